Background: an optimization exercise with open tools, aiming at small area. Do not read the settings as production practice.
Where RTL was checked, it was by simulation tests only, not by an equivalence proof against the original.
Order is by start time. A run may have started before the one above it ended, and the first run may already hold edits.
Some runs may be left out. An edit can pass the tests and still lose a function that they never use.
For runs 9 to 11, only the layout was checked, not whether the RTL still works.
Power figures rest on the tool's default switching activity, not on a simulated workload.

[flow/design.v]
module mux2_to_1(input_a,input_b,sel,result);
input [15:0] input_a;
input [15:0] input_b;
input sel;
output [15:0] result;
reg    [15:0] result;
always@(*)
begin
	case(sel)
	0:begin result <= input_a; end
	1:begin result <= input_b; end
	default: begin result <= 16'b0; end
	endcase
end
endmodule
module mux2_to_1_3bit(input_a,input_b,sel,result);
input [2:0] input_a;
input [2:0] input_b;
input sel;
output [2:0] result;
reg    [2:0] result;
always@(*)
begin
	case(sel)
	0:begin result <= input_a; end
	1:begin result <= input_b; end
	default: begin result <= 3'b0; end
	endcase
end
endmodule
module mux3Bit_4_to_1(input_a,input_b, input_c, input_d, sel,result);
input [2:0] input_a;
input [2:0] input_b;
input [2:0] input_c;
input [2:0] input_d;
input [1:0] sel;
output reg [2:0] result;
always@(*)
begin
	case(sel)
	2'b00:begin result <= input_a; end
	2'b01:begin result <= input_b; end
	2'b10:begin result <= input_c; end
	2'b11:begin result <= input_d; end
	default: begin result <= 3'b0; end
	endcase
end
endmodule
module mux4_to_1(input_a,input_b, input_c, input_d, sel,result);
input [15:0] input_a;
input [15:0] input_b;
input [15:0] input_c;
input [15:0] input_d;
input [1:0]sel;
output [15:0] result;
reg    [15:0] result;
always@(*)
begin
	case(sel)
	2'b00:begin result <= input_a; end
	2'b01:begin result <= input_b; end
	2'b10:begin result <= input_c; end
	2'b11:begin result <= input_d; end
	default: begin result <= 16'b0; end
	endcase
end
endmodule
module register(clk, in, out);
input [15:0] in;
output reg [15:0] out;
input clk;
always @(posedge clk)begin
out <= in;
end
endmodule 
module register2bit(clk, in, out); 
input [1:0] in;
output reg [1:0] out;
input clk;
always @(posedge clk)begin
out <= in;
end
endmodule 
module regsel(clk, regwrite, in, out);
input [15:0] in;
output reg [15:0] out;
input clk, regwrite;
always @(posedge clk)begin
out <= regwrite == 1'b1 ? in : out;
end
endmodule 
module regsel2bit(reset, clk, regwrite, in, out);
input [1:0] in;
output reg [1:0] out;
input reset, clk, regwrite;
always @(posedge clk)begin
out <= reset == 1'b0 ? 2'b00 : regwrite == 1'b1 ? in : out;
end
endmodule 
module regfile(reset, clk, rdAddrA, rdDataA, rdDataB, rdAddrB, wrenbl, wrAddr, wrData, rg0, rg1, rg2, rg3, rg4, rg5, rg6, rg7);
input reset, clk, wrenbl; 
input [2:0] rdAddrA, rdAddrB, wrAddr;
input[15:0] wrData;
output[15:0] rdDataA, rdDataB; 
output reg [15:0] rg0, rg1, rg2, rg3, rg4, rg5, rg6, rg7;
assign rdDataA = rdAddrA == 3'd0 ? rg0 :
		    rdAddrA == 3'd1 ? rg1 :
		    rdAddrA == 3'd2 ? rg2 :
		    rdAddrA == 3'd3 ? rg3 : 
			 rdAddrA == 3'd4 ? rg4 :
		    rdAddrA == 3'd5 ? rg5 :
		    rdAddrA == 3'd6 ? rg6 : 
			 rdAddrA == 3'd7 ? rg7 : 15'd0;
assign rdDataB = rdAddrB == 3'd0 ? rg0 :
		    rdAddrB == 3'd1 ? rg1 :
		    rdAddrB == 3'd2 ? rg2 :
		    rdAddrB == 3'd3 ? rg3 : 
			 rdAddrB == 3'd4 ? rg4 :
		    rdAddrB == 3'd5 ? rg5 :
		    rdAddrB == 3'd6 ? rg6 : 
			 rdAddrB == 3'd7 ? rg7 : 15'd0;
always @ (posedge clk) begin
		if(reset==0) begin
			rg0<=16'h0000; rg1<=16'h0000; rg2<=16'h0000; rg3<=16'h0000;
			rg4<=16'h0000; rg5<=16'h0000; rg6<=16'h0000; rg7<=16'h0000;
		end
		else if(wrenbl)
			case(wrAddr)
				3'd0: rg0<=wrData;
				3'd1: rg1<=wrData;
				3'd2: rg2<=wrData;
				3'd3: rg3<=wrData;
				3'd4: rg4<=wrData;
				3'd5: rg5<=wrData;
				3'd6: rg6<=wrData;
				3'd7: rg7<=wrData;
			endcase
end			
endmodule
module alu(r1, r2, op, carry, zf, out1); 		 
input [15:0] r1, r2;
input[1:0] op;
output carry, zf;
output reg [15:0] out1;
always @(*)
begin
case(op)
2'b00: out1 <= r1+r2;              
2'b01: out1 <= r1-r2;					 
2'b10: out1 <= ~(r1&r2); 			 
2'b11: out1 <= 16'h1111;					 
endcase
end
assign zf = out1 == 16'h0000 ? 1'b1 : 1'b0;
assign carry= ((r1&16'h8000)==(r2&16'h8000)) ? ((r1&16'h8000)==16'h8000 ? 1'b1: 1'b0): ((out1 & 16'h8000)==16'h8000 ? 1'b0: 1'b1);
endmodule
module Encoder (enbl, inst, dout, out_en, clk, reset);
input enbl, clk, reset;
input [7:0] inst;
output reg [2:0] dout; 
reg [7:0] din;
output reg out_en;
always @ (posedge clk) begin
if (reset==1'b0) begin din<=8'b00000000; end
	else if (enbl==1'b1) begin din<=inst; end
	else din[dout]<=1'b0;
end
always @(*) begin
	 if (din[0]==1'b1) begin  dout<=3'b000;  out_en<=1'b1; end
else if (din[1]==1'b1) begin  dout<=3'b001;  out_en<=1'b1; end
else if (din[2]==1'b1) begin  dout<=3'b010;  out_en<=1'b1; end
else if (din[3]==1'b1) begin  dout<=3'b011;  out_en<=1'b1; end
else if (din[4]==1'b1) begin  dout<=3'b100;  out_en<=1'b1; end
else if (din[5]==1'b1) begin  dout<=3'b101;   out_en<=1'b1;end
else if (din[6]==1'b1) begin  dout<=3'b110;  out_en<=1'b1; end
else if (din[7]==1'b1) begin  dout<=3'b111;  out_en<=1'b1; end
else begin dout<=3'b000; out_en<=1'b0; end
end
endmodule 
module Datapath(reset, clk, memAddr, memWrData, R_pc, ccr_update,
 memDataOut, aluSrca, aluScrb, RegDst, RegWrite, B_C,
 MemtoReg, IorD, IrWrite, Aluop, instr, zero, overflow, flagreg,aluout,aluRegOut, irOut,enbl,C_add, out_en,regA_in, rg0, rg1, rg2, rg3, rg4, rg5, rg6, rg7);
input reset, clk,  ccr_update,enbl;
input wire [15:0] memDataOut;
output wire [15:0] memAddr, memWrData;
input aluSrca, RegWrite, regA_in,   IrWrite; 
input [1:0] Aluop,R_pc,  B_C,aluScrb, RegDst, MemtoReg,IorD;
output [15:0] instr,aluRegOut,aluout; output zero, overflow; output [1:0] flagreg; 
output [15:0]irOut;
wire [15:0] aluRegOut, irOut,mux_b_A_out, mux_after_mdr_Out, regFileOutA, regFileOutB, regAout, regBout, small_mux_before_alu_out, big_mux_before_alu_out;
wire [2:0] mux_after_ir_out, Pc_sel, mux4B_C_out;
output [15:0]  rg0, rg1, rg2, rg3, rg4, rg5, rg6, rg7;
wire [2:0]regCkBits= irOut[11:9];
output wire [2:0]C_add;
output wire out_en;
wire [15:0] count_addr;
assign count_addr[15:3]=13'b0000000000000;
assign count_addr[2:0]=C_add;
wire [2:0]regAkBits= irOut[8:6];            
wire [2:0]regBkBits= irOut[5:3];
wire [15:0]ir2signextend_kbaad= (irOut[5]==0)?(irOut & 16'h003F):(irOut | 16'hFFC0);
wire [15:0]jtype_signextend_kbaad= (irOut[8]==0)?(irOut & 16'h01FF):(irOut | 16'hFE00);
wire [15:0] aluout; 
wire [15:0]instr=irOut;
wire [7:0]inst=irOut[7:0];
wire [1:0]flags;
assign flags[0]= zero;
assign flags[1]= overflow;
assign memWrData= regFileOutB;
mux4_to_1 mux_after_pc(regFileOutA,regAout,16'h0000, aluout, IorD, memAddr); 
mux2_to_1 mux_bef_RegA(regFileOutA, aluout, regA_in,mux_b_A_out );
regsel ir( clk, IrWrite, memDataOut, irOut);
mux3Bit_4_to_1 mux4PcSelect(regAkBits,regBkBits,regCkBits, 3'b111, R_pc, Pc_sel);
mux3Bit_4_to_1 mux_after_ir(regBkBits, regCkBits, 3'b111, C_add, RegDst, mux_after_ir_out);
mux3Bit_4_to_1 mux4B_C(regBkBits,regAkBits, C_add, regCkBits, B_C, mux4B_C_out);
mux4_to_1 mux_after_mdr(memDataOut, aluRegOut,aluout, jtype_signextend_kbaad, MemtoReg , mux_after_mdr_Out);  
regfile regFile(reset, clk, Pc_sel, regFileOutA, regFileOutB, mux4B_C_out, RegWrite, mux_after_ir_out, mux_after_mdr_Out, rg0, rg1, rg2, rg3, rg4, rg5, rg6, rg7);
register regA(clk, mux_b_A_out, regAout);
register regB(clk, regFileOutB, regBout);
mux2_to_1 small_mux_before_alu(regAout, regFileOutA, aluSrca, small_mux_before_alu_out);
mux4_to_1 big_mux_before_alu(regFileOutB, ir2signextend_kbaad, count_addr, 16'h0001, aluScrb, big_mux_before_alu_out);      
alu alu1(small_mux_before_alu_out, big_mux_before_alu_out, Aluop, overflow, zero, aluout);
regsel2bit flagregs(reset, clk, ccr_update, flags, flagreg );
register aluOutReg(clk, aluout, aluRegOut);
Encoder encoder(enbl, inst, C_add, out_en, clk, reset);
endmodule
module controller(reset, clk, mem_read, mem_write,  R_pc,
						alusrc_a, alusrc_b, regdst, reg_w,b_c, memtoreg,
						i_d, ir_w, alu_op, inst, car_zer, st,ccr_update,enbl,count, out_en,regA_in);
input clk, reset;
output reg mem_read, mem_write,  alusrc_a, reg_w,  ir_w, ccr_update,enbl,regA_in;
input [15:0] inst;
input [1:0] car_zer;
input [2:0] count;
input out_en;
output [15:0]st;
output reg [1:0] alusrc_b,i_d, alu_op,R_pc,b_c, regdst, memtoreg;
reg [15:0]state;
reg [15:0]next_state;
assign st=state;
parameter state_reset 			= 16'b0000000000000000;
parameter read 					= 16'b0000000000000001;
parameter decode 					= 16'b0000000000000010;
parameter adi_execute 			= 16'b0000000000000100;
parameter regw_frm_aluout 		= 16'b0000000000001000;
parameter i_type_load 			= 16'b0000000000010000;
parameter lhi_execute 			= 16'b0000000000100000;
parameter i_type_store 			= 16'b0000000010000000;
parameter branch_compare 		= 16'b0000000100000000;
parameter br_check 				= 16'b0000001000000000;
parameter br_yes 					= 16'b0000010000000000;
parameter jmp_add 				= 16'b0000100000000000;
parameter jmp_store_pc 			= 16'b0001000000000000;
parameter add 						= 16'b0010000000000000;
parameter nanda 					= 16'b0100000000000000;
parameter jlr 						= 16'b1000000000000000;
parameter lw_execute 			= 16'b1000000000000011;
parameter sw_execute 			= 16'b1000000000000101;
parameter LM1 						= 16'b1000000000111100;
parameter LM2			 			= 16'b1000000001111111;
parameter SM1			 			= 16'b1111000001111111;
parameter SM2			 			= 16'b0000100001111110;
always @(posedge clk) begin 
		if(reset==0) begin 
			state <= state_reset; 
		end
		else begin 
			state <= next_state;  
		end
end 
always @(*) begin
		if(reset==0) next_state=state_reset;
		else
			case(state)
	 state_reset:  begin 
						next_state=read; 
						end
	 read: 			begin 
						next_state=decode; 
						end
	 decode: 
		begin
			if(inst [15:12] == 4'b0000 ) begin
					if ( inst[1:0] ==2'b00 )next_state = add;	
					else if( inst[1:0] ==2'b10 ) begin                      
						 if (car_zer == 2'b10 || car_zer == 2'b11)           
								next_state = add;
						 else  
								next_state = read;
					end
					else if( inst[1:0] ==2'b01 ) begin                     
						 if (car_zer==2'b01 || car_zer==2'b11)              
								next_state = add;
						 else  
								next_state = read;
					end
					else 
						next_state = read;
			end
			else if(inst [15:12] == 4'b0010 ) begin
					if ( inst[1:0] ==2'b00 )	next_state = nanda;	
					else if( inst[1:0] ==2'b10 ) begin                      
						 if (car_zer == 2'b10 || car_zer == 2'b11)           
								next_state = nanda;
						 else  
								next_state = read;
					end
					else if( inst[1:0] ==2'b01 ) begin                     
						 if (car_zer==2'b01 || car_zer==2'b11)              
								next_state = nanda;
						 else  
								next_state = read;
					end				
					else next_state = read;
			end
			else if(inst [15:12] == 4'b0001 ) begin
				    next_state=adi_execute;    
			end      
         else if(inst [15:12] == 4'b0011 ) begin
					   next_state= lhi_execute;   
			end                         
	      else if(inst [15:12] == 4'b0100 ) begin
					next_state=lw_execute;      end 						 
			else if(inst [15:12] == 4'b0101 ) begin											
					next_state=sw_execute;      end                  
			else if(inst [15:12] == 4'b0110 ) begin
						  next_state= LM1; end                  
				else if(inst [15:12] == 4'b0111 ) begin
                    next_state=  SM1;  end                 
			else if(inst [15:12] == 4'b1100 ) begin
               next_state= branch_compare;  end      
			else if(inst [15:12] == 4'b1000 ) begin
               next_state= jmp_add;    end       
			else if(inst [15:12] == 4'b1001 ) begin
               next_state= jmp_add;    end       
			else next_state= read;
		end
	LM1: begin next_state=LM2; end
	LM2: begin if(out_en==1) next_state=LM2; 
					else next_state=read;		end
	SM1: begin next_state=SM2; end
	SM2: begin if(out_en==1) next_state=SM2; 
					else next_state=read;		end		
	add:		begin next_state=regw_frm_aluout; end
	nanda:	begin next_state=read; end
	adi_execute:		begin next_state=read; end  
	lw_execute:      begin next_state=i_type_load; end
	sw_execute:      begin next_state=i_type_store; end
	branch_compare: begin next_state=br_check; end
	br_check:begin 
					if (car_zer == 2'b01 || car_zer == 2'b11 ) next_state=br_yes;
					else next_state=read; 
				end
	jmp_add: begin if (inst[12]== 1'b0)  next_state=jmp_store_pc;
					else next_state=jlr; 
				end					
	jlr: begin next_state=read; end
	regw_frm_aluout: begin next_state=read; end
	lhi_execute: begin next_state=read; end
	i_type_load: begin next_state=read; end
	i_type_store: begin next_state= read; end
	br_yes: begin next_state= read; end
	jmp_store_pc: begin next_state = read; end
	default: next_state = state_reset;
		endcase
end
always @ (state ,out_en) begin
	case(state)
	state_reset:
		  begin
	  mem_read <= 1'b0;
	  mem_write <= 1'b0;
	  R_pc <= 2'b11;         
	  alusrc_a <= 1'b1;
	  alusrc_b <= 2'b11;
	  regdst <= 2'b10;
	  reg_w <= 1'b0;
	  memtoreg <= 2'b10;
	  i_d <= 2'b00;
	  ir_w <= 1'b0;
	  alu_op <= 2'b00;
	  b_c<=2'b00;
	  ccr_update<=1'b0;
	  enbl<=0;
	  regA_in<=0;
	  end
	read:
	  begin
	  mem_read <= 1'b1;
	  mem_write <= 1'b0;
	  R_pc <= 2'b11;         
	  alusrc_a <= 1'b1;
	  alusrc_b <= 2'b11;
	  regdst <= 2'b10;
	  reg_w <= 1'b1;
	  memtoreg <= 2'b10;
	  i_d <= 2'b00;
	  ir_w <= 1'b1;
	  alu_op <= 2'b00;
	  b_c<=2'b00;
	  ccr_update<=1'b0;
	  enbl<=0;
	  regA_in<=0;
	  end
	 	decode:
	  begin
	  mem_read <= 1'b0;     
	  mem_write <= 1'b0;    
	  R_pc <= 2'b00;          
	  alusrc_a <= 1'b1;    
	  alusrc_b <= 2'b11;  
	  regdst <= 2'b10;     
	  reg_w <= 1'b0;      
	  memtoreg <= 2'b10;    
	  i_d <= 2'b00;  			 
	  ir_w <= 1'b0;	
	  alu_op <= 2'b00;       
	  b_c<=2'b00;
	  ccr_update<=1'b0;
	  enbl<=0;
	  regA_in<=0;
	  end	 	
	LM1:
	  begin
	  mem_read <= 1'b1;
	  mem_write <= 1'b0;
	  R_pc <= 2'b10;         
	  alusrc_a <= 1'b1;
	  alusrc_b <= 2'b10;
	  regdst <= 2'b11;		 
	  reg_w <= 1'b0;
	  memtoreg <= 2'b00;		 
	  i_d <= 2'b11;
	  ir_w <= 1'b0;
	  alu_op <= 2'b00;
	  b_c<=2'b10;				 
	  ccr_update<=1'b0;
	  enbl<=1;
	  regA_in<=0;
	  end
LM2:
	  begin
	  mem_read <= 1'b1;
	  mem_write <= 1'b0;
	  R_pc <= 2'b10;         
	  alusrc_a <= 1'b0;
	  alusrc_b <= 2'b11;
	  regdst <= 2'b11;		 
	  reg_w <= out_en;
	  memtoreg <= 2'b00;
	  i_d <= 2'b01;
	  ir_w <= 1'b0;
	  alu_op <= 2'b00;
	  b_c<=2'b00;
	  ccr_update<=1'b0;
	  enbl<=0;
	  regA_in<=1;
	  end
SM1:
	  begin
	  mem_read <= 1'b1;
	  mem_write <= 1'b0;
	  R_pc <= 2'b10;         
	  alusrc_a <= 1'b1;
	  alusrc_b <= 2'b10;
	  regdst <= 2'b11;		 
	  reg_w <= 1'b0;
	  memtoreg <= 2'b00;		 
	  i_d <= 2'b11;
	  ir_w <= 1'b0;
	  alu_op <= 2'b00;
	  b_c<=2'b10;				 
	  ccr_update<=1'b0;
	  enbl<=1;
	  regA_in<=0;
	  end
SM2:
	  begin
	  mem_read <= 1'b0;
	  mem_write <= out_en;
	  R_pc <= 2'b10;         
	  alusrc_a <= 1'b0;
	  alusrc_b <= 2'b11;
	  regdst <= 2'b11;		 
	  reg_w <= 1'b0;
	  memtoreg <= 2'b00;
	  i_d <= 2'b01;
	  ir_w <= 1'b0;
	  alu_op <= 2'b00;
	  b_c<=2'b10;
	  ccr_update<=1'b0;
	  enbl<=0;
	  regA_in<=1;
	  end
	add:
	  begin
	  mem_read <= 1'b0;     
	  mem_write <= 1'b0;    
	  R_pc <= 2'b10;          
	  alusrc_a <= 1'b0;    
	  alusrc_b <= 2'b00;  
	  regdst <= 2'b00;     
	  reg_w <= 1'b0;      
	  memtoreg <= 2'b10;    
	  i_d <= 2'b00;  			 
	  ir_w <= 1'b0;	
	  alu_op <= 2'b00;
	  b_c<=2'b01;
	  ccr_update<=1'b1;
	  enbl<=0;
	  regA_in<=0;
	  end
	regw_frm_aluout:
	  begin
	  mem_read <= 1'b0;     
	  mem_write <= 1'b0;    
	  R_pc <= 2'b10;         
	  alusrc_a <= 1'b0;     
	  alusrc_b <= 2'b00;    
	  regdst <= 2'b00;                   
	  reg_w <= 1'b1;      
	  memtoreg <= 2'b10;   
	  i_d <= 2'b00;  			 
	  ir_w <= 1'b0;	
	  alu_op <= 2'b00;
	  b_c<=2'b01;
	  ccr_update<=1'b0;
		enbl<=0;
	  regA_in<=0;
	  end		  
	nanda:
	  begin
	  mem_read <= 1'b0;     
	  mem_write <= 1'b0;    
	  R_pc <= 2'b10;          
	  alusrc_a <= 1'b1;    
	  alusrc_b <= 2'b00;  
	  regdst <= 2'b00;     
	  reg_w <= 1'b1;      
	  memtoreg <= 2'b10;    
	  i_d <= 2'b00;  			 
	  ir_w <= 1'b0;	
	  alu_op <= 2'b10;
	  b_c<=2'b01;
	  ccr_update<=1'b0;
		enbl<=0;
	  regA_in<=0;
	  end	  
	lhi_execute:
	  begin
	  mem_read <= 1'b1;     
	  mem_write <= 1'b0;    
	  R_pc <= 2'b00;          
	  alusrc_a <= 1'b0;     
	  alusrc_b <= 2'b00;    
	  regdst <= 2'b01;              
	  reg_w <= 1'b1;      
	  memtoreg <= 2'b11;    
	  i_d <= 2'b00;  			 
	  ir_w <= 1'b0;	       
	  alu_op <= 2'b10;       
	  b_c<=2'b00;
	  ccr_update<=1'b0;
	  enbl<=0;
	  regA_in<=0;
	  end	 	  
	adi_execute:
	  begin
	  mem_read <= 1'b0;      
	  mem_write <= 1'b0;     
	  R_pc <= 2'b00;                 
	  alusrc_a <= 1'b0;         
	  alusrc_b <= 2'b01;  
	  regdst <= 2'b01;                   
	  reg_w <= 1'b1;      
	  memtoreg <= 2'b10;    
	  i_d <= 2'b00;       
	  ir_w <= 1'b0;	
	  alu_op <= 2'b00;
	  b_c<=2'b11;        
	  ccr_update<=1'b1;
	  enbl<=0;
	  regA_in<=0;
	  end	  
	lw_execute:
	  begin
	  mem_read <= 1'b1;      
	  mem_write <= 1'b0;     
	  R_pc <= 2'b00;                 
	  alusrc_a <= 1'b0;         
	  alusrc_b <= 2'b01;  
	  regdst <= 2'b01;     
	  reg_w <= 1'b1;      
	  memtoreg <= 2'b00;    
	  i_d <= 2'b11;       
	  ir_w <= 1'b0;	
	  alu_op <= 2'b00;
	  b_c<=2'b11;        
	  ccr_update<=1'b0;
	  enbl<=0;
	  regA_in<=0;
	  end	  
	sw_execute:
	  begin
	  mem_read <= 1'b0;      
	  mem_write <= 1'b0;     
	  R_pc <= 2'b00;                 
	  alusrc_a <= 1'b0;         
	  alusrc_b <= 2'b01;  
	  regdst <= 2'b10;     
	  reg_w <= 1'b0;      
	  memtoreg <= 2'b11;    
	  i_d <= 2'b00;       
	  ir_w <= 1'b0;	
	  alu_op <= 2'b00;
	  b_c<=2'b11;        
	  ccr_update<=1'b0;
	  enbl<=0;
	  regA_in<=0;
	  end	  
	i_type_load:
	  begin
	  mem_read <= 1'b0;     
	  mem_write <= 1'b0;   
	  R_pc <= 2'b10;                 
	  alusrc_a <= 1'b0;   
	  alusrc_b <= 2'b10;   
	  regdst <= 2'b01;                  
	  reg_w <= 1'b0;      
	  memtoreg <= 2'b00;      
	  i_d <= 2'b11;  			
	  ir_w <= 1'b0;	
	  alu_op <= 2'b00;      
	  b_c<=2'b00;	
	  ccr_update<=1'b1;
	  enbl<=0;
	  regA_in<=0;
	  end		
	i_type_store:
	  begin
     mem_read <= 1'b0;     
	  mem_write <= 1'b1;   
	  R_pc <= 2'b00;       
	  alusrc_a <= 1'b0;   
	  alusrc_b <= 2'b01;   
	  regdst <= 2'b01;       
	  reg_w <= 1'b0;          
	  memtoreg <= 2'b00;      
	  i_d <= 2'b11;  			
	  ir_w <= 1'b0;	
	  alu_op <= 2'b00;      
	  b_c<=2'b11;
	  ccr_update<=1'b0;
	  enbl<=0;
	  regA_in<=0;
	  end	
   branch_compare: 
    begin
	  mem_read <= 1'b0;      
	  mem_write <= 1'b0;     
	  R_pc <= 2'b00;                 
	  alusrc_a <= 1'b0;         
	  alusrc_b <= 2'b00;  
	  regdst <= 2'b10;     
	  reg_w <= 1'b0;       
	  memtoreg <= 2'b00;    
	  i_d <= 2'b00;       
	  ir_w <= 1'b0;	
	  alu_op <= 2'b01;
	  b_c<=2'b11;        
	  ccr_update<=1'b1;
	  enbl<=0;
	  regA_in<=0;
	  end	
   br_check: 
    begin
	  mem_read <= 1'b0;      
	  mem_write <= 1'b0;     
	  R_pc <= 2'b00;                 
	  alusrc_a <= 1'b0;         
	  alusrc_b <= 2'b00;  
	  regdst <= 2'b10;     
	  reg_w <= 1'b0;       
	  memtoreg <= 2'b00;    
	  i_d <= 2'b00;       
	  ir_w <= 1'b0;	
	  alu_op <= 2'b01;
	  b_c<=2'b11;        
	  ccr_update<=1'b0;
	  enbl<=0;
	  regA_in<=0;
	  end		  
   br_yes:
	  begin
	  mem_read <= 1'b0;
	  mem_write <= 1'b0;
	  R_pc <= 2'b11;         
	  alusrc_a <= 1'b1;
	  alusrc_b <= 2'b01;
	  regdst <= 2'b10;
	  reg_w <= 1'b1;
	  memtoreg <= 2'b10;
	  i_d <= 2'b00;
	  ir_w <= 1'b0;
	  alu_op <= 2'b00;
	  b_c <=2'b11;    
	  ccr_update<=1'b0;
	  enbl<=0;
	  regA_in<=0;
	  end
   jmp_add:
	  begin
	  mem_read <= 1'b0;
	  mem_write <= 1'b0;
	  R_pc <= 2'b11;         
	  alusrc_a <= 1'b1;
	  alusrc_b <= 2'b10;	 
	  regdst <= 2'b01;
	  reg_w <= 1'b1;
	  memtoreg <= 2'b10;
	  i_d <= 2'b00;
	  ir_w <= 1'b0;
	  alu_op <= 2'b00;
	  b_c <=2'b11;    
	  ccr_update<=1'b0;
	  enbl<=0;
	  regA_in<=0;
	  end
   jmp_store_pc:
	  begin
	  mem_read <= 1'b0;
	  mem_write <= 1'b0;
	  R_pc <= 2'b11;         
	  alusrc_a <= 1'b1;
	  alusrc_b <= 2'b01;
	  regdst <= 2'b10;
	  reg_w <= 1'b1;
	  memtoreg <= 2'b10;
	  i_d <= 2'b00;
	  ir_w <= 1'b0;
	  alu_op <= 2'b00;
	  b_c <=2'b11;    
	  ccr_update<=1'b0;
	  enbl<=0;
	  regA_in<=0;
	  end
   jlr:
	  begin
	  mem_read <= 1'b0;
	  mem_write <= 1'b0;
	  R_pc <= 2'b00;         
	  alusrc_a <= 1'b1;
	  alusrc_b <= 2'b10;
	  regdst <= 2'b10;
	  reg_w <= 1'b1;
	  memtoreg <= 2'b10;
	  i_d <= 2'b00;
	  ir_w <= 1'b0;
	  alu_op <= 2'b00;
	  b_c <=2'b00;    
	  ccr_update<=1'b0;
	  enbl<=0;
	  regA_in<=0;
	  end
	  default:
		begin
	  mem_read <= 1'b1;
	  mem_write <= 1'b0;
	  R_pc <= 2'b11;         
	  alusrc_a <= 1'b1;
	  alusrc_b <= 2'b11;
	  regdst <= 2'b10;
	  reg_w <= 1'b1;
	  memtoreg <= 2'b10;
	  i_d <= 2'b00;
	  ir_w <= 1'b1;
	  alu_op <= 2'b00;
	  b_c<=2'b00;
	  ccr_update<=1'b0;
	  enbl<=0;
	  regA_in<=0;
	  end
endcase
	  end
endmodule	  
module risc(clk, reset, mem_addr, mem_wdata, mem_rdata, mem_read, mem_write,
            rg0, rg1, rg2, rg3, rg4, rg5, rg6, rg7);
input clk, reset;
output [15:0] mem_addr, mem_wdata;
input  [15:0] mem_rdata;
output mem_read, mem_write;
wire ccr_update,aluSrca, regA_in, RegWrite, IrWrite, zero, overflow, enbl;
wire [1:0] aluSrcb,  R_pc, RegDst, Aluop,b_c, MemtoReg, IorD, flagreg;
wire [2:0] count;
wire out_en;
output [15:0] rg0, rg1, rg2, rg3, rg4, rg5, rg6, rg7;
wire [15:0] memAddr, memWrData, memDataOut, instr;
wire [15:0]st1,o2,o4, irOutt;
assign mem_addr = memAddr;
assign mem_wdata = memWrData;
assign memDataOut = mem_rdata;
Datapath dp (reset, clk, memAddr, memWrData, R_pc, ccr_update,
 memDataOut, aluSrca, aluSrcb, RegDst, RegWrite, b_c,
 MemtoReg, IorD, IrWrite, Aluop, instr, zero, overflow, flagreg,o4,o2,irOutt,enbl,count, out_en,regA_in,  rg0, rg1, rg2, rg3, rg4, rg5, rg6, rg7);
controller con(reset, clk, mem_read, mem_write,  R_pc,
				aluSrca, aluSrcb, RegDst, RegWrite, b_c, MemtoReg,
				IorD, IrWrite, Aluop, instr, flagreg,st1, ccr_update,enbl,count, out_en,regA_in);
endmodule
[flow/run.sh]
#!/bin/bash
# synth_recipe.tcl (not shown) runs the flow's synth.tcl, then flattens the netlist and writes it again
# the make line also repeats each setting of config.mk as NAME=value (left out here)
make -C /OpenROAD-flow-scripts/flow DESIGN_CONFIG=/design/flow/config.mk WORK_HOME=/design/flow/orfs CLKGATE_MAP_FILE= SYNTH_SCRIPT=/design/flow/synth_recipe.tcl finish
[flow/config.mk]
export PLATFORM = sky130hd
export DESIGN_NAME = risc
export DESIGN_NICKNAME = risc
export VERILOG_FILES = /design/flow/design.v
export SDC_FILE = /design/flow/constraint.sdc
export NUM_CORES = 4
export LEC_CHECK = 0
export CAP_MARGIN = 20
export CORE_MARGIN = 2
export CORE_UTILIZATION = 40
export SLEW_MARGIN = 20
[flow/constraint.sdc]
create_clock -name core_clock -period 10.0 [get_ports {clk}]
set_input_delay 2.0000 -clock core_clock [delete_from_list [all_inputs] [get_ports {clk}]]
set_output_delay 2.0000 -clock core_clock [all_outputs]
set_load 0.01 [all_outputs]
==> flow_summary.toml, run 1 <==
[critical_path]
reg2reg_slack_ps = 2550
path_max_fanout = 10
worstSetupPathType = "reg -> out"
max_stage_delay_ps = 640
cp.arrival_ps = 7520
r2r-end = "dp.regFile.rg7[14]$_SDFFE_PN0P_"
critPathLaunch = "con.state[8]$_SDFF_PN0_"
cp-endpoint = "mem_addr[14]"
cp_common_cell = "o21ai_0"
cp.required_ps = 8000
worst_setup_path_start_kind = "register"
r2r-start = "con.state[8]$_SDFF_PN0_"
ff2ff_path_depth = 30
cp_slowest_cell = "or4_4"
worstSetupEndpointType = "output port"

[power]
p_sw_uw = 1930
irDropWorstVdd_mv = 0.152
p_per_area_nw_per_um2 = 238
netSwitchingFraction = 0.489
p_int_uw = 2020
seq_power_share = 0.248
p_clk_frac = 0.182
combPwrFrac = 0.570
power.leakage_uw = 0.00627

[run_status]
outcome = "complete, no violations"

[synthesis]
yosysTopAreaCellShare = 0.258
syn-mean-instance-area_um2 = 7.61
yosys-top-cells-area = "dfxtp_1, nand2_1, mux2i_1, a21oi_1, nor2_1"
syn-num-nets = 1777
synth_commonest_cells = "nand2_1, dfxtp_1, nor2_1, a21oi_1, mux2i_1"
ys_seq_area_frac = 0.294
synth_ff_type = "dfxtp_1"
yosysWarnings = 10
synth_area_um2 = 13200
synth_edf_count = 16
ys_types = 103
yosysMostFrequentCell = "nand2_1"
netlist_instances = 1737
yosysTopAreaCell = "dfxtp_1"
async_flop_share = 0
ys_ff_latch = 186

[floorplanning]
start_util = 0.406
die-area_um2 = 34500
dieHeight_um = 186
io-pin-count = 180
die_w_um = 186
coreArea_um2 = 32500
rows = 66

[finish]
multiInputGateArea_um2 = 8820
fill_cells = 3206
register_area_um2 = 3890
fin_cells = 2371
nets = 1956
area_growth_syn_to_layout_pct = 25.3
diodes = 0
final_layout_size_suffix_gt1_frac = 0.127

[clock_tree]
postCtsHoldBufs = 0
clkSlewWorstSetupHoldPaths_ps = 70
cts_tree = "built"
clk_latency_ps = 480
cts.htree.levels = 4
cts_sinks = 186
cts_buffers = 17
cts-root-buf = "clkbuf_16"
cts.path.max_buffers = 2

[global_route]
antenna_found_initial = 0
grt_max_degree = 91
grt_pass1_wl_um = 94700
grt-ovfl-total = 0
grt_pass1_vias = 14000
grtUsageTotal = 0.377

[timing]
rsz0062_at_grt = "false"
max_freq_mhz = 105
finalSetupTns_ps = 0
setup_viol_count_final = 0
relSlewSlack = 0.272
hold_viol_final = 0
slew_viol_final = 0
finClkSkew_ps = 19.6
worst_pin_slew_ps = 1090
layout_worst_path_cycle_share = 0.952
fin_crit_ps = 9520

[route]
drcViolationCount = 0
first_iter_violations = 2089
wl_per_cell_um = 27.7
wirelength_um = 65600
vias = 15200
postRouteAntennaNets = 0
firstDrtPassIters = 6
via_per_inst = 6.42

[job]
maxCapViolCount = 0

[place]
port_buffers = 179
gp_congestion = 1.02
place_inst = 2322
dp_hpwl_um = 50400

[hold_path]
min-delay-start = "dp.regFile.rg0[12]$_SDFFE_PN0P_"
hold_path.class = "reg -> reg"
[per-layer routing]
| layer | vias up | GRT usage | wire, um |
|---|---|---|---|
| met4 | 0 | 0.178 | 3510 |
| met5 | - | 0 | 0 |
| met2 | 986 | 0.569 | 28000 |
| met3 | 185 | 0.0749 | 6590 |
| met1 | 7286 | 0.516 | 27500 |
| li1 | 6770 | - | - |
[sequential cells by signal, summed over array words and instances (netlist names)]
name	count
con.state	16
dp.encoder.din	8
dp.flagregs.out	2
dp.ir.out	16
dp.regA.out	16
dp.regFile.rg0	16
dp.regFile.rg1	16
dp.regFile.rg2	16
dp.regFile.rg3	16
dp.regFile.rg4	16
dp.regFile.rg5	16
dp.regFile.rg6	16
dp.regFile.rg7	16
[power by group through the flow]
| stage | Combinational, uW | Sequential (uW) | Clock [uW] |
|---|---|---|---|
| finish | 2250 | 978 | 717 |
| global route | 2350 | 983 | 749 |
| CTS | 2130 | 971 | 720 |
| detailed placement | 2100 | 987 | 0 |
| global placement | 2100 | 987 | 0 |
| floorplan | 1280 | 913 | 0 |
[cells by family (layout without fill, tap and decap cells)]
group | Yosys count | count (layout) | share of synthesized area
adder cells (fa/ha/maj) | 22 | 22 | 0.0214
buffers and inverters | 147 | 339 | 0.0511
AND/OR/NAND/NOR | 745 | 745 | 0.272
XOR/XNOR | 27 | 27 | 0.0179
multiplexers | 99 | 99 | 0.0771
flip-flops | 186 | 186 | 0.294
AO/OA/AOI/OAI | 511 | 511 | 0.267
[worst min path at each step]
stage	cells after the start	to	slack, ps
final	2	dp.regFile.rg0[12]$_SDFFE_PN0P_	510
after global routing	2	dp.regFile.rg1[6]$_SDFFE_PN0P_	540
after detailed placement	2	dp.regFile.rg1[7]$_SDFFE_PN0P_	490
after global placement	2	dp.regFile.rg0[12]$_SDFFE_PN0P_	490
after CTS	2	dp.regFile.rg1[7]$_SDFFE_PN0P_	510
after floorplan	2	con.state[10]$_SDFF_PN0_	440
[worst max-delay path: cells and delay by family, from the launching register on]
family,cells,cell delay (ps)
AO/OA/AOI/OAI,15,2880
AND/OR/NAND/NOR,6,1770
buffers and inverters,3,870
adder cells (fa/ha/maj),2,730
flip-flops,1,440
multiplexers,1,200
XOR/XNOR,1,150
[per-stage QoR]
stage / utilization / cell area (um2) / setup WS, ps / total power, uW / hold slack, ps
5_1_grt: 0.509 / 16500 / 14.5 / 4080 / 538
4_1_cts: 0.502 / 16300 / 51.0 / 3820 / 509
3_5_place_dp: 0.481 / 15700 / 390 / 3090 / 492
2_1_floorplan: - / 13200 / 1410 / 2190 / 437
3_3_place_gp: 0.481 / 15700 / 481 / 3080 / 485
6_report: 0.509 / 16500 / 479 / 3940 / 508
[repair_timing]
action / CTS / global route
buffers inserted: 6 / 11
setup endpoints to repair: 1 / 5
pin swaps: 4 / 10
resized for setup: 1 / 36
[layout make-up]
cell class,instances,share of cell area
clock buffer,19,0.0281
clock inverter,13,0.00930
inverter,30,0.00688
multi-input combinational,1404,0.533
sequential,186,0.235
tap,442,0.0334
timing repair buffer,277,0.154
[cells in the final DEF, fill, tap and decap left out, types with 28 or more instances in the layout]
cell / count
a211oi_1: 34
buf_4: 96
mux2i_1: 81
a31oi_1: 34
nand2_1: 287
inv_1: 28
o21ai_0: 71
nor2_1: 157
nand3_1: 75
dfxtp_1: 164
clkdlybuf4s50_1: 178
a21oi_1: 135
==> inputs of run 2 (changes only) <==
==> flow/design.v (replaced) <==
module risc(clk, reset, mem_addr, mem_wdata, mem_rdata, mem_read, mem_write,
            rg0, rg1, rg2, rg3, rg4, rg5, rg6, rg7);
input clk, reset;
output [15:0] mem_addr, mem_wdata;
input  [15:0] mem_rdata;
output mem_read, mem_write;
output reg [15:0] rg0, rg1, rg2, rg3, rg4, rg5, rg6, rg7;
localparam P_RST = 3'd0, P_FET = 3'd1, P_DEC = 3'd2,
           P_E1  = 3'd3, P_E2  = 3'd4, P_E3  = 3'd5;
reg [2:0]  ph;
reg [15:0] ir;
reg [15:0] t;
reg        cf, zf;
wire fet = ph == P_FET;
wire dec = ph == P_DEC;
wire e1  = ph == P_E1;
wire e2  = ph == P_E2;
wire e3  = ph == P_E3;
wire [3:0] op = ir[15:12];
wire [2:0] ra = ir[11:9];
wire [2:0] rb = ir[8:6];
wire [2:0] rc = ir[5:3];
wire [1:0] cz = ir[1:0];
wire o_add  = op == 4'b0000;
wire o_adi  = op == 4'b0001;
wire o_nand = op == 4'b0010;
wire o_lhi  = op == 4'b0011;
wire o_lw   = op == 4'b0100;
wire o_sw   = op == 4'b0101;
wire o_lm   = op == 4'b0110;
wire o_sm   = op == 4'b0111;
wire o_lmsm = op[3:1] == 3'b011;
wire o_j    = op[3:1] == 3'b100;
wire o_jal  = op == 4'b1000;
wire o_jlr  = op == 4'b1001;
wire o_beq  = op == 4'b1100;
wire [15:0] sext6 = {{10{ir[5]}}, ir[5:0]};
wire [15:0] sext9 = {{7{ir[8]}}, ir[8:0]};
wire [7:0] msk = ir[7:0];
wire       out_en = |msk;
reg  [2:0] cadd;
always @(*) begin
  casez (msk)
    8'b???????1: cadd = 3'd0;
    8'b??????10: cadd = 3'd1;
    8'b?????100: cadd = 3'd2;
    8'b????1000: cadd = 3'd3;
    8'b???10000: cadd = 3'd4;
    8'b??100000: cadd = 3'd5;
    8'b?1000000: cadd = 3'd6;
    default:     cadd = 3'd7;
  endcase
end
wire cond_ok = (cz == 2'b00) | (cz == 2'b10 & cf) | (cz == 2'b01 & zf);
wire dec_go  = ((o_add | o_nand) & cond_ok) | o_adi | o_lhi | o_lw | o_sw |
               o_lmsm | o_j | o_beq;
reg [2:0] aaddr;
always @(*) begin
  aaddr = 3'd7;
  if (dec)
    aaddr = o_beq ? ra : rb;
  else if (e1)
    aaddr = (o_lhi | o_beq) ? rb : o_j ? 3'd7 : ra;
  else if (e2)
    aaddr = o_lmsm ? cadd : o_jal ? 3'd7 : o_jlr ? rb : ra;
end
reg [15:0] pa;
always @(*) begin
  case (aaddr)
    3'd0: pa = rg0;
    3'd1: pa = rg1;
    3'd2: pa = rg2;
    3'd3: pa = rg3;
    3'd4: pa = rg4;
    3'd5: pa = rg5;
    3'd6: pa = rg6;
    default: pa = rg7;
  endcase
end
wire a_t = (e1 & (o_adi | o_lw | o_sw)) | (e2 & (o_add | o_lmsm | o_sw | o_beq | o_lw));
wire [15:0] a = a_t ? t : pa;
wire b_t   = e1 & (o_add | o_nand | o_beq);
wire b_imm = (dec & (o_adi | o_lw | o_sw)) | (e2 & o_jal) | e3;
wire b_ff  = dec & o_beq;
wire [15:0] b = ({16{b_t}} & t) | ({16{b_imm}} & sext6) | {16{b_ff}};
wire cin   = fet | (e1 & o_beq) | (e2 & o_lmsm);
wire nand_op = (dec & o_beq) | (e1 & o_nand);
wire [15:0] sum = a + b + {15'd0, cin};
wire [15:0] y = nand_op ? ~(a & b) : sum;
wire z15  = ~|a[14:0];
wire a15  = a[15];
wire r2s  = b[15] ^ (e1 & o_beq);
wire fcar = (a15 == r2s) ? a15 : ~y[15];
assign mem_addr  = a;
assign mem_wdata = pa;
assign mem_read  = fet | (e1 & (o_lhi | o_lw | o_lmsm)) | (e2 & o_lm);
assign mem_write = e2 & ((o_sw) | (o_sm & out_en));
wire wen = fet | (e1 & (o_adi | o_lhi | o_lw | o_nand | o_j)) |
           (e2 & (o_add | (o_lm & out_en) | o_j)) | e3;
reg [2:0] waddr;
always @(*) begin
  waddr = 3'd7;
  if (e1)
    waddr = o_nand ? rc : ra;
  else if (e2)
    waddr = o_add ? rc : o_lm ? cadd : 3'd7;
end
wire [15:0] wd = (e1 & o_lw) | (e2 & o_lm) ? mem_rdata :
                 (e1 & o_lhi) ? sext9 : y;
wire [15:0] wdg = wd & {16{reset}};
wire [7:0] we;
genvar k;
generate for (k = 0; k < 8; k = k + 1) begin : g_we
  assign we[k] = ~reset | (wen & waddr == k);
end endgenerate
always @(posedge clk) begin
  if (we[0]) rg0 <= wdg;
  if (we[1]) rg1 <= wdg;
  if (we[2]) rg2 <= wdg;
  if (we[3]) rg3 <= wdg;
  if (we[4]) rg4 <= wdg;
  if (we[5]) rg5 <= wdg;
  if (we[6]) rg6 <= wdg;
  if (we[7]) rg7 <= wdg;
end
always @(posedge clk) t <= y;
always @(posedge clk) begin
  if (fet)
    ir <= mem_rdata;
  else if (e2 & o_lmsm)
    ir[7:0] <= msk & (msk - 8'd1);
end
always @(posedge clk) begin
  if (!reset) begin
    cf <= 1'b0;
    zf <= 1'b0;
  end else begin
    if (dec & o_add & cond_ok) begin
      cf <= a15;
      zf <= z15;
    end
    if (dec & o_lw) begin
      cf <= 1'b0;
      zf <= z15 & ~a15;
    end
    if (dec & o_adi) cf <= fcar;
    if (e1 & o_adi) zf <= z15 & ~a15;
    if (e1 & o_beq) cf <= fcar;
    if (e2 & o_beq) zf <= z15 & ~a15;
  end
end
always @(posedge clk) begin
  if (!reset)
    ph <= P_RST;
  else case (ph)
    P_RST: ph <= P_FET;
    P_FET: ph <= P_DEC;
    P_DEC: ph <= dec_go ? P_E1 : P_FET;
    P_E1:  ph <= (o_add | o_lw | o_sw | o_lmsm | o_beq | o_j) ? P_E2 : P_FET;
    P_E2:  ph <= (o_lmsm & out_en) ? P_E2 :
                 (o_beq & z15 & ~a15) ? P_E3 : P_FET;
    default: ph <= P_FET;
  endcase
end
endmodule
==> run 2 against run 1 <==
Compared with the run above: non-clock buffer count fell by 80; maximum frequency rose by 33%; register-to-register slack improved by 450 ps; first-iteration DRC count fell by 58%; sequential share of layout area rose by 17 points; flip-flop and latch count fell by 21; worst setup slack improved by 2400 ps; area after synthesis fell by 32%.
==> flow_summary.toml, run 2 <==
[synthesis]
synth_top_family_by_area = "compound AO/OA/AOI/OAI gates"
synth_area_um2 = 9030
synth_compound_area_frac = 0.189
ys_types = 91
synthXorXnorAreaFrac = 0.0116
synth_commonest_cells = "edfxtp_1, nand2_1, nor2_1, a21oi_1, o21ai_0"
syn-num-nets = 875
netlist_instances = 839
yosys-top-cells-area = "edfxtp_1, dfxtp_1, nand2_1, nor2_1, mux2i_1"
synth_ff_type = "edfxtp_1"
syn-mean-instance-area_um2 = 10.8
ys_seq_area_frac = 0.525
synth_edf_count = 144
synth.mux.area_fraction = 0.0499
yosysMostFrequentCell = "edfxtp_1"
synthAdderAreaFrac = 0.0277
yosysTopAreaCell = "edfxtp_1"
ys_ff_latch = 165
yosysWarnings = 1
yosysTopAreaCellShare = 0.479
synth-simple-area-share = 0.154
async_flop_share = 0

[clock_tree]
cts-root-buf = "clkbuf_16"
clk_latency_ps = 440
postCtsResizedCells = 0
clkSlewWorstSetupHoldPaths_ps = 70
cts.htree.levels = 4
cts_sinks = 165
cts.path.max_buffers = 2
postCtsSetupBuffers = 0
cts_tree = "built"
postCtsHoldBufs = 0
cts_buffers = 17

[floorplanning]
rows = 54
die-area_um2 = 23800
io-pin-count = 180
start_util = 0.411
die_w_um = 154
dieHeight_um = 154
coreArea_um2 = 22000

[hold_path]
hold_path.class = "reg -> reg"
min-delay-start = "cf$_SDFFE_PN0P_"

[timing]
setup_viol_count_final = 0
relSlewSlack = 0.341
fin_crit_ps = 7140
finalHoldWorstSlack_ps = 671
worst_pin_slew_ps = 985
layout_worst_path_cycle_share = 0.714
max_freq_mhz = 140
slew_viol_final = 0
hold_viol_final = 0
rsz0062_at_grt = "false"
finalSetupTns_ps = 0
finClkSkew_ps = 13.9

[critical_path]
cp.required_ps = 8000
worstSetupPathType = "reg -> out"
critPathLaunch = "ph[0]$_SDFF_PN0_"
max_stage_delay_ps = 770
cp_common_cell = "nand3_1"
r2r-start = "ph[0]$_SDFF_PN0_"
path_max_fanout = 28
critPathBufInv = 2
cp_slowest_cell = "nor2_1"
worstSetupEndpointType = "output port"
cp_top_family = "simple AND/OR/NAND/NOR gates"
worst_setup_path_start_kind = "register"
path_cells = "nand3b_1 > nor2_1 > nand2_1 > nand3_1 > buf_4 > nand3_1 > or2_2 > o31a_1 > mux2_2 > clkdlybuf4s50_1"
cp.arrival_ps = 5140

[place]
dp_hpwl_um = 23900
port_buffers = 179
gp_congestion = 0.989
place_inst = 1254

[power]
power.leakage_uw = 0.00442
p_per_area_nw_per_um2 = 189
irDropWorstVdd_mv = 0.144

[route]
via_per_inst = 6.11
wl_per_cell_um = 25.5
drcViolationCount = 0
postRouteAntennaNets = 0
wirelength_um = 32800
firstDrtPassIters = 5
first_iter_violations = 882
vias = 7853

[finish]
fin_cells = 1286
area_growth_syn_to_layout_pct = 29.2
mostFrequentLayoutCell = "clkdlybuf4s50_1"
layout_common_cells = "clkdlybuf4s50_1, edfxtp_1, nand2_1, nor2_1, a21oi_1"
final_layout_size_suffix_gt1_frac = 0.0815
nets = 1029
final_core_util = 0.531
diodes = 0

[global_route]
antenna_found_initial = 0
grt-ovfl-total = 0
grtUsageTotal = 0.275
grt_max_degree = 42
grt_pass1_vias = 7472
grt_pass1_wl_um = 48400

[run_status]
outcome = "complete, no violations"

[job]
maxCapViolCount = 0
-- run 2: cell types whose count changed after synthesis, sizes merged, moves of 24 or more --
cell / delta
dfxtp: -149
nand2: -209
nand3: -51
a211oi: -24
nor2: -85
mux2i: -56
o21ai: -48
or2: -25
a31oi: -24
edfxtp: +128
clkbuf: -39
a21oi: -95
-- run 2: final cells by class --
type                    instances  area (um2)
inverters                      21        78.8
fillers                      1942       10300
flip-flops and latches        165        4740
repair buffers                197        1930
clock buffers                  18         429
multi-input cells             591        3980
clock inverters                14         158
well taps                     280         350
-- run 2: logic make-up (layout without fill, tap and decap cells) --
family                     count (synthesis)  after routing
adders and majority gates                 19             19
AOI/OAI and AO/OA                        239            239
and+or+nand+nor                          280            280
buffers and inverters                     83            250
xor gates and xnor gates                  12             12
DFF                                      165            165
muxes                                     41             41
-- run 2: worst register-to-register path: cells and delay by family (launching register included) --
| kind | cells | cell delay (ps) |
|---|---|---|
| adder cells (fa/ha/maj) | 2 | 950 |
| AND/OR/NAND/NOR | 5 | 1690 |
| buffers and inverters | 1 | 260 |
| AO/OA/AOI/OAI | 13 | 3040 |
| flip-flops | 1 | 720 |
-- run 2: report_power, final --
part           internal [uW]  total [uW]  switching (uW)
clock                    335         651             316
sequential               873         949            76.6
combinational            278         606             329
-- run 2: final timing paths --
path / slack, ps / depth (start not counted) / endpoint
max reg2reg: 3000 / 21 / rg5[10]$_DFFE_PP_
max: 2860 / 10 / mem_addr[5]
min: 670 / 3 / cf$_SDFFE_PN0P_
min reg2reg: 670 / 3 / cf$_SDFFE_PN0P_
-- run 2: routing by layer --
metal  GRT usage  share of wire  vias up
met5           0              0        -
met4       0.110          0.034        0
met3      0.0507          0.079       64
met2       0.425           0.45      420
met1       0.384           0.43     3860
li1            -              -     3509
-- run 2: stage by stage --
step | instance area, um2 | total power [uW] | setup slack, ps
6_report | 11700 | 2210 | 2860
5_1_grt | 11700 | 2290 | 2400
4_1_cts | 11700 | 2210 | 2980
3_5_place_dp | 11100 | 1560 | 3140
3_3_place_gp | 11100 | 1560 | 3310
2_1_floorplan | 9030 | 1220 | 4480
==> inputs of run 3 (changes only) <==
--- a/flow/design.v
+++ b/flow/design.v
@@ -38,5 +38,11 @@
 wire [15:0] sext9 = {{7{ir[8]}}, ir[8:0]};
 wire [7:0] msk = ir[7:0];
-wire       out_en = |msk;
+wire [8:0] mlow;
+assign mlow[0] = 1'b0;
+genvar m;
+generate for (m = 0; m < 8; m = m + 1) begin : g_msk
+  assign mlow[m+1] = mlow[m] | msk[m];
+end endgenerate
+wire       out_en = mlow[8];
 reg  [2:0] cadd;
 always @(*) begin
@@ -86,6 +92,14 @@
 wire cin   = fet | (e1 & o_beq) | (e2 & o_lmsm);
 wire nand_op = (dec & o_beq) | (e1 & o_nand);
-wire [15:0] sum = a + b + {15'd0, cin};
-wire [15:0] y = nand_op ? ~(a & b) : sum;
+wire [16:0] c;
+wire [15:0] sum;
+assign c[0] = cin;
+genvar i;
+generate for (i = 0; i < 16; i = i + 1) begin : g_add
+  assign sum[i]  = a[i] ^ b[i] ^ c[i];
+  assign c[i+1]  = (a[i] & b[i]) | (c[i] & (a[i] ^ b[i]));
+end endgenerate
+wire [15:0] nandv = ~(pa & (t | {16{b_ff}}));
+wire [15:0] y = nand_op ? nandv : sum;
 wire z15  = ~|a[14:0];
 wire a15  = a[15];
@@ -129,5 +143,5 @@
     ir <= mem_rdata;
   else if (e2 & o_lmsm)
-    ir[7:0] <= msk & (msk - 8'd1);
+    ir[7:0] <= msk & mlow[7:0];
 end
 always @(posedge clk) begin
==> flow/flow/run.sh (new file) <==
#!/bin/bash
# The standard layout (standard.sh) with these changes to how the layout
# is made:
#  - synthesis: synth_recipe.tcl unchanged, except that ABC maps the logic with
#    an area script (flow/area.abc); see flow/area_synth.tcl;
#  - each port gets a buf_1 as its port buffer;
#  - CTS uses clkbuf_8 cells and no dummy loads.
# make's output goes to standard.log; ORFS's per-step logs stay under orfs/logs.
set -euo pipefail
WORK=$(pwd)
export AREA_ABC_SCRIPT=$WORK/flow/area.abc
export FLOW_SYNTH_TCL=$WORK/synth_recipe.tcl
export BUFFER_PORTS_ARGS="-buffer_cell sky130_fd_sc_hd__buf_1"
export CTS_ARGS="-sink_clustering_enable -repair_clock_nets -dont_use_dummy_load -buf_list sky130_fd_sc_hd__clkbuf_8"
sed "s|SYNTH_SCRIPT=[^ ]*|SYNTH_SCRIPT=$WORK/flow/area_synth.tcl|" standard.sh > my_standard.sh
grep -q "SYNTH_SCRIPT=$WORK/flow/area_synth.tcl" my_standard.sh
bash my_standard.sh > standard.log 2>&1
==> flow/flow/area.abc (new file) <==
strash
dc2
dch -f
map -a
strash
dc2
dch -f
map -a
strash
dch -f
map -a
==> flow/flow/area_synth.tcl (new file) <==
# The standard flow's synthesis script (synth_recipe.tcl, sourced unchanged) with one
# change: ABC's technology mapping uses flow/area.abc, an area-oriented
# script, in place of ORFS's script. Registers are mapped before ABC runs,
# so they are exactly the standard synthesis's.
proc abc {args} {
  set i [lsearch -exact $args -script]
  if { $i >= 0 } {
    lset args [expr { $i + 1 }] $::env(AREA_ABC_SCRIPT)
  }
  yosys abc {*}$args
}
source $::env(FLOW_SYNTH_TCL)
==> flow/standard.sh (new file) <==
#!/bin/bash
# synth_recipe.tcl (not shown) runs the flow's synth.tcl, then flattens the netlist and writes it again
# the make line also repeats each setting of config.mk as NAME=value (left out here)
make -C /OpenROAD-flow-scripts/flow DESIGN_CONFIG=/design/flow/config.mk WORK_HOME=/design/flow/orfs CLKGATE_MAP_FILE= SYNTH_SCRIPT=/design/flow/synth_recipe.tcl "${@:-finish}"
--- a/flow/config.mk
+++ b/flow/config.mk
@@ -9,3 +9,4 @@
 export CORE_MARGIN = 2
 export CORE_UTILIZATION = 40
+export GPL_TIMING_DRIVEN = 0
 export SLEW_MARGIN = 20
removed: flow/run.sh
==> run 3 against run 2 <==
Compared with the run above: via count down 15%; synthesized cell count fell by 20%; register-to-register slack got worse by 2700 ps; clock skew increased by 28 ps; sequential share of layout area grew 8.9 points; flip-flop and latch count stayed put; non-clock buffer count is 29 higher; critical path type is now reg -> reg.
==> flow_summary.toml, run 3 <==
[global_route]
grtUsageTotal = 0.263
grt_pass1_wl_um = 38500
grt_max_degree = 22
antenna_found_initial = 0
grt_pass1_vias = 6356
grt-ovfl-total = 0

[synthesis]
synth_edf_count = 144
yosysWarnings = 1
async_flop_share = 0
ys_ff_latch = 165
yosys-top-cells-area = "edfxtp_1, dfxtp_1, a22oi_1, a21oi_1, o21ai_0"
synth_ff_type = "edfxtp_1"
syn-num-nets = 705
ys_types = 31
ys_seq_area_frac = 0.631
synth_area_um2 = 7510
yosysTopAreaCell = "edfxtp_1"
yosysTopAreaCellShare = 0.575
yosysMostFrequentCell = "edfxtp_1"
netlist_instances = 672
synth_commonest_cells = "edfxtp_1, clkinv_1, a21oi_1, nor2_1, nand2_1"
syn-mean-instance-area_um2 = 11.2

[clock_tree]
cts_tree = "built"
clkSlewWorstSetupHoldPaths_ps = 70
cts-root-buf = "clkbuf_8"
cts.path.max_buffers = 2
cts.htree.levels = 4
cts_sinks = 165
cts_buffers = 17
clk_latency_ps = 460

[critical_path]
max_stage_delay_ps = 430
critPathLaunch = "ir[13]$_DFFE_PP_"
worstSetupEndpointType = "register"
worst_setup_path_start_kind = "register"
cp_slowest_cell = "fa_1"
cp_common_cell = "fa_2"
path_max_fanout = 8
cp.required_ps = 10230
worstSetupPathType = "reg -> reg"
cp.arrival_ps = 9900
r2r-start = "ir[13]$_DFFE_PP_"

[floorplanning]
die_w_um = 141
rows = 50
dieHeight_um = 141
die-area_um2 = 19900
coreArea_um2 = 18600
start_util = 0.404
io-pin-count = 180

[job]
maxCapViolCount = 0

[place]
dpl_cell_area_um2 = 8930
gp_congestion = 0.969
dp_hpwl_um = 18900
port_buffers = 179
place_ws_ps = -2480

[timing]
layout_worst_path_cycle_share = 0.967
fin_crit_ps = 9670
max_freq_mhz = 103
hold_viol_final = 0
finClkSkew_ps = 41.7
relSlewSlack = 0.261
worst_slack_ps = 335
setup_viol_count_final = 0
finalSetupTns_ps = 0
worst_pin_slew_ps = 1100
slew_viol_final = 0

[hold_path]
hold_path.class = "reg -> reg"
min-delay-start = "cf$_SDFFE_PN0P_"

[power]
power.leakage_uw = 0.00321
irDropWorstVdd_mv = 0.0904
p_per_area_nw_per_um2 = 194

[finish]
final_core_util = 0.515
nets = 949
mostFrequentLayoutCell = "buf_1"
design_area_um2 = 9570
final_layout_size_suffix_gt1_frac = 0.160
area_growth_syn_to_layout_pct = 27.4
diodes = 0
layout_common_cells = "buf_1, edfxtp_1, a21oi_1, clkinv_1, nand2_1"

[route]
wl_per_cell_um = 23.0
via_per_inst = 5.84
firstDrtPassIters = 5
drcViolationCount = 0
postRouteAntennaNets = 0
vias = 6700
first_iter_violations = 737
wirelength_um = 26400

[run_status]
outcome = "complete, no violations"
-- run 3: changes by cell type in the layout (fill, tap and decap cells not counted), moves of 18 or more --
cell | previous run | this run
o21ai_0 | 31 | 53
clkinv_1 | 0 | 68
nand2_1 | 79 | 61
a22oi_1 | 2 | 55
a21oi_1 | 44 | 69
mux2i_1 | 27 | 0
clkdlybuf4s50_1 | 179 | 0
buf_1 | 0 | 178
nor2_1 | 76 | 47
inv_1 | 21 | 0
-- run 3: cell type report --
type / count / area, um2
fillers: 1675 / 9010
flip-flops and latches: 165 / 4750
multi-input cells: 425 / 2800
repair buffers: 225 / 1160
inverters: 81 / 328
well taps: 234 / 293
clock buffers: 17 / 234
plain buffers: 1 / 7.51
-- run 3: kinds of logic (layout without fill, tap and decap cells) --
| logic type | Yosys count | count (layout) | share of synthesized area |
|---|---|---|---|
| flops | 165 | 165 | 0.631 |
| fa+ha+maj | 15 | 15 | 0.0400 |
| buf+inv | 82 | 324 | 0.0415 |
| xor+xnor | 2 | 2 | 0.00233 |
| compound gates | 229 | 229 | 0.184 |
| simple gates | 179 | 179 | 0.101 |
-- run 3: per-layer routing --
| metal | wire [um] | vias up | global-route usage |
|---|---|---|---|
| li1 | - | 2995 | - |
| met1 | 10800 | 3273 | 0.354 |
| met2 | 12500 | 380 | 0.414 |
| met3 | 2340 | 52 | 0.0584 |
| met4 | 766 | 0 | 0.107 |
| met5 | 0 | - | 0 |
-- run 3: where the power goes --
| part | switching, uW | internal (uW) |
|---|---|---|
| clock network | 208 | 150 |
| logic | 371 | 158 |
| registers | 64.3 | 904 |
-- run 3: stage by stage --
step	std cells	hold slack [ps]	power [uW]
2_1_floorplan	672	469	1240
3_3_place_gp	1085	486	1450
3_5_place_dp	1107	486	1470
4_1_cts	1137	495	1850
5_1_grt	1148	520	1940
6_report	1148	495	1860
-- run 3: path summary, 6_finish.rpt --
| kind | cells past startpoint | slack, ps | endpoint |
|---|---|---|---|
| setup / recovery | 39 | 330 | rg7[15]$_DFFE_PP_ |
| hold / removal | 2 | 490 | cf$_SDFFE_PN0P_ |
| hold reg to reg | 2 | 490 | cf$_SDFFE_PN0P_ |
| setup reg to reg | 39 | 330 | rg7[15]$_DFFE_PP_ |
-- run 3: worst max-delay path, delay by kind of cell, from the launching register on --
family | cells | cell delay (ps)
DFF | 1 | 420
adders and majority gates | 15 | 5670
buffers and inverters | 8 | 980
AOI/OAI and AO/OA | 7 | 1070
and+or+nand+nor | 9 | 1300
-- run 3: what timing repair did --
action,in CTS,in global routing
hold buffers,0,0
pin swaps,10,8
gates resized for setup,46,28
setup endpoints to repair,62,26
setup buffers,13,11
cloned,0,0
==> inputs of run 4 (changes only) <==
--- a/flow/config.mk
+++ b/flow/config.mk
@@ -8,5 +8,5 @@
 export CAP_MARGIN = 20
 export CORE_MARGIN = 2
-export CORE_UTILIZATION = 40
+export CORE_UTILIZATION = 60
 export GPL_TIMING_DRIVEN = 0
 export SLEW_MARGIN = 20
==> run 4 against run 3 <==
Compared with the run above: total power grew 1.1%; sequential power is essentially flat; hold slack gained 26 ps; flip-flop and latch count is the same; area after synthesis is the same; final cell count shrank 6.3%; final area shrank 2.3%; die area shrank 32%; critical path depth grew 1; synthesized cell count is the same; worst setup slack lost 64 ps; sequential share of layout area grew 1.1 points; critical endpoint is now cf$_SDFFE_PN0P_.
==> flow_summary.toml, run 4 <==
[hold_path]
min-delay-start = "cf$_SDFFE_PN0P_"
hold_path.class = "reg -> reg"
whs_path_depth = 2
holdPathEnd = "cf$_SDFFE_PN0P_"

[finish]
mostFrequentLayoutCell = "buf_1"
fill_cells = 808
register_area_um2 = 4750
design_area_um2 = 9350
nets = 943
diodes = 0
layout_common_cells = "buf_1, edfxtp_1, a21oi_1, clkinv_1, nand2_1"
multiInputGateArea_um2 = 2800
area_growth_syn_to_layout_pct = 24.5
final_layout_size_suffix_gt1_frac = 0.160

[critical_path]
r2r-end = "cf$_SDFFE_PN0P_"
cp_top_family = "adder cells"
worstSetupPathType = "reg -> reg"
worst_setup_path_start_kind = "register"
ff2ff_path_depth = 40
r2r-start = "ir[1]$_DFFE_PP_"
path_max_fanout = 6
cp.required_ps = 10310
critPathBufInv = 5
cp.arrival_ps = 10040
cp_common_cell = "fa_2"
cp_slowest_cell = "edfxtp_1"
reg2reg_slack_ps = 270
max_stage_delay_ps = 440
worstSetupEndpointType = "register"

[synthesis]
ys_types = 31
yosysTopAreaCell = "edfxtp_1"
yosysTopAreaCellShare = 0.575
syn-num-nets = 705
synth_area_um2 = 7510
synth_edf_count = 144
ys_seq_area_frac = 0.631
yosysMostFrequentCell = "edfxtp_1"
ys_ff_latch = 165
yosysWarnings = 1
async_flop_share = 0
netlist_instances = 672
synth_ff_type = "edfxtp_1"
synth_commonest_cells = "edfxtp_1, clkinv_1, a21oi_1, nor2_1, nand2_1"
yosys-top-cells-area = "edfxtp_1, dfxtp_1, a22oi_1, a21oi_1, o21ai_0"
syn-mean-instance-area_um2 = 11.2

[route]
firstDrtPassIters = 8
drcViolationCount = 0
wl_per_cell_um = 24.0
routed.top_layer = "met4"
wirelength_um = 25800
via_per_inst = 6.54
first_iter_violations = 1151
vias = 7038
dr_wl_met3_um = 3440
m1WireLength_um = 8810
routed-wl-met2_um = 12100
postRouteAntennaNets = 0

[floorplanning]
rows = 40
die_w_um = 116
die-area_um2 = 13400
start_util = 0.620
dieHeight_um = 116
coreArea_um2 = 12100
io-pin-count = 180

[clock_tree]
clk_latency_ps = 460
cts.htree.levels = 4
cts.path.max_buffers = 2
cts_sinks = 165
cts_tree = "built"
cts-root-buf = "clkbuf_8"
clkSlewWorstSetupHoldPaths_ps = 70
cts_buffers = 17
postCtsHoldBufs = 0

[place]
dpl_cell_area_um2 = 8670
port_buffers = 179
dp_hpwl_um = 18000
gp_congestion = 1.03

[power]
power.leakage_uw = 0.00317
p_per_area_nw_per_um2 = 200
irDropWorstVdd_mv = 0.160

[global_route]
grt_pass1_vias = 6888
grt_pass1_wl_um = 37500
antenna_found_initial = 0
grt_max_degree = 26
grt-ovfl-total = 0
grtUsageTotal = 0.387

[timing]
fin_crit_ps = 9730
worst_pin_slew_ps = 1160
layout_worst_path_cycle_share = 0.973
finClkSkew_ps = 34.0
relSlewSlack = 0.216
setup_viol_count_final = 0
hold_viol_final = 0
max_freq_mhz = 103
finalHoldWorstSlack_ps = 521
slew_viol_final = 0

[run_status]
outcome = "complete, no violations"

[job]
maxCapViolCount = 0
## run 4: cell count changes in the layout (fill, tap and decap cells not counted), moves of 4 or more
cell	previous run	this run
o21ai_2	2	6
buf_6	11	6
o21ai_4	8	4
buf_16	4	0
clkinv_2	6	10
clkinv_1	68	63
## run 4: cell families (layout without fill, tap and decap cells)
group,after synthesis,after routing,synth area share
simple gates,179,179,0.101
fa+ha+maj,15,15,0.0400
xor+xnor,2,2,0.00233
buf+inv,82,318,0.0415
flops,165,165,0.631
compound gates,229,229,0.184
## run 4: metrics by stage
step	instances	util	worst slack [ps]	setup TNS, ps	power, uW
after global placement	1019	0.694	-1830	-53530	1430
after floorplan	672	-	11.5	0	1240
after global routing	1076	0.772	-59.2	-59.2	1940
after detailed placement	1034	0.716	-2200	-73620	1470
after CTS	1069	0.760	26.4	0	1840
final	1076	0.772	270	0	1880
## run 4: how the worst max path moves through the flow
stage | startpoint | end | slack [ps] | cells after the start
finish | ir[1]$_DFFE_PP_ | cf$_SDFFE_PN0P_ | 270 | 40
global placement | ir[1]$_DFFE_PP_ | rg3[15]$_DFFE_PP_ | -1830 | 39
CTS | ir[1]$_DFFE_PP_ | rg5[15]$_DFFE_PP_ | 30 | 40
detailed placement | ir[1]$_DFFE_PP_ | rg1[15]$_DFFE_PP_ | -2200 | 39
floorplan | ir[1]$_DFFE_PP_ | rg0[15]$_DFFE_PP_ | 10 | 39
global route | ir[1]$_DFFE_PP_ | cf$_SDFFE_PN0P_ | -60 | 40
## run 4: worst reg2reg max path: cells and delay by family, from the launching register on
family                   cells  cell delay, ps
adder cells (fa/ha/maj)     15            5790
AO/OA/AOI/OAI                9            1560
AND/OR/NAND/NOR             11            1210
buffers and inverters        5             590
flip-flops                   1             440
## run 4: per-layer routing
metal | vias to the layer above | global-route usage
met2 | 609 | 0.610
met4 | 0 | 0.223
met3 | 132 | 0.120
li1 | 2973 | -
met1 | 3324 | 0.476
met5 | - | 0
## run 4: timing repair
action | 4_1_cts | 5_1_grt
pin swaps | 12 | 11
buffers inserted | 18 | 7
gates resized for setup | 55 | 31
setup endpoints to repair | 62 | 26
## run 4: power by group
| part | switching (uW) | internal [uW] |
|---|---|---|
| registers | 65.8 | 904 |
| logic | 385 | 158 |
| clock network | 213 | 150 |
## run 4: layout make-up
cell class	instances	share of cell area
inverters	81	0.0353
well taps	168	0.0225
flip-flops and latches	165	0.507
repair buffers	219	0.110
clock buffers	17	0.0250
plain buffers	1	0.000803
multi-input cells	425	0.299
==> inputs of run 5 (changes only) <==
--- a/flow/config.mk
+++ b/flow/config.mk
@@ -8,5 +8,4 @@
 export CAP_MARGIN = 20
 export CORE_MARGIN = 2
-export CORE_UTILIZATION = 60
-export GPL_TIMING_DRIVEN = 0
+export CORE_UTILIZATION = 40
 export SLEW_MARGIN = 20
==> run 5 against run 4 <==
Compared with the run above: register-to-register slack gained 280 ps; critical path depth fell by 2; global-route usage shrank 12 points; critical endpoint is now rg4[15]$_DFFE_PP_.
==> flow_summary.toml, run 5 <==
[run_status]
outcome = "complete, no violations"

[synthesis]
synth_area_um2 = 7510
ys_types = 31
syn-mean-instance-area_um2 = 11.2
yosysTopAreaCell = "edfxtp_1"
yosysMostFrequentCell = "edfxtp_1"
async_flop_share = 0
yosys-top-cells-area = "edfxtp_1, dfxtp_1, a22oi_1, a21oi_1, o21ai_0"
netlist_instances = 672
yosysTopAreaCellShare = 0.575
synth_ff_type = "edfxtp_1"
ys_seq_area_frac = 0.631
syn-num-nets = 705
synth_commonest_cells = "edfxtp_1, clkinv_1, a21oi_1, nor2_1, nand2_1"
synth_edf_count = 144
ys_ff_latch = 165
yosysWarnings = 1

[critical_path]
cp.required_ps = 10310
worstSetupEndpointType = "register"
r2r-start = "ir[14]$_DFFE_PP_"
worstSetupPathType = "reg -> reg"
reg2reg_slack_ps = 550
path_max_fanout = 8
worst_setup_path_start_kind = "register"
cp.arrival_ps = 9760
cp_slowest_cell = "fa_1"
max_stage_delay_ps = 440
critPathLaunch = "ir[14]$_DFFE_PP_"
cp_common_cell = "fa_1"

[route]
firstDrtPassIters = 5
drcViolationCount = 0
vias = 6736
wirelength_um = 26600
wl_per_cell_um = 22.6
first_iter_violations = 675
postRouteAntennaNets = 0
via_per_inst = 5.72

[floorplanning]
die_w_um = 141
die-area_um2 = 19900
io-pin-count = 180
dieHeight_um = 141
rows = 50
coreArea_um2 = 18600
start_util = 0.404

[timing]
worst_pin_slew_ps = 1050
setup_viol_count_final = 0
max_freq_mhz = 106
rsz0062_at_grt = "false"
relSlewSlack = 0.292
finalSetupTns_ps = 0
layout_worst_path_cycle_share = 0.945
finClkSkew_ps = 38.8
fin_crit_ps = 9450
slew_viol_final = 0
worst_slack_ps = 551
hold_viol_final = 0

[global_route]
grt_max_degree = 25
grt-ovfl-total = 0
grt_pass1_wl_um = 39400
grt_pass1_vias = 6499
grtUsageTotal = 0.268
antenna_found_initial = 0

[finish]
fin_cells = 1178
final_core_util = 0.507
final_layout_size_suffix_gt1_frac = 0.142
design_area_um2 = 9420
nets = 979
layout_common_cells = "buf_1, edfxtp_1, clkinv_1, buf_4, a21oi_1"
area_growth_syn_to_layout_pct = 25.3
diodes = 0
mostFrequentLayoutCell = "buf_1"
fill_cells = 1749

[clock_tree]
cts-root-buf = "clkbuf_8"
cts.path.max_buffers = 2
postCtsHoldBufs = 0
clk_latency_ps = 480
cts_sinks = 165
clkSlewWorstSetupHoldPaths_ps = 70
cts_tree = "built"
cts.htree.levels = 4
cts_buffers = 17

[job]
maxCapViolCount = 0

[place]
port_buffers = 179
dpl_cell_area_um2 = 9090
place_ws_ps = -95.2
dp_hpwl_um = 19400
gp_congestion = 0.932
place_inst = 1157

[hold_path]
hold_path.class = "reg -> reg"
min-delay-start = "cf$_SDFFE_PN0P_"

[power]
p_per_area_nw_per_um2 = 197
power.leakage_uw = 0.00326
irDropWorstVdd_mv = 0.0993
## run 5: cell counts after synthesis
Identical to the previous run, type by type.
## run 5: final timing paths
path,cells after the start,to
max,38,rg4[15]$_DFFE_PP_
max reg2reg,38,rg4[15]$_DFFE_PP_
min,2,cf$_SDFFE_PN0P_
min reg2reg,2,cf$_SDFFE_PN0P_
## run 5: report_power, final
part           switching [uW]  internal [uW]
Combinational             365            160
Clock                     216            150
Sequential               64.1            904
Total                     646           1210
## run 5: area by class of cell
class / count / area, um2 / share of cell area
Inverter: 81 / 308 / 0.0327
Timing Repair Buffer: 256 / 1250 / 0.133
Sequential cell: 165 / 4740 / 0.504
Multi-Input combinational cell: 425 / 2590 / 0.275
Clock buffer: 17 / 234 / 0.0249
Tap cell: 234 / 293 / 0.0311
## run 5: kinds of logic after synthesis
group / count (synthesis) / synth area share
AOI/OAI and AO/OA: 229 / 0.184
and+or+nand+nor: 179 / 0.101
DFF: 165 / 0.631
buffers and inverters: 82 / 0.0415
adders and majority gates: 15 / 0.0400
xor gates and xnor gates: 2 / 0.00233
## run 5: timing repair
action                                  4_1_cts  5_1_grt
resized for setup                             4       19
endpoints found under the setup margin       17       35
buffers inserted                              2        2
pin swaps                                     1        5
## run 5: metrics by stage
stage	total power, uW	hold WS, ps
3_5_place_dp	1490	508
5_1_grt	1950	541
6_report	1860	527
4_1_cts	1850	519
2_1_floorplan	1240	469
3_3_place_gp	1490	509
## run 5: worst max-delay path: cells and delay by family (launching register included)
| kind | cells | cell delay [ps] |
|---|---|---|
| adder cells (fa/ha/maj) | 15 | 5890 |
| AO/OA/AOI/OAI | 7 | 1160 |
| AND/OR/NAND/NOR | 9 | 1090 |
| buffers and inverters | 7 | 770 |
| flip-flops | 1 | 390 |
## run 5: routing by layer
layer  GRT usage  part of all wire  up-vias
met5           0                 0        -
met4       0.102             0.027        0
met3      0.0615             0.092       49
met2       0.404              0.46      365
met1       0.379              0.42     3280
li1            -                 -     3042
==> inputs of run 6 (changes only) <==
--- a/flow/design.v
+++ b/flow/design.v
@@ -6,7 +6,8 @@
 output mem_read, mem_write;
 output reg [15:0] rg0, rg1, rg2, rg3, rg4, rg5, rg6, rg7;
-localparam P_RST = 3'd0, P_FET = 3'd1, P_DEC = 3'd2,
-           P_E1  = 3'd3, P_E2  = 3'd4, P_E3  = 3'd5;
+localparam P_RST = 3'd0, P_FET = 3'd1, P_DEC = 3'd2, P_E1 = 3'd3,
+           P_E2  = 3'd4, P_E3  = 3'd5, P_E2L = 3'd6;
 reg [2:0]  ph;
+reg [2:0]  aq;
 reg [15:0] ir;
 reg [15:0] t;
@@ -17,4 +18,5 @@
 wire e2  = ph == P_E2;
 wire e3  = ph == P_E3;
+wire e2l = ph == P_E2L;
 wire [3:0] op = ir[15:12];
 wire [2:0] ra = ir[11:9];
@@ -44,16 +46,16 @@
   assign mlow[m+1] = mlow[m] | msk[m];
 end endgenerate
-wire       out_en = mlow[8];
-reg  [2:0] cadd;
+wire       m_any = mlow[8];
+reg  [2:0] m_idx;
 always @(*) begin
   casez (msk)
-    8'b???????1: cadd = 3'd0;
-    8'b??????10: cadd = 3'd1;
-    8'b?????100: cadd = 3'd2;
-    8'b????1000: cadd = 3'd3;
-    8'b???10000: cadd = 3'd4;
-    8'b??100000: cadd = 3'd5;
-    8'b?1000000: cadd = 3'd6;
-    default:     cadd = 3'd7;
+    8'b???????1: m_idx = 3'd0;
+    8'b??????10: m_idx = 3'd1;
+    8'b?????100: m_idx = 3'd2;
+    8'b????1000: m_idx = 3'd3;
+    8'b???10000: m_idx = 3'd4;
+    8'b??100000: m_idx = 3'd5;
+    8'b?1000000: m_idx = 3'd6;
+    default:     m_idx = 3'd7;
   endcase
 end
@@ -61,14 +63,35 @@
 wire dec_go  = ((o_add | o_nand) & cond_ok) | o_adi | o_lhi | o_lw | o_sw |
                o_lmsm | o_j | o_beq;
-reg [2:0] aaddr;
-always @(*) begin
-  aaddr = 3'd7;
-  if (dec)
-    aaddr = o_beq ? ra : rb;
+wire beq_taken;
+reg [2:0] nph;
+always @(*) begin
+  case (ph)
+    P_RST: nph = P_FET;
+    P_FET: nph = P_DEC;
+    P_DEC: nph = dec_go ? P_E1 : P_FET;
+    P_E1:  nph = o_lmsm ? (m_any ? P_E2 : P_E2L) :
+                 (o_add | o_lw | o_sw | o_beq | o_j) ? P_E2 : P_FET;
+    P_E2:  nph = o_lmsm ? (m_any ? P_E2 : P_E2L) :
+                 beq_taken ? P_E3 : P_FET;
+    default: nph = P_FET;
+  endcase
+end
+wire [3:0] n_op = mem_rdata[15:12];
+reg  [2:0] na;
+always @(*) begin
+  na = 3'd7;
+  if (nph == P_FET)
+    na = 3'd7;
+  else if (fet)
+    na = (n_op == 4'b1100) ? mem_rdata[11:9] : mem_rdata[8:6];
+  else if (dec)
+    na = (o_lhi | o_beq) ? rb : o_j ? 3'd7 : ra;
   else if (e1)
-    aaddr = (o_lhi | o_beq) ? rb : o_j ? 3'd7 : ra;
+    na = o_lmsm ? m_idx : o_jlr ? rb : o_jal ? 3'd7 : ra;
   else if (e2)
-    aaddr = o_lmsm ? cadd : o_jal ? 3'd7 : o_jlr ? rb : ra;
-end
+    na = o_lmsm ? m_idx : 3'd7;
+end
+always @(posedge clk) aq <= na;
+wire [2:0] aaddr = aq;
 reg [15:0] pa;
 always @(*) begin
@@ -84,12 +107,19 @@
   endcase
 end
-wire a_t = (e1 & (o_adi | o_lw | o_sw)) | (e2 & (o_add | o_lmsm | o_sw | o_beq | o_lw));
+wire [3:0] nop = mem_rdata[15:12];
+wire n_adi_lw_sw = nop == 4'b0001 || nop == 4'b0100 || nop == 4'b0101;
+wire n_beq       = nop == 4'b1100;
+reg a_t, b_t, b_imm, b_ff, cin, nand_op;
+always @(posedge clk) begin
+  a_t     <= (dec & (o_adi | o_lw | o_sw)) | (e1 & (o_add | o_lw | o_sw | o_beq)) |
+             ((e1 | e2) & o_lmsm);
+  b_t     <= dec & (((o_add | o_nand) & cond_ok) | o_beq);
+  b_imm   <= (fet & n_adi_lw_sw) | (e1 & o_jal) | (e2 & beq_taken);
+  b_ff    <= fet & n_beq;
+  cin     <= (nph == P_FET) | (dec & o_beq) | ((e1 | e2) & o_lmsm & m_any);
+  nand_op <= (fet & n_beq) | (dec & o_nand & cond_ok);
+end
 wire [15:0] a = a_t ? t : pa;
-wire b_t   = e1 & (o_add | o_nand | o_beq);
-wire b_imm = (dec & (o_adi | o_lw | o_sw)) | (e2 & o_jal) | e3;
-wire b_ff  = dec & o_beq;
 wire [15:0] b = ({16{b_t}} & t) | ({16{b_imm}} & sext6) | {16{b_ff}};
-wire cin   = fet | (e1 & o_beq) | (e2 & o_lmsm);
-wire nand_op = (dec & o_beq) | (e1 & o_nand);
 wire [16:0] c;
 wire [15:0] sum;
@@ -106,10 +136,11 @@
 wire r2s  = b[15] ^ (e1 & o_beq);
 wire fcar = (a15 == r2s) ? a15 : ~y[15];
+assign beq_taken = o_beq & z15 & ~a15;
 assign mem_addr  = a;
 assign mem_wdata = pa;
-assign mem_read  = fet | (e1 & (o_lhi | o_lw | o_lmsm)) | (e2 & o_lm);
-assign mem_write = e2 & ((o_sw) | (o_sm & out_en));
+assign mem_read  = fet | (e1 & (o_lhi | o_lw | o_lmsm)) | ((e2 | e2l) & o_lm);
+assign mem_write = e2 & (o_sw | o_sm);
 wire wen = fet | (e1 & (o_adi | o_lhi | o_lw | o_nand | o_j)) |
-           (e2 & (o_add | (o_lm & out_en) | o_j)) | e3;
+           (e2 & (o_add | o_lm | o_j)) | e3;
 reg [2:0] waddr;
 always @(*) begin
@@ -118,5 +149,5 @@
     waddr = o_nand ? rc : ra;
   else if (e2)
-    waddr = o_add ? rc : o_lm ? cadd : 3'd7;
+    waddr = o_add ? rc : o_lm ? aq : 3'd7;
 end
 wire [15:0] wd = (e1 & o_lw) | (e2 & o_lm) ? mem_rdata :
@@ -142,5 +173,5 @@
   if (fet)
     ir <= mem_rdata;
-  else if (e2 & o_lmsm)
+  else if ((e1 | e2) & o_lmsm)
     ir[7:0] <= msk & mlow[7:0];
 end
@@ -167,13 +198,6 @@
   if (!reset)
     ph <= P_RST;
-  else case (ph)
-    P_RST: ph <= P_FET;
-    P_FET: ph <= P_DEC;
-    P_DEC: ph <= dec_go ? P_E1 : P_FET;
-    P_E1:  ph <= (o_add | o_lw | o_sw | o_lmsm | o_beq | o_j) ? P_E2 : P_FET;
-    P_E2:  ph <= (o_lmsm & out_en) ? P_E2 :
-                 (o_beq & z15 & ~a15) ? P_E3 : P_FET;
-    default: ph <= P_FET;
-  endcase
+  else
+    ph <= nph;
 end
 endmodule
--- a/flow/config.mk
+++ b/flow/config.mk
@@ -6,6 +6,6 @@
 export NUM_CORES = 4
 export LEC_CHECK = 0
-export CAP_MARGIN = 20
+export CAP_MARGIN = 0
 export CORE_MARGIN = 2
 export CORE_UTILIZATION = 40
-export SLEW_MARGIN = 20
+export SLEW_MARGIN = 0
==> run 6 against run 5 <==
Compared with the run above: still clean on timing, DRC and antenna; register-to-register slack improved by 400 ps; routed wire length up 1.4%; maximum frequency increased by 4.4%; hold slack gained 40 ps; combinational power increased by 21%; sequential power grew 12%; clock skew down 5.9 ps; total power up 12%; area after synthesis is 3.8% higher; largest power group unchanged.
==> flow_summary.toml, run 6 <==
[finish]
mostFrequentLayoutCell = "buf_1"
area_growth_syn_to_layout_pct = 18.1
final_core_util = 0.478
multiInputGateArea_um2 = 2590
diodes = 0
final_layout_size_suffix_gt1_frac = 0.0526
register_area_um2 = 4920
layout_common_cells = "buf_1, edfxtp_1, clkinv_1, a21oi_1, nor2_1"
fill_cells = 1847
nets = 948

[timing]
setup_viol_count_final = 0
finalHoldWorstSlack_ps = 567
hold_viol_final = 0
max_freq_mhz = 111
layout_worst_path_cycle_share = 0.905
slew_viol_final = 0
fin_crit_ps = 9050
worst_pin_slew_ps = 1320
relSlewSlack = 0.121
finalSetupTns_ps = 0
finClkSkew_ps = 32.9
rsz0062_at_grt = "false"
worst_slack_ps = 952

[synthesis]
yosys-top-cells-area = "edfxtp_1, dfxtp_1, a22oi_1, a21oi_1, o21ai_0"
synth-simple-area-share = 0.0963
async_flop_share = 0
synth_commonest_cells = "edfxtp_1, clkinv_1, a21oi_1, nor2_1, o21ai_0"
synth.mux.area_fraction = 0
ys_types = 32
synthAdderAreaFrac = 0.0385
yosysTopAreaCell = "edfxtp_1"
yosysMostFrequentCell = "edfxtp_1"
synth_compound_area_frac = 0.187
synth_ff_type = "edfxtp_1"
synth_edf_count = 144
netlist_instances = 700
yosysTopAreaCellShare = 0.554
ys_seq_area_frac = 0.631
ys_ff_latch = 174
synthXorXnorAreaFrac = 0.00337
synth_area_um2 = 7800
syn-num-nets = 733
synth_top_family_by_area = "compound AO/OA/AOI/OAI gates"
yosysWarnings = 1
syn-mean-instance-area_um2 = 11.1

[critical_path]
cp-endpoint = "rg3[15]$_DFFE_PP_"
critPathBufInv = 5
cp.required_ps = 10300
worstSetupEndpointType = "register"
reg2reg_slack_ps = 950
critPathLaunch = "aq[2]$_SDFF_PP1_"
cp_top_family = "adder cells"
ff2ff_path_depth = 29
path_max_fanout = 8
r2r-end = "rg3[15]$_DFFE_PP_"
worstSetupPathType = "reg -> reg"
cp_slowest_cell = "fa_1"
max_stage_delay_ps = 500
crit_cells = 29
cp_common_cell = "fa_1"
r2r-start = "aq[2]$_SDFF_PP1_"
worst_setup_path_start_kind = "register"
cp.arrival_ps = 9350

[route]
drcViolationCount = 0
first_iter_violations = 715
wl_per_cell_um = 22.9
postRouteAntennaNets = 0
via_per_inst = 5.71
vias = 6726
wirelength_um = 27000
firstDrtPassIters = 5

[power]
p_per_area_nw_per_um2 = 227
power.total_uw = 2090
irDropWorstVdd_mv = 0.102
power.leakage_uw = 0.00313

[clock_tree]
cts.path.max_buffers = 2
cts_tree = "built"
postCtsSetupBuffers = 0
cts_buffers = 17
cts-root-buf = "clkbuf_8"
cts.htree.levels = 4
postCtsHoldBufs = 0
clkSlewWorstSetupHoldPaths_ps = 70
clk_latency_ps = 470
cts_sinks = 174
postCtsResizedCells = 0

[hold_path]
whs_path_depth = 2
hold_path.class = "reg -> reg"

[place]
place_ws_ps = 1020
gp_congestion = 0.909
port_buffers = 179
dp_hpwl_um = 19800

[floorplanning]
io-pin-count = 180
die_w_um = 144
rows = 51
die-area_um2 = 20600
coreArea_um2 = 19300
dieHeight_um = 144
start_util = 0.405

[global_route]
grt_pass1_vias = 6253
grt_max_degree = 25
grt-ovfl-total = 0
antenna_found_initial = 0
grt_pass1_wl_um = 38900
grtUsageTotal = 0.263

[run_status]
outcome = "complete, no violations"

[job]
maxCapViolCount = 0
run 6: changes by cell type after synthesis, sizes merged, moves of 4 or more:
cell / before / now
dfxtp: 21 / 30
o21ai: 64 / 68
o211ai: 10 / 1
nor3: 18 / 12
clkinv: 81 / 88
nand3: 7 / 14
a211oi: 2 / 8
run 6: area by class of cell:
cell class	instances	share of cell area
clock buffers	17	0.0254
inverters	88	0.0359
multi-input cells	437	0.281
flip-flops and latches	174	0.534
well taps	265	0.0360
repair buffers	197	0.0876
run 6: power by group:
group          internal (uW)  total, uW  switching (uW)
Clock                    150        369             219
Combinational            174        636             462
Sequential               986       1080            97.2
run 6: kinds of logic after synthesis:
kind of cell	after synthesis
flops	174
xor+xnor	3
buf+inv	89
fa+ha+maj	15
compound gates	240
simple gates	179
run 6: worst min-delay path by stage:
stage	startpoint	to	slack, ps
final	cf$_SDFFE_PN0P_	cf$_SDFFE_PN0P_	570
after global placement	cf$_SDFFE_PN0P_	cf$_SDFFE_PN0P_	550
after floorplan	cf$_SDFFE_PN0P_	cf$_SDFFE_PN0P_	510
after CTS	cf$_SDFFE_PN0P_	cf$_SDFFE_PN0P_	570
after global routing	cf$_SDFFE_PN0P_	cf$_SDFFE_PN0P_	590
after detailed placement	cf$_SDFFE_PN0P_	cf$_SDFFE_PN0P_	540
run 6: tightest hold or removal path, stage by stage (launching register included):
cell and delay [ps]:
dfxtp_1 320, a31oi_1 140, nor3_1 60
run 6: layer usage:
| metal | track usage | up-vias | part of all wire |
|---|---|---|---|
| li1 | - | 3031 | - |
| met1 | 0.356 | 3274 | 0.41 |
| met2 | 0.420 | 374 | 0.48 |
| met3 | 0.0573 | 47 | 0.095 |
| met4 | 0.0918 | 0 | 0.022 |
| met5 | 0 | - | 0 |
run 6: stage by stage:
step	cell area [um2]	std cells
3_5_place_dp	8980	1161
4_1_cts	9210	1178
6_report	9210	1178
5_1_grt	9210	1178
3_3_place_gp	8980	1161
2_1_floorplan	7800	700
==> inputs of run 7 (changes only) <==
--- a/flow/config.mk
+++ b/flow/config.mk
@@ -6,6 +6,6 @@
 export NUM_CORES = 4
 export LEC_CHECK = 0
-export CAP_MARGIN = 0
+export CAP_MARGIN = 20
 export CORE_MARGIN = 2
 export CORE_UTILIZATION = 40
-export SLEW_MARGIN = 0
+export SLEW_MARGIN = 20
==> run 7 against run 6 <==
Compared with the run above: maximum frequency shrank 0.17%; clock power barely moved; still clean; first-iteration DRC count down 3.6%; via count rose by 0.21%; critical endpoint unchanged; flip-flop and latch count did not move; critical path depth unchanged; largest power group unchanged; final area is 0.27% higher; synthesized cell count is the same; sequential share of layout area down 0.14 points; die area is the same; area after synthesis stayed put.
==> flow_summary.toml, run 7 <==
[power]
netSwitchingFraction = 0.373
p_clk_frac = 0.177
irDropWorstVdd_mv = 0.102
combPwrFrac = 0.306
power.leakage_uw = 0.00313
p_per_area_nw_per_um2 = 226
p_sw_uw = 779
p_int_uw = 1310
seq_power_share = 0.518

[global_route]
grt_pass1_vias = 6253
antenna_found_initial = 0
grt_pass1_wl_um = 38900
grtUsageTotal = 0.263
grt-ovfl-total = 0
grt_max_degree = 25

[place]
port_buffers = 179
place_inst = 1161
dp_hpwl_um = 19800
gp_congestion = 0.909
place_ws_ps = 1020
dpl_cell_area_um2 = 8980

[synthesis]
synth_edf_count = 144
syn-num-nets = 733
synth_ff_type = "edfxtp_1"
syn-mean-instance-area_um2 = 11.1
ys_types = 32
yosysMostFrequentCell = "edfxtp_1"
ys_ff_latch = 174
async_flop_share = 0
yosysWarnings = 1
netlist_instances = 700
synth_commonest_cells = "edfxtp_1, clkinv_1, a21oi_1, nor2_1, o21ai_0"
yosysTopAreaCellShare = 0.554
synth_area_um2 = 7800
yosysTopAreaCell = "edfxtp_1"
ys_seq_area_frac = 0.631
yosys-top-cells-area = "edfxtp_1, dfxtp_1, a22oi_1, a21oi_1, o21ai_0"

[job]
maxCapViolCount = 0

[critical_path]
worstSetupPathType = "reg -> reg"
ff2ff_path_depth = 29
max_stage_delay_ps = 500
worst_setup_path_start_kind = "register"
cp_common_cell = "fa_1"
path_max_fanout = 8
cp.required_ps = 10300
cp.arrival_ps = 9370
r2r-start = "aq[2]$_SDFF_PP1_"
reg2reg_slack_ps = 940
r2r-end = "rg3[15]$_DFFE_PP_"
cp_slowest_cell = "fa_1"
worstSetupEndpointType = "register"

[timing]
fin_crit_ps = 9060
setup_viol_count_final = 0
slew_viol_final = 0
finalSetupTns_ps = 0
finClkSkew_ps = 33.0
layout_worst_path_cycle_share = 0.906
max_freq_mhz = 110
rsz0062_at_grt = "false"
worst_pin_slew_ps = 1150
relSlewSlack = 0.234
worst_slack_ps = 936
hold_viol_final = 0

[route]
first_iter_violations = 689
postRouteAntennaNets = 0
wl_per_cell_um = 23.0
firstDrtPassIters = 6
via_per_inst = 5.72
vias = 6740
drcViolationCount = 0
wirelength_um = 27100

[clock_tree]
clk_latency_ps = 470
postCtsHoldBufs = 0
cts_tree = "built"
cts.htree.levels = 4
clkSlewWorstSetupHoldPaths_ps = 70
postCtsResizedCells = 0
postCtsSetupBuffers = 0
cts.path.max_buffers = 2
cts-root-buf = "clkbuf_8"
cts_buffers = 17
cts_sinks = 174

[floorplanning]
dieHeight_um = 144
coreArea_um2 = 19300
io-pin-count = 180
die-area_um2 = 20600
die_w_um = 144
start_util = 0.405
rows = 51

[hold_path]
hold_path.class = "reg -> reg"
min-delay-start = "cf$_SDFFE_PN0P_"
holdPathEnd = "cf$_SDFFE_PN0P_"
whs_path_depth = 2

[finish]
fill_cells = 1843
fin_cells = 1179
nets = 949
mostFrequentLayoutCell = "buf_1"
design_area_um2 = 9240
diodes = 0
final_layout_size_suffix_gt1_frac = 0.0547
layout_common_cells = "buf_1, edfxtp_1, clkinv_1, a21oi_1, nor2_1"
area_growth_syn_to_layout_pct = 18.5

[run_status]
outcome = "complete, no violations"
## run 7: cell counts after synthesis
Identical to the previous run, type by type.
## run 7: power by group through the flow
stage	Sequential (uW)	Clock (uW)	Combinational [uW]
2_1_floorplan	1120	0	304
3_3_place_gp	1100	0	629
3_5_place_dp	1100	0	635
4_1_cts	1080	374	638
5_1_grt	1090	402	702
6_report	1080	369	639
## run 7: cell families (layout without fill, tap and decap cells)
| kind of cell | count (synthesis) | count (layout) | synth area share |
|---|---|---|---|
| buf+inv | 89 | 303 | 0.0433 |
| simple gates | 179 | 179 | 0.0963 |
| flops | 174 | 174 | 0.631 |
| fa+ha+maj | 15 | 15 | 0.0385 |
| xor+xnor | 3 | 3 | 0.00337 |
| compound gates | 240 | 240 | 0.187 |
## run 7: through the flow
step           hold WS (ps)   util  power, uW
6_report                567  0.479       2090
5_1_grt                 591  0.479       2200
4_1_cts                 565  0.478       2090
3_5_place_dp            544  0.466       1730
3_3_place_gp            555  0.466       1730
2_1_floorplan           506      -       1420
## run 7: critical path, delay by kind of cell, from the launching register on
kind	cells	cell delay, ps
AO/OA/AOI/OAI	5	970
XOR/XNOR	1	130
adder cells (fa/ha/maj)	15	6200
buffers and inverters	5	710
flip-flops	1	480
AND/OR/NAND/NOR	3	410
## run 7: how the worst max path moves through the flow
stage	from	to	slack, ps	cells after the start
2_1_floorplan	aq[2]$_SDFF_PP1_	rg0[15]$_DFFE_PP_	1000	28
3_3_place_gp	aq[2]$_SDFF_PP1_	rg4[15]$_DFFE_PP_	1110	29
3_5_place_dp	aq[2]$_SDFF_PP1_	rg4[15]$_DFFE_PP_	1020	29
4_1_cts	aq[2]$_SDFF_PP1_	rg3[15]$_DFFE_PP_	960	29
5_1_grt	aq[2]$_SDFF_PP1_	rg3[15]$_DFFE_PP_	370	29
6_report	aq[2]$_SDFF_PP1_	rg3[15]$_DFFE_PP_	940	29
## run 7: routing by layer
metal	vias up	wire length [um]	global-route usage
li1	3029	-	-
met1	3252	10900	0.356
met2	399	12800	0.420
met3	60	2640	0.0573
met4	0	740	0.0918
met5	-	0	0
## run 7: final cells by class
cell class	count	area [um2]	area share
tap	265	332	0.0359
inverter	88	330	0.0358
timing repair buffer	198	812	0.0879
sequential	174	4920	0.533
multi-input combinational	437	2610	0.282
clock buffer	17	234	0.0253
==> inputs of run 8 (changes only) <==
--- a/flow/flow/run.sh
+++ b/flow/flow/run.sh
@@ -12,5 +12,5 @@
 export FLOW_SYNTH_TCL=$WORK/synth_recipe.tcl
 export BUFFER_PORTS_ARGS="-buffer_cell sky130_fd_sc_hd__buf_1"
-export CTS_ARGS="-sink_clustering_enable -repair_clock_nets -dont_use_dummy_load -buf_list sky130_fd_sc_hd__clkbuf_8"
+export CTS_ARGS="-sink_clustering_enable -repair_clock_nets -dont_use_dummy_load -buf_list {sky130_fd_sc_hd__clkbuf_4 sky130_fd_sc_hd__clkbuf_8}"
 sed "s|SYNTH_SCRIPT=[^ ]*|SYNTH_SCRIPT=$WORK/flow/area_synth.tcl|" standard.sh > my_standard.sh
 grep -q "SYNTH_SCRIPT=$WORK/flow/area_synth.tcl" my_standard.sh
--- a/flow/config.mk
+++ b/flow/config.mk
@@ -6,6 +6,6 @@
 export NUM_CORES = 4
 export LEC_CHECK = 0
-export CAP_MARGIN = 20
+export CAP_MARGIN = 0
 export CORE_MARGIN = 2
 export CORE_UTILIZATION = 40
-export SLEW_MARGIN = 20
+export SLEW_MARGIN = 0
==> run 8 against run 7 <==
Compared with the run above: clock power about the same; synthesized cell count unchanged; utilization shrank 0.13 points; combinational power about the same; routed wire length shrank 0.37%; hold slack about the same; area after synthesis did not move; largest cell class unchanged.
==> flow_summary.toml, run 8 <==
[run_status]
outcome = "complete, no violations"

[timing]
finClkSkew_ps = 32.9
setup_viol_count_final = 0
hold_viol_final = 0
layout_worst_path_cycle_share = 0.905
finalSetupTns_ps = 0
slew_viol_final = 0
relSlewSlack = 0.121
worst_pin_slew_ps = 1320
max_freq_mhz = 111
fin_crit_ps = 9050
rsz0062_at_grt = "false"

[power]
p_clk_frac = 0.177
netSwitchingFraction = 0.373
power.total_uw = 2090
combPwrFrac = 0.305
p_per_area_nw_per_um2 = 227
p_sw_uw = 779
p_int_uw = 1310
power.leakage_uw = 0.00313
irDropWorstVdd_mv = 0.102
seq_power_share = 0.518

[route]
m1WireLength_um = 10900
routed-wl-met2_um = 12900
wl_per_cell_um = 22.9
postRouteAntennaNets = 0
wirelength_um = 27000
vias = 6726
firstDrtPassIters = 5
drcViolationCount = 0
routed.top_layer = "met4"
first_iter_violations = 715
via_per_inst = 5.71
dr_wl_met3_um = 2550

[floorplanning]
die_w_um = 144
rows = 51
dieHeight_um = 144
start_util = 0.405
io-pin-count = 180
coreArea_um2 = 19300
die-area_um2 = 20600

[clock_tree]
clkSlewWorstSetupHoldPaths_ps = 70
postCtsHoldBufs = 0
clk_latency_ps = 470
cts_tree = "built"
cts_buffers = 17
cts_sinks = 174
postCtsResizedCells = 0
cts.htree.levels = 4
postCtsSetupBuffers = 0
cts-root-buf = "clkbuf_8"
cts.path.max_buffers = 2

[place]
dpl_cell_area_um2 = 8980
port_buffers = 179
dp_hpwl_um = 19800
gp_congestion = 0.909
place_inst = 1161

[synthesis]
async_flop_share = 0
yosysTopAreaCell = "edfxtp_1"
synth_edf_count = 144
yosysMostFrequentCell = "edfxtp_1"
synth_commonest_cells = "edfxtp_1, clkinv_1, a21oi_1, nor2_1, o21ai_0"
synth_ff_type = "edfxtp_1"
syn-num-nets = 733
ys_seq_area_frac = 0.631
syn-mean-instance-area_um2 = 11.1
yosysTopAreaCellShare = 0.554
yosysWarnings = 1
yosys-top-cells-area = "edfxtp_1, dfxtp_1, a22oi_1, a21oi_1, o21ai_0"
ys_types = 32
ys_ff_latch = 174
netlist_instances = 700
synth_area_um2 = 7800

[critical_path]
cp_slowest_cell = "fa_1"
worstSetupEndpointType = "register"
cp_common_cell = "fa_1"
worst_setup_path_start_kind = "register"
max_stage_delay_ps = 500
worstSetupPathType = "reg -> reg"
path_max_fanout = 8
cp.required_ps = 10300
cp.arrival_ps = 9350

[global_route]
grt_pass1_wl_um = 38900
grt_max_degree = 25
antenna_found_initial = 0
grt_pass1_vias = 6253
grt-ovfl-total = 0
grtUsageTotal = 0.263

[finish]
final_layout_size_suffix_gt1_frac = 0.0526
area_growth_syn_to_layout_pct = 18.1
fin_cells = 1178
diodes = 0
nets = 948
layout_common_cells = "buf_1, edfxtp_1, clkinv_1, a21oi_1, nor2_1"
mostFrequentLayoutCell = "buf_1"
design_area_um2 = 9210

[job]
maxCapViolCount = 0

[hold_path]
hold_path.class = "reg -> reg"
[run 8: kinds of logic (layout without fill, tap and decap cells)]
| logic type | after synthesis | count (layout) | share of synthesized area |
|---|---|---|---|
| compound gates | 240 | 240 | 0.187 |
| simple gates | 179 | 179 | 0.0963 |
| flops | 174 | 174 | 0.631 |
| buf+inv | 89 | 302 | 0.0433 |
| fa+ha+maj | 15 | 15 | 0.0385 |
| xor+xnor | 3 | 3 | 0.00337 |
[run 8: worst paths after layout]
| path | end | start | depth (start not counted) | slack [ps] |
|---|---|---|---|---|
| max reg2reg | rg3[15]$_DFFE_PP_ | aq[2]$_SDFF_PP1_ | 29 | 950 |
| max | rg3[15]$_DFFE_PP_ | aq[2]$_SDFF_PP1_ | 29 | 950 |
| min | cf$_SDFFE_PN0P_ | cf$_SDFFE_PN0P_ | 2 | 570 |
| min reg2reg | cf$_SDFFE_PN0P_ | cf$_SDFFE_PN0P_ | 2 | 570 |
[run 8: final cells by class]
type | count | area (um2)
Inverter | 88 | 330
Clock buffer | 17 | 234
Sequential cell | 174 | 4920
Fill cell | 1847 | 10100
Tap cell | 265 | 332
Timing Repair Buffer | 197 | 807
Multi-Input combinational cell | 437 | 2590
[run 8: power groups by stage]
| stage | Clock (uW) | Combinational, uW | Sequential [uW] |
|---|---|---|---|
| after floorplan | 0 | 304 | 1120 |
| after global placement | 0 | 629 | 1100 |
| final | 369 | 636 | 1080 |
| after global routing | 402 | 699 | 1090 |
| after CTS | 374 | 638 | 1080 |
| after detailed placement | 0 | 635 | 1100 |
[run 8: metal layers]
metal,track usage,vias to the layer above
li1,-,3031
met1,0.356,3274
met2,0.420,374
met3,0.0573,47
met4,0.0918,0
met5,0,-
[run 8: critical path: cells and delay by family (launching register included)]
family / cells / cell delay (ps)
adders and majority gates: 15 / 6200
AOI/OAI and AO/OA: 5 / 960
buffers and inverters: 5 / 720
DFF: 1 / 480
and+or+nand+nor: 3 / 400
xor gates and xnor gates: 1 / 130
[run 8: per-stage QoR]
step                      utilization  worst slack (ps)  hold slack, ps
after detailed placement        0.466              1020             544
after CTS                       0.478               959             565
final                           0.478               952             567
after floorplan                     -              1000             506
after global routing            0.478               367             591
after global placement          0.466              1110             555
==> inputs of run 9 (changes only) <==
--- a/flow/design.v
+++ b/flow/design.v
@@ -151,7 +151,8 @@
     waddr = o_add ? rc : o_lm ? aq : 3'd7;
 end
-wire [15:0] wd = (e1 & o_lw) | (e2 & o_lm) ? mem_rdata :
-                 (e1 & o_lhi) ? sext9 : y;
-wire [15:0] wdg = wd & {16{reset}};
+wire wd_m = reset & ((e1 & o_lw) | (e2 & o_lm));
+wire wd_s = reset & e1 & o_lhi;
+wire wd_y = reset & ~((e1 & (o_lw | o_lhi)) | (e2 & o_lm));
+wire [15:0] wdg = ({16{wd_m}} & mem_rdata) | ({16{wd_s}} & sext9) | ({16{wd_y}} & y);
 wire [7:0] we;
 genvar k;
@@ -176,22 +177,12 @@
     ir[7:0] <= msk & mlow[7:0];
 end
+wire add_go = dec & o_add & cond_ok;
+wire cf_en  = ~reset | add_go | (dec & (o_lw | o_adi)) | (e1 & o_beq);
+wire cf_d   = reset & (add_go ? a15 : ~(dec & o_lw) & fcar);
+wire zf_en  = ~reset | add_go | (dec & o_lw) | (e1 & o_adi) | (e2 & o_beq);
+wire zf_d   = reset & z15 & (~a15 | add_go);
 always @(posedge clk) begin
-  if (!reset) begin
-    cf <= 1'b0;
-    zf <= 1'b0;
-  end else begin
-    if (dec & o_add & cond_ok) begin
-      cf <= a15;
-      zf <= z15;
-    end
-    if (dec & o_lw) begin
-      cf <= 1'b0;
-      zf <= z15 & ~a15;
-    end
-    if (dec & o_adi) cf <= fcar;
-    if (e1 & o_adi) zf <= z15 & ~a15;
-    if (e1 & o_beq) cf <= fcar;
-    if (e2 & o_beq) zf <= z15 & ~a15;
-  end
+  if (cf_en) cf <= cf_d;
+  if (zf_en) zf <= zf_d;
 end
 always @(posedge clk) begin
--- a/flow/flow/run.sh
+++ b/flow/flow/run.sh
@@ -12,5 +12,5 @@
 export FLOW_SYNTH_TCL=$WORK/synth_recipe.tcl
 export BUFFER_PORTS_ARGS="-buffer_cell sky130_fd_sc_hd__buf_1"
-export CTS_ARGS="-sink_clustering_enable -repair_clock_nets -dont_use_dummy_load -buf_list {sky130_fd_sc_hd__clkbuf_4 sky130_fd_sc_hd__clkbuf_8}"
+export CTS_ARGS="-sink_clustering_enable -repair_clock_nets -dont_use_dummy_load -buf_list sky130_fd_sc_hd__clkbuf_8"
 sed "s|SYNTH_SCRIPT=[^ ]*|SYNTH_SCRIPT=$WORK/flow/area_synth.tcl|" standard.sh > my_standard.sh
 grep -q "SYNTH_SCRIPT=$WORK/flow/area_synth.tcl" my_standard.sh
==> run 9 against run 8 <==
Compared with the run above: still clean; final area down 0.75%; sequential power up 4%; routed wire length down 3.5%; global-route usage down 0.84 points; final cell count down 2.3%; clock-buffer cell count unchanged; die area down 0.40%; flip-flop and latch count unchanged; sequential share of layout area up 0.62 points; non-clock buffer count down 4; first-iteration DRC count up 19%.
==> flow_summary.toml, run 9 <==
[synthesis]
syn-num-nets = 715
synth_ff_type = "edfxtp_1"
yosys-top-cells-area = "edfxtp_1, dfxtp_1, a22oi_1, clkinv_1, fa_1"
netlist_instances = 682
yosysTopAreaCell = "edfxtp_1"
yosysMostFrequentCell = "edfxtp_1"
ys_seq_area_frac = 0.637
synth_edf_count = 146
synth_commonest_cells = "edfxtp_1, clkinv_1, nand2_1, nor2_1, a22oi_1"
ys_types = 34
yosysTopAreaCellShare = 0.565
syn-mean-instance-area_um2 = 11.4
synth_area_um2 = 7770
yosysWarnings = 1
async_flop_share = 0
ys_ff_latch = 174

[clock_tree]
postCtsHoldBufs = 0
cts_tree = "built"
clk_latency_ps = 460
cts_sinks = 174
cts_buffers = 17
clkSlewWorstSetupHoldPaths_ps = 90
cts-root-buf = "clkbuf_8"
cts.htree.levels = 4
cts.path.max_buffers = 2
postCtsSetupBuffers = 0
postCtsResizedCells = 0

[finish]
mostFrequentLayoutCell = "buf_1"
area_growth_syn_to_layout_pct = 17.8
diodes = 0
final_layout_size_suffix_gt1_frac = 0.0572
final_core_util = 0.484
layout_common_cells = "buf_1, edfxtp_1, clkinv_1, nand2_1, nor2_1"
nets = 926

[power]
seq_power_share = 0.510
p_sw_uw = 834
p_clk_frac = 0.166
netSwitchingFraction = 0.381
irDropWorstVdd_mv = 0.119
combPwrFrac = 0.324
p_per_area_nw_per_um2 = 239
p_int_uw = 1360
power.leakage_uw = 0.00313

[critical_path]
worstSetupPathType = "reg -> reg"
cp_common_cell = "fa_1"
path_max_fanout = 8
critPathBufInv = 4
cp_top_family = "adder cells"
max_stage_delay_ps = 490
cp.required_ps = 10140
cp.arrival_ps = 9260
cp_slowest_cell = "fa_1"
worst_setup_path_start_kind = "register"
worstSetupEndpointType = "register"

[floorplanning]
dieHeight_um = 143
start_util = 0.411
die_w_um = 143
io-pin-count = 180
coreArea_um2 = 18900
die-area_um2 = 20500
rows = 50

[timing]
max_freq_mhz = 110
rsz0062_at_grt = "false"
relSlewSlack = 0.166
layout_worst_path_cycle_share = 0.912
fin_crit_ps = 9120
slew_viol_final = 0
worst_pin_slew_ps = 1250
setup_viol_count_final = 0
finClkSkew_ps = 30.0
hold_viol_final = 0
finalSetupTns_ps = 0

[route]
wl_per_cell_um = 22.6
via_per_inst = 5.71
wirelength_um = 26000
postRouteAntennaNets = 0
firstDrtPassIters = 6
drcViolationCount = 0
vias = 6568
first_iter_violations = 848

[run_status]
outcome = "complete, no violations"

[hold_path]
hold_path.class = "reg -> reg"

[global_route]
grt_pass1_wl_um = 37900
antenna_found_initial = 0
grt_max_degree = 24
grtUsageTotal = 0.254
grt-ovfl-total = 0
grt_pass1_vias = 6138

[place]
port_buffers = 179
dp_hpwl_um = 19100
gp_congestion = 0.962

[job]
maxCapViolCount = 0
run 9: changes by cell type after synthesis, moves of 4 or more:
cell      previous run  this run
a211oi_1             8         1
a21oi_1             74        59
o21ai_0             68        57
o211ai_1             1         6
nor2_1              68        63
o22ai_1              4         8
a22oi_1             57        62
run 9: through the flow:
step	cells	power, uW	setup slack, ps	area, um2	hold WS [ps]
3_5_place_dp	1134	1840	912	8910	604
4_1_cts	1151	2200	840	9150	609
6_report	1151	2190	878	9150	604
3_3_place_gp	1134	1840	1010	8910	586
5_1_grt	1151	2300	336	9150	682
2_1_floorplan	682	1490	1310	7770	530
run 9: cell type report:
class	instances	area [um2]
fillers	1821	9750
repair buffers	193	777
inverters	89	334
multi-input cells	418	2530
clock buffers	17	234
well taps	260	325
flip-flops and latches	174	4940
run 9: power by group through the flow:
stage | combinational (uW) | clock (uW) | sequential (uW)
global route | 773 | 398 | 1130
CTS | 709 | 372 | 1110
global placement | 702 | 0 | 1130
finish | 709 | 364 | 1120
detailed placement | 706 | 0 | 1130
floorplan | 338 | 0 | 1160
run 9: kinds of logic after synthesis:
logic type / share of synthesized area
simple gates: 0.0967
fa+ha+maj: 0.0387
xor+xnor: 0.00338
compound gates: 0.181
flops: 0.637
buf+inv: 0.0440
run 9: tightest hold or removal path, delay by kind of cell, from the launching register on:
kind | cells | cell delay, ps
flops | 1 | 390
compound gates | 1 | 100
simple gates | 1 | 80
run 9: worst paths after layout:
check	start	to	slack, ps	depth (start not counted)
setup / recovery	aq[2]$_SDFF_PP1_	rg7[15]$_DFFE_PP_	880	28
hold / removal	ph[1]$_SDFF_PN0_	ph[0]$_SDFF_PN0_	600	2
setup reg to reg	aq[2]$_SDFF_PP1_	rg7[15]$_DFFE_PP_	880	28
hold reg to reg	ph[1]$_SDFF_PN0_	ph[0]$_SDFF_PN0_	600	2
run 9: per-layer routing:
layer | share of wire | track usage | routed length [um]
met2 | 0.46 | 0.396 | 12100
met1 | 0.42 | 0.356 | 10900
met3 | 0.090 | 0.0497 | 2350
met4 | 0.030 | 0.0955 | 789
met5 | 0 | 0 | 0
==> inputs of run 10 (changes only) <==
--- a/flow/design.v
+++ b/flow/design.v
@@ -110,5 +110,5 @@
 wire n_adi_lw_sw = nop == 4'b0001 || nop == 4'b0100 || nop == 4'b0101;
 wire n_beq       = nop == 4'b1100;
-reg a_t, b_t, b_imm, b_ff, cin, nand_op;
+reg a_t, b_t, b_imm, cin, nand_op;
 always @(posedge clk) begin
   a_t     <= (dec & (o_adi | o_lw | o_sw)) | (e1 & (o_add | o_lw | o_sw | o_beq)) |
@@ -116,10 +116,9 @@
   b_t     <= dec & (((o_add | o_nand) & cond_ok) | o_beq);
   b_imm   <= (fet & n_adi_lw_sw) | (e1 & o_jal) | (e2 & beq_taken);
-  b_ff    <= fet & n_beq;
   cin     <= (nph == P_FET) | (dec & o_beq) | ((e1 | e2) & o_lmsm & m_any);
   nand_op <= (fet & n_beq) | (dec & o_nand & cond_ok);
 end
 wire [15:0] a = a_t ? t : pa;
-wire [15:0] b = ({16{b_t}} & t) | ({16{b_imm}} & sext6) | {16{b_ff}};
+wire [15:0] b = ({16{b_t}} & t) | ({16{b_imm}} & sext6);
 wire [16:0] c;
 wire [15:0] sum;
@@ -130,5 +129,5 @@
   assign c[i+1]  = (a[i] & b[i]) | (c[i] & (a[i] ^ b[i]));
 end endgenerate
-wire [15:0] nandv = ~(pa & (t | {16{b_ff}}));
+wire [15:0] nandv = ~(pa & (t | {16{~b_t}}));
 wire [15:0] y = nand_op ? nandv : sum;
 wire z15  = ~|a[14:0];
--- a/flow/flow/run.sh
+++ b/flow/flow/run.sh
@@ -3,5 +3,6 @@
 # is made:
 #  - synthesis: synth_recipe.tcl unchanged, except that ABC maps the logic with
-#    an area script (flow/area.abc); see flow/area_synth.tcl;
+#    the smallest result of the area scripts flow/area*.abc; see
+#    flow/area_synth.tcl;
 #  - each port gets a buf_1 as its port buffer;
 #  - CTS uses clkbuf_8 cells and no dummy loads.
@@ -9,5 +10,5 @@
 set -euo pipefail
 WORK=$(pwd)
-export AREA_ABC_SCRIPT=$WORK/flow/area.abc
+export AREA_ABC_DIR=$WORK/flow
 export FLOW_SYNTH_TCL=$WORK/synth_recipe.tcl
 export BUFFER_PORTS_ARGS="-buffer_cell sky130_fd_sc_hd__buf_1"
==> flow/flow/area1.abc (new file) <==
strash
dc2
dch -f
map -a
strash
dc2
dch -f
map -a
strash
dch -f
map -a
==> flow/flow/area2.abc (new file) <==
strash
dc2
dch -f
map -a
strash
dc2
dch -f
map -a
strash
dch -f
amap
==> flow/flow/area3.abc (new file) <==
strash
dc2
resub -K 8
refactor
dc2
dch -f
map -a
strash
dc2
dch -f
map -a
strash
dch -f
map -a
==> flow/flow/area4.abc (new file) <==
strash
ifraig
scorr
dc2
dch -f
map -a
==> flow/flow/area_synth.tcl (replaced) <==
# The standard flow's synthesis script (synth_recipe.tcl, sourced unchanged) with one
# change: ABC's technology mapping runs each area-oriented script in
# flow/area*.abc in place of ORFS's script and keeps the smallest result.
# Registers are mapped before ABC runs, so they are exactly the standard
# synthesis's; only the combinational mapping differs.
proc abc {args} {
  set i [lsearch -exact $args -script]
  set l [lsearch -exact $args -liberty]
  set lib [lindex $args [expr { $l + 1 }]]
  yosys design -save my_pre_abc
  set best_area ""
  set best_script ""
  foreach script [lsort [glob $::env(AREA_ABC_DIR)/area*.abc]] {
    yosys design -load my_pre_abc
    lset args [expr { $i + 1 }] $script
    yosys abc {*}$args
    set report [tee -q -s result.string stat -liberty $lib]
    if { ![regexp {Chip area for module '[^']*': ([0-9.]+)} $report -> area] } {
      error "no area in stat report"
    }
    puts "area script [file tail $script]: $area"
    if { $best_area eq "" || $area < $best_area } {
      set best_area $area
      set best_script $script
      yosys design -save my_best_abc
    }
  }
  puts "area script chosen: [file tail $best_script] ($best_area)"
  yosys design -load my_best_abc
}
source $::env(FLOW_SYNTH_TCL)
removed: flow/flow/area.abc
==> run 10 against run 9 <==
Compared with the run above: clock-buffer cell count did not move; hold slack lost 24 ps; flip-flop and latch count is 1 lower; first-iteration DRC count decreased by 22%; total power is 7.4% lower; clock power barely moved; global-route usage grew 0.27 points; final cell count decreased by 6.6%; clock skew is 4.6 ps lower; maximum frequency increased by 0.63%; utilization is 0.18 points higher; worst setup slack improved by 57 ps; critical endpoint is now rg0[14]$_DFFE_PP_; largest cell class unchanged.
==> flow_summary.toml, run 10 <==
[timing]
slew_viol_final = 0
fin_crit_ps = 9070
setup_viol_count_final = 0
finClkSkew_ps = 25.4
layout_worst_path_cycle_share = 0.907
finalSetupTns_ps = 0
max_freq_mhz = 110
worst_pin_slew_ps = 1060
rsz0062_at_grt = "false"
relSlewSlack = 0.287
finalHoldWorstSlack_ps = 580
hold_viol_final = 0

[place]
gp_congestion = 0.940
dp_hpwl_um = 18500
dpl_cell_area_um2 = 8850
port_buffers = 179

[finish]
layout_common_cells = "buf_1, edfxtp_1, clkinv_1, nor2_1, nand2_1"
final_layout_size_suffix_gt1_frac = 0.0666
diodes = 0
design_area_um2 = 9090
nets = 876
register_area_um2 = 4920
area_growth_syn_to_layout_pct = 18.8
multiInputGateArea_um2 = 2490
fill_cells = 1736
mostFrequentLayoutCell = "buf_1"

[route]
vias = 6407
wl_per_cell_um = 24.2
first_iter_violations = 658
wirelength_um = 26000
postRouteAntennaNets = 0
via_per_inst = 5.96
drcViolationCount = 0
firstDrtPassIters = 5

[synthesis]
netlist_instances = 622
synth_ff_type = "edfxtp_1"
synth_edf_count = 146
syn-mean-instance-area_um2 = 12.3
async_flop_share = 0
yosysTopAreaCell = "edfxtp_1"
yosysMostFrequentCell = "edfxtp_1"
syn-num-nets = 655
synth_area_um2 = 7650
ys_types = 43
ys_ff_latch = 173
ys_seq_area_frac = 0.644
yosysTopAreaCellShare = 0.573
synth_commonest_cells = "edfxtp_1, clkinv_1, nor2_1, o21ai_0, nand2_1"
yosys-top-cells-area = "edfxtp_1, dfxtp_1, fa_1, clkinv_1, nor2_1"
yosysWarnings = 1

[global_route]
grt_max_degree = 30
grt_pass1_vias = 6235
antenna_found_initial = 0
grt-ovfl-total = 0
grt_pass1_wl_um = 37800
grtUsageTotal = 0.257

[critical_path]
cp.required_ps = 10140
worstSetupPathType = "reg -> reg"
worstSetupEndpointType = "register"
worst_setup_path_start_kind = "register"
path_cells = "nor3_2 > a222oi_1 > nand3_1 > clkinv_1 > o22ai_1 > fa_1 > fa_1 > fa_1 > fa_1 > fa_1 > fa_1 > fa_1 > fa_1 > fa_1 > fa_1 > fa_1 > fa_1 > fa_1 > clkinv_1 > fa_1 > clkinv_1 > fa_1 > o32ai_1 > o21ai_0"
cp.arrival_ps = 9200
critPathBufInv = 3
max_stage_delay_ps = 660
cp_common_cell = "fa_1"
path_max_fanout = 11
cp_top_family = "adder cells"
reg2reg_slack_ps = 930
cp_slowest_cell = "o21ai_0"

[floorplanning]
start_util = 0.409
die_w_um = 142
coreArea_um2 = 18700
dieHeight_um = 142
die-area_um2 = 20200
io-pin-count = 180
rows = 50

[clock_tree]
postCtsResizedCells = 0
cts.htree.levels = 4
cts_buffers = 17
clkSlewWorstSetupHoldPaths_ps = 80
clk_latency_ps = 460
postCtsSetupBuffers = 0
postCtsHoldBufs = 0
cts_sinks = 173
cts-root-buf = "clkbuf_8"
cts.path.max_buffers = 2
cts_tree = "built"

[power]
irDropWorstVdd_mv = 0.0867
power.total_uw = 2030
p_per_area_nw_per_um2 = 223
power.leakage_uw = 0.00307

[run_status]
outcome = "complete, no violations"

[job]
maxCapViolCount = 0

[hold_path]
hold_path.class = "reg -> reg"
run 10: power by group:
group	total, uW	switching (uW)	leakage [uW]	internal (uW)
Combinational	597	409	0.00123	188
Sequential	1060	88.9	0.00171	975
Clock	366	216	0.000122	150
Total	2030	714	0.00307	1310
run 10: area by class of cell:
| cell class | count | area share |
|---|---|---|
| tap | 234 | 0.0322 |
| clock buffer | 17 | 0.0257 |
| sequential | 173 | 0.542 |
| timing repair buffer | 203 | 0.0938 |
| multi-input combinational | 369 | 0.274 |
| inverter | 79 | 0.0326 |
run 10: logic make-up (layout without fill, tap and decap cells):
family / Yosys count / count (layout) / share of synthesized area
and+or+nand+nor: 156 / 156 / 0.0877
AOI/OAI and AO/OA: 197 / 197 / 0.188
xor gates and xnor gates: 1 / 1 / 0.00115
DFF: 173 / 173 / 0.644
buffers and inverters: 80 / 299 / 0.0397
adders and majority gates: 15 / 15 / 0.0393
run 10: tightest hold or removal path, cell delays in order, from the launching register on:
cell and delay, ps:
dfxtp_1 320, nor2_1 100, o32ai_1 100, clkinv_1 40
run 10: path summary, 6_finish.rpt:
check	start	endpoint	depth (start not counted)
setup / recovery	aq[2]$_SDFF_PP1_	rg0[14]$_DFFE_PP_	24
hold / removal	t[14]$_DFF_P_	t[14]$_DFF_P_	3
setup reg to reg	aq[2]$_SDFF_PP1_	rg0[14]$_DFFE_PP_	24
hold reg to reg	t[14]$_DFF_P_	t[14]$_DFF_P_	3
run 10: per-layer routing:
metal | track usage | part of all wire | vias to the layer above
li1 | - | - | 2865
met1 | 0.341 | 0.41 | 3130
met2 | 0.411 | 0.47 | 371
met3 | 0.0616 | 0.093 | 41
met4 | 0.102 | 0.028 | 0
met5 | 0 | 0 | -
run 10: metrics by stage:
step                      std cells  setup WS (ps)   util
after floorplan                 622           1370      -
final                          1075            935  0.486
after CTS                      1075            907  0.486
after global routing           1075            511  0.486
after global placement         1058           1140  0.473
after detailed placement       1058            973  0.473
==> inputs of run 11 (changes only) <==
==> flow/flow/area1.abc (replaced) <==
strash
dc2
dch -f
map -a
strash
dc2
dch -f
map -a
strash
dch -f
amap
==> flow/flow/area2.abc (replaced) <==
strash
dch -f
amap
==> flow/flow/area3.abc (replaced) <==
strash
dc2
dc2
dch -f
map -a
strash
dch -f
amap
==> flow/flow/area4.abc (replaced) <==
strash
balance
dc2
dch -f
map -a
strash
balance
dc2
dch -f
amap
==> flow/flow/area5.abc (new file) <==
strash
rewrite
refactor
balance
dch -f
map -a
strash
dch -f
amap
==> flow/flow/area6.abc (new file) <==
strash
dc2
dch -f
amap
strash
dc2
dch -f
amap
==> run 11 against run 10 <==
Compared with the run above: final cell count decreased by 1.7%; critical endpoint is now rg0[15]$_DFFE_PP_; sequential share of layout area rose by 0.30 points; area after synthesis down 0.31%; largest cell class unchanged; worst setup slack improved by 40 ps; clock power barely moved.
==> flow_summary.toml, run 11 <==
[synthesis]
ys_seq_area_frac = 0.646
async_flop_share = 0
yosys-top-cells-area = "edfxtp_1, dfxtp_1, a22oi_1, fa_1, clkinv_1"
syn-num-nets = 641
yosysTopAreaCell = "edfxtp_1"
synth_edf_count = 146
yosysWarnings = 1
synth_area_um2 = 7630
synth_commonest_cells = "edfxtp_1, clkinv_1, nor2_1, a22oi_1, o21ai_0"
ys_types = 39
netlist_instances = 608
syn-mean-instance-area_um2 = 12.5
yosysTopAreaCellShare = 0.575
ys_ff_latch = 173
synth_ff_type = "edfxtp_1"
yosysMostFrequentCell = "edfxtp_1"

[route]
postRouteAntennaNets = 0
firstDrtPassIters = 8
drcViolationCount = 0
first_iter_violations = 886
wl_per_cell_um = 24.2
via_per_inst = 6.12
vias = 6464
wirelength_um = 25600

[global_route]
grt-ovfl-total = 0
grtUsageTotal = 0.251
grt_pass1_vias = 6149
grt_pass1_wl_um = 37300
grt_max_degree = 31
antenna_found_initial = 0

[clock_tree]
postCtsSetupBuffers = 0
cts_sinks = 173
cts_tree = "built"
cts-root-buf = "clkbuf_8"
postCtsResizedCells = 0
cts.path.max_buffers = 2
clkSlewWorstSetupHoldPaths_ps = 70
cts.htree.levels = 4
cts_buffers = 17
postCtsHoldBufs = 0
clk_latency_ps = 470

[critical_path]
worst_setup_path_start_kind = "register"
worstSetupPathType = "reg -> reg"
cp.arrival_ps = 9190
worstSetupEndpointType = "register"
path_max_fanout = 8
cp.required_ps = 10160

[timing]
layout_worst_path_cycle_share = 0.903
slew_viol_final = 0
setup_viol_count_final = 0
worst_slack_ps = 975
finalSetupTns_ps = 0
worst_pin_slew_ps = 953
relSlewSlack = 0.358
finClkSkew_ps = 36.4
rsz0062_at_grt = "false"
max_freq_mhz = 111
hold_viol_final = 0
fin_crit_ps = 9030

[finish]
layout_common_cells = "buf_1, edfxtp_1, clkinv_1, nor2_1, a22oi_1"
area_growth_syn_to_layout_pct = 18.5
final_layout_size_suffix_gt1_frac = 0.0644
register_area_um2 = 4920
diodes = 0
mostFrequentLayoutCell = "buf_1"
fill_cells = 1686
nets = 858
multiInputGateArea_um2 = 2510
final_core_util = 0.483

[run_status]
outcome = "complete, no violations"

[floorplanning]
coreArea_um2 = 18700
dieHeight_um = 142
die-area_um2 = 20200
rows = 50
io-pin-count = 180
die_w_um = 142
start_util = 0.408

[place]
place_ws_ps = 996
dp_hpwl_um = 18800
port_buffers = 179
gp_congestion = 0.979

[power]
irDropWorstVdd_mv = 0.0865
p_per_area_nw_per_um2 = 222
seq_power_share = 0.526
combPwrFrac = 0.291
p_int_uw = 1300
power.leakage_uw = 0.00302
netSwitchingFraction = 0.352
p_clk_frac = 0.184
p_sw_uw = 706

[job]
maxCapViolCount = 0

[hold_path]
hold_path.class = "reg -> reg"
## run 11: cell count changes in the layout (fill, tap and decap cells not counted), moves of 7 or more
cell | before | now
o21ai_0 | 34 | 27
a21oi_1 | 16 | 27
nand3_1 | 10 | 20
a22o_1 | 8 | 0
a22oi_1 | 20 | 40
clkinv_1 | 79 | 68
nand2_1 | 41 | 23
## run 11: cell type report
cell class / count / area share
multi-input combinational: 366 / 0.278
tap: 234 / 0.0324
timing repair buffer: 199 / 0.0910
inverter: 68 / 0.0282
sequential: 173 / 0.545
clock buffer: 17 / 0.0259
## run 11: metrics by stage
stage | total power (uW) | cells | cell area (um2) | hold slack [ps]
floorplan | 1380 | 608 | 7630 | 574
global placement | 1630 | 1040 | 8800 | 584
detailed placement | 1650 | 1040 | 8800 | 604
CTS | 2010 | 1057 | 9040 | 622
global route | 2100 | 1057 | 9040 | 660
finish | 2010 | 1057 | 9040 | 628
## run 11: layer usage
| layer | share of wire | vias to the layer above | track usage | wire length (um) |
|---|---|---|---|---|
| met3 | 0.087 | 66 | 0.0468 | 2230 |
| met5 | 0 | - | 0 | 0 |
| li1 | - | 2832 | - | - |
| met1 | 0.40 | 3187 | 0.328 | 10300 |
| met2 | 0.47 | 379 | 0.405 | 12100 |
| met4 | 0.039 | 0 | 0.118 | 992 |
## run 11: final timing paths
path                             to             start  cells after the start  slack [ps]
setup / recovery  rg0[15]$_DFFE_PP_  aq[1]$_SDFF_PP1_                     27         970
hold / removal         t[1]$_DFF_P_      t[1]$_DFF_P_                      2         630
setup reg to reg  rg0[15]$_DFFE_PP_  aq[1]$_SDFF_PP1_                     27         970
hold reg to reg        t[1]$_DFF_P_      t[1]$_DFF_P_                      2         630
## run 11: worst max-delay path: stages (launching register included)
cell and delay [ps]:
dfxtp_1 390, clkinv_1 170, nor3_2 70, a222oi_1 360, nand3_1 120, a21oi_1 240
o22ai_1 190, fa_1 510, fa_1 430, fa_1 420, fa_1 440, fa_1 430
fa_1 440, fa_1 440, fa_1 430, fa_1 430, fa_1 430, fa_1 430
fa_1 430, fa_1 420, clkinv_1 70, fa_1 160, clkinv_1 80, fa_1 410
nor2_1 110, a21oi_1 50, o22a_1 200, a221o_1 440
## run 11: logic make-up (layout without fill, tap and decap cells)
family	after synthesis	in the layout	synth area share
compound gates	202	202	0.192
flops	173	173	0.646
simple gates	149	149	0.0881
buf+inv	69	284	0.0345
fa+ha+maj	15	15	0.0394
## run 11: power by group through the flow
stage | Clock [uW] | Combinational, uW | Sequential (uW)
finish | 369 | 583 | 1050
global route | 399 | 630 | 1070
floorplan | 0 | 290 | 1090
detailed placement | 0 | 578 | 1070
global placement | 0 | 565 | 1060
CTS | 374 | 580 | 1050
==> inputs of run 12 (changes only) <==
--- a/flow/design.v
+++ b/flow/design.v
@@ -110,5 +110,5 @@
 wire n_adi_lw_sw = nop == 4'b0001 || nop == 4'b0100 || nop == 4'b0101;
 wire n_beq       = nop == 4'b1100;
-reg a_t, b_t, b_imm, cin, nand_op;
+reg a_t, b_t, b_imm, cin;
 always @(posedge clk) begin
   a_t     <= (dec & (o_adi | o_lw | o_sw)) | (e1 & (o_add | o_lw | o_sw | o_beq)) |
@@ -117,5 +117,4 @@
   b_imm   <= (fet & n_adi_lw_sw) | (e1 & o_jal) | (e2 & beq_taken);
   cin     <= (nph == P_FET) | (dec & o_beq) | ((e1 | e2) & o_lmsm & m_any);
-  nand_op <= (fet & n_beq) | (dec & o_nand & cond_ok);
 end
 wire [15:0] a = a_t ? t : pa;
@@ -130,4 +129,5 @@
 end endgenerate
 wire [15:0] nandv = ~(pa & (t | {16{~b_t}}));
+wire nand_op = (dec & o_beq) | (e1 & o_nand);
 wire [15:0] y = nand_op ? nandv : sum;
 wire z15  = ~|a[14:0];
--- a/flow/flow/run.sh
+++ b/flow/flow/run.sh
@@ -5,4 +5,6 @@
 #    the smallest result of the area scripts flow/area*.abc; see
 #    flow/area_synth.tcl;
+#  - timing-driven global placement keeps none of its trial resizer changes
+#    (repair_design after placement does the buffering);
 #  - each port gets a buf_1 as its port buffer;
 #  - CTS uses clkbuf_8 cells and no dummy loads.
@@ -12,4 +14,5 @@
 export AREA_ABC_DIR=$WORK/flow
 export FLOW_SYNTH_TCL=$WORK/synth_recipe.tcl
+export GPL_KEEP_OVERFLOW=0
 export BUFFER_PORTS_ARGS="-buffer_cell sky130_fd_sc_hd__buf_1"
 export CTS_ARGS="-sink_clustering_enable -repair_clock_nets -dont_use_dummy_load -buf_list sky130_fd_sc_hd__clkbuf_8"
==> run 12 against run 11 <==
Compared with the run above: synthesized cell count down 0.66%; sequential power about the same; total power about the same; largest cell class unchanged; still clean; first-iteration DRC count up 14%; non-clock buffer count down 5.
==> flow_summary.toml, run 12 <==
[place]
dpl_cell_area_um2 = 8810
dp_hpwl_um = 19500
place_ws_ps = 510
port_buffers = 179
gp_congestion = 0.959

[power]
p_per_area_nw_per_um2 = 221
irDropWorstVdd_mv = 0.103
power.leakage_uw = 0.00304

[route]
m1WireLength_um = 10400
first_iter_violations = 1011
via_per_inst = 6.34
routed-wl-met2_um = 12500
wirelength_um = 26900
wl_per_cell_um = 25.7
drcViolationCount = 0
firstDrtPassIters = 5
vias = 6647
routed.top_layer = "met4"
postRouteAntennaNets = 0
dr_wl_met3_um = 3180

[synthesis]
synthXorXnorAreaFrac = 0
synth_ff_type = "edfxtp_1"
synth_compound_area_frac = 0.186
synth_edf_count = 146
yosys-top-cells-area = "edfxtp_1, dfxtp_1, fa_1, clkinv_1, nor2_1"
synth_top_family_by_area = "compound AO/OA/AOI/OAI gates"
yosysWarnings = 1
synth-simple-area-share = 0.0885
syn-num-nets = 637
yosysTopAreaCellShare = 0.580
netlist_instances = 604
ys_types = 39
synth_area_um2 = 7560
async_flop_share = 0
ys_seq_area_frac = 0.648
synth.mux.area_fraction = 0
syn-mean-instance-area_um2 = 12.5
yosysTopAreaCell = "edfxtp_1"
ys_ff_latch = 172
synthAdderAreaFrac = 0.0397
yosysMostFrequentCell = "edfxtp_1"
synth_commonest_cells = "edfxtp_1, clkinv_1, nor2_1, nand2_1, o21ai_0"

[timing]
setup_viol_count_final = 0
worst_pin_slew_ps = 1380
relSlewSlack = 0.0747
rsz0062_at_grt = "false"
finClkSkew_ps = 36.8
hold_viol_final = 0
fin_crit_ps = 9490
layout_worst_path_cycle_share = 0.949
slew_viol_final = 0
finalSetupTns_ps = 0
worst_slack_ps = 505
max_freq_mhz = 105

[global_route]
grt_pass1_vias = 6374
grtUsageTotal = 0.266
antenna_found_initial = 0
grt_max_degree = 31
grt_pass1_wl_um = 39200
grt-ovfl-total = 0

[clock_tree]
cts.path.max_buffers = 2
cts_sinks = 172
cts-root-buf = "clkbuf_8"
cts_tree = "built"
cts.htree.levels = 4
cts_buffers = 17
clk_latency_ps = 480
clkSlewWorstSetupHoldPaths_ps = 80
postCtsHoldBufs = 0

[critical_path]
cp.required_ps = 10140
path_max_fanout = 9
max_stage_delay_ps = 710
ff2ff_path_depth = 27
worstSetupPathType = "reg -> reg"
worst_setup_path_start_kind = "register"
reg2reg_slack_ps = 510
worstSetupEndpointType = "register"
cp_common_cell = "fa_1"
cp_slowest_cell = "o21ai_0"
cp.arrival_ps = 9640

[finish]
fill_cells = 1725
diodes = 0
register_area_um2 = 4900
design_area_um2 = 9050
mostFrequentLayoutCell = "buf_1"
multiInputGateArea_um2 = 2440
area_growth_syn_to_layout_pct = 19.7
nets = 849
final_layout_size_suffix_gt1_frac = 0.0590
layout_common_cells = "buf_1, edfxtp_1, clkinv_1, nor2_1, nand2_1"

[floorplanning]
rows = 50
die-area_um2 = 20000
die_w_um = 142
io-pin-count = 180
start_util = 0.406
dieHeight_um = 142
coreArea_um2 = 18600

[hold_path]
whs_path_depth = 3
hold_path.class = "reg -> reg"

[job]
maxCapViolCount = 0

[run_status]
outcome = "complete, no violations"
==> run 12: cell count changes in the layout (fill, tap and decap cells not counted), moves of 9 or more <==
cell and delta:
a22oi_1 -32, buf_4 -20, nand2_1 +17, a22o_1 +10, a21oi_1 -9, a221oi_1 +9
nor2_1 +9
==> run 12: power by group <==
part	switching, uW	internal [uW]	total [uW]
logic	398	178	577
registers	92.3	962	1050
clock network	224	150	374
total	714	1290	2000
==> run 12: cell families after synthesis <==
family,Yosys count
buf+inv,74
compound gates,186
simple gates,157
fa+ha+maj,15
flops,172
==> run 12: path summary, 6_finish.rpt <==
| kind | start | endpoint |
|---|---|---|
| max | aq[2]$_SDFF_PP1_ | rg2[14]$_DFFE_PP_ |
| min | t[14]$_DFF_P_ | t[14]$_DFF_P_ |
| min reg2reg | t[14]$_DFF_P_ | t[14]$_DFF_P_ |
| max reg2reg | aq[2]$_SDFF_PP1_ | rg2[14]$_DFFE_PP_ |
==> run 12: what timing repair did <==
item	4_1_cts	5_1_grt
endpoints found under the hold margin	0	0
setup buffers	0	0
endpoints found under the setup margin	0	8
gates resized for setup	0	1
==> run 12: metrics by stage <==
| stage | power (uW) | util | hold WS [ps] | instances |
|---|---|---|---|---|
| floorplan | 1370 | - | 544 | 604 |
| global placement | 1610 | 0.457 | 564 | 1016 |
| detailed placement | 1630 | 0.472 | 571 | 1030 |
| CTS | 1990 | 0.485 | 591 | 1047 |
| global route | 2090 | 0.486 | 643 | 1048 |
| finish | 2000 | 0.486 | 590 | 1048 |
==> run 12: worst max-delay path: cells and delay by family, from the launching register on <==
| family | cells | cell delay, ps |
|---|---|---|
| buffers and inverters | 4 | 530 |
| adder cells (fa/ha/maj) | 15 | 6290 |
| flip-flops | 1 | 380 |
| AND/OR/NAND/NOR | 2 | 240 |
| AO/OA/AOI/OAI | 6 | 1710 |
==> run 12: area by class of cell <==
class / instances / share of cell area
Clock buffer: 17 / 0.0259
Timing Repair Buffer: 194 / 0.0998
Inverter: 73 / 0.0303
Multi-Input combinational cell: 358 / 0.270
Sequential cell: 172 / 0.542
Tap cell: 234 / 0.0323
==> run 12: metal layers <==
metal  vias to the layer above  GRT usage
met1                      3260      0.355
li1                       2803          -
met2                       526      0.418
met4                         0      0.105
met5                         -          0
met3                        58     0.0699
==> inputs of run 13 (changes only) <==
--- a/flow/flow/run.sh
+++ b/flow/flow/run.sh
@@ -5,6 +5,4 @@
 #    the smallest result of the area scripts flow/area*.abc; see
 #    flow/area_synth.tcl;
-#  - timing-driven global placement keeps none of its trial resizer changes
-#    (repair_design after placement does the buffering);
 #  - each port gets a buf_1 as its port buffer;
 #  - CTS uses clkbuf_8 cells and no dummy loads.
@@ -14,5 +12,4 @@
 export AREA_ABC_DIR=$WORK/flow
 export FLOW_SYNTH_TCL=$WORK/synth_recipe.tcl
-export GPL_KEEP_OVERFLOW=0
 export BUFFER_PORTS_ARGS="-buffer_cell sky130_fd_sc_hd__buf_1"
 export CTS_ARGS="-sink_clustering_enable -repair_clock_nets -dont_use_dummy_load -buf_list sky130_fd_sc_hd__clkbuf_8"
==> run 13 against run 12 <==
Compared with the run above: still clean on timing, DRC and antenna; maximum frequency increased by 1.5%; clock skew decreased by 2.9 ps; routed wire length decreased by 3.3%.
==> flow_summary.toml, run 13 <==
[route]
routed.top_layer = "met4"
wl_per_cell_um = 24.7
postRouteAntennaNets = 0
dr_wl_met3_um = 2840
routed-wl-met2_um = 12000
via_per_inst = 6.17
m1WireLength_um = 10100
vias = 6503
first_iter_violations = 852
drcViolationCount = 0
wirelength_um = 26000
firstDrtPassIters = 6

[place]
port_buffers = 179
dpl_cell_area_um2 = 8740
dp_hpwl_um = 19200
gp_congestion = 0.944

[timing]
finalSetupTns_ps = 0
rsz0062_at_grt = "false"
worst_pin_slew_ps = 905
slew_viol_final = 0
hold_viol_final = 0
finClkSkew_ps = 33.9
fin_crit_ps = 9350
max_freq_mhz = 107
setup_viol_count_final = 0
layout_worst_path_cycle_share = 0.935
relSlewSlack = 0.397

[synthesis]
synth_compound_area_frac = 0.186
synth_commonest_cells = "edfxtp_1, clkinv_1, nor2_1, nand2_1, o21ai_0"
yosysTopAreaCell = "edfxtp_1"
syn-mean-instance-area_um2 = 12.5
yosysTopAreaCellShare = 0.580
yosysWarnings = 1
netlist_instances = 604
ys_types = 39
synthXorXnorAreaFrac = 0
syn-num-nets = 637
yosysMostFrequentCell = "edfxtp_1"
synth-simple-area-share = 0.0885
synth_area_um2 = 7560
synth.mux.area_fraction = 0
async_flop_share = 0
ys_ff_latch = 172
synth_edf_count = 146
ys_seq_area_frac = 0.648
yosys-top-cells-area = "edfxtp_1, dfxtp_1, fa_1, clkinv_1, nor2_1"
synth_top_family_by_area = "compound AO/OA/AOI/OAI gates"
synth_ff_type = "edfxtp_1"
synthAdderAreaFrac = 0.0397

[run_status]
outcome = "complete, no violations"

[finish]
diodes = 0
final_core_util = 0.481
area_growth_syn_to_layout_pct = 18.6
final_layout_size_suffix_gt1_frac = 0.0634
layout_common_cells = "buf_1, edfxtp_1, clkinv_1, nor2_1, nand2_1"
design_area_um2 = 8970
mostFrequentLayoutCell = "buf_1"
nets = 855

[power]
p_per_area_nw_per_um2 = 221
irDropWorstVdd_mv = 0.0957
power.leakage_uw = 0.00303

[global_route]
grtUsageTotal = 0.259
grt_pass1_wl_um = 38200
grt_max_degree = 30
grt-ovfl-total = 0
antenna_found_initial = 0
grt_pass1_vias = 6393

[floorplanning]
die_w_um = 142
die-area_um2 = 20000
coreArea_um2 = 18600
dieHeight_um = 142
io-pin-count = 180
start_util = 0.406
rows = 50

[clock_tree]
postCtsHoldBufs = 0
postCtsSetupBuffers = 0
postCtsResizedCells = 0
cts-root-buf = "clkbuf_8"
cts_tree = "built"
clk_latency_ps = 460
cts.path.max_buffers = 2
cts_sinks = 172
clkSlewWorstSetupHoldPaths_ps = 90
cts.htree.levels = 4
cts_buffers = 17

[critical_path]
max_stage_delay_ps = 650
critPathBufInv = 3
cp_slowest_cell = "o21ai_0"
worstSetupEndpointType = "register"
cp.required_ps = 10120
cp.arrival_ps = 9470
path_max_fanout = 8
cp_top_family = "adder cells"
worstSetupPathType = "reg -> reg"
cp_common_cell = "fa_1"
worst_setup_path_start_kind = "register"

[hold_path]
hold_path.class = "reg -> reg"

[job]
maxCapViolCount = 0
-- run 13: final cells by class --
cell class                 instances  area (um2)
inverter                          73         274
fill                            1744        9670
tap                              234         293
multi-input combinational        358        2440
sequential                       172        4900
timing repair buffer             200         830
clock buffer                      17         234
-- run 13: layer usage --
metal,up-vias,global-route usage
li1,2809,-
met1,3183,0.343
met2,441,0.401
met3,70,0.0651
met4,0,0.125
met5,-,0
-- run 13: final timing paths --
check / startpoint / endpoint / slack (ps) / depth (start not counted)
setup reg to reg: aq[2]$_SDFF_PP1_ / rg1[15]$_DFFE_PP_ / 650 / 27
setup / recovery: aq[2]$_SDFF_PP1_ / rg1[15]$_DFFE_PP_ / 650 / 27
hold / removal: t[14]$_DFF_P_ / t[14]$_DFF_P_ / 590 / 3
hold reg to reg: t[14]$_DFF_P_ / t[14]$_DFF_P_ / 590 / 3
-- run 13: report_power, final --
group / switching [uW] / internal [uW] / leakage (uW) / total (uW)
logic: 398 / 177 / 0.00120 / 574
clock network: 215 / 150 / 0.000122 / 365
registers: 86.6 / 961 / 0.00171 / 1050
-- run 13: logic make-up after synthesis --
| logic type | Yosys count |
|---|---|
| adder cells (fa/ha/maj) | 15 |
| AND/OR/NAND/NOR | 157 |
| AO/OA/AOI/OAI | 186 |
| buffers and inverters | 74 |
| flip-flops | 172 |
-- run 13: through the flow --
| stage | std cells | power (uW) | hold WS (ps) | setup WS, ps |
|---|---|---|---|---|
| after global routing | 1054 | 2080 | 640 | 61.9 |
| after global placement | 1037 | 1620 | 566 | 1090 |
| after floorplan | 604 | 1370 | 544 | 1330 |
| after CTS | 1054 | 1980 | 592 | 622 |
| final | 1054 | 1990 | 591 | 649 |
| after detailed placement | 1037 | 1620 | 576 | 654 |
-- run 13: worst min-delay path: cells and delay by family, from the launching register on --
kind	cells	cell delay, ps
buffers and inverters	1	50
flip-flops	1	320
AO/OA/AOI/OAI	1	100
AND/OR/NAND/NOR	1	100
==> inputs of run 14 (changes only) <==
--- a/flow/flow/run.sh
+++ b/flow/flow/run.sh
@@ -5,4 +5,5 @@
 #    the smallest result of the area scripts flow/area*.abc; see
 #    flow/area_synth.tcl;
+#  - buf_4 and larger plain buffers are not used (repair buffers with buf_1/2);
 #  - each port gets a buf_1 as its port buffer;
 #  - CTS uses clkbuf_8 cells and no dummy loads.
@@ -12,4 +13,5 @@
 export AREA_ABC_DIR=$WORK/flow
 export FLOW_SYNTH_TCL=$WORK/synth_recipe.tcl
+export DONT_USE_CELLS="sky130_fd_sc_hd__buf_4 sky130_fd_sc_hd__buf_6 sky130_fd_sc_hd__buf_8 sky130_fd_sc_hd__buf_12 sky130_fd_sc_hd__buf_16"
 export BUFFER_PORTS_ARGS="-buffer_cell sky130_fd_sc_hd__buf_1"
 export CTS_ARGS="-sink_clustering_enable -repair_clock_nets -dont_use_dummy_load -buf_list sky130_fd_sc_hd__clkbuf_8"
==> run 14 against run 13 <==
Compared with the run above: clock-buffer cell count stayed put; final area stayed put; highest routed layer unchanged; worst setup slack stayed put; hold slack stayed put; non-clock buffer count stayed put; largest power group unchanged; via count stayed put; critical path type unchanged.
==> flow_summary.toml, run 14 <==
[run_status]
outcome = "complete, no violations"

[place]
dpl_cell_area_um2 = 8740
gp_congestion = 0.944
dp_hpwl_um = 19200
port_buffers = 179

[critical_path]
path_max_fanout = 8
r2r-end = "rg1[15]$_DFFE_PP_"
cp_slowest_cell = "o21ai_0"
critPathBufInv = 3
worstSetupEndpointType = "register"
worst_setup_path_start_kind = "register"
cp.required_ps = 10120
max_stage_delay_ps = 650
cp_common_cell = "fa_1"
ff2ff_path_depth = 27
cp.arrival_ps = 9470
r2r-start = "aq[2]$_SDFF_PP1_"
cp_top_family = "adder cells"
reg2reg_slack_ps = 650
worstSetupPathType = "reg -> reg"

[hold_path]
whs_path_depth = 3
hold_path.class = "reg -> reg"
min-delay-start = "t[14]$_DFF_P_"
holdPathEnd = "t[14]$_DFF_P_"

[job]
maxCapViolCount = 0

[timing]
finalSetupTns_ps = 0
rsz0062_at_grt = "false"
worst_pin_slew_ps = 905
max_freq_mhz = 107
finClkSkew_ps = 33.9
setup_viol_count_final = 0
hold_viol_final = 0
relSlewSlack = 0.397
fin_crit_ps = 9350
layout_worst_path_cycle_share = 0.935
slew_viol_final = 0

[synthesis]
yosys-top-cells-area = "edfxtp_1, dfxtp_1, fa_1, clkinv_1, nor2_1"
syn-mean-instance-area_um2 = 12.5
ys_seq_area_frac = 0.648
ys_types = 39
synth_area_um2 = 7560
yosysTopAreaCell = "edfxtp_1"
async_flop_share = 0
netlist_instances = 604
ys_ff_latch = 172
syn-num-nets = 637
yosysWarnings = 1
yosysTopAreaCellShare = 0.580
synth_commonest_cells = "edfxtp_1, clkinv_1, nor2_1, nand2_1, o21ai_0"
synth_ff_type = "edfxtp_1"
yosysMostFrequentCell = "edfxtp_1"
synth_edf_count = 146

[clock_tree]
cts-root-buf = "clkbuf_8"
cts_sinks = 172
cts_buffers = 17
clk_latency_ps = 460
postCtsResizedCells = 0
cts.path.max_buffers = 2
clkSlewWorstSetupHoldPaths_ps = 90
postCtsSetupBuffers = 0
cts_tree = "built"
postCtsHoldBufs = 0
cts.htree.levels = 4

[finish]
nets = 855
design_area_um2 = 8970
diodes = 0
final_layout_size_suffix_gt1_frac = 0.0634
area_growth_syn_to_layout_pct = 18.6
layout_common_cells = "buf_1, edfxtp_1, clkinv_1, nor2_1, nand2_1"
mostFrequentLayoutCell = "buf_1"
fill_cells = 1744

[floorplanning]
io-pin-count = 180
rows = 50
dieHeight_um = 142
die-area_um2 = 20000
coreArea_um2 = 18600
start_util = 0.406
die_w_um = 142

[global_route]
grt_pass1_vias = 6393
grt_max_degree = 30
antenna_found_initial = 0
grt_pass1_wl_um = 38200
grtUsageTotal = 0.259
grt-ovfl-total = 0

[route]
via_per_inst = 6.17
postRouteAntennaNets = 0
vias = 6503
drcViolationCount = 0
wl_per_cell_um = 24.7
wirelength_um = 26000
first_iter_violations = 852
firstDrtPassIters = 6

[power]
irDropWorstVdd_mv = 0.0957
power.leakage_uw = 0.00303
p_per_area_nw_per_um2 = 221
power.total_uw = 1990
-- run 14: cell counts after synthesis --
Identical to the previous run, type by type.
-- run 14: metal layers --
layer / wire [um] / vias to the layer above / track usage
li1: - / 2809 / -
met1: 10100 / 3183 / 0.343
met2: 12000 / 441 / 0.401
met3: 2840 / 70 / 0.0651
met4: 1060 / 0 / 0.125
met5: 0 / - / 0
-- run 14: cell families after synthesis --
| kind of cell | synth area share |
|---|---|
| AO/OA/AOI/OAI | 0.186 |
| buffers and inverters | 0.0372 |
| flip-flops | 0.648 |
| adder cells (fa/ha/maj) | 0.0397 |
| AND/OR/NAND/NOR | 0.0885 |
-- run 14: metrics by stage --
stage                     std cells  hold WS (ps)  worst slack [ps]   util
after floorplan                 604           544              1330      -
after detailed placement       1037           576               654  0.469
after CTS                      1054           592               622  0.481
final                          1054           591               649  0.481
after global placement         1037           566              1090  0.469
after global routing           1054           640              61.9  0.481
-- run 14: layout make-up --
class | count | area (um2) | area share
multi-input cells | 358 | 2440 | 0.272
repair buffers | 200 | 830 | 0.0925
clock buffers | 17 | 234 | 0.0261
inverters | 73 | 274 | 0.0305
flip-flops and latches | 172 | 4900 | 0.547
well taps | 234 | 293 | 0.0326
-- run 14: worst register-to-register path: stages, from the launching register on --
cell and delay (ps):
dfxtp_1 370, clkinv_1 170, nor3_2 70, a22o_1 240, a221oi_1 250, nand2_1 100, a21oi_1 250, o22ai_1 220
fa_1 540, fa_1 430, fa_1 430, fa_1 430, fa_1 440, fa_1 430, fa_1 430, fa_1 450
fa_1 440, fa_1 440, fa_1 420, fa_1 420, fa_1 400, clkinv_1 70, fa_1 160, clkinv_1 80
fa_1 410, o21ai_0 150, o21ai_0 160, o21ai_0 650
-- run 14: how the worst max path moves through the flow --
stage                           from                 to  depth (start not counted)
floorplan           aq[2]$_SDFF_PP1_  rg0[15]$_DFFE_PP_                         27
global placement    aq[2]$_SDFF_PP1_  rg1[15]$_DFFE_PP_                         27
detailed placement  aq[2]$_SDFF_PP1_  rg4[15]$_DFFE_PP_                         27
CTS                 aq[2]$_SDFF_PP1_  rg1[15]$_DFFE_PP_                         27
global route        aq[2]$_SDFF_PP1_  rg4[15]$_DFFE_PP_                         27
finish              aq[2]$_SDFF_PP1_  rg1[15]$_DFFE_PP_                         27
-- run 14: power breakdown --
part	leakage, uW	total, uW	internal [uW]	switching (uW)
registers	0.00171	1050	961	86.6
logic	0.00120	574	177	398
clock network	0.000122	365	150	215
==> inputs of run 15 (changes only) <==
--- a/flow/flow/run.sh
+++ b/flow/flow/run.sh
@@ -5,5 +5,4 @@
 #    the smallest result of the area scripts flow/area*.abc; see
 #    flow/area_synth.tcl;
-#  - buf_4 and larger plain buffers are not used (repair buffers with buf_1/2);
 #  - each port gets a buf_1 as its port buffer;
 #  - CTS uses clkbuf_8 cells and no dummy loads.
@@ -13,5 +12,4 @@
 export AREA_ABC_DIR=$WORK/flow
 export FLOW_SYNTH_TCL=$WORK/synth_recipe.tcl
-export DONT_USE_CELLS="sky130_fd_sc_hd__buf_4 sky130_fd_sc_hd__buf_6 sky130_fd_sc_hd__buf_8 sky130_fd_sc_hd__buf_12 sky130_fd_sc_hd__buf_16"
 export BUFFER_PORTS_ARGS="-buffer_cell sky130_fd_sc_hd__buf_1"
 export CTS_ARGS="-sink_clustering_enable -repair_clock_nets -dont_use_dummy_load -buf_list sky130_fd_sc_hd__clkbuf_8"
--- a/flow/config.mk
+++ b/flow/config.mk
@@ -9,3 +9,4 @@
 export CORE_MARGIN = 2
 export CORE_UTILIZATION = 40
+export GPL_TIMING_DRIVEN = 0
 export SLEW_MARGIN = 0
==> run 15 against run 14 <==
Compared with the run above: final cell count rose by 0.28%; sequential share of layout area fell by 1.2 points; via count rose by 2.2%; global-route usage rose by 0.46 points; flip-flop and latch count did not move; critical path type unchanged; largest cell class unchanged; largest power group unchanged.
==> flow_summary.toml, run 15 <==
[run_status]
outcome = "complete, no violations"

[place]
port_buffers = 179
gp_congestion = 0.906
dp_hpwl_um = 19600

[critical_path]
cp_common_cell = "fa_1"
worst_setup_path_start_kind = "register"
worstSetupEndpointType = "register"
cp_slowest_cell = "fa_1"
worstSetupPathType = "reg -> reg"
r2r-start = "aq[2]$_SDFF_PP1_"
cp_top_family = "adder cells"
cp.required_ps = 10270
max_stage_delay_ps = 500
cp.arrival_ps = 9740
critPathBufInv = 5
path_max_fanout = 6
critPathLaunch = "aq[2]$_SDFF_PP1_"

[route]
via_per_inst = 6.29
first_iter_violations = 832
wl_per_cell_um = 25.3
postRouteAntennaNets = 0
wirelength_um = 26800
drcViolationCount = 0
firstDrtPassIters = 5
vias = 6646

[timing]
max_freq_mhz = 106
slew_viol_final = 0
hold_viol_final = 0
rsz0062_at_grt = "false"
worst_pin_slew_ps = 1380
fin_crit_ps = 9470
finalSetupTns_ps = 0
finClkSkew_ps = 32.4
layout_worst_path_cycle_share = 0.947
finalHoldWorstSlack_ps = 597
setup_viol_count_final = 0
relSlewSlack = 0.0736

[finish]
final_layout_size_suffix_gt1_frac = 0.0778
fill_cells = 1686
final_core_util = 0.493
area_growth_syn_to_layout_pct = 21.5
diodes = 0
layout_common_cells = "buf_1, edfxtp_1, clkinv_1, nor2_1, nand2_1"
nets = 858
mostFrequentLayoutCell = "buf_1"

[job]
maxCapViolCount = 0

[power]
netSwitchingFraction = 0.352
p_sw_uw = 708
irDropWorstVdd_mv = 0.0946
p_per_area_nw_per_um2 = 219
seq_power_share = 0.522
combPwrFrac = 0.294
power.total_uw = 2010
p_clk_frac = 0.184
p_int_uw = 1300
power.leakage_uw = 0.00310

[synthesis]
yosysMostFrequentCell = "edfxtp_1"
ys_ff_latch = 172
synth_edf_count = 146
synth_commonest_cells = "edfxtp_1, clkinv_1, nor2_1, nand2_1, o21ai_0"
yosysTopAreaCell = "edfxtp_1"
synth_area_um2 = 7560
yosys-top-cells-area = "edfxtp_1, dfxtp_1, fa_1, clkinv_1, nor2_1"
synth_ff_type = "edfxtp_1"
yosysTopAreaCellShare = 0.580
ys_types = 39
ys_seq_area_frac = 0.648
async_flop_share = 0
syn-num-nets = 637
syn-mean-instance-area_um2 = 12.5
yosysWarnings = 1
netlist_instances = 604

[floorplanning]
rows = 50
die-area_um2 = 20000
io-pin-count = 180
die_w_um = 142
coreArea_um2 = 18600
start_util = 0.406
dieHeight_um = 142

[clock_tree]
cts-root-buf = "clkbuf_8"
cts.path.max_buffers = 2
cts_sinks = 172
cts_buffers = 17
clkSlewWorstSetupHoldPaths_ps = 80
cts.htree.levels = 4
cts_tree = "built"
clk_latency_ps = 460

[global_route]
grtUsageTotal = 0.263
antenna_found_initial = 0
grt_pass1_vias = 6375
grt_pass1_wl_um = 38800
grt_max_degree = 31
grt-ovfl-total = 0

[hold_path]
hold_path.class = "reg -> reg"
min-delay-start = "t[14]$_DFF_P_"
run 15: cell counts after synthesis:
No cell type changed its count.
run 15: kinds of logic (layout without fill, tap and decap cells):
| family | count (synthesis) | after routing | share of synthesized area |
|---|---|---|---|
| AND/OR/NAND/NOR | 157 | 157 | 0.0885 |
| adder cells (fa/ha/maj) | 15 | 15 | 0.0397 |
| buffers and inverters | 74 | 293 | 0.0372 |
| AO/OA/AOI/OAI | 186 | 186 | 0.186 |
| flip-flops | 172 | 172 | 0.648 |
run 15: timing repair:
action / 4_1_cts / 5_1_grt
hold buffers: 0 / 0
cloned: 0 / 0
hold endpoints to repair: 0 / 0
buffers inserted: 0 / 3
setup endpoints to repair: 8 / 17
resized for setup: 1 / 9
run 15: power groups by stage:
stage	Combinational, uW	Clock [uW]	Sequential (uW)
after floorplan	279	0	1090
after global routing	637	405	1060
after CTS	575	373	1040
after detailed placement	572	0	1060
after global placement	540	0	1050
final	591	370	1050
run 15: layout make-up:
type | instances | area, um2 | area share
well taps | 234 | 293 | 0.0319
inverters | 73 | 278 | 0.0302
flip-flops and latches | 172 | 4910 | 0.534
plain buffers | 1 | 7.51 | 0.000817
clock buffers | 17 | 234 | 0.0255
multi-input cells | 358 | 2470 | 0.269
repair buffers | 202 | 998 | 0.109
run 15: metrics by stage:
step	area [um2]	cells	setup WS [ps]
floorplan	7560	604	1330
global placement	8530	1017	167
detailed placement	8900	1037	-57.3
CTS	9130	1054	100
global route	9190	1057	1.66
finish	9190	1057	526
run 15: final timing paths:
check / end / slack, ps / depth (start not counted)
hold / removal: t[14]$_DFF_P_ / 600 / 3
setup / recovery: cf$_DFFE_PP_ / 530 / 33
hold reg to reg: t[14]$_DFF_P_ / 600 / 3
setup reg to reg: cf$_DFFE_PP_ / 530 / 33
run 15: layer usage:
layer / wire length, um / vias up / global-route usage / part of all wire
met3: 2770 / 72 / 0.0834 / 0.10
met1: 10800 / 3293 / 0.350 / 0.40
met5: 0 / - / 0 / 0
li1: - / 2824 / - / -
met2: 12300 / 457 / 0.407 / 0.46
met4: 896 / 0 / 0.100 / 0.033
run 15: worst register-to-register path: cells and delay by family (launching register included):
| family | cells | cell delay [ps] |
|---|---|---|
| AO/OA/AOI/OAI | 9 | 1550 |
| adder cells (fa/ha/maj) | 15 | 6350 |
| buffers and inverters | 5 | 630 |
| flip-flops | 1 | 400 |
| AND/OR/NAND/NOR | 4 | 390 |
==> inputs of run 16 (changes only) <==
--- a/flow/config.mk
+++ b/flow/config.mk
@@ -8,5 +8,4 @@
 export CAP_MARGIN = 0
 export CORE_MARGIN = 2
-export CORE_UTILIZATION = 40
-export GPL_TIMING_DRIVEN = 0
+export CORE_UTILIZATION = 60
 export SLEW_MARGIN = 0
==> run 16 against run 15 <==
Compared with the run above: final cell count decreased by 6.2%; worst setup slack got worse by 36 ps; combinational power decreased by 3.4%; largest power group unchanged; die area decreased by 32%; critical path type unchanged; critical endpoint is now rg7[15]$_DFFE_PP_; synthesized cell count unchanged; critical path depth decreased by 6.
==> flow_summary.toml, run 16 <==
[synthesis]
yosysTopAreaCellShare = 0.580
netlist_instances = 604
yosysTopAreaCell = "edfxtp_1"
ys_seq_area_frac = 0.648
syn-num-nets = 637
synth_edf_count = 146
syn-mean-instance-area_um2 = 12.5
async_flop_share = 0
synth_ff_type = "edfxtp_1"
yosysMostFrequentCell = "edfxtp_1"
ys_types = 39
synth_commonest_cells = "edfxtp_1, clkinv_1, nor2_1, nand2_1, o21ai_0"
synth_area_um2 = 7560
yosysWarnings = 1
yosys-top-cells-area = "edfxtp_1, dfxtp_1, fa_1, clkinv_1, nor2_1"
ys_ff_latch = 172

[global_route]
antenna_found_initial = 0
grt_pass1_vias = 6368
grtUsageTotal = 0.378
grt_max_degree = 30
grt-ovfl-total = 0
grt_pass1_wl_um = 36400

[clock_tree]
cts-root-buf = "clkbuf_8"
postCtsResizedCells = 0
postCtsHoldBufs = 0
clk_latency_ps = 460
cts.path.max_buffers = 2
postCtsSetupBuffers = 0
cts_sinks = 172
clkSlewWorstSetupHoldPaths_ps = 80
cts_buffers = 17
cts_tree = "built"
cts.htree.levels = 4

[route]
wl_per_cell_um = 25.4
first_iter_violations = 983
via_per_inst = 6.75
postRouteAntennaNets = 0
drcViolationCount = 0
firstDrtPassIters = 6
wirelength_um = 25200
vias = 6691

[power]
power.leakage_uw = 0.00302
p_sw_uw = 687
p_clk_frac = 0.182
p_int_uw = 1290
combPwrFrac = 0.289
seq_power_share = 0.529
p_per_area_nw_per_um2 = 222
irDropWorstVdd_mv = 0.160
netSwitchingFraction = 0.348

[critical_path]
r2r-end = "rg7[15]$_DFFE_PP_"
worst_setup_path_start_kind = "register"
worstSetupPathType = "reg -> reg"
ff2ff_path_depth = 27
cp.required_ps = 10130
reg2reg_slack_ps = 490
worstSetupEndpointType = "register"
path_max_fanout = 8
r2r-start = "aq[2]$_SDFF_PP1_"
cp.arrival_ps = 9640

[timing]
fin_crit_ps = 9510
layout_worst_path_cycle_share = 0.951
relSlewSlack = 0.118
setup_viol_count_final = 0
max_freq_mhz = 105
hold_viol_final = 0
slew_viol_final = 0
worst_pin_slew_ps = 1320
finalSetupTns_ps = 0
rsz0062_at_grt = "false"
finClkSkew_ps = 25.5

[place]
dpl_cell_area_um2 = 8650
gp_congestion = 0.961
dp_hpwl_um = 17700
port_buffers = 179

[floorplanning]
io-pin-count = 180
coreArea_um2 = 12500
dieHeight_um = 116
die-area_um2 = 13500
start_util = 0.607
die_w_um = 116
rows = 41

[finish]
diodes = 0
multiInputGateArea_um2 = 2440
final_layout_size_suffix_gt1_frac = 0.0623
nets = 854
design_area_um2 = 8890
register_area_um2 = 4900
mostFrequentLayoutCell = "buf_1"
area_growth_syn_to_layout_pct = 17.5
fill_cells = 905
layout_common_cells = "buf_1, edfxtp_1, clkinv_1, nor2_1, nand2_1"

[job]
maxCapViolCount = 0

[hold_path]
whs_path_depth = 3
holdPathEnd = "t[14]$_DFF_P_"
hold_path.class = "reg -> reg"
min-delay-start = "t[14]$_DFF_P_"

[run_status]
outcome = "complete, no violations"
==> run 16: cell counts after synthesis <==
Identical to the previous run, type by type.
==> run 16: cell families after synthesis <==
family	after synthesis	synth area share
buffers and inverters	74	0.0372
adders and majority gates	15	0.0397
AOI/OAI and AO/OA	186	0.186
DFF	172	0.648
and+or+nand+nor	157	0.0885
==> run 16: layout make-up <==
| type | instances | area share |
|---|---|---|
| Timing Repair Buffer | 199 | 0.0925 |
| Sequential cell | 172 | 0.552 |
| Multi-Input combinational cell | 358 | 0.274 |
| Inverter | 73 | 0.0308 |
| Clock buffer | 17 | 0.0263 |
| Tap cell | 172 | 0.0242 |
==> run 16: worst max-delay path by stage <==
stage / slack [ps] / start / endpoint / cells past startpoint
floorplan: 1330 / aq[2]$_SDFF_PP1_ / rg0[15]$_DFFE_PP_ / 27
global placement: 1000 / aq[2]$_SDFF_PP1_ / rg1[15]$_DFFE_PP_ / 27
detailed placement: 630 / aq[2]$_SDFF_PP1_ / rg7[15]$_DFFE_PP_ / 27
CTS: 530 / aq[2]$_SDFF_PP1_ / rg5[15]$_DFFE_PP_ / 27
global route: 90 / aq[2]$_SDFF_PP1_ / rg7[15]$_DFFE_PP_ / 27
finish: 490 / aq[2]$_SDFF_PP1_ / rg7[15]$_DFFE_PP_ / 27
==> run 16: critical path, cell delays in order, from the launching register on <==
cell	delay, ps
dfxtp_1	390
clkinv_1	190
nor3_2	70
a22o_1	230
a221oi_1	210
nand2_1	100
a21oi_1	290
o22ai_1	200
fa_1	540
fa_1	450
fa_1	430
fa_1	440
fa_1	430
fa_1	430
fa_1	440
fa_1	430
fa_1	430
fa_1	430
fa_1	430
fa_1	420
fa_1	400
clkinv_1	70
fa_1	170
clkinv_1	80
fa_1	430
o21ai_0	160
o21ai_0	160
o21ai_0	720
==> run 16: power by group through the flow <==
| stage | logic (uW) | registers, uW | clock network (uW) |
|---|---|---|---|
| 2_1_floorplan | 279 | 1090 | 0 |
| 3_3_place_gp | 545 | 1050 | 0 |
| 3_5_place_dp | 554 | 1060 | 0 |
| 4_1_cts | 558 | 1040 | 360 |
| 5_1_grt | 611 | 1060 | 384 |
| 6_report | 571 | 1050 | 360 |
==> run 16: routing by layer <==
| metal | GRT usage | vias to the layer above | wire length, um |
|---|---|---|---|
| met2 | 0.614 | 531 | 12100 |
| met5 | 0 | - | 0 |
| met3 | 0.102 | 90 | 2900 |
| met4 | 0.202 | 0 | 1120 |
| li1 | - | 2813 | - |
| met1 | 0.468 | 3257 | 9030 |
==> run 16: stage by stage <==
| stage | setup slack, ps | util | instances | hold slack, ps | power (uW) |
|---|---|---|---|---|---|
| floorplan | 1330 | - | 604 | 544 | 1370 |
| global placement | 1000 | 0.694 | 974 | 562 | 1590 |
| detailed placement | 625 | 0.694 | 974 | 579 | 1610 |
| CTS | 532 | 0.713 | 991 | 598 | 1960 |
| global route | 87.3 | 0.713 | 991 | 647 | 2050 |
| finish | 490 | 0.713 | 991 | 598 | 1980 |

[static timing again, ports no longer ideal]
Ports are ideal in the flow. The routed layouts listed here were re-timed in OpenROAD.
Step 1 (the two cells are an assumption about what drives the block):
set clk [get_ports {clk}]
set_driving_cell -lib_cell sky130_fd_sc_hd__clkbuf_16 $clk
set_driving_cell -lib_cell sky130_fd_sc_hd__buf_2 [delete_from_list [all_inputs] $clk]
Step 2 adds t to the input delays and takes it off the output delays; t is the mean of the earliest and latest rising clock arrival at the registers after step 1. Input paths then give back, and output paths get back, about the clock's delay inside the block.
Three values: no drivers, after step 1, after step 2; two values: the first two.
run	t, ns	slack for setup (ns)	worst hold slack (ns)	worst setup path after step 2	latest minus earliest clock arrival (ns)
run 1	0.522	0.479 / 0.423 / 0.945	0.508 / 0.508 / 0.508	register to output	0.019 / 0.019
run 2	0.476	2.858 / 2.814 / 2.996	0.671 / 0.671 / 0.671	register to register	0.014 / 0.014
run 3	0.482	0.335 / 0.335 / 0.335	0.495 / 0.495 / 0.495	register to register	0.042 / 0.042
run 4	0.483	0.270 / 0.270 / 0.270	0.521 / 0.521 / 0.521	register to register	0.034 / 0.034
run 5	0.502	0.551 / 0.551 / 0.551	0.527 / 0.527 / 0.527	register to register	0.039 / 0.038
run 6	0.498	0.952 / 0.952 / 0.952	0.567 / 0.567 / 0.567	register to register	0.033 / 0.033
run 7	0.498	0.936 / 0.936 / 0.936	0.567 / 0.567 / 0.567	register to register	0.033 / 0.033
run 8	0.498	0.952 / 0.952 / 0.952	0.567 / 0.567 / 0.567	register to register	0.033 / 0.033
run 9	0.485	0.878 / 0.878 / 0.878	0.604 / 0.604 / 0.604	register to register	0.030 / 0.030
run 10	0.489	0.935 / 0.935 / 0.935	0.580 / 0.580 / 0.580	register to register	0.026 / 0.025
run 11	0.492	0.975 / 0.975 / 0.975	0.628 / 0.628 / 0.628	register to register	0.037 / 0.036
run 12	0.506	0.505 / 0.505 / 0.505	0.590 / 0.590 / 0.590	register to register	0.037 / 0.036
run 13	0.480	0.649 / 0.649 / 0.649	0.591 / 0.591 / 0.591	register to register	0.034 / 0.034
run 14	0.480	0.649 / 0.649 / 0.649	0.591 / 0.591 / 0.591	register to register	0.034 / 0.034
run 15	0.480	0.526 / 0.526 / 0.526	0.597 / 0.597 / 0.597	register to register	0.033 / 0.033
run 16	0.490	0.490 / 0.490 / 0.490	0.598 / 0.598 / 0.598	register to register	0.026 / 0.026
After both steps every run listed still meets setup and hold.
